This is an optimization exercise on Yosys and OpenROAD, whose aim is small area and few clock cycles, not a production implementation.
RTL that was checked went through simulation tests only; none was proved equivalent to the original.
The runs stand in the order in which they began. Some may have run side by side, so a run need not build on the results above it, and the first need not be the original design.
Not every run is shown, and edits may drop behaviour that the tests do not exercise.
For run 1, only the layout was checked, not whether the RTL still works.
Power and IR drop assume default switching activity.

==> design.v <==
function integer powlib_clogb2;
  input reg [32-1:0] value;
  begin
    value = value - 1;
    for (powlib_clogb2=0; value>0; powlib_clogb2=powlib_clogb2+1) begin
      value = value >> 1;
    end
  end
endfunction
function integer powlib_grayencode;
  input reg [32-1:0] value;
  begin
    powlib_grayencode = value^(value>>1);
  end
endfunction
function integer powlib_graydecode;
  input reg     [32-1:0] encoded;
        reg     [32-1:0] value;
        integer                  i;
  begin
    value[32-1] = encoded[32-1];
    for (i=32-2; i>=0; i=i-1) begin
      value[i] = encoded[i]^value[i+1];
    end
    powlib_graydecode = value;
  end 
endfunction
function integer powlib_digits;
  input reg     [32-1:0] value;
  input reg     [32-1:0] base;
        integer                  i;
  begin
    i = 0;
    while (value!=0) begin
      value = value/base;
      i     = i+1;
    end
    if (i==0) begin
      powlib_digits = 1;
    end else begin
      powlib_digits = i;
    end    
  end
endfunction
function integer powlib_itoaw;
  parameter                      BASE = 10;          
  parameter                      CW   = 8;  
  input     reg [32-1:0] value;
  begin
    powlib_itoaw = (powlib_digits(value,BASE)+1)*CW;
  end
endfunction    
function [32*8-1:0] powlib_itoa;
  parameter                      BASE = 10;          
  parameter                      CW   = 8;  
  input     reg [32-1:0] value;  
            reg [CW-1:0]         digit;
            integer              i;
  begin
    powlib_itoa = 0;
    i           = 1;
    while (value!=0) begin
      digit                 = value%BASE;
      value                 = value/BASE;
      powlib_itoa[i*CW+:CW] = digit + "0";
      i                     = i+1;
    end
    if (i==1) begin
      powlib_itoa[1*CW+:CW] = "0";
    end
  end
endfunction
`timescale 1ns / 1ps
module powlib_flipflop(d,q,clk,rst,vld);
  parameter              W    = 1;     
  parameter      [W-1:0] INIT = 0;     
  parameter              EAR  = 0;     
  parameter              EVLD = 0;     
  input     wire [W-1:0] d;            
  input     wire         vld;          
  input     wire         clk;          
  input     wire         rst;          
  output    reg  [W-1:0] q;            
            reg          vld0;
  always @(*) begin
    vld0 <= vld==1 || EVLD==0;
  end            
  if (EAR==0) begin
    always @(posedge clk) begin
      if (rst==1) begin
        q <= INIT;
      end else if (vld0==1) begin
        q <= d;
      end
    end
  end else begin
    always @(posedge clk or posedge rst) begin
      if (rst==1) begin
        q <= INIT;
      end else if (vld0==1) begin
        q <= d;
      end    
    end  
  end
endmodule
module powlib_ffsync(d,q,aclk,bclk,arst,brst,vld);
  parameter                W    = 1;     
  parameter        [W-1:0] INIT = 0;     
  parameter                EAR  = 0;     
  parameter                EVLD = 0;     
  parameter                S    = 2;     
  input     wire   [W-1:0] d;            
  input     wire           vld;          
  input     wire           aclk, bclk;   
  input     wire           arst, brst;   
  output    wire   [W-1:0] q;            
            genvar         i;
            wire   [W-1:0] ds [0:S];
            wire   [W-1:0] aq;
  powlib_flipflop #(.W(W),.INIT(INIT),.EAR(EAR),.EVLD(EVLD))  aff (.d(d),.q(aq),.clk(aclk),.rst(arst),.vld(vld));
  for (i=0; i<S; i=i+1) begin
    powlib_flipflop #(.W(W),.INIT(INIT),.EAR(EAR))  bffs (.d(ds[i]),.q(ds[i+1]),.clk(bclk),.rst(brst));
  end
  if (S<1) begin
    assign q     = aq;
  end else begin
    assign ds[0] = aq;
    assign q     = ds[S];
  end 
endmodule
module powlib_edge(d,q,clk,rst,vld);
  parameter              W    = 1;       
  parameter      [W-1:0] INIT = 0;       
  parameter              EAR  = 0;       
  parameter              EHP  = 1;       
  parameter              EHN  = 0;       
  parameter              EVLD = 0;       
  input     wire [W-1:0] d;              
  output    wire [W-1:0] q;              
  input     wire         vld;            
  input     wire         clk;            
  input     wire         rst;            
            wire [W-1:0] q_0;
  assign                 q = ( (EHP!=0) ? (d & ~q_0) : {W{1'd0}} ) |
                             ( (EHN!=0) ? (~d & q_0) : {W{1'd0}} );             
  powlib_flipflop #(.W(W),.INIT(INIT),.EAR(EAR),.EVLD(EVLD))  ff (.d(d),.q(q_0),.clk(clk),.rst(rst),.vld(vld));
endmodule
module powlib_pipe(d,q,clk,rst,vld);
  parameter              W    = 1;     
  parameter      [W-1:0] INIT = 0;     
  parameter              EAR  = 0;     
  parameter              EVLD = 0;     
  parameter              S    = 4;     
  input     wire [W-1:0] d;            
  output    wire [W-1:0] q;            
  input     wire         clk;          
  input     wire         rst;          
  input     wire         vld;          
  if (S<1) begin
    assign q = d;
  end else begin
    powlib_ffsync #(.W(W),.INIT(INIT),.EAR(EAR),.EVLD(EVLD),.S(S-1)) ffs (.d(d),.q(q),.aclk(clk),.bclk(clk),.arst(rst),.brst(rst),.vld(vld));
  end
endmodule
module powlib_flag(q,set,clr,clk,rst);
  parameter      INIT = 0;     
  parameter      EAR  = 0;     
  output    wire q;            
  input     wire set;          
  input     wire clr;          
  input     wire clk;          
  input     wire rst;          
  powlib_flipflop #(.W(1),.INIT(INIT),.EAR(EAR),.EVLD(1)) flag_inst (
    .d((clr) ? 1'd0 :
       (set) ? 1'd1 : q),
    .q(q),
    .clk(clk),
    .rst(rst),
    .vld(clr||set));
endmodule
module powlib_cntr(cntr,nval,adv,ld,dx,clr,clk,rst);
  parameter              W     = 32;  
  parameter      [W-1:0] X     = 1;   
  parameter      [W-1:0] INIT  = 0;   
  parameter              ELD   = 1;   
  parameter              EDX   = 0;   
  parameter              EAR   = 0;   
  output    wire [W-1:0] cntr;        
  input     wire [W-1:0] nval;        
  input     wire         adv;         
  input     wire         ld;          
  input     wire [W-1:0] dx;          
  input     wire         clr;         
  input     wire         clk;         
  input     wire         rst;         
            wire         ld0   = ld && (ELD!=0);
            wire [W-1:0] x0    = (EDX!=0) ? dx : X;        
  powlib_flipflop #(.W(W),.INIT(INIT),.EAR(EAR),.EVLD(1)) cntr_inst (
    .d((clr) ? INIT    : 
       (ld0) ? nval    :
       (adv) ? cntr+x0 : cntr),
    .q(cntr),
    .clk(clk),
    .rst(rst),
    .vld(clr||ld0||adv));
endmodule
module powlib_grayencodeff(d,q,clk,rst,vld);
function integer powlib_clogb2;
  input reg [32-1:0] value;
  begin
    value = value - 1;
    for (powlib_clogb2=0; value>0; powlib_clogb2=powlib_clogb2+1) begin
      value = value >> 1;
    end
  end
endfunction
function integer powlib_grayencode;
  input reg [32-1:0] value;
  begin
    powlib_grayencode = value^(value>>1);
  end
endfunction
function integer powlib_graydecode;
  input reg     [32-1:0] encoded;
        reg     [32-1:0] value;
        integer                  i;
  begin
    value[32-1] = encoded[32-1];
    for (i=32-2; i>=0; i=i-1) begin
      value[i] = encoded[i]^value[i+1];
    end
    powlib_graydecode = value;
  end 
endfunction
function integer powlib_digits;
  input reg     [32-1:0] value;
  input reg     [32-1:0] base;
        integer                  i;
  begin
    i = 0;
    while (value!=0) begin
      value = value/base;
      i     = i+1;
    end
    if (i==0) begin
      powlib_digits = 1;
    end else begin
      powlib_digits = i;
    end    
  end
endfunction
function integer powlib_itoaw;
  parameter                      BASE = 10;          
  parameter                      CW   = 8;  
  input     reg [32-1:0] value;
  begin
    powlib_itoaw = (powlib_digits(value,BASE)+1)*CW;
  end
endfunction    
function [32*8-1:0] powlib_itoa;
  parameter                      BASE = 10;          
  parameter                      CW   = 8;  
  input     reg [32-1:0] value;  
            reg [CW-1:0]         digit;
            integer              i;
  begin
    powlib_itoa = 0;
    i           = 1;
    while (value!=0) begin
      digit                 = value%BASE;
      value                 = value/BASE;
      powlib_itoa[i*CW+:CW] = digit + "0";
      i                     = i+1;
    end
    if (i==1) begin
      powlib_itoa[1*CW+:CW] = "0";
    end
  end
endfunction
  parameter                       W    = 1;            
  parameter      [W-1:0]          INIT = 0;            
  parameter                       EAR  = 0;            
  parameter                       EVLD = 0;            
  input     wire [W-1:0]          d;                   
  input     wire                  vld;                 
  input     wire                  clk;                 
  input     wire                  rst;                 
  output    wire [W-1:0]          q;                   
            wire [32-1:0] d0 = powlib_grayencode(d); 
            wire [W-1:0]          d1 = d0[W-1:0];
  powlib_flipflop #(.W(W),.INIT(powlib_grayencode(INIT)),.EAR(EAR),.EVLD(EVLD)) ff_inst (
    .d(d1),.q(q),.vld(vld),.clk(clk),.rst(rst));
endmodule
module powlib_graydecodeff(d,q,clk,rst,vld);
function integer powlib_clogb2;
  input reg [32-1:0] value;
  begin
    value = value - 1;
    for (powlib_clogb2=0; value>0; powlib_clogb2=powlib_clogb2+1) begin
      value = value >> 1;
    end
  end
endfunction
function integer powlib_grayencode;
  input reg [32-1:0] value;
  begin
    powlib_grayencode = value^(value>>1);
  end
endfunction
function integer powlib_graydecode;
  input reg     [32-1:0] encoded;
        reg     [32-1:0] value;
        integer                  i;
  begin
    value[32-1] = encoded[32-1];
    for (i=32-2; i>=0; i=i-1) begin
      value[i] = encoded[i]^value[i+1];
    end
    powlib_graydecode = value;
  end 
endfunction
function integer powlib_digits;
  input reg     [32-1:0] value;
  input reg     [32-1:0] base;
        integer                  i;
  begin
    i = 0;
    while (value!=0) begin
      value = value/base;
      i     = i+1;
    end
    if (i==0) begin
      powlib_digits = 1;
    end else begin
      powlib_digits = i;
    end    
  end
endfunction
function integer powlib_itoaw;
  parameter                      BASE = 10;          
  parameter                      CW   = 8;  
  input     reg [32-1:0] value;
  begin
    powlib_itoaw = (powlib_digits(value,BASE)+1)*CW;
  end
endfunction    
function [32*8-1:0] powlib_itoa;
  parameter                      BASE = 10;          
  parameter                      CW   = 8;  
  input     reg [32-1:0] value;  
            reg [CW-1:0]         digit;
            integer              i;
  begin
    powlib_itoa = 0;
    i           = 1;
    while (value!=0) begin
      digit                 = value%BASE;
      value                 = value/BASE;
      powlib_itoa[i*CW+:CW] = digit + "0";
      i                     = i+1;
    end
    if (i==1) begin
      powlib_itoa[1*CW+:CW] = "0";
    end
  end
endfunction
  parameter                       W    = 1;          
  parameter      [W-1:0]          INIT = 0;          
  parameter                       EAR  = 0;          
  parameter                       EVLD = 0;          
  input     wire [W-1:0]          d;                 
  input     wire                  vld;               
  input     wire                  clk;               
  input     wire                  rst;               
  output    wire [W-1:0]          q;                 
            wire [32-1:0] d0 = powlib_graydecode(d); 
            wire [W-1:0]          d1 = d0[W-1:0];
  powlib_flipflop #(.W(W),.INIT(powlib_graydecode(INIT)),.EAR(EAR),.EVLD(EVLD)) ff_inst (
    .d(d1),.q(q),.vld(vld),.clk(clk),.rst(rst));
endmodule
module powlib_dpram(wridx,wrdata,wrvld,wrbe,rdidx,rddata,rdrdy,clk,wrclk,rdclk);
function integer powlib_clogb2;
  input reg [32-1:0] value;
  begin
    value = value - 1;
    for (powlib_clogb2=0; value>0; powlib_clogb2=powlib_clogb2+1) begin
      value = value >> 1;
    end
  end
endfunction
function integer powlib_grayencode;
  input reg [32-1:0] value;
  begin
    powlib_grayencode = value^(value>>1);
  end
endfunction
function integer powlib_graydecode;
  input reg     [32-1:0] encoded;
        reg     [32-1:0] value;
        integer                  i;
  begin
    value[32-1] = encoded[32-1];
    for (i=32-2; i>=0; i=i-1) begin
      value[i] = encoded[i]^value[i+1];
    end
    powlib_graydecode = value;
  end 
endfunction
function integer powlib_digits;
  input reg     [32-1:0] value;
  input reg     [32-1:0] base;
        integer                  i;
  begin
    i = 0;
    while (value!=0) begin
      value = value/base;
      i     = i+1;
    end
    if (i==0) begin
      powlib_digits = 1;
    end else begin
      powlib_digits = i;
    end    
  end
endfunction
function integer powlib_itoaw;
  parameter                      BASE = 10;          
  parameter                      CW   = 8;  
  input     reg [32-1:0] value;
  begin
    powlib_itoaw = (powlib_digits(value,BASE)+1)*CW;
  end
endfunction    
function [32*8-1:0] powlib_itoa;
  parameter                      BASE = 10;          
  parameter                      CW   = 8;  
  input     reg [32-1:0] value;  
            reg [CW-1:0]         digit;
            integer              i;
  begin
    powlib_itoa = 0;
    i           = 1;
    while (value!=0) begin
      digit                 = value%BASE;
      value                 = value/BASE;
      powlib_itoa[i*CW+:CW] = digit + "0";
      i                     = i+1;
    end
    if (i==1) begin
      powlib_itoa[1*CW+:CW] = "0";
    end
  end
endfunction
  parameter                    W      = 32;                
  parameter                    D      = 128;               
  parameter         [W*D-1:0]  INIT   = 0;                 
  parameter                    WIDX   = powlib_clogb2(D);  
  parameter                    EWBE   = 0;                 
  parameter                    ERDRDY = 0;                 
  parameter                    ERRD   = 0;                 
  parameter                    EASYNC = 0;                 
  parameter                    EDBG   = 0;                 
  parameter                    ID     = "DPRAM";           
  input     wire    [WIDX-1:0] wridx;                      
  input     wire    [W-1:0]    wrdata;                     
  input     wire               wrvld;                      
  input     wire    [W-1:0]    wrbe;                       
  input     wire    [WIDX-1:0] rdidx;                      
  output    reg     [W-1:0]    rddata;                     
  input     wire               rdrdy;                      
  input     wire               clk;                        
  input     wire               wrclk;                      
  input     wire               rdclk;                      
            wire               wrclk0, rdclk0;
            reg     [W-1:0]    mem[D-1:0];                 
            reg                rdrdy0;
            integer            i; 
  assign wrclk0 = (EASYNC!=0) ? wrclk : clk; 
  assign rdclk0 = (EASYNC!=0) ? rdclk : clk;
  always @(*) begin
    rdrdy0 <= rdrdy==1 || ERDRDY==0;
  end    
  if (ERRD!=0) begin
    always @(posedge rdclk0) begin
      if (rdrdy0==1) begin
        rddata <= mem[rdidx];
      end
    end
  end else begin
    always @(*) begin
      rddata <= mem[rdidx];
    end
  end
  always @(posedge wrclk0) begin               
    if (EWBE==0) begin
      if (wrvld==1) begin
        mem[wridx] <= wrdata;
      end
    end else begin
      for (i=0; i<W; i=i+1) begin
        if (wrbe[i]==1) begin
          mem[wridx][i] <= wrdata[i];
        end
      end
    end    
  end
  if (EDBG!=0) begin
    always @(posedge wrclk0) begin      
      for (i=0; i<D; i=i+1) begin
        $display("ID: %s, i: %d, mem[i]: %h", ID, i, mem[i]);        
      end     
    end
  end
endmodule
`timescale 1ns / 1ps
module powlib_downfifo(wrdata,wrvld,wrrdy,wrnf,rddata,rdvld,rdrdy,wrclk,wrrst,rdclk,rdrst);
function integer powlib_clogb2;
  input reg [32-1:0] value;
  begin
    value = value - 1;
    for (powlib_clogb2=0; value>0; powlib_clogb2=powlib_clogb2+1) begin
      value = value >> 1;
    end
  end
endfunction
function integer powlib_grayencode;
  input reg [32-1:0] value;
  begin
    powlib_grayencode = value^(value>>1);
  end
endfunction
function integer powlib_graydecode;
  input reg     [32-1:0] encoded;
        reg     [32-1:0] value;
        integer                  i;
  begin
    value[32-1] = encoded[32-1];
    for (i=32-2; i>=0; i=i-1) begin
      value[i] = encoded[i]^value[i+1];
    end
    powlib_graydecode = value;
  end 
endfunction
function integer powlib_digits;
  input reg     [32-1:0] value;
  input reg     [32-1:0] base;
        integer                  i;
  begin
    i = 0;
    while (value!=0) begin
      value = value/base;
      i     = i+1;
    end
    if (i==0) begin
      powlib_digits = 1;
    end else begin
      powlib_digits = i;
    end    
  end
endfunction
function integer powlib_itoaw;
  parameter                      BASE = 10;          
  parameter                      CW   = 8;  
  input     reg [32-1:0] value;
  begin
    powlib_itoaw = (powlib_digits(value,BASE)+1)*CW;
  end
endfunction    
function [32*8-1:0] powlib_itoa;
  parameter                      BASE = 10;          
  parameter                      CW   = 8;  
  input     reg [32-1:0] value;  
            reg [CW-1:0]         digit;
            integer              i;
  begin
    powlib_itoa = 0;
    i           = 1;
    while (value!=0) begin
      digit                 = value%BASE;
      value                 = value/BASE;
      powlib_itoa[i*CW+:CW] = digit + "0";
      i                     = i+1;
    end
    if (i==1) begin
      powlib_itoa[1*CW+:CW] = "0";
    end
  end
endfunction
  parameter                  W      = 16;          
  parameter                  MULT   = 2;           
  parameter                  NFS    = 0;           
  parameter                  D      = 12;          
  parameter                  S      = 0;           
  parameter                  EASYNC = 0;           
  parameter                  DD     = 8;           
  parameter                  EAR    = 0;           
  parameter                  ID     = "DOWNFIFO";  
  parameter                  EDBG   = 0;           
  localparam                 WR_W   = W*MULT;      
  localparam                 PTR_W  = powlib_clogb2(WR_W);
  input      wire             wrclk;                
  input      wire             wrrst;                
  input      wire             rdclk;                
  input      wire             rdrst;                
  input      wire [WR_W-1:0]  wrdata;               
  input      wire             wrvld;                
  output     wire             wrrdy;                
  output     wire             wrnf;                 
  output     wire [W-1:0]     rddata;               
  output     wire             rdvld;                
  input      wire             rdrdy;                
             wire [WR_W-1:0]  data_s0_0, data_s1_0;
             wire [W-1:0]     data_s1_1 [0:MULT-1];
             reg  [W-1:0]     data_s2_0;
             wire [W-1:0]     data_s3_0;
             wire             vld_s0_0, vld_s0_1, vld_s1_0, 
                              vld_s1_1, vld_s2_0, vld_s3_0;
             wire             rdy_s0_0, rdy_s3_0;
             wire             nf_s3_0;             
             wire [PTR_W-1:0] ptr_s1_0;
             wire             adv_s0_0;
             wire             clr_s0_0;
             genvar           i;
  powlib_swissfifo #(.W(WR_W),.NFS(NFS),.D(D),.S(S),
    .EASYNC(EASYNC),.DD(DD),.EAR(EAR),
    .ID({ID,"_WR_FIFO"}),.EDBG(EDBG))
  fifo_wr_s0_inst (
    .wrdata(wrdata),.wrvld(wrvld),.wrrdy(wrrdy),.wrnf(wrnf),.wrclk(wrclk),.wrrst(wrrst),
    .rddata(data_s0_0),.rdvld(vld_s0_0),.rdrdy(rdy_s0_0),.rdclk(rdclk),.rdrst(rdrst));
  assign rdy_s0_0 = !nf_s3_0 && (!adv_s0_0 || clr_s0_0);
  assign vld_s0_1 = vld_s0_0 && rdy_s0_0;
  assign adv_s0_0 = vld_s1_0 || (ptr_s1_0!=0);
  assign clr_s0_0 = ptr_s1_0 == (MULT-1);
  powlib_flipflop #(.W(WR_W), .EAR(EAR),.EVLD(1)) data_s0_s1_0_inst (.d(data_s0_0),.q(data_s1_0),.vld(vld_s0_1),   .clk(rdclk),.rst(1'd0));
  powlib_flipflop #(.W(1),    .EAR(EAR))           vld_s0_s1_0_inst (.d(vld_s0_1), .q(vld_s1_0),                   .clk(rdclk),.rst(rdrst));  
  powlib_cntr     #(.W(PTR_W),.EAR(EAR),.ELD(0))  cntr_s0_s1_0_inst (.cntr(ptr_s1_0),.adv(adv_s0_0),.clr(clr_s0_0),.clk(rdclk),.rst(rdrst));
  for (i=0; i<MULT; i=i+1) assign data_s1_1[i] = data_s1_0[i*W+:W];
  assign vld_s1_1 = adv_s0_0;
  always @(posedge rdclk) data_s2_0 <= data_s1_1[ptr_s1_0];
  powlib_flipflop #(.W(1),    .EAR(EAR))           vld_s1_s2_0_inst (.d(vld_s1_1), .q(vld_s2_0),                   .clk(rdclk),.rst(rdrst));
  powlib_flipflop #(.W(W),    .EAR(EAR))          data_s2_s3_0_inst (.d(data_s2_0),.q(data_s3_0),                  .clk(rdclk),.rst(1'd0));
  powlib_flipflop #(.W(1),    .EAR(EAR))           vld_s2_s3_0_inst (.d(vld_s2_0), .q(vld_s3_0),                   .clk(rdclk),.rst(rdrst));   
  powlib_swissfifo #(.W(W),.NFS(3+(MULT-1)),.D(10+(MULT-1)),
    .EASYNC(0),.EAR(EAR),.ID({ID,"_RD_FIFO"}),.EDBG(EDBG))
  fifo_s3_rd_inst (
    .wrdata(data_s3_0),.wrvld(vld_s3_0),.wrrdy(rdy_s3_0),.wrnf(nf_s3_0),.wrclk(rdclk),.wrrst(rdrst),
    .rddata(rddata),.rdvld(rdvld),.rdrdy(rdrdy),.rdclk(rdclk),.rdrst(rdrst));   
endmodule
module powlib_upfifo(wrdata,wrvld,wrrdy,wrnf,rddata,rdvld,rdrdy,wrclk,wrrst,rdclk,rdrst);
function integer powlib_clogb2;
  input reg [32-1:0] value;
  begin
    value = value - 1;
    for (powlib_clogb2=0; value>0; powlib_clogb2=powlib_clogb2+1) begin
      value = value >> 1;
    end
  end
endfunction
function integer powlib_grayencode;
  input reg [32-1:0] value;
  begin
    powlib_grayencode = value^(value>>1);
  end
endfunction
function integer powlib_graydecode;
  input reg     [32-1:0] encoded;
        reg     [32-1:0] value;
        integer                  i;
  begin
    value[32-1] = encoded[32-1];
    for (i=32-2; i>=0; i=i-1) begin
      value[i] = encoded[i]^value[i+1];
    end
    powlib_graydecode = value;
  end 
endfunction
function integer powlib_digits;
  input reg     [32-1:0] value;
  input reg     [32-1:0] base;
        integer                  i;
  begin
    i = 0;
    while (value!=0) begin
      value = value/base;
      i     = i+1;
    end
    if (i==0) begin
      powlib_digits = 1;
    end else begin
      powlib_digits = i;
    end    
  end
endfunction
function integer powlib_itoaw;
  parameter                      BASE = 10;          
  parameter                      CW   = 8;  
  input     reg [32-1:0] value;
  begin
    powlib_itoaw = (powlib_digits(value,BASE)+1)*CW;
  end
endfunction    
function [32*8-1:0] powlib_itoa;
  parameter                      BASE = 10;          
  parameter                      CW   = 8;  
  input     reg [32-1:0] value;  
            reg [CW-1:0]         digit;
            integer              i;
  begin
    powlib_itoa = 0;
    i           = 1;
    while (value!=0) begin
      digit                 = value%BASE;
      value                 = value/BASE;
      powlib_itoa[i*CW+:CW] = digit + "0";
      i                     = i+1;
    end
    if (i==1) begin
      powlib_itoa[1*CW+:CW] = "0";
    end
  end
endfunction
  parameter                  W      = 16;          
  parameter                  MULT   = 2;           
  parameter                  NFS    = 0;           
  parameter                  D      = 8;           
  parameter                  S      = 0;           
  parameter                  EASYNC = 0;           
  parameter                  DD     = 4;           
  parameter                  EAR    = 0;           
  parameter                  ID     = "UPFIFO";    
  parameter                  EDBG   = 0;           
  localparam                 RD_W   = W*MULT;      
  localparam                 PTR_W  = powlib_clogb2(RD_W);
  input      wire             wrclk;                
  input      wire             wrrst;                
  input      wire             rdclk;                
  input      wire             rdrst;                
  input      wire [W-1:0]     wrdata;               
  input      wire             wrvld;                
  output     wire             wrrdy;                
  output     wire             wrnf;                 
  output     wire [RD_W-1:0]  rddata;               
  output     wire             rdvld;                
  input      wire             rdrdy;                
             wire [W-1:0]     data_s0_0, data_s1_0;
             reg  [W-1:0]     datas_s2_0 [0:MULT-1];
             wire [RD_W-1:0]  datas_s2_1, datas_s3_0;
             wire             vld_s0_0, vld_s0_1, 
                              vld_s1_0, vld_s1_1,
                              vld_s2_0, vld_s3_0;
             wire             rdy_s0_0, rdy_s3_0, nf_s3_0;
             wire [PTR_W-1:0] ptr_s2_0;
             wire             adv_s1_0, clr_s1_0;
             genvar           i;
  powlib_swissfifo #(.W(W),.NFS(NFS),.D(D),.S(S),
    .EASYNC(0),.DD(DD),.EAR(EAR),
    .ID({ID,"_WR_FIFO"}),.EDBG(EDBG))
  fifo_wr_s0_inst (
    .wrdata(wrdata),.wrvld(wrvld),.wrrdy(wrrdy),.wrnf(wrnf),.wrclk(wrclk),.wrrst(wrrst),
    .rddata(data_s0_0),.rdvld(vld_s0_0),.rdrdy(rdy_s0_0),.rdclk(wrclk),.rdrst(wrrst));
  assign rdy_s0_0 = !nf_s3_0;
  assign vld_s0_1 = vld_s0_0 && rdy_s0_0;
  powlib_flipflop #(.W(W),    .EAR(EAR))         data_s0_s1_inst  (.d(data_s0_0), .q(data_s1_0),                .clk(wrclk),.rst(1'd0));
  powlib_flipflop #(.W(1),    .EAR(EAR))          vld_s0_s1_inst  (.d(vld_s0_1),  .q(vld_s1_0),                 .clk(wrclk),.rst(wrrst));
  assign vld_s1_1 = (ptr_s2_0==(MULT-1)) && vld_s1_0;
  assign adv_s1_0 = vld_s1_0;
  assign clr_s1_0 = vld_s1_1;
  always @(posedge wrclk) datas_s2_0[ptr_s2_0] <= data_s1_0;  
  powlib_flipflop #(.W(1),    .EAR(EAR))          vld_s1_s2_inst  (.d(vld_s1_1),  .q(vld_s2_0),                 .clk(wrclk),.rst(wrrst));
  powlib_cntr     #(.W(PTR_W),.EAR(EAR),.ELD(0)) cntr_s1_s2_inst (.cntr(ptr_s2_0),.adv(adv_s1_0),.clr(clr_s1_0),.clk(wrclk),.rst(wrrst));
  for (i=0; i<MULT; i=i+1) assign datas_s2_1[i*W+:W] = datas_s2_0[i];
  powlib_flipflop #(.W(RD_W),.EAR(EAR))          data_s2_s3_inst  (.d(datas_s2_1),.q(datas_s3_0),               .clk(wrclk),.rst(1'd0));
  powlib_flipflop #(.W(1),   .EAR(EAR))          vld_s2_s3_inst   (.d(vld_s2_0),  .q(vld_s3_0),                 .clk(wrclk),.rst(wrrst));
  powlib_swissfifo #(.W(RD_W),.NFS(3),.D(10),
    .EASYNC(EASYNC),.EAR(EAR),
    .ID({ID,"_RD_FIFO"}),.EDBG(EDBG))
  fifo_s3_rd_inst (
    .wrdata(datas_s3_0),.wrvld(vld_s3_0),.wrrdy(rdy_s3_0),.wrnf(nf_s3_0),.wrclk(wrclk),.wrrst(wrrst),
    .rddata(rddata),.rdvld(rdvld),.rdrdy(rdrdy),.rdclk(rdclk),.rdrst(rdrst));  
endmodule
module powlib_swissfifo(wrdata,wrvld,wrrdy,wrnf,rddata,rdvld,rdrdy,wrclk,wrrst,rdclk,rdrst);
  parameter               W      = 16;          
  parameter               NFS    = 0;           
  parameter               D      = 8;           
  parameter               S      = 0;           
  parameter               EASYNC = 0;           
  parameter               DD     = 4;           
  parameter               EAR    = 0;           
  parameter               ID     = "SWISSFIFO"; 
  parameter               EDBG   = 0;           
  input      wire         wrclk;                
  input      wire         wrrst;                
  input      wire         rdclk;                
  input      wire         rdrst;                
  input      wire [W-1:0] wrdata;               
  input      wire         wrvld;                
  output     wire         wrrdy;                
  output     wire         wrnf;                 
  output     wire [W-1:0] rddata;               
  output     wire         rdvld;                
  input      wire         rdrdy;                
             wire [W-1:0] data_s0_0, data_s1_0, 
                          data_s2_0, data_s3_0,
                          data_s4_0;
             wire         vld_s0_0, vld_s1_0, vld_s1_1,
                          vld_s2_0, vld_s3_0, vld_s4_0,
                          rdy_s0_0, rdy_s1_0, rdy_s2_0,
                          rdy_s3_0, rdy_s4_0,
                          nf_s0_0, nf_s2_0;
  if (S!=0 && EASYNC!=0) begin
    localparam LD        = D-( 2*(S+1)+DD );
    assign     data_s0_0 = wrdata;
    assign     vld_s0_0  = wrvld;
    assign     wrrdy     = rdy_s0_0;
    assign     wrnf      = nf_s0_0;
    assign     rdy_s1_0  = ~nf_s2_0;
    assign     vld_s1_1  = vld_s1_0 & rdy_s1_0; 
    assign     rddata    = data_s4_0;
    assign     rdvld     = vld_s4_0;
    assign     rdy_s4_0  = rdrdy;
    powlib_sfifo #(.W(W),.D(S+1),.NFS(NFS),.EAR(EAR),.EDBG(EDBG),.ID({ID,"_SFIFO_0"})) sfifo_0_inst (
      .wrdata(data_s0_0),.wrvld(vld_s0_0),.wrrdy(rdy_s0_0),.wrnf(nf_s0_0),
      .rddata(data_s1_0),.rdvld(vld_s1_0),.rdrdy(rdy_s1_0), 
      .clk(wrclk),.rst(wrrst));
    powlib_pipe #(.W(W),.EAR(EAR),.S(S)) datapipe_inst (
      .d(data_s1_0),.q(data_s2_0),.clk(wrclk),.rst(0));
    powlib_pipe #(.W(1),.EAR(EAR),.S(S)) vldpipe_inst (
      .d(vld_s1_1),.q(vld_s2_0),.clk(wrclk),.rst(wrrst));  
    powlib_sfifo #(.W(W),.D(LD+S+1),.NFS(S),.EAR(EAR),.EDBG(EDBG),.ID({ID,"_SFIFO_1"})) sfifo_1_inst (
      .wrdata(data_s2_0),.wrvld(vld_s2_0),.wrrdy(rdy_s2_0),.wrnf(nf_s2_0),
      .rddata(data_s3_0),.rdvld(vld_s3_0),.rdrdy(rdy_s3_0), 
      .clk(wrclk),.rst(wrrst));  
    powlib_afifo #(.W(W),.D(DD),.EAR(EAR),.EDBG(EDBG),.ID({ID,"_AFIFO"})) afifo_inst (
      .wrdata(data_s3_0),.wrvld(vld_s3_0),.wrrdy(rdy_s3_0),.wrclk(wrclk),.wrrst(wrrst),
      .rddata(data_s4_0),.rdvld(vld_s4_0),.rdrdy(rdy_s4_0),.rdclk(rdclk),.rdrst(rdrst));
    initial begin
      if ( ( 2*(S+1)+DD )>=D ) begin
        $display("ID: %s, D: %d, S: %d, DD: %d, EASYNC: %d, D should be greater than ( 2*(S+1)+DD ).", ID, D, S, DD, EASYNC);
        $finish;
      end
    end
  end
  if (S!=0 && EASYNC==0) begin
    localparam LD        = D-( 2*(S+1) );
    assign     data_s0_0 = wrdata;
    assign     vld_s0_0  = wrvld;
    assign     wrrdy     = rdy_s0_0;
    assign     wrnf      = nf_s0_0;
    assign     rdy_s1_0  = ~nf_s2_0;
    assign     vld_s1_1  = vld_s1_0 & rdy_s1_0; 
    assign     rddata    = data_s3_0;
    assign     rdvld     = vld_s3_0;
    assign     rdy_s3_0  = rdrdy;
    powlib_sfifo #(.W(W),.D(S+1),.NFS(NFS),.EAR(EAR),.EDBG(EDBG),.ID({ID,"_SFIFO_0"})) sfifo_0_inst (
      .wrdata(data_s0_0),.wrvld(vld_s0_0),.wrrdy(rdy_s0_0),.wrnf(nf_s0_0),
      .rddata(data_s1_0),.rdvld(vld_s1_0),.rdrdy(rdy_s1_0), 
      .clk(wrclk),.rst(wrrst));
    powlib_pipe #(.W(W),.EAR(EAR),.S(S)) datapipe_inst (
      .d(data_s1_0),.q(data_s2_0),.clk(wrclk),.rst(0));
    powlib_pipe #(.W(1),.EAR(EAR),.S(S)) vldpipe_inst (
      .d(vld_s1_1),.q(vld_s2_0),.clk(wrclk),.rst(wrrst));  
    powlib_sfifo #(.W(W),.D(LD+S+1),.NFS(S),.EAR(EAR),.EDBG(EDBG),.ID({ID,"_SFIFO_1"})) sfifo_1_inst (
      .wrdata(data_s2_0),.wrvld(vld_s2_0),.wrrdy(rdy_s2_0),.wrnf(nf_s2_0),
      .rddata(data_s3_0),.rdvld(vld_s3_0),.rdrdy(rdy_s3_0), 
      .clk(wrclk),.rst(wrrst));  
    initial begin
      if ( ( 2*(S+1) )>=D ) begin
        $display("ID: %s, D: %d, S: %d, DD: %d, EASYNC: %d, D should be greater than ( 2*(S+1) ).", ID, D, S, DD, EASYNC);
        $finish;
      end    
    end
  end
  if (S==0 && EASYNC!=0) begin
    localparam LD        = D-( DD );
    assign     data_s0_0 = wrdata;
    assign     vld_s0_0  = wrvld;
    assign     wrrdy     = rdy_s0_0;
    assign     wrnf      = nf_s0_0;
    assign     rddata    = data_s2_0;
    assign     rdvld     = vld_s2_0;
    assign     rdy_s2_0  = rdrdy;
    powlib_sfifo #(.W(W),.D(LD),.NFS(NFS),.EAR(EAR),.EDBG(EDBG),.ID({ID,"_SFIFO"})) sfifo_inst (
      .wrdata(data_s0_0),.wrvld(vld_s0_0),.wrrdy(rdy_s0_0),.wrnf(nf_s0_0),
      .rddata(data_s1_0),.rdvld(vld_s1_0),.rdrdy(rdy_s1_0), 
      .clk(wrclk),.rst(wrrst));
    powlib_afifo #(.W(W),.D(DD),.EAR(EAR),.EDBG(EDBG),.ID({ID,"_AFIFO"})) afifo_inst (
      .wrdata(data_s1_0),.wrvld(vld_s1_0),.wrrdy(rdy_s1_0),.wrclk(wrclk),.wrrst(wrrst),
      .rddata(data_s2_0),.rdvld(vld_s2_0),.rdrdy(rdy_s2_0),.rdclk(rdclk),.rdrst(rdrst));
    initial begin
      if ( ( DD )>=D ) begin
        $display("ID: %s, D: %d, S: %d, DD: %d, EASYNC: %d, D should be greater than ( DD ).", ID, D, S, DD, EASYNC);
        $finish;
      end    
    end    
  end
  if (S==0 && EASYNC==0) begin
    assign data_s0_0 = wrdata;
    assign vld_s0_0  = wrvld;
    assign wrrdy     = rdy_s0_0;
    assign wrnf      = nf_s0_0;
    assign rddata    = data_s1_0;
    assign rdvld     = vld_s1_0;
    assign rdy_s1_0  = rdrdy;
    powlib_sfifo #(.W(W),.D(D),.NFS(NFS),.EAR(EAR),.EDBG(EDBG),.ID({ID,"_SFIFO"})) sfifo_inst (
      .wrdata(data_s0_0),.wrvld(vld_s0_0),.wrrdy(rdy_s0_0),.wrnf(nf_s0_0),
      .rddata(data_s1_0),.rdvld(vld_s1_0),.rdrdy(rdy_s1_0), 
      .clk(wrclk),.rst(wrrst));
  end
endmodule
module powlib_sfifo(wrdata,wrvld,wrrdy,wrnf,rddata,rdvld,rdrdy,clk,rst);
function integer powlib_clogb2;
  input reg [32-1:0] value;
  begin
    value = value - 1;
    for (powlib_clogb2=0; value>0; powlib_clogb2=powlib_clogb2+1) begin
      value = value >> 1;
    end
  end
endfunction
function integer powlib_grayencode;
  input reg [32-1:0] value;
  begin
    powlib_grayencode = value^(value>>1);
  end
endfunction
function integer powlib_graydecode;
  input reg     [32-1:0] encoded;
        reg     [32-1:0] value;
        integer                  i;
  begin
    value[32-1] = encoded[32-1];
    for (i=32-2; i>=0; i=i-1) begin
      value[i] = encoded[i]^value[i+1];
    end
    powlib_graydecode = value;
  end 
endfunction
function integer powlib_digits;
  input reg     [32-1:0] value;
  input reg     [32-1:0] base;
        integer                  i;
  begin
    i = 0;
    while (value!=0) begin
      value = value/base;
      i     = i+1;
    end
    if (i==0) begin
      powlib_digits = 1;
    end else begin
      powlib_digits = i;
    end    
  end
endfunction
function integer powlib_itoaw;
  parameter                      BASE = 10;          
  parameter                      CW   = 8;  
  input     reg [32-1:0] value;
  begin
    powlib_itoaw = (powlib_digits(value,BASE)+1)*CW;
  end
endfunction    
function [32*8-1:0] powlib_itoa;
  parameter                      BASE = 10;          
  parameter                      CW   = 8;  
  input     reg [32-1:0] value;  
            reg [CW-1:0]         digit;
            integer              i;
  begin
    powlib_itoa = 0;
    i           = 1;
    while (value!=0) begin
      digit                 = value%BASE;
      value                 = value/BASE;
      powlib_itoa[i*CW+:CW] = digit + "0";
      i                     = i+1;
    end
    if (i==1) begin
      powlib_itoa[1*CW+:CW] = "0";
    end
  end
endfunction
  parameter                     W     = 16;       
  parameter                     D     = 8;        
  parameter                     NFS   = 0;        
  parameter                     EAR   = 0;        
  parameter                     EDBG  = 0;        
  parameter                     ID    = "SFIFO";  
  localparam                    WPTR  = powlib_clogb2(D);
  localparam         [WPTR-1:0] NFT   = D-NFS-1;  
  input      wire               clk;              
  input      wire               rst;              
  input      wire    [W-1:0]    wrdata;           
  input      wire               wrvld;            
  output     wire               wrrdy;            
  output     wire               wrnf;             
  output     wire    [W-1:0]    rddata;           
  output     wire               rdvld;            
  input      wire               rdrdy;            
             wire    [WPTR-1:0] wrptr, rdptr0, rdptrm1;     
  assign                        wrrdy  = (wrptr!=rdptrm1) && !rst;
             wire               wrinc  =  wrvld && wrrdy; 
             wire               wrclr  = (wrptr==(D-1))   && wrinc;    
  assign                        rdvld  = rdvld1;
             wire               rdvld0 = (rdptr0!=wrptr)  && !rst;
             wire               rdinc  = rdvld0 && (rdrdy||!rdvld1);    
             wire               rdrdy0 = rdinc || (rdvld1 && rdrdy);             
             wire               rdclr0 = (rdptr0==(D-1))  && rdinc;   
             wire    [WPTR-1:0] amtcurr;
             wire               amtop  =  wrinc || rdinc;      
             wire    [WPTR-1:0] amtdx  = (wrinc!=0 && rdinc==0) ?  1 : 
                                         (wrinc==0 && rdinc!=0) ? -1 : 0;
  assign                        wrnf   = (amtcurr>=NFT)   || rst;                     
  powlib_cntr     #(.W(WPTR),.ELD(0),            .EAR(EAR))  wrcntr_inst (.cntr(wrptr),  .adv(wrinc),           .clr(wrclr), .clk(clk),.rst(rst));
  powlib_cntr     #(.W(WPTR),.ELD(0),            .EAR(EAR))  rdcntr_inst (.cntr(rdptr0), .adv(rdinc),           .clr(rdclr0),.clk(clk),.rst(rst));
  powlib_cntr     #(.W(WPTR),.ELD(0), .EDX(1),   .EAR(EAR))  nfcntr_inst (.cntr(amtcurr),.adv(amtop),.dx(amtdx),.clr(1'b0),  .clk(clk),.rst(rst));  
  powlib_flipflop #(.W(WPTR),.EVLD(1),.INIT(D-1),.EAR(EAR)) rdptrm1_inst (.d(rdptr0),.q(rdptrm1),.vld(rdinc),                .clk(clk),.rst(rst));  
  powlib_flipflop #(.W(1),   .EVLD(1),           .EAR(EAR))   rdvld_inst (.d(rdvld0),.q(rdvld1), .vld(rdrdy0),               .clk(clk),.rst(rst));
  powlib_dpram    #(.W(W),.D(D),.EDBG(EDBG),.ID({ID,"_DPRAM"}),.ERRD(1),.ERDRDY(1)) ram_inst (.wridx(wrptr),.wrdata(wrdata),.wrvld(wrinc),.rdidx(rdptr0),.rddata(rddata),.rdrdy(rdrdy0),.clk(clk));
  initial begin
    if ((NFS+1)>D) begin
      $display("ID: %s, NFS: %d, D: %d, NFS+1 should not be greater than D.", ID, NFS, D);
      $finish;
    end
    if (D<2) begin
      $display("ID: %s, D: %d, D should be at least 2.", ID, D);
      $finish;
    end
  end
endmodule
module powlib_afifo(wrdata,wrvld,wrrdy,rddata,rdvld,rdrdy,wrclk,wrrst,rdclk,rdrst);
function integer powlib_clogb2;
  input reg [32-1:0] value;
  begin
    value = value - 1;
    for (powlib_clogb2=0; value>0; powlib_clogb2=powlib_clogb2+1) begin
      value = value >> 1;
    end
  end
endfunction
function integer powlib_grayencode;
  input reg [32-1:0] value;
  begin
    powlib_grayencode = value^(value>>1);
  end
endfunction
function integer powlib_graydecode;
  input reg     [32-1:0] encoded;
        reg     [32-1:0] value;
        integer                  i;
  begin
    value[32-1] = encoded[32-1];
    for (i=32-2; i>=0; i=i-1) begin
      value[i] = encoded[i]^value[i+1];
    end
    powlib_graydecode = value;
  end 
endfunction
function integer powlib_digits;
  input reg     [32-1:0] value;
  input reg     [32-1:0] base;
        integer                  i;
  begin
    i = 0;
    while (value!=0) begin
      value = value/base;
      i     = i+1;
    end
    if (i==0) begin
      powlib_digits = 1;
    end else begin
      powlib_digits = i;
    end    
  end
endfunction
function integer powlib_itoaw;
  parameter                      BASE = 10;          
  parameter                      CW   = 8;  
  input     reg [32-1:0] value;
  begin
    powlib_itoaw = (powlib_digits(value,BASE)+1)*CW;
  end
endfunction    
function [32*8-1:0] powlib_itoa;
  parameter                      BASE = 10;          
  parameter                      CW   = 8;  
  input     reg [32-1:0] value;  
            reg [CW-1:0]         digit;
            integer              i;
  begin
    powlib_itoa = 0;
    i           = 1;
    while (value!=0) begin
      digit                 = value%BASE;
      value                 = value/BASE;
      powlib_itoa[i*CW+:CW] = digit + "0";
      i                     = i+1;
    end
    if (i==1) begin
      powlib_itoa[1*CW+:CW] = "0";
    end
  end
endfunction
  parameter                  W    = 16;        
  parameter                  D    = 8;         
  parameter                  EAR  = 0;         
  parameter                  EDBG = 0;         
  parameter                  ID   = "AFIFO";   
  localparam                 WPTR =  powlib_clogb2(D);
  input      wire [W-1:0]    wrdata;           
  input      wire            wrvld;            
  output     wire            wrrdy;            
  output     wire [W-1:0]    rddata;           
  output     wire            rdvld;            
  input      wire            rdrdy;            
  input      wire            wrclk;            
  input      wire            wrrst;            
  input      wire            rdclk;            
  input      wire            rdrst;            
             wire [WPTR-1:0] wrptr, graywrptr,   graywrptr0;
             wire [WPTR-1:0] rdptr, grayrdptrm1, grayrdptrm10;
             wire            rdrdy0 = rdinc || (rdvld1 && rdrdy); 
             assign          rdvld  = rdvld1;
  powlib_afifo_wrcntrl #(.W(WPTR),.EAR(EAR)) wrcntrl_inst (
    .wrptr(wrptr),.graywrptr(graywrptr),.grayrdptrm1(grayrdptrm10),
    .wrvld(wrvld),.wrrdy(wrrdy),.wrinc(wrinc),
    .wrclk(wrclk),.wrrst(wrrst));
  powlib_afifo_rdcntrl #(.W(WPTR),.EAR(EAR)) rdcntrl_inst (
    .rdptr(rdptr), .grayrdptrm1(grayrdptrm1),.graywrptr(graywrptr0),
    .rdvld(rdvld0),.rdvld1(rdvld1),.rdrdy(rdrdy),.rdinc(rdinc),
    .rdclk(rdclk), .rdrst(rdrst));
  powlib_ffsync #(.W(WPTR),.INIT(0),.EAR(EAR)) graywrptr_sync_inst (
    .d(graywrptr),.q(graywrptr0),
    .aclk(wrclk),.bclk(rdclk),.arst(wrrst),.brst(rdrst));
  powlib_ffsync #(.W(WPTR),.INIT(powlib_grayencode({WPTR{1'd1}})),.EAR(EAR)) grayrdptrm1_sync_inst (
    .d(grayrdptrm1),.q(grayrdptrm10),
    .aclk(rdclk),.bclk(wrclk),.arst(rdrst),.brst(wrrst));
  powlib_flipflop #(.W(1),.EVLD(1),.EAR(EAR)) rdvld_inst (.d(rdvld0),.q(rdvld1),.vld(rdrdy0),.clk(rdclk),.rst(rdrst));
  powlib_dpram #(.W(W),.D(D),.EDBG(EDBG),.ERRD(1),.ERDRDY(1),.EASYNC(1),.ID({ID,"_DPRAM"})) ram_inst (
    .wridx(wrptr),.wrdata(wrdata),.wrvld(wrinc), .wrclk(wrclk),
    .rdidx(rdptr),.rddata(rddata),.rdrdy(rdrdy0),.rdclk(rdclk));
  initial begin
    if ((1<<WPTR)!=D) begin
      $display("ID: %s, D: %d, D is not a power of 2.", ID, D);
      $finish;
    end
    if (D<2) begin
      $display("ID: %s, D: %d, D should be at least 2.", ID, D);
      $finish;
    end    
  end
endmodule
module powlib_afifo_wrcntrl(wrptr,graywrptr,grayrdptrm1,wrvld,wrrdy,wrinc,wrclk,wrrst);
function integer powlib_clogb2;
  input reg [32-1:0] value;
  begin
    value = value - 1;
    for (powlib_clogb2=0; value>0; powlib_clogb2=powlib_clogb2+1) begin
      value = value >> 1;
    end
  end
endfunction
function integer powlib_grayencode;
  input reg [32-1:0] value;
  begin
    powlib_grayencode = value^(value>>1);
  end
endfunction
function integer powlib_graydecode;
  input reg     [32-1:0] encoded;
        reg     [32-1:0] value;
        integer                  i;
  begin
    value[32-1] = encoded[32-1];
    for (i=32-2; i>=0; i=i-1) begin
      value[i] = encoded[i]^value[i+1];
    end
    powlib_graydecode = value;
  end 
endfunction
function integer powlib_digits;
  input reg     [32-1:0] value;
  input reg     [32-1:0] base;
        integer                  i;
  begin
    i = 0;
    while (value!=0) begin
      value = value/base;
      i     = i+1;
    end
    if (i==0) begin
      powlib_digits = 1;
    end else begin
      powlib_digits = i;
    end    
  end
endfunction
function integer powlib_itoaw;
  parameter                      BASE = 10;          
  parameter                      CW   = 8;  
  input     reg [32-1:0] value;
  begin
    powlib_itoaw = (powlib_digits(value,BASE)+1)*CW;
  end
endfunction    
function [32*8-1:0] powlib_itoa;
  parameter                      BASE = 10;          
  parameter                      CW   = 8;  
  input     reg [32-1:0] value;  
            reg [CW-1:0]         digit;
            integer              i;
  begin
    powlib_itoa = 0;
    i           = 1;
    while (value!=0) begin
      digit                 = value%BASE;
      value                 = value/BASE;
      powlib_itoa[i*CW+:CW] = digit + "0";
      i                     = i+1;
    end
    if (i==1) begin
      powlib_itoa[1*CW+:CW] = "0";
    end
  end
endfunction
  parameter              W   = 16;        
  parameter              EAR = 0;
  output    wire [W-1:0] wrptr;
  output    wire [W-1:0] graywrptr;
  input     wire [W-1:0] grayrdptrm1;
  input     wire         wrvld;
  output    wire         wrrdy;
  output    wire         wrinc;
  input     wire         wrclk;
  input     wire         wrrst;
            wire [W-1:0] wrptr0;
            wire         wrinc0 = wrvld && wrrdy0;
            wire         wrrdy0 = (graywrptr!=grayrdptrm1) && !wrrst;
  assign                 wrinc  = wrinc0;
  assign                 wrrdy  = wrrdy0;
  powlib_flipflop #(.W(W),.INIT(0),.EAR(EAR),.EVLD(1)) wrptr0_inst (
    .d(wrptr0),.q(wrptr),.vld(wrinc0),.clk(wrclk),.rst(wrrst));
  powlib_grayencodeff #(.W(W),.INIT(0),.EAR(EAR),.EVLD(1)) encode_inst (
    .d(wrptr0),.q(graywrptr),.vld(wrinc0),.clk(wrclk),.rst(wrrst));
  powlib_cntr #(.W(W),.INIT(1),.EAR(EAR),.ELD(0)) cntr_inst (
    .cntr(wrptr0),.adv(wrinc0),.clr(1'd0),.clk(wrclk),.rst(wrrst));
endmodule
module powlib_afifo_rdcntrl(rdptr,grayrdptrm1,graywrptr,rdvld,rdvld1,rdrdy,rdclk,rdrst,rdinc);
function integer powlib_clogb2;
  input reg [32-1:0] value;
  begin
    value = value - 1;
    for (powlib_clogb2=0; value>0; powlib_clogb2=powlib_clogb2+1) begin
      value = value >> 1;
    end
  end
endfunction
function integer powlib_grayencode;
  input reg [32-1:0] value;
  begin
    powlib_grayencode = value^(value>>1);
  end
endfunction
function integer powlib_graydecode;
  input reg     [32-1:0] encoded;
        reg     [32-1:0] value;
        integer                  i;
  begin
    value[32-1] = encoded[32-1];
    for (i=32-2; i>=0; i=i-1) begin
      value[i] = encoded[i]^value[i+1];
    end
    powlib_graydecode = value;
  end 
endfunction
function integer powlib_digits;
  input reg     [32-1:0] value;
  input reg     [32-1:0] base;
        integer                  i;
  begin
    i = 0;
    while (value!=0) begin
      value = value/base;
      i     = i+1;
    end
    if (i==0) begin
      powlib_digits = 1;
    end else begin
      powlib_digits = i;
    end    
  end
endfunction
function integer powlib_itoaw;
  parameter                      BASE = 10;          
  parameter                      CW   = 8;  
  input     reg [32-1:0] value;
  begin
    powlib_itoaw = (powlib_digits(value,BASE)+1)*CW;
  end
endfunction    
function [32*8-1:0] powlib_itoa;
  parameter                      BASE = 10;          
  parameter                      CW   = 8;  
  input     reg [32-1:0] value;  
            reg [CW-1:0]         digit;
            integer              i;
  begin
    powlib_itoa = 0;
    i           = 1;
    while (value!=0) begin
      digit                 = value%BASE;
      value                 = value/BASE;
      powlib_itoa[i*CW+:CW] = digit + "0";
      i                     = i+1;
    end
    if (i==1) begin
      powlib_itoa[1*CW+:CW] = "0";
    end
  end
endfunction
  parameter              W   = 16;        
  parameter              EAR = 0;
  output    wire [W-1:0] rdptr;
  output    wire [W-1:0] grayrdptrm1;
  input     wire [W-1:0] graywrptr;
  output    wire         rdvld;
  input     wire         rdvld1;
  input     wire         rdrdy;
  output    wire         rdinc;
  input     wire         rdclk;
  input     wire         rdrst;
            wire [W-1:0] grayrdptr;
            wire         rdvld0 = (graywrptr!=grayrdptr) && !rdrst;
            wire [W-1:0] rdptr0;
            wire         rdinc0 = rdvld0 && (rdrdy||!rdvld1);
  assign                 rdvld  = rdvld0;
  assign                 rdinc  = rdinc0;
  powlib_flipflop #(.W(W),.INIT(0),.EAR(EAR),.EVLD(1)) rdptr0_inst (
    .d(rdptr0),.q(rdptr),.vld(rdinc0),.clk(rdclk),.rst(rdrst));
  powlib_flipflop #(.W(W),.INIT(powlib_grayencode({W{1'd1}})),.EAR(EAR),.EVLD(1)) encodem1_inst (
    .d(grayrdptr),.q(grayrdptrm1),.vld(rdinc0),.clk(rdclk),.rst(rdrst));
  powlib_grayencodeff #(.W(W),.INIT(0),.EAR(EAR),.EVLD(1)) encode_inst (
    .d(rdptr0),.q(grayrdptr),.vld(rdinc0),.clk(rdclk),.rst(rdrst));
  powlib_cntr #(.W(W),.INIT(1),.EAR(EAR),.ELD(0)) cntr_inst (
    .cntr(rdptr0),.adv(rdinc0),.clr(1'd0),.clk(rdclk),.rst(rdrst));
endmodule
`timescale 1ns / 1ps
module powlib_buscross(wrclks,wrrsts,wrdatas,wraddrs,wrvlds,wrrdys,wrnfs,
                       rdclks,rdrsts,rddatas,rdaddrs,rdvlds,rdrdys);
function integer powlib_clogb2;
  input reg [32-1:0] value;
  begin
    value = value - 1;
    for (powlib_clogb2=0; value>0; powlib_clogb2=powlib_clogb2+1) begin
      value = value >> 1;
    end
  end
endfunction
function integer powlib_grayencode;
  input reg [32-1:0] value;
  begin
    powlib_grayencode = value^(value>>1);
  end
endfunction
function integer powlib_graydecode;
  input reg     [32-1:0] encoded;
        reg     [32-1:0] value;
        integer                  i;
  begin
    value[32-1] = encoded[32-1];
    for (i=32-2; i>=0; i=i-1) begin
      value[i] = encoded[i]^value[i+1];
    end
    powlib_graydecode = value;
  end 
endfunction
function integer powlib_digits;
  input reg     [32-1:0] value;
  input reg     [32-1:0] base;
        integer                  i;
  begin
    i = 0;
    while (value!=0) begin
      value = value/base;
      i     = i+1;
    end
    if (i==0) begin
      powlib_digits = 1;
    end else begin
      powlib_digits = i;
    end    
  end
endfunction
function integer powlib_itoaw;
  parameter                      BASE = 10;          
  parameter                      CW   = 8;  
  input     reg [32-1:0] value;
  begin
    powlib_itoaw = (powlib_digits(value,BASE)+1)*CW;
  end
endfunction    
function [32*8-1:0] powlib_itoa;
  parameter                      BASE = 10;          
  parameter                      CW   = 8;  
  input     reg [32-1:0] value;  
            reg [CW-1:0]         digit;
            integer              i;
  begin
    powlib_itoa = 0;
    i           = 1;
    while (value!=0) begin
      digit                 = value%BASE;
      value                 = value/BASE;
      powlib_itoa[i*CW+:CW] = digit + "0";
      i                     = i+1;
    end
    if (i==1) begin
      powlib_itoa[1*CW+:CW] = "0";
    end
  end
endfunction
  parameter                        NFS       = 0;                      
  parameter                        D         = 8;                      
  parameter                        S         = 0;                      
  parameter                        EAR       = 0;                      
  parameter                        ID        = "BUSCROSS";             
  parameter                        EDBG      = 0;                      
  parameter                        B_WRS     = 4;                      
  parameter                        B_RDS     = 3;                      
  parameter                        B_AW      = 2;                      
  parameter                        B_DW      = 4;                      
  parameter                        B_D       = 8;                      
  parameter                        B_S       = 0;                      
  parameter                        B_DD      = 4;                      
  parameter      [B_WRS*B_RDS-1:0] B_EASYNCS = {1'b0,1'b0,1'b0,1'b0,
                                                1'b0,1'b0,1'b0,1'b0,
                                                1'b0,1'b0,1'b0,1'b0};  
  parameter      [B_AW*B_RDS-1:0]  B_BASES   = {2'b00,2'b10,2'b11};    
  parameter      [B_AW*B_RDS-1:0]  B_SIZES   = {2'b01,2'b00,2'b00};    
  input     wire [B_WRS-1:0]       wrclks;                             
  input     wire [B_WRS-1:0]       wrrsts;                             
  input     wire [B_WRS*B_DW-1:0]  wrdatas;                            
  input     wire [B_WRS*B_AW-1:0]  wraddrs;                            
  input     wire [B_WRS-1:0]       wrvlds;                             
  output    wire [B_WRS-1:0]       wrrdys;                             
  output    wire [B_WRS-1:0]       wrnfs;                              
  input     wire [B_RDS-1:0]       rdclks;                             
  input     wire [B_RDS-1:0]       rdrsts;                             
  output    wire [B_RDS*B_DW-1:0]  rddatas;                            
  output    wire [B_RDS*B_AW-1:0]  rdaddrs;                            
  output    wire [B_RDS-1:0]       rdvlds;                             
  input     wire [B_RDS-1:0]       rdrdys;                             
            wire [B_WRS*B_DW-1:0]  datas_s0_0;
            wire [B_WRS*B_AW-1:0]  addrs_s0_0;
            wire [B_WRS-1:0]       vlds_s0_0;
            wire [B_RDS-1:0]       rdys_s0_0 [0:B_WRS-1];
            wire [B_WRS-1:0]       rdys_s0_1 [0:B_RDS-1];
            wire [B_WRS-1:0]       nfs_s0_0;
            genvar i, j;
  for (i=0; i<B_WRS; i=i+1) begin
    wire                             vld_s0_0;
    wire                             rdy_s0_0;    
    assign                           vlds_s0_0[i] = vld_s0_0 && rdy_s0_0;
    assign                           rdy_s0_0     = &rdys_s0_0[i];    
    powlib_busfifo #(.NFS(NFS),.D(D),.S(S),.EAR(EAR),.ID({ID,"_INPUTFIFO"}),.B_AW(B_AW),.B_DW(B_DW)) fifo_in_s0_inst (
      .wrclk(wrclks[i]),.wrrst(wrrsts[i]),.rdclk(wrclks[i]),.rdrst(wrrsts[i]),
      .wrdata(   wrdatas[i*B_DW+:B_DW]),.wraddr(   wraddrs[i*B_AW+:B_AW]),.wrvld(wrvlds[i]),.wrrdy(wrrdys[i]),.wrnf(wrnfs[i]),
      .rddata(datas_s0_0[i*B_DW+:B_DW]),.rdaddr(addrs_s0_0[i*B_AW+:B_AW]),.rdvld(vld_s0_0), .rdrdy(rdy_s0_0));    
  end
  for (j=0; j<B_RDS; j=j+1) begin    
    for (i=0; i<B_WRS; i=i+1) begin
      assign rdys_s0_0[i][j] = rdys_s0_1[j][i];
    end    
    powlib_buscross_lane #(
      .NFS(0),.D(B_D),.S(B_S),.DD(B_DD),.EAR(EAR),.ID({ID,"_LANE"}),.EDBG(EDBG),
      .B_WRS(B_WRS),.B_AW(B_AW),.B_DW(B_DW),.B_EASYNCS(B_EASYNCS[j*B_WRS+:B_WRS]),
      .B_BASE(B_BASES[j*B_AW+:B_AW]),.B_SIZE(B_SIZES[j*B_AW+:B_AW]))
    lane_s0_out_inst (
      .wrclks(wrclks),.wrrsts(wrrsts),.rdclk(rdclks[j]),.rdrst(rdrsts[j]),
      .wrdatas(datas_s0_0),.wraddrs(addrs_s0_0),.wrvlds(vlds_s0_0),.wrrdys(rdys_s0_1[j]),.wrnfs(nfs_s0_0),
      .rddata(rddatas[j*B_DW+:B_DW]),.rdaddr(rdaddrs[j*B_AW+:B_AW]),.rdvld(rdvlds[j]),.rdrdy(rdrdys[j]));    
  end
endmodule
module powlib_buscross_lane(wrdatas,wraddrs,wrvlds,wrrdys,wrnfs,wrclks,wrrsts,rddata,rdaddr,rdvld,rdrdy,rdclk,rdrst);
function integer powlib_clogb2;
  input reg [32-1:0] value;
  begin
    value = value - 1;
    for (powlib_clogb2=0; value>0; powlib_clogb2=powlib_clogb2+1) begin
      value = value >> 1;
    end
  end
endfunction
function integer powlib_grayencode;
  input reg [32-1:0] value;
  begin
    powlib_grayencode = value^(value>>1);
  end
endfunction
function integer powlib_graydecode;
  input reg     [32-1:0] encoded;
        reg     [32-1:0] value;
        integer                  i;
  begin
    value[32-1] = encoded[32-1];
    for (i=32-2; i>=0; i=i-1) begin
      value[i] = encoded[i]^value[i+1];
    end
    powlib_graydecode = value;
  end 
endfunction
function integer powlib_digits;
  input reg     [32-1:0] value;
  input reg     [32-1:0] base;
        integer                  i;
  begin
    i = 0;
    while (value!=0) begin
      value = value/base;
      i     = i+1;
    end
    if (i==0) begin
      powlib_digits = 1;
    end else begin
      powlib_digits = i;
    end    
  end
endfunction
function integer powlib_itoaw;
  parameter                      BASE = 10;          
  parameter                      CW   = 8;  
  input     reg [32-1:0] value;
  begin
    powlib_itoaw = (powlib_digits(value,BASE)+1)*CW;
  end
endfunction    
function [32*8-1:0] powlib_itoa;
  parameter                      BASE = 10;          
  parameter                      CW   = 8;  
  input     reg [32-1:0] value;  
            reg [CW-1:0]         digit;
            integer              i;
  begin
    powlib_itoa = 0;
    i           = 1;
    while (value!=0) begin
      digit                 = value%BASE;
      value                 = value/BASE;
      powlib_itoa[i*CW+:CW] = digit + "0";
      i                     = i+1;
    end
    if (i==1) begin
      powlib_itoa[1*CW+:CW] = "0";
    end
  end
endfunction
  parameter                        NFS       = 0;        
  parameter                        D         = 8;        
  parameter                        S         = 0;        
  parameter                        DD        = 4;        
  parameter                        EAR       = 0;        
  parameter                        ID        = "LANE";   
  parameter                        EDBG      = 0;        
  parameter                        B_WRS     = 4;
  parameter                        B_AW      = 2;
  parameter                        B_DW      = 4;
  parameter       [B_WRS-1:0]      B_EASYNCS = {1'b0,1'b0,1'b0,1'b0};           
  parameter       [B_AW-1:0]       B_BASE    = 0;        
  parameter       [B_AW-1:0]       B_SIZE    = 2;        
  localparam      [B_AW-1:0]       B_HIGH    = B_BASE+B_SIZE;  
  input      wire [B_WRS-1:0]      wrclks;
  input      wire [B_WRS-1:0]      wrrsts;
  input      wire [B_WRS*B_DW-1:0] wrdatas;
  input      wire [B_WRS*B_AW-1:0] wraddrs;
  input      wire [B_WRS-1:0]      wrvlds;
  output     wire [B_WRS-1:0]      wrrdys; 
  output     wire [B_WRS-1:0]      wrnfs;  
  input      wire                  rdclk;
  input      wire                  rdrst;
  output     wire [B_DW-1:0]       rddata;
  output     wire [B_AW-1:0]       rdaddr;
  output     wire                  rdvld;
  input      wire                  rdrdy;  
             wire [B_WRS-1:0]      conds_s0_0;    
             wire [B_WRS-1:0]      vlds_s1_0; 
             wire                  vld_s1_0;
             wire [B_DW-1:0]       data_s1_0;
             wire [B_AW-1:0]       addr_s1_0; 
             wire [B_DW-1:0]       data_s2_0;
             wire [B_AW-1:0]       addr_s2_0;             
             wire                  vld_s2_0;
             wire                  nf_s2_0;
             wire                  rdy_s2_0;
             wire [B_DW-1:0]       datas_s1_2 [0:B_WRS];
             wire [B_AW-1:0]       addrs_s1_2 [0:B_WRS];
             genvar                i;
             assign                vld_s1_0 = |vlds_s1_0;
             assign                datas_s1_2[0] = {B_DW{1'b0}};
             assign                addrs_s1_2[0] = {B_AW{1'b0}};
             assign                data_s1_0 = datas_s1_2[B_WRS];
             assign                addr_s1_0 = addrs_s1_2[B_WRS];
  for (i=0; i<B_WRS; i=i+1) begin
    wire [B_DW-1:0] data_in_0;
    wire [B_AW-1:0] addr_in_0;
    wire [B_DW-1:0] data_s0_0;
    wire [B_AW-1:0] addr_s0_0;
    wire            vld_s0_0;
    wire            rdy_s0_0;
    wire            cond_s0_0;
    wire            cond_s0_1;   
    wire            cond_in_0;
    wire            vld_in_0;
    wire            rdy_in_0;
    wire            nf_in_0;
    wire [B_DW-1:0] data_s1_1;
    wire [B_AW-1:0] addr_s1_1;     
    assign          addr_in_0     = wraddrs[i*B_AW+:B_AW];
    assign          data_in_0     = wrdatas[i*B_DW+:B_DW];
    assign          cond_in_0     = (addr_in_0>=B_BASE) && (addr_in_0<=B_HIGH);        
    assign          vld_in_0      = cond_in_0 && wrvlds[i];                            
    assign          wrrdys[i]     = rdy_in_0;
    assign          wrnfs[i]      = nf_in_0; 
    assign          conds_s0_0[i] = ((i==0) ? 0 :  conds_s0_0[i-1]) || vld_s0_0;       
    assign          cond_s0_0     = ((i==0) ? 1 : !conds_s0_0[i-1]) && conds_s0_0[i];  
    assign          cond_s0_1     = cond_s0_0 && !nf_s2_0;
    assign          rdy_s0_0      = cond_s0_1;
    assign          addrs_s1_2[i+1] = addrs_s1_2[i] | ((vlds_s1_0[i]) ? addr_s1_1 : {B_AW{1'b0}});  
    assign          datas_s1_2[i+1] = datas_s1_2[i] | ((vlds_s1_0[i]) ? data_s1_1 : {B_DW{1'b0}});  
    powlib_busfifo #(
      .D(D),.S(S),.EASYNC(B_EASYNCS[i]),.DD(DD),.EAR(EAR),
      .ID({ID,"_INFIFO"}),.EDBG(EDBG),
      .B_AW(B_AW),.B_DW(B_DW))
    fifo_in_s0_inst (
      .wrclk(wrclks[i]),.wrrst(wrrsts[i]),
      .rdclk(rdclk),    .rdrst(rdrst),
      .wrdata(data_in_0),.wraddr(addr_in_0),.wrvld(vld_in_0),.wrrdy(rdy_in_0),.wrnf(nf_in_0),
      .rddata(data_s0_0),.rdaddr(addr_s0_0),.rdvld(vld_s0_0),.rdrdy(rdy_s0_0));
    powlib_flipflop #(         .EAR(EAR))  vld_s0_s1_0_inst (.d(cond_s0_1),.q(vlds_s1_0[i]),.clk(rdclk),.rst(rdrst));
    powlib_flipflop #(.W(B_AW),.EAR(EAR)) addr_s0_s1_0_inst (.d(addr_s0_0),.q(addr_s1_1),   .clk(rdclk),.rst(1'b0));
    powlib_flipflop #(.W(B_DW),.EAR(EAR)) data_s0_s1_0_inst (.d(data_s0_0),.q(data_s1_1),   .clk(rdclk),.rst(1'b0));
  end
  powlib_flipflop #(         .EAR(EAR))  vld_s1_s2_0_inst (.d( vld_s1_0),.q( vld_s2_0),.clk(rdclk),.rst(rdrst));
  powlib_flipflop #(.W(B_AW),.EAR(EAR)) addr_s1_s2_0_inst (.d(addr_s1_0),.q(addr_s2_0),.clk(rdclk),.rst(1'b0));
  powlib_flipflop #(.W(B_DW),.EAR(EAR)) data_s1_s2_0_inst (.d(data_s1_0),.q(data_s2_0),.clk(rdclk),.rst(1'b0));  
  powlib_busfifo #(
    .NFS(2),.D(8),.EAR(EAR),.EDBG(EDBG),.ID({ID,"_OUTFIFO"}),
    .B_AW(B_AW),.B_DW(B_DW)) 
  fifo_s2_out_inst (
    .wrclk(rdclk),.wrrst(rdrst),.rdclk(rdclk),.rdrst(rdrst),
    .wrdata(data_s2_0),.wraddr(addr_s2_0),.wrvld(vld_s2_0),.wrrdy(rdy_s2_0),.wrnf(nf_s2_0),
    .rddata(rddata),   .rdaddr(rdaddr),   .rdvld(rdvld),   .rdrdy(rdrdy));
endmodule
module powlib_busfifo(wrdata,wraddr,wrvld,wrrdy,wrnf,wrclk,wrrst,
                      rddata,rdaddr,rdvld,rdrdy,     rdclk,rdrst);
  parameter                   NFS    = 0;           
  parameter                   D      = 8;           
  parameter                   S      = 0;           
  parameter                   EASYNC = 0;           
  parameter                   DD     = 4;           
  parameter                   EAR    = 0;           
  parameter                   ID     = "BUSFIFO";   
  parameter                   EDBG   = 0;           
  parameter                   B_AW   = 2;           
  parameter                   B_DW   = 4;           
  localparam                  OFF_0  = 0;
  localparam                  OFF_1  = OFF_0+B_DW;
  localparam                  OFF_2  = OFF_1+B_AW;
  localparam                  B_WW   = OFF_2;
  input      wire             wrclk;                
  input      wire             wrrst;                
  input      wire             rdclk;                
  input      wire             rdrst;                
  input      wire [B_DW-1:0]  wrdata;               
  input      wire [B_AW-1:0]  wraddr;               
  input      wire             wrvld;                
  output     wire             wrrdy;                
  output     wire             wrnf;                 
  output     wire [B_DW-1:0]  rddata;               
  output     wire [B_AW-1:0]  rdaddr;               
  output     wire             rdvld;                
  input      wire             rdrdy;                
             wire [B_WW-1:0]  wrword;  
             wire [B_WW-1:0]  rdword;
  assign                      wrword[OFF_0 +: B_DW]  = wrdata;
  assign                      wrword[OFF_1 +: B_AW]  = wraddr;                     
  assign                      rddata                 = rdword[OFF_0 +: B_DW];
  assign                      rdaddr                 = rdword[OFF_1 +: B_AW];
  powlib_swissfifo #(
    .W(B_WW),.NFS(NFS),.D(D),.S(S),.EASYNC(EASYNC),.DD(DD),.EAR(EAR),
    .ID({ID,"_SWISS"}),.EDBG(EDBG))
  swissfifo_inst (
    .wrdata(wrword),.wrvld(wrvld),.wrrdy(wrrdy),.wrnf(wrnf),.wrclk(wrclk),.wrrst(wrrst),
    .rddata(rdword),.rdvld(rdvld),.rdrdy(rdrdy),            .rdclk(rdclk),.rdrst(rdrst));
endmodule
`timescale 1ns / 1ps
module powlib_ipunpackintr0(wrdata,rddata,rdbe,rdop);
function integer powlib_clogb2;
  input reg [32-1:0] value;
  begin
    value = value - 1;
    for (powlib_clogb2=0; value>0; powlib_clogb2=powlib_clogb2+1) begin
      value = value >> 1;
    end
  end
endfunction
function integer powlib_grayencode;
  input reg [32-1:0] value;
  begin
    powlib_grayencode = value^(value>>1);
  end
endfunction
function integer powlib_graydecode;
  input reg     [32-1:0] encoded;
        reg     [32-1:0] value;
        integer                  i;
  begin
    value[32-1] = encoded[32-1];
    for (i=32-2; i>=0; i=i-1) begin
      value[i] = encoded[i]^value[i+1];
    end
    powlib_graydecode = value;
  end 
endfunction
function integer powlib_digits;
  input reg     [32-1:0] value;
  input reg     [32-1:0] base;
        integer                  i;
  begin
    i = 0;
    while (value!=0) begin
      value = value/base;
      i     = i+1;
    end
    if (i==0) begin
      powlib_digits = 1;
    end else begin
      powlib_digits = i;
    end    
  end
endfunction
function integer powlib_itoaw;
  parameter                      BASE = 10;          
  parameter                      CW   = 8;  
  input     reg [32-1:0] value;
  begin
    powlib_itoaw = (powlib_digits(value,BASE)+1)*CW;
  end
endfunction    
function [32*8-1:0] powlib_itoa;
  parameter                      BASE = 10;          
  parameter                      CW   = 8;  
  input     reg [32-1:0] value;  
            reg [CW-1:0]         digit;
            integer              i;
  begin
    powlib_itoa = 0;
    i           = 1;
    while (value!=0) begin
      digit                 = value%BASE;
      value                 = value/BASE;
      powlib_itoa[i*CW+:CW] = digit + "0";
      i                     = i+1;
    end
    if (i==1) begin
      powlib_itoa[1*CW+:CW] = "0";
    end
  end
endfunction
  parameter                   B_BPD   = 4;
  localparam                  B_DW    = 8*B_BPD;
  localparam                  B_BEW   = B_BPD;
  localparam                  B_OPW   = 1;
  localparam                  OFF_0   = 0;
  localparam                  OFF_1   = OFF_0+B_DW;
  localparam                  OFF_2   = OFF_1+B_BEW;
  localparam                  OFF_3   = OFF_2+B_OPW;
  localparam                  B_WW    = OFF_3;
  input      wire [B_WW-1:0]  wrdata;
  output     wire [B_DW-1:0]  rddata;
  output     wire [B_BEW-1:0] rdbe;
  output     wire [B_OPW-1:0] rdop;
  assign                      rddata = wrdata[OFF_0+:B_DW];
  assign                      rdbe   = wrdata[OFF_1+:B_BEW];
  assign                      rdop   = wrdata[OFF_2+:B_OPW];
endmodule
module powlib_ippackintr0(rddata,wrdata,wrbe,wrop);
function integer powlib_clogb2;
  input reg [32-1:0] value;
  begin
    value = value - 1;
    for (powlib_clogb2=0; value>0; powlib_clogb2=powlib_clogb2+1) begin
      value = value >> 1;
    end
  end
endfunction
function integer powlib_grayencode;
  input reg [32-1:0] value;
  begin
    powlib_grayencode = value^(value>>1);
  end
endfunction
function integer powlib_graydecode;
  input reg     [32-1:0] encoded;
        reg     [32-1:0] value;
        integer                  i;
  begin
    value[32-1] = encoded[32-1];
    for (i=32-2; i>=0; i=i-1) begin
      value[i] = encoded[i]^value[i+1];
    end
    powlib_graydecode = value;
  end 
endfunction
function integer powlib_digits;
  input reg     [32-1:0] value;
  input reg     [32-1:0] base;
        integer                  i;
  begin
    i = 0;
    while (value!=0) begin
      value = value/base;
      i     = i+1;
    end
    if (i==0) begin
      powlib_digits = 1;
    end else begin
      powlib_digits = i;
    end    
  end
endfunction
function integer powlib_itoaw;
  parameter                      BASE = 10;          
  parameter                      CW   = 8;  
  input     reg [32-1:0] value;
  begin
    powlib_itoaw = (powlib_digits(value,BASE)+1)*CW;
  end
endfunction    
function [32*8-1:0] powlib_itoa;
  parameter                      BASE = 10;          
  parameter                      CW   = 8;  
  input     reg [32-1:0] value;  
            reg [CW-1:0]         digit;
            integer              i;
  begin
    powlib_itoa = 0;
    i           = 1;
    while (value!=0) begin
      digit                 = value%BASE;
      value                 = value/BASE;
      powlib_itoa[i*CW+:CW] = digit + "0";
      i                     = i+1;
    end
    if (i==1) begin
      powlib_itoa[1*CW+:CW] = "0";
    end
  end
endfunction
  parameter                   B_BPD                 = 4;
  localparam                  B_DW                  = 8*B_BPD;
  localparam                  B_BEW                 = B_BPD;
  localparam                  B_OPW                 = 1;
  localparam                  OFF_0                 = 0;
  localparam                  OFF_1                 = OFF_0+B_DW;
  localparam                  OFF_2                 = OFF_1+B_BEW;
  localparam                  OFF_3                 = OFF_2+B_OPW;
  localparam                  B_WW                  = OFF_3;
  output     wire [B_WW-1:0]  rddata;
  input      wire [B_DW-1:0]  wrdata;
  input      wire [B_BEW-1:0] wrbe;  
  input      wire [B_OPW-1:0] wrop;
  assign                      rddata[OFF_0+:B_DW]  = wrdata;
  assign                      rddata[OFF_1+:B_BEW] = wrbe;
  assign                      rddata[OFF_2+:B_OPW] = wrop;
endmodule
module powlib_ipram(wraddr,wrdata,wrvld,wrrdy,wrnf,rdaddr,rddata,rdvld,rdrdy,clk,rst);
function integer powlib_clogb2;
  input reg [32-1:0] value;
  begin
    value = value - 1;
    for (powlib_clogb2=0; value>0; powlib_clogb2=powlib_clogb2+1) begin
      value = value >> 1;
    end
  end
endfunction
function integer powlib_grayencode;
  input reg [32-1:0] value;
  begin
    powlib_grayencode = value^(value>>1);
  end
endfunction
function integer powlib_graydecode;
  input reg     [32-1:0] encoded;
        reg     [32-1:0] value;
        integer                  i;
  begin
    value[32-1] = encoded[32-1];
    for (i=32-2; i>=0; i=i-1) begin
      value[i] = encoded[i]^value[i+1];
    end
    powlib_graydecode = value;
  end 
endfunction
function integer powlib_digits;
  input reg     [32-1:0] value;
  input reg     [32-1:0] base;
        integer                  i;
  begin
    i = 0;
    while (value!=0) begin
      value = value/base;
      i     = i+1;
    end
    if (i==0) begin
      powlib_digits = 1;
    end else begin
      powlib_digits = i;
    end    
  end
endfunction
function integer powlib_itoaw;
  parameter                      BASE = 10;          
  parameter                      CW   = 8;  
  input     reg [32-1:0] value;
  begin
    powlib_itoaw = (powlib_digits(value,BASE)+1)*CW;
  end
endfunction    
function [32*8-1:0] powlib_itoa;
  parameter                      BASE = 10;          
  parameter                      CW   = 8;  
  input     reg [32-1:0] value;  
            reg [CW-1:0]         digit;
            integer              i;
  begin
    powlib_itoa = 0;
    i           = 1;
    while (value!=0) begin
      digit                 = value%BASE;
      value                 = value/BASE;
      powlib_itoa[i*CW+:CW] = digit + "0";
      i                     = i+1;
    end
    if (i==1) begin
      powlib_itoa[1*CW+:CW] = "0";
    end
  end
endfunction
  parameter                  ID       = "IPRAM";   
  parameter                  EAR      = 0;         
  parameter                  EDBG     = 0;
  parameter                  IN_NFS   = 0;
  parameter                  IN_D     = 8;
  parameter                  IN_S     = 0;
  parameter                  B_SIZE   = 8'hFF;
  parameter                  B_BPD    = 4;
  parameter                  B_AW     = 8*B_BPD;
  localparam                 B_DW     = 8*B_BPD;
  localparam                 B_BEW    = B_BPD;
  localparam                 B_OPW    = 1;
  localparam                 B_WW     = B_OPW+B_BEW+B_DW;
  localparam                 RAM_D    = (B_SIZE+1)/B_BPD;
  localparam                 RAM_WIDX = powlib_clogb2(RAM_D);
  localparam                 RAM_LB   = powlib_clogb2(B_BPD);
  input  wire                clk;
  input  wire                rst;
  input  wire [B_AW-1:0]     wraddr;
  input  wire [B_WW-1:0]     wrdata;
  input  wire                wrvld;
  output wire                wrrdy;
  output wire                wrnf;
  output wire [B_AW-1:0]     rdaddr;
  output wire [B_WW-1:0]     rddata;
  output wire                rdvld;
  input  wire                rdrdy;
         wire [B_DW-1:0]     wrdata_s0_0;
         wire [B_DW-1:0]     rddata_s1_0;
         wire [B_DW-1:0]     wrbe_s0_0;
         wire [RAM_WIDX-1:0] wridx_s0_0;
         wire [RAM_WIDX-1:0] rdidx_s0_0;
         wire [B_WW-1:0]     data_in_0;
         wire [B_AW-1:0]     addr_in_0;   
         wire [B_AW-1:0]     addr_s0_0;
         wire [B_WW-1:0]     data_s0_0;
         wire [B_DW-1:0]     data_s0_1;
         wire [B_BEW-1:0]    be_s0_0;
         wire [B_OPW-1:0]    op_s0_0;
         wire [B_AW-1:0]     addr_s1_0;
         wire [B_DW-1:0]     data_s1_0;
         wire [B_AW-1:0]     addr_s2_0;
         wire [B_DW-1:0]     data_s2_0;
         wire [B_WW-1:0]     data_s2_1;
         wire                vld_in_0, rdy_in_0, vld_in_1;
         wire                vld_s0_0, vld_s0_1, vld_s1_0, vld_s2_0;
         wire                rdy_s2_0, nf_s2_0;
         genvar              i;
  for (i=0; i<B_BPD; i=i+1) begin
    wire be_s0_1 = (vld_s0_0)&&(op_s0_0==1'd0)&&(be_s0_0[i]);
    powlib_dpram         #(.W(8),.D(RAM_D),.EDBG(EDBG),.ID({ID,"_DPRAM"}),.ERRD(1)) ram_inst (
      .wridx(wridx_s0_0),.wrdata(wrdata_s0_0[(i*8)+:8]),.wrvld(be_s0_1),
      .rdidx(rdidx_s0_0),.rddata(rddata_s1_0[(i*8)+:8]),.clk(clk));
  end
  powlib_busfifo #(.NFS(IN_NFS),.D(IN_D),.S(IN_S),.EAR(EAR),.ID({ID,"_INFIFO"}),.EDBG(EDBG),.B_AW(B_AW),.B_DW(B_WW)) infifo_inst (
    .wrdata(wrdata),.wraddr(wraddr),.wrvld(wrvld),.wrrdy(wrrdy),.wrnf(wrnf),.wrclk(clk),.wrrst(rst),
    .rddata(data_in_0),.rdaddr(addr_in_0),.rdvld(vld_in_0),.rdrdy(rdy_in_0),.rdclk(clk),.rdrst(rst));
  assign rdy_in_0 = !nf_s2_0;
  assign vld_in_1 = vld_in_0 && rdy_in_0;
  powlib_flipflop #(.W(B_AW),.EAR(EAR)) addr_in_s0_inst (.d(addr_in_0),.q(addr_s0_0),.clk(clk),.rst(1'd0));
  powlib_flipflop #(.W(B_WW),.EAR(EAR)) data_in_s0_inst (.d(data_in_0),.q(data_s0_0),.clk(clk),.rst(1'd0));
  powlib_flipflop #(.W(1),   .EAR(EAR)) vld_in_s0_inst  (.d(vld_in_1), .q(vld_s0_0), .clk(clk),.rst(rst));
  powlib_ipunpackintr0 #(.B_BPD(B_BPD)) unpack_s0_inst  (.wrdata(data_s0_0),.rddata(data_s0_1),.rdbe(be_s0_0),.rdop(op_s0_0));
  assign wridx_s0_0  = addr_s0_0[RAM_LB+:RAM_WIDX];
  assign wrdata_s0_0 = data_s0_1;  
  assign rdidx_s0_0  = wridx_s0_0;
  assign vld_s0_1    = (vld_s0_0==1)&&(op_s0_0==1'd1);  
  powlib_flipflop #(.W(1),   .EAR(EAR)) vld_s0_s1_inst  (.d(vld_s0_1),          .q(vld_s1_0), .clk(clk),.rst(rst));
  powlib_flipflop #(.W(B_AW),.EAR(EAR)) addr_s0_s1_inst (.d(data_s0_1[0+:B_AW]),.q(addr_s1_0),.clk(clk),.rst(1'd0));
  assign data_s1_0   = rddata_s1_0;
  powlib_flipflop #(.W(1),   .EAR(EAR)) vld_s1_s2_inst  (.d(vld_s1_0), .q(vld_s2_0), .clk(clk),.rst(rst));
  powlib_flipflop #(.W(B_AW),.EAR(EAR)) addr_s1_s2_inst (.d(addr_s1_0),.q(addr_s2_0),.clk(clk),.rst(1'd0));
  powlib_flipflop #(.W(B_DW),.EAR(EAR)) data_s1_s2_inst (.d(data_s1_0),.q(data_s2_0),.clk(clk),.rst(1'd0));
  powlib_ippackintr0 #(.B_BPD(B_BPD)) pack_s2_inst   (.wrdata(data_s2_0),.wrbe({B_BEW{1'b1}}),.wrop(1'd0),.rddata(data_s2_1));
  powlib_busfifo #(.NFS(3),.D(8),.S(IN_S),.ID({ID,"_OUTFIFO"}),.EDBG(EDBG),.B_AW(B_AW),.B_DW(B_WW)) outfifo_inst (
    .wrdata(data_s2_1),.wraddr(addr_s2_0),.wrvld(vld_s2_0),.wrrdy(rdy_s2_0),.wrnf(nf_s2_0),.wrclk(clk),.wrrst(rst),
    .rddata(rddata),.rdaddr(rdaddr),.rdvld(rdvld),.rdrdy(rdrdy),.rdclk(clk),.rdrst(rst));
  initial begin
    if (B_DW<B_AW) begin
      $display("ID: %s, B_DW: %d, B_AW: %d, B_DW must be equal to or greater than B_AW", ID, B_DW, B_AW);
      $finish;
    end
  end
endmodule
`timescale 1ns / 1ps
module powlib_ipram_top(clk,rst,wraddr,wrdata,wrvld,wrrdy,rdaddr,rddata,rdvld,rdrdy);
  localparam          B_AW = 32;
  localparam          B_WW = 37;
  input  wire             clk;
  input  wire             rst;
  input  wire [B_AW-1:0]  wraddr;
  input  wire [B_WW-1:0]  wrdata;
  input  wire             wrvld;
  output wire             wrrdy;
  output wire [B_AW-1:0]  rdaddr;
  output wire [B_WW-1:0]  rddata;
  output wire             rdvld;
  input  wire             rdrdy;
         wire             wrnf;
  powlib_ipram ram_inst (
    .wraddr(wraddr),.wrdata(wrdata),.wrvld(wrvld),.wrrdy(wrrdy),.wrnf(wrnf),
    .rdaddr(rdaddr),.rddata(rddata),.rdvld(rdvld),.rdrdy(rdrdy),
    .clk(clk),.rst(rst));
endmodule
==> run.sh <==
#!/bin/bash
# synth_recipe.tcl (not shown) runs the flow's synth.tcl, then flattens the netlist and writes it again
# the make line also repeats each setting of config.mk as NAME=value (left out here)
make -C /OpenROAD-flow-scripts/flow DESIGN_CONFIG=/design/flow/config.mk WORK_HOME=/design/flow/orfs CLKGATE_MAP_FILE= SYNTH_SCRIPT=/design/flow/synth_recipe.tcl finish
==> config.mk <==
export PLATFORM = sky130hd
export DESIGN_NAME = powlib_ipram_top
export DESIGN_NICKNAME = powlib_ipram_top
export VERILOG_FILES = /design/flow/design.v
export SDC_FILE = /design/flow/constraint.sdc
export NUM_CORES = 4
export LEC_CHECK = 0
export CAP_MARGIN = 20
export CORE_MARGIN = 2
export CORE_UTILIZATION = 40
export SLEW_MARGIN = 20
==> constraint.sdc <==
create_clock -name core_clock -period 4.0 [get_ports {clk}]
set_input_delay 0.8000 -clock core_clock [delete_from_list [all_inputs] [get_ports {clk}]]
set_output_delay 0.8000 -clock core_clock [all_outputs]
set_load 0.01 [all_outputs]
==> summary.md, run 1 <==
| Metric | Value |
|---|---|
| Cells after Synth | 5,821 |
| Final setup violation count | 0 |
| Largest cells by area after synthesis | edfxtp_1 (76%), mux4_2 (9.0%), dfxtp_1 (3.3%), a221oi_1 (1.8%), mux2i_1 (1.6%) |
| Clock slew at reported path FFs | 0.06 ns |
| Post-CTS Setup Repair Bufs | 0 |
| Largest net degree at the start of global routing | 132 |
| DIE HEIGHT | 548 µm |
| Congestion Overflow GR | 0 |
| # clock sinks | 3,208 |
| Final setup margin | 0.535 ns |
| Status | timing/DRC/antenna clean |
| CTS resizes | 0 |
| WP data arrival | 4.13 ns |
| Clk network pwr share | 0.390 |
| Highest Clock Rate | 289 MHz |
| Most common cell in the synthesized netlist | edfxtp_1 |
| Initial antenna violation count | 22 |
| Clock latency on the worst-skew pair | 0.88 ns |
| Post-synth EDFFs | 3,011 |
| Fraction of layout cells with a size suffix above 1 | 0.239 |
| Ys flop type | edfxtp_1 |
| CTS hold repair buffers | 0 |
| Drt drc | 0 |
| Synth Warn # | 14 |
| Die W | 548 µm |
| Ys async rst share | 0 |
| Placed insts | 9,944 |
| Relative contribution of sequential cells to total power | 0.523 |
| Nets | 6,438 |
| Core area | 294,000 µm² |
| Seq cells post-synth | 3,208 |
| Post-Place Setup Slack | 0.413 ns |
| Root Buffer | clkbuf_16 |
| GPL Wtd Cong | 0.857 |
| Int Pwr | 58.4 mW |
| Post-DRT Antenna Nets | 0 |
| Full die area | 301,000 µm² |
| Rows | 199 |
| Crit end category | flop |
| Startpoint types | flop |
| Total power | 76.5 mW |
| Net Sw Power | 18.1 mW |
| Vias/cell | 5.62 |
| Dominant cell type by area after synthesis | edfxtp_1 |
| Post-synthesis sequential area ratio | 0.796 |
| H-tree levels | 5 |
| Synthesized area | 119,000 µm² |
| Initial Util | 0.403 |
| RSZ-0062 raised after global routing | false |
| Tmin final | 3.47 ns |
| Synthesized area per cell | 20.4 µm² |
| CTS tree | done |
| Port buffer count | 112 |
| Leak | 43.4 nW |
| Crit share post-route | 0.866 |
| CP Max Fanout | 44 |
| Post-synth cell types | 56 |
| Least-Margin Pin Slew | 1.20 ns |
| Total CTS buffers | 326 |
| Detailed Route WL | 293,000 µm |
| Initial drt markers | 6,913 |
| IO Count | 144 |
| Finished Cell Area | 138,000 µm² |
| Worst endpoint required time | 4.66 ns |
| Max_cap viols | 0 |
| Post-DP HPWL | 179,000 µm |
| Routed len/inst | 27.8 µm |
| Switching share of power | 0.236 |
| Slew HR | 0.194 |
| Maximum VDD drop | 349 µV |
| Max Slew Vio Count | 0 |
| Total GRT Usage | 0.192 |
| Synth top area share | 0.763 |
| TritonRoute pass-1 iters | 5 |
| Final Skew | 0.0450 ns |
| Clock Tree Buf Depth | 4 |
| Synth cell count leaders | edfxtp_1 (3,011), mux4_2 (474), nor2_1 (341), a221oi_1 (247), nand2_1 (240) |
| Vias in the first global route | 59,387 |
| P&R area growth vs syn | 16.2% |
| P per Cell Area | 555 nW/µm² |
| First-pass GRT wire length | 422,000 µm |
| Logic pwr share | 0.087 |
| Non-Filler Instances | 10,544 |
| Worst min path class | reg -> reg |
| Worst Setup Path Type | reg -> reg |
| Via count | 59,252 |
| Final hold viol count | 0 |
| Placed Area | 127,000 µm² |
## routing by layer
| metal | vias to the layer above | track usage | part of all wire |
|---|---|---|---|
| met2 | 2460 | 0.303 | 0.47 |
| met5 | - | 0 | 0.00032 |
| met4 | 14 | 0.0549 | 0.028 |
| met1 | 31282 | 0.273 | 0.42 |
| met3 | 449 | 0.0348 | 0.080 |
| li1 | 25047 | - | - |
## placed cells by master (no fill, tap or decap), types with 6 or more instances in the layout
| cell | Yosys | final |
|---|---|---|
| clkinv_1 | 0 | 47 |
| nand4_1 | 29 | 29 |
| clkbuf_8 | 0 | 22 |
| dfxtp_4 | 0 | 12 |
| o21ai_0 | 100 | 100 |
| clkinv_2 | 0 | 57 |
| a221oi_1 | 247 | 247 |
| dfxtp_1 | 197 | 156 |
| inv_1 | 13 | 13 |
| buf_4 | 16 | 402 |
| nand2b_1 | 11 | 7 |
| mux2i_1 | 190 | 190 |
| o22a_1 | 30 | 30 |
| ha_1 | 11 | 11 |
| xnor2_1 | 6 | 6 |
| o211ai_1 | 31 | 31 |
| clkinvlp_4 | 0 | 8 |
| diode_2 | 0 | 10 |
| nor2b_1 | 9 | 8 |
| o22ai_1 | 67 | 67 |
| bufinv_16 | 0 | 24 |
| buf_12 | 0 | 49 |
| mux4_2 | 474 | 474 |
| a21oi_1 | 93 | 93 |
| a22oi_1 | 137 | 137 |
| nor2_1 | 341 | 336 |
| nand2_1 | 240 | 236 |
| edfxtp_1 | 3011 | 3011 |
| dfxtp_2 | 0 | 29 |
| clkdlybuf4s50_1 | 0 | 112 |
| a211oi_1 | 27 | 27 |
| xor2_1 | 7 | 7 |
| clkbuf_1 | 199 | 81 |
| clkbuf_16 | 0 | 336 |
| nor3b_4 | 0 | 8 |
| mux2_2 | 113 | 113 |
## critical path, stage by stage (launching register included)
cell      delay, ns
dfxtp_4        0.88
and3b_2        0.50
a22oi_1        0.27
o211ai_1       0.19
a211oi_1       1.03
nand4_1        0.23
## cell families (layout without fill, tap and decap cells)
group                    after synthesis  after routing  synth area share
flip-flops                          3208           3208             0.796
multiplexers                         777            777             0.117
AND/OR/NAND/NOR                      687            687            0.0245
buffers and inverters                376           1167            0.0145
XOR/XNOR                              13             13          0.000961
other                                  2             15         0.0000634
adder cells (fa/ha/maj)               12             12           0.00133
AO/OA/AOI/OAI                        746            746            0.0455
## final timing paths
kind,start,end,slack [ns],cells after the start
worst max-delay path,ram_inst.addr_in_s0_inst.q[3],ram_inst.genblk1[1].ram_inst.rddata[2],0.53,5
worst min-delay path,ram_inst.genblk1[1].ram_inst.rddata[6],ram_inst.data_s1_s2_inst.q[14],0.33,0
worst min register to register,ram_inst.genblk1[1].ram_inst.rddata[6],ram_inst.data_s1_s2_inst.q[14],0.33,0
worst max register to register,ram_inst.addr_in_s0_inst.q[3],ram_inst.genblk1[1].ram_inst.rddata[2],0.53,5
## final cells by class
type	count	area [µm²]
diodes	10	25.0
clock buffers	439	9010
clock inverters	151	1450
fillers	24258	157000
inverters	14	60.1
multi-input cells	2240	22700
flip-flops and latches	3208	94400
well taps	3919	4900
repair buffers	563	5120
## metrics by stage
stage          hold slack [ns]  setup TNS, ns   util
2_1_floorplan            0.310         -28.66      -
3_3_place_gp             0.312              0  0.432
3_5_place_dp             0.312              0  0.432
4_1_cts                  0.325              0  0.468
5_1_grt                  0.331              0  0.468
6_report                 0.325              0  0.468
## power by group through the flow
stage                     sequential [mW]  clock (mW)  combinational [mW]
after floorplan                      40.2           0                3.78
after global placement               40.7           0                6.55
after detailed placement             40.8           0                6.64
after CTS                            40.0        30.3                6.66
after global routing                 40.1        31.6                7.05
final                                40.0        29.8                6.63
==> run 2: changes to the inputs <==
==> design.v (replaced) <==
`timescale 1ns / 1ps
module powlib_ipram_top(clk,rst,wraddr,wrdata,wrvld,wrrdy,rdaddr,rddata,rdvld,rdrdy);
  input  wire             clk;
  input  wire             rst;
  input  wire [31:0]      wraddr;
  input  wire [36:0]      wrdata;
  input  wire             wrvld;
  output wire             wrrdy;
  output wire [31:0]      rdaddr;
  output wire [36:0]      rddata;
  output wire             rdvld;
  input  wire             rdrdy;
  reg  [31:0] mem [0:63];
  reg  [31:0] h_addr, s_addr;
  reg  [5:0]  h_idx,  s_idx;
  reg         h_vld,  s_vld;
  wire [5:0]  idx   = wraddr[7:2];
  wire        op_rd = wrdata[36];
  wire [3:0]  be    = wrdata[35:32];
  wire h_pop  = h_vld && rdrdy;
  wire blk    = (h_vld && !rdrdy && h_idx==idx) || (s_vld && s_idx==idx);
  assign wrrdy = op_rd ? (!s_vld || rdrdy) : !blk;
  wire wr     = wrvld && !op_rd && !blk && !rst;
  wire rd     = wrvld && op_rd && (!s_vld || rdrdy) && !rst;
  integer k;
  always @(posedge clk) begin
    for (k=0; k<4; k=k+1)
      if (wr && be[k]) mem[idx][k*8+:8] <= wrdata[k*8+:8];
  end
  wire h_load = !h_vld || rdrdy;
  always @(posedge clk) begin
    if (h_load) begin
      h_addr <= s_vld ? s_addr : wrdata[31:0];
      h_idx  <= s_vld ? s_idx  : idx;
    end
  end
  wire s_load = h_vld && (s_vld == rdrdy);
  always @(posedge clk) begin
    if (s_load) begin
      s_addr <= wrdata[31:0];
      s_idx  <= idx;
    end
  end
  always @(posedge clk) begin
    if (rst) begin
      h_vld <= 1'b0;
      s_vld <= 1'b0;
    end else begin
      if (h_load) h_vld <= s_vld || rd;
      if (h_load) s_vld <= s_vld && rd;
      else        s_vld <= s_vld || rd;
    end
  end
  assign rdaddr = h_addr;
  wire [63:0] h_sel;
  wire [31:0] h_word;
  genvar gi, gb;
  for (gi=0; gi<64; gi=gi+1) begin : g_sel
    assign h_sel[gi] = (h_idx == gi);
  end
  for (gb=0; gb<32; gb=gb+1) begin : g_bit
    wire [21:0] grp_n;
    wire [5:0]  any;
    wire [1:0]  none;
    for (gi=0; gi<21; gi=gi+1) begin : g_grp
      ram_aoi222 aoi_inst (
        .a1(h_sel[3*gi]),  .a2(mem[3*gi][gb]),
        .b1(h_sel[3*gi+1]),.b2(mem[3*gi+1][gb]),
        .c1(h_sel[3*gi+2]),.c2(mem[3*gi+2][gb]),
        .y(grp_n[gi]));
    end
    ram_nand2 last_inst (.a(h_sel[63]),.b(mem[63][gb]),.y(grp_n[21]));
    for (gi=0; gi<5; gi=gi+1) begin : g_n4
      ram_nand4 n4_inst (.a(grp_n[4*gi]),.b(grp_n[4*gi+1]),.c(grp_n[4*gi+2]),.d(grp_n[4*gi+3]),.y(any[gi]));
    end
    ram_nand2 n2_inst (.a(grp_n[20]),.b(grp_n[21]),.y(any[5]));
    ram_nor3 r0_inst (.a(any[0]),.b(any[1]),.c(any[2]),.y(none[0]));
    ram_nor3 r1_inst (.a(any[3]),.b(any[4]),.c(any[5]),.y(none[1]));
    ram_nand2 o_inst (.a(none[0]),.b(none[1]),.y(h_word[gb]));
  end
  assign rddata = {5'b01111, h_word};
  assign rdvld  = h_vld;
endmodule
module ram_aoi222(a1,a2,b1,b2,c1,c2,y);
  input  wire a1, a2, b1, b2, c1, c2;
  output wire y;
  assign y = !((a1 && a2) || (b1 && b2) || (c1 && c2));
endmodule
module ram_nand4(a,b,c,d,y);
  input  wire a, b, c, d;
  output wire y;
  assign y = !(a && b && c && d);
endmodule
module ram_nand2(a,b,y);
  input  wire a, b;
  output wire y;
  assign y = !(a && b);
endmodule
module ram_nor3(a,b,c,y);
  input  wire a, b, c;
  output wire y;
  assign y = !(a || b || c);
endmodule
--- a/config.mk
+++ b/config.mk
@@ -11 +11,2 @@
 export SLEW_MARGIN = 20
+export SYNTH_HIERARCHICAL = 1
==> summary.md, run 2 <==
| Metric | Value |
|---|---|
| Vias/cell | 6.23 |
| Post-synth cell types | 34 |
| Initial drt markers | 8,748 |
| Max_cap viols | 0 |
| WP data arrival | 3.69 ns |
| Synth cell count leaders | edfxtp_1 (2,124), a222oi_1 (672), nand2_1 (289), nor3_1 (177), nand4_1 (163) |
| Largest net degree at the start of global routing | 75 |
| Maximum VDD drop | 400 µV |
| Seq cells post-synth | 2,126 |
| Hold path depth | 1 |
| Die W | 442 µm |
| Port buffer count | 112 |
| Clock Tree Buf Depth | 3 |
| Biggest register | mem |
| Worst endpoint required time | 3.20 ns |
| Max Slew Vio Count | 0 |
| Post-DP HPWL | 154,000 µm |
| Hold Slack | 0.142 ns |
| Post-DRT Antenna Nets | 0 |
| Worst Reg-to-Reg Cells | 8 |
| P per Cell Area | 479 nW/µm² |
| Total GRT Usage | 0.239 |
| Crit end category | output pin |
| Initial Util | 0.403 |
| Finished Cell Area | 95,500 µm² |
| Placed Area | 86,600 µm² |
| P&R area growth vs syn | 24.7% |
| TritonRoute pass-1 iters | 8 |
| Nets | 4,916 |
| CTS tree | done |
| Synth Warn # | 7 |
| Post-Place Setup Slack | -0.452 ns |
| Routed len/inst | 32.3 µm |
| Least-Margin Pin Slew | 1.19 ns |
| Synthesized area per cell | 19.6 µm² |
| Via count | 46,815 |
| Most frequent cells in the layout | edfxtp_1 (2,124), a222oi_1 (672), buf_4 (559), nand2_1 (251), clkbuf_16 (210) |
| Crit share post-route | 1.12 |
| RR Endpoint | mem[10][20] |
| Synthesized area | 76,600 µm² |
| CP Max Fanout | 7 |
| Placed insts | 7,033 |
| Final setup margin | -0.486 ns |
| Core area | 190,000 µm² |
| First-pass GRT wire length | 333,000 µm |
| Slew HR | 0.205 |
| IO Count | 144 |
| Reg2Reg Launch Point | h_idx[2] |
| Most common cell in the synthesized netlist | edfxtp_1 |
| Hold Path Sink | s_addr[2] |
| Tmin final | 4.49 ns |
| Post-synthesis sequential area ratio | 0.833 |
| Highest Clock Rate | 223 MHz |
| Non-Filler Instances | 7,518 |
| Ys flop type | edfxtp_1 |
| Startpoint types | flop |
| Final setup violation count | 32 |
| # clock sinks | 2,126 |
| Largest register FFs | 2,048 |
| Synth top area share | 0.832 |
| Min-delay src | wrdata[2] |
| Worst Setup Path Type | reg -> out |
| Final Skew | 0.0657 ns |
| Post-synth EDFFs | 2,124 |
| Clock latency on the worst-skew pair | 0.88 ns |
| Total CTS buffers | 202 |
| Dominant cell type by area after synthesis | edfxtp_1 |
| Fraction of layout cells with a size suffix above 1 | 0.279 |
| CTS hold repair buffers | 0 |
| GPL Wtd Cong | 0.958 |
| Drt drc | 0 |
| R2R Setup Slk | 1.00 ns |
| Clock slew at reported path FFs | 0.07 ns |
| Commonest non-fill, non-tap cell in the layout | edfxtp_1 |
| Vias in the first global route | 44,399 |
| Ys async rst share | 0 |
| Largest cells by area after synthesis | edfxtp_1 (83%), a222oi_1 (8.8%), nand2_1 (1.4%), nand4_1 (1.3%), nor3_1 (1.2%) |
| Leading registers by flop count | mem x2048, h_addr x32, s_addr x32 |
| Root Buffer | clkbuf_16 |
| Setup TNS Final | -11.78 ns |
| RSZ-0062 raised after global routing | true |
| Initial antenna violation count | 20 |
| H-tree levels | 4 |
| SO Viols | negative setup slack |
| Leak | 30.4 nW |
| Detailed Route WL | 243,000 µm |
| Status | finished with violations |
| DIE HEIGHT | 442 µm |
| Final hold viol count | 0 |
| Congestion Overflow GR | 0 |
| Worst min path class | in -> reg |
| Cells after Synth | 3,919 |
| Full die area | 195,000 µm² |
| Rows | 160 |
## run 2: changes by cell type in the layout (fill, tap and decap cells not counted), moves of 100 or more
cell       delta
dfxtp_1     -155
nand4_1     +134
clkbuf_16   -126
buf_4       +157
a221oi_1    -247
nor3_1      +146
edfxtp_1    -887
a22oi_1     -137
mux4_2      -474
mux2i_1     -190
o21ai_0     -100
nor2_1      -289
a222oi_1    +672
## run 2: worst max path at each step
| stage | slack (ns) | cells past startpoint | startpoint | endpoint |
|---|---|---|---|---|
| floorplan | 0.52 | 8 | h_idx[4] | rddata[0] |
| global placement | -0.42 | 10 | h_idx[2] | rddata[31] |
| detailed placement | -0.45 | 10 | h_idx[2] | rddata[31] |
| CTS | -0.41 | 12 | h_idx[1] | rddata[21] |
| global route | -0.50 | 12 | h_idx[0] | rddata[26] |
| finish | -0.49 | 11 | h_idx[1] | rddata[19] |
## run 2: what timing repair did
action / in CTS / in global routing
buffers inserted: 73 / 26
gates resized for setup: 312 / 53
gates cloned: 13 / 6
pin swaps: 264 / 142
endpoints found under the setup margin: 32 / 33
## run 2: layout make-up
type	count	area, µm²
flip-flops and latches	2126	63800
inverters	3	11.3
repair buffers	831	8200
fillers	15316	94700
diodes	2	5.00
well taps	2511	3140
clock inverters	118	1290
clock buffers	249	5230
multi-input cells	1678	13800
## run 2: stage by stage
stage	power [mW]	utilization
after global placement	27.1	0.454
after floorplan	25.7	-
after global routing	46.9	0.502
after CTS	45.9	0.499
final	45.8	0.502
after detailed placement	27.1	0.455
## run 2: cells by family after synthesis
| kind of cell | share of synthesized area |
|---|---|
| AOI/OAI and AO/OA | 0.0884 |
| xor gates and xnor gates | 0.00137 |
| adders and majority gates | 0.000163 |
| buffers and inverters | 0.00679 |
| DFF | 0.833 |
| muxes | 0.00558 |
| other | 0.0000980 |
| and+or+nand+nor | 0.0647 |
## run 2: per-layer routing
layer  up-vias  global-route usage  wire [µm]
li1      19396                   -          -
met1     24003               0.318      89800
met2      2951               0.386     116000
met3       461              0.0342      23900
met4         4               0.120      13200
met5         -                   0         27
## run 2: Yosys stat by module (local to each module, per instance)
module            cells  flops+latches  cell area, µm²  copies in the design
ram_nand2             1              0            3.75                    96
ram_nor3              1              0            10.0                    64
powlib_ipram_top   2927           2126           67900                     1
ram_nand4             1              0            6.26                   160
ram_aoi222            1              0            10.0                   672
## run 2: power by group
group / total [mW] / internal (mW) / leakage, nW / switching, mW
sequential: 24.6 / 24.6 / 19.2 / 0.0228
combinational: 2.37 / 0.826 / 8.10 / 1.54
clock: 18.8 / 10.5 / 3.15 / 8.33
## run 2: worst max-delay path, cell delays in order, from the launching register on
cell	delay (ns)
edfxtp_1	0.47
buf_6	0.17
buf_6	0.12
nand3_4	0.09
buf_6	0.12
nor2_4	0.08
buf_12	0.17
a222oi_1	0.51
nand4_1	0.41
nor3_4	0.36
nand2_2	0.14
buf_6	0.15
Testbench counts for the RTL of run 2, summed over its fixed seeds: cycles 8,060.
==> run 3: changes to the inputs <==
--- a/design.v
+++ b/design.v
@@ -13,4 +13,4 @@
   reg  [31:0] mem [0:63];
-  reg  [31:0] h_addr, s_addr;
-  reg  [5:0]  h_idx,  s_idx;
+  reg  [31:0] h_addr, h_data, s_addr;
+  reg  [5:0]  s_idx;
   reg         h_vld,  s_vld;
@@ -19,4 +19,4 @@
   wire [3:0]  be    = wrdata[35:32];
-  wire h_pop  = h_vld && rdrdy;
-  wire blk    = (h_vld && !rdrdy && h_idx==idx) || (s_vld && s_idx==idx);
+  wire h_load = !h_vld || rdrdy;
+  wire blk    = s_vld && !rdrdy && (s_idx == idx);
   assign wrrdy = op_rd ? (!s_vld || rdrdy) : !blk;
@@ -24,8 +24,23 @@
   wire rd     = wrvld && op_rd && (!s_vld || rdrdy) && !rst;
-  integer k;
+  wire [255:0] we;
+  ram_wrdec wrdec_inst (.idx(idx),.wr(wr),.be(be),.we(we));
+  integer w, k;
   always @(posedge clk) begin
-    for (k=0; k<4; k=k+1)
-      if (wr && be[k]) mem[idx][k*8+:8] <= wrdata[k*8+:8];
+    for (w=0; w<64; w=w+1)
+      for (k=0; k<4; k=k+1)
+        if (we[4*w+k]) mem[w][k*8+:8] <= wrdata[k*8+:8];
   end
-  wire h_load = !h_vld || rdrdy;
+  wire [5:0]  r_idx = s_vld ? s_idx : idx;
+  wire [31:0] r_word;
+  ram_rdmux rdmux_inst (
+    .idx(r_idx),
+    .words({mem[63],mem[62],mem[61],mem[60],mem[59],mem[58],mem[57],mem[56],
+            mem[55],mem[54],mem[53],mem[52],mem[51],mem[50],mem[49],mem[48],
+            mem[47],mem[46],mem[45],mem[44],mem[43],mem[42],mem[41],mem[40],
+            mem[39],mem[38],mem[37],mem[36],mem[35],mem[34],mem[33],mem[32],
+            mem[31],mem[30],mem[29],mem[28],mem[27],mem[26],mem[25],mem[24],
+            mem[23],mem[22],mem[21],mem[20],mem[19],mem[18],mem[17],mem[16],
+            mem[15],mem[14],mem[13],mem[12],mem[11],mem[10],mem[9], mem[8],
+            mem[7], mem[6], mem[5], mem[4], mem[3], mem[2], mem[1], mem[0]}),
+    .word(r_word));
   always @(posedge clk) begin
@@ -33,3 +48,3 @@
       h_addr <= s_vld ? s_addr : wrdata[31:0];
-      h_idx  <= s_vld ? s_idx  : idx;
+      h_data <= r_word;
     end
@@ -54,7 +69,13 @@
   assign rdaddr = h_addr;
-  wire [63:0] h_sel;
-  wire [31:0] h_word;
+  assign rddata = {5'b01111, h_data};
+  assign rdvld  = h_vld;
+endmodule
+module ram_rdmux(idx,words,word);
+  input  wire [5:0]    idx;
+  input  wire [2047:0] words;
+  output wire [31:0]   word;
+  wire [63:0] sel;
   genvar gi, gb;
   for (gi=0; gi<64; gi=gi+1) begin : g_sel
-    assign h_sel[gi] = (h_idx == gi);
+    assign sel[gi] = (idx == gi);
   end
@@ -63,11 +84,11 @@
     wire [5:0]  any;
-    wire [1:0]  none;
+    wire [2:0]  none;
     for (gi=0; gi<21; gi=gi+1) begin : g_grp
       ram_aoi222 aoi_inst (
-        .a1(h_sel[3*gi]),  .a2(mem[3*gi][gb]),
-        .b1(h_sel[3*gi+1]),.b2(mem[3*gi+1][gb]),
-        .c1(h_sel[3*gi+2]),.c2(mem[3*gi+2][gb]),
+        .a1(sel[3*gi]),  .a2(words[(3*gi)*32+gb]),
+        .b1(sel[3*gi+1]),.b2(words[(3*gi+1)*32+gb]),
+        .c1(sel[3*gi+2]),.c2(words[(3*gi+2)*32+gb]),
         .y(grp_n[gi]));
     end
-    ram_nand2 last_inst (.a(h_sel[63]),.b(mem[63][gb]),.y(grp_n[21]));
+    ram_nand2 last_inst (.a(sel[63]),.b(words[63*32+gb]),.y(grp_n[21]));
     for (gi=0; gi<5; gi=gi+1) begin : g_n4
@@ -76,8 +97,29 @@
     ram_nand2 n2_inst (.a(grp_n[20]),.b(grp_n[21]),.y(any[5]));
-    ram_nor3 r0_inst (.a(any[0]),.b(any[1]),.c(any[2]),.y(none[0]));
-    ram_nor3 r1_inst (.a(any[3]),.b(any[4]),.c(any[5]),.y(none[1]));
-    ram_nand2 o_inst (.a(none[0]),.b(none[1]),.y(h_word[gb]));
+    for (gi=0; gi<3; gi=gi+1) begin : g_r2
+      ram_nor2 r2_inst (.a(any[2*gi]),.b(any[2*gi+1]),.y(none[gi]));
+    end
+    ram_nand3 o_inst (.a(none[0]),.b(none[1]),.c(none[2]),.y(word[gb]));
   end
-  assign rddata = {5'b01111, h_word};
-  assign rdvld  = h_vld;
+endmodule
+module ram_wrdec(idx,wr,be,we);
+  input  wire [5:0]   idx;
+  input  wire         wr;
+  input  wire [3:0]   be;
+  output wire [255:0] we;
+  wire [7:0]  lo_n;    
+  wire [7:0]  hi;      
+  wire [31:0] hb_n;    
+  genvar gh, gl, gk;
+  for (gl=0; gl<8; gl=gl+1) begin : g_lo
+    assign lo_n[gl] = !(idx[2:0] == gl);
+  end
+  for (gh=0; gh<8; gh=gh+1) begin : g_hi
+    assign hi[gh] = wr && (idx[5:3] == gh);
+    for (gk=0; gk<4; gk=gk+1) begin : g_hb
+      ram_nand2 hb_inst (.a(hi[gh]),.b(be[gk]),.y(hb_n[4*gh+gk]));
+      for (gl=0; gl<8; gl=gl+1) begin : g_we
+        ram_nor2 we_inst (.a(hb_n[4*gh+gk]),.b(lo_n[gl]),.y(we[4*(8*gh+gl)+gk]));
+      end
+    end
+  end
 endmodule
@@ -93,2 +135,7 @@
 endmodule
+module ram_nand3(a,b,c,y);
+  input  wire a, b, c;
+  output wire y;
+  assign y = !(a && b && c);
+endmodule
 module ram_nand2(a,b,y);
@@ -98,6 +145,6 @@
 endmodule
-module ram_nor3(a,b,c,y);
-  input  wire a, b, c;
+module ram_nor2(a,b,y);
+  input  wire a, b;
   output wire y;
-  assign y = !(a || b || c);
+  assign y = !(a || b);
 endmodule
--- a/config.mk
+++ b/config.mk
@@ -9,3 +9,5 @@
 export CORE_MARGIN = 2
-export CORE_UTILIZATION = 40
+export CORE_UTILIZATION = 65
+export CTS_CLUSTER_DIAMETER = 60
+export CTS_CLUSTER_SIZE = 40
 export SLEW_MARGIN = 20
==> summary.md, run 3 <==
| Metric | Value |
|---|---|
| Post-synthesis mux area share | 0.00567 |
| Worst endpoint required time | 4.62 ns |
| Vias/cell | 7.37 |
| Clock Tree Buf Depth | 3 |
| Cells after Synth | 3,645 |
| Worst min path class | reg -> reg |
| Status | timing/DRC/antenna clean |
| Die W | 345 µm |
| Final setup violation count | 0 |
| Most common cell in the synthesized netlist | edfxtp_1 |
| H-tree levels | 4 |
| Placed insts | 5,666 |
| Post-Synth Adder-Cell Area | 0.000315 |
| Most frequent cells in the layout | edfxtp_1 (2,150), a222oi_1 (672), buf_4 (364), nor2_1 (353), nand4_1 (161) |
| Seq cells post-synth | 2,152 |
| First-pass GRT wire length | 290,000 µm |
| Root Buffer | clkbuf_16 |
| Footprint of the multi-input gates | 10,900 µm² |
| IO Count | 144 |
| Synth top area share | 0.856 |
| Synthesized area per cell | 20.7 µm² |
| Initial drt markers | 8,910 |
| Synth cell count leaders | edfxtp_1 (2,150), a222oi_1 (672), nor2_1 (417), nand4_1 (161), nand2_1 (98) |
| Non-Filler Instances | 5,912 |
| Post-synth cell types | 40 |
| Crit end category | flop |
| Final hold viol count | 0 |
| CP dominant cell by count | buf_4 |
| CTS resizes | 0 |
| Worst Setup Path Type | reg -> reg |
| WP data arrival | 4.31 ns |
| Clock slew at reported path FFs | 0.08 ns |
| Crit share post-route | 0.924 |
| Min-delay src | s_addr[2] |
| Post-DP HPWL | 133,000 µm |
| Startpoint types | flop |
| Fillers | 6,291 |
| Port buffer count | 112 |
| Full die area | 119,000 µm² |
| Congestion Overflow GR | 0 |
| Biggest register | mem |
| Total CTS buffers | 137 |
| Ys async rst share | 0 |
| Sequential cell area | 64,600 µm² |
| Reg2Reg Launch Point | s_vld |
| Routed len/inst | 34.7 µm |
| Largest family of logic cells by synthesized area | compound AO/OA/AOI/OAI gates |
| XOR/XNOR Fraction of Synth Area | 0.000697 |
| Total power | 42.1 mW |
| Detailed Route WL | 205,000 µm |
| Commonest non-fill, non-tap cell in the layout | edfxtp_1 |
| Final Skew | 0.0310 ns |
| Max Slew Vio Count | 0 |
| Synth Warn # | 8 |
| Slowest cell on the critical path | nor2_2 |
| Max_cap viols | 0 |
| Ys flop type | edfxtp_1 |
| Compound-gate portion of the synthesized area | 0.0894 |
| DIE HEIGHT | 345 µm |
| Synthesized area | 75,400 µm² |
| Crit-path leading delay family | simple AND/OR/NAND/NOR gates |
| Leak | 27.3 nW |
| # clock sinks | 2,152 |
| Drt drc | 0 |
| Slew HR | 0.227 |
| P per Cell Area | 484 nW/µm² |
| Core area | 115,000 µm² |
| CTS hold repair buffers | 0 |
| Largest register FFs | 2,048 |
| CP Max Fanout | 13 |
| Crit-path cells | mux2_2 > nand4bb_1 > buf_4 > nor2_2 > a222oi_1 > buf_4 > nand4_1 > nor2_1 > buf_4 > nand3_1 |
| TritonRoute pass-1 iters | 10 |
| Buf/Inv on CP | 3 |
| CTS tree | done |
| Initial antenna violation count | 11 |
| GPL Wtd Cong | 0.878 |
| Post-synthesis simple-gate area fraction | 0.0458 |
| Clock latency on the worst-skew pair | 0.77 ns |
| Vias in the first global route | 42,031 |
| Fraction of layout cells with a size suffix above 1 | 0.181 |
| Initial Util | 0.658 |
| Largest cells by area after synthesis | edfxtp_1 (86%), a222oi_1 (8.9%), nor2_1 (2.1%), nand4_1 (1.3%), mux2_2 (0.57%) |
| Post-DRT Antenna Nets | 0 |
| Maximum VDD drop | 407 µV |
| Least-Margin Pin Slew | 1.16 ns |
| RSZ-0062 raised after global routing | false |
| P&R area growth vs syn | 15.4% |
| Biggest cell delay along the critical path | 0.76 ns |
| Setup TNS Final | 0 ns |
| Rows | 124 |
| Total GRT Usage | 0.347 |
| Via count | 43,573 |
| Post-synthesis sequential area ratio | 0.856 |
| Tmin final | 3.69 ns |
| Largest net degree at the start of global routing | 52 |
| Post-CTS Setup Repair Bufs | 0 |
| Highest Clock Rate | 271 MHz |
| CP startpoint | s_vld |
| Post-synth EDFFs | 2,150 |
| Nets | 4,367 |
| Dominant cell type by area after synthesis | edfxtp_1 |
## run 3: cell types whose count changed in the layout (fill, tap and decap cells not counted), sizes merged, moves of 7 or more
cell           previous run  this run
edfxtp                 2124      2150
or2                      12         1
inv                      13        35
nand3                     8        33
nor4                     81         1
nand2b                    9         2
nor2                    114       418
clkdlybuf4s50            48        80
nand2                   289        98
clkinv                   85        41
nor3                    241         0
clkbuf                  257       148
buf                     771       446
## run 3: final cells by class
class,count,area share
Antenna cell,2,0.0000575
Clock buffer,148,0.0413
Clock inverter,96,0.0142
Inverter,2,0.0000863
Multi-Input combinational cell,1474,0.125
Sequential cell,2152,0.742
Tap cell,1512,0.0217
Timing Repair Buffer,526,0.0548
## run 3: cell families after synthesis
kind of cell | count (synthesis)
compound gates | 675
xor+xnor | 6
fa+ha+maj | 2
buf+inv | 22
flops | 2152
mux | 38
other cells | 2
simple gates | 748
## run 3: where the power goes
group / total [mW] / switching [mW] / internal (mW) / leakage [nW]
logic: 1.71 / 1.19 / 0.521 / 5.49
clock network: 15.4 / 7.66 / 7.71 / 2.33
registers: 25.0 / 0.0770 / 24.9 / 19.4
## run 3: path summary, 6_finish.rpt
check | to | slack, ns | depth (start not counted)
min reg2reg | h_addr[2] | 0.55 | 1
min | h_addr[2] | 0.55 | 1
max | h_data[21] | 0.31 | 10
max reg2reg | h_data[21] | 0.31 | 10
## run 3: metrics by stage
stage	util	setup slack, ns	hold slack [ns]	cell area, µm²
after floorplan	-	0.558	0.523	75400
after global placement	0.716	-0.170	0.529	82100
after detailed placement	0.717	-0.212	0.532	82200
after CTS	0.759	0.372	0.537	87000
after global routing	0.759	0.240	0.562	87000
final	0.759	0.305	0.549	87000
## run 3: metal layers
layer | up-vias | routed length [µm] | track usage | share of wire
met4 | 6 | 8720 | 0.143 | 0.043
met5 | - | 36 | 0 | 0.00018
li1 | 17784 | - | - | -
met1 | 22248 | 73700 | 0.491 | 0.36
met3 | 398 | 25500 | 0.0685 | 0.12
met2 | 3137 | 97200 | 0.541 | 0.47
## run 3: modules after synthesis, one instance, submodules excluded
module / times used / cells inside
ram_wrdec: 1 / 16
ram_nor2: 352 / 1
ram_nand4: 160 / 1
powlib_ipram_top: 1 / 2222
ram_aoi222: 672 / 1
ram_rdmux: 1 / 95
ram_nand3: 32 / 1
ram_nand2: 96 / 1
Testbench counts for the RTL of run 3, summed over its fixed seeds: cycles 8,048.
==> run 4: changes to the inputs <==
--- a/config.mk
+++ b/config.mk
@@ -9,5 +9,5 @@
 export CORE_MARGIN = 2
-export CORE_UTILIZATION = 65
-export CTS_CLUSTER_DIAMETER = 60
-export CTS_CLUSTER_SIZE = 40
+export CORE_UTILIZATION = 70
+export CTS_CLUSTER_DIAMETER = 100
+export CTS_CLUSTER_SIZE = 25
 export SLEW_MARGIN = 20
==> summary.md, run 4 <==
| Metric | Value |
|---|---|
| Biggest cell delay along the critical path | 1.01 ns |
| Post-CTS Setup Repair Bufs | 0 |
| Ys flop type | edfxtp_1 |
| Clock slew at reported path FFs | 0.09 ns |
| P&R area growth vs syn | 13.8% |
| Post-synth cell types | 40 |
| Tmin final | 3.76 ns |
| RR Endpoint | h_data[3] |
| Seq cells post-synth | 2,152 |
| CTS tree | done |
| Initial drt markers | 9,527 |
| Die W | 332 µm |
| Largest cells by area after synthesis | edfxtp_1 (86%), a222oi_1 (8.9%), nor2_1 (2.1%), nand4_1 (1.3%), mux2_2 (0.57%) |
| Post-DRT Antenna Nets | 0 |
| P per Cell Area | 437 nW/µm² |
| Crit end category | flop |
| First-pass GRT wire length | 283,000 µm |
| Crit-path cells | clkdlybuf4s50_1 > mux2_2 > nand4bb_1 > nor2_2 > a222oi_1 > buf_4 > nand4_1 > buf_4 > nor2_1 > nand3_1 |
| Startpoint types | input pin |
| Highest Clock Rate | 266 MHz |
| RSZ-0062 raised after global routing | false |
| Post-synth EDFFs | 2,150 |
| Worst Reg-to-Reg Cells | 9 |
| DIE HEIGHT | 332 µm |
| Crit share post-route | 0.941 |
| Synth top area share | 0.856 |
| Least-Margin Pin Slew | 1.17 ns |
| CP Max Fanout | 16 |
| Status | timing/DRC/antenna clean |
| Fillers | 5,272 |
| Non-Filler Instances | 5,821 |
| Fraction of layout cells with a size suffix above 1 | 0.185 |
| Most frequent cells in the layout | edfxtp_1 (2,150), a222oi_1 (672), buf_4 (512), nor2_1 (353), nand4_1 (161) |
| Core area | 107,000 µm² |
| R2R Setup Slk | 0.32 ns |
| Post-DP HPWL | 130,000 µm |
| CP dominant cell by count | buf_4 |
| IO Count | 144 |
| Nets | 4,473 |
| Core Util, Final | 0.803 |
| TritonRoute pass-1 iters | 12 |
| Root Buffer | clkbuf_16 |
| Leak | 27.1 nW |
| Worst Setup Path Type | in -> reg |
| Initial antenna violation count | 9 |
| Post-synthesis sequential area ratio | 0.856 |
| Cells after Synth | 3,645 |
| Commonest non-fill, non-tap cell in the layout | edfxtp_1 |
| Full die area | 110,000 µm² |
| Largest register FFs | 2,048 |
| Maximum VDD drop | 491 µV |
| Hold Path Sink | s_addr[27] |
| Setup TNS Final | 0 ns |
| Slowest cell on the critical path | nor2_2 |
| Placed Area | 83,100 µm² |
| Worst endpoint required time | 4.57 ns |
| Slew HR | 0.217 |
| H-tree levels | 3 |
| Initial Util | 0.706 |
| Synthesized area per cell | 20.7 µm² |
| Max Slew Vio Count | 0 |
| Placed insts | 5,704 |
| WP data arrival | 4.34 ns |
| Rows | 120 |
| Total CTS buffers | 96 |
| Ys async rst share | 0 |
| Port buffer count | 112 |
| Hold path depth | 1 |
| Clock Tree Buf Depth | 3 |
| GPL Wtd Cong | 0.883 |
| Final setup violation count | 0 |
| Min-delay src | wrdata[27] |
| Final Skew | 0.0217 ns |
| Biggest register | mem |
| Congestion Overflow GR | 0 |
| Max_cap viols | 0 |
| Most common cell in the synthesized netlist | edfxtp_1 |
| Final hold viol count | 0 |
| Total GRT Usage | 0.357 |
| # clock sinks | 2,152 |
| Finished Cell Area | 85,800 µm² |
| Worst min path class | in -> reg |
| Vias/cell | 7.58 |
| Detailed Route WL | 198,000 µm |
| Post-Place Setup Slack | -0.372 ns |
| Dominant cell type by area after synthesis | edfxtp_1 |
| Vias in the first global route | 42,207 |
| Largest net degree at the start of global routing | 65 |
| CTS hold repair buffers | 0 |
| Clock latency on the worst-skew pair | 0.72 ns |
| Synth Warn # | 8 |
| Final setup margin | 0.237 ns |
| Via count | 44,105 |
| Synth cell count leaders | edfxtp_1 (2,150), a222oi_1 (672), nor2_1 (417), nand4_1 (161), nand2_1 (98) |
| Reg2Reg Launch Point | s_vld |
| Synthesized area | 75,400 µm² |
| Routed len/inst | 33.9 µm |
| Drt drc | 0 |
| CTS resizes | 0 |
run 4: cell counts after synthesis:
Identical to the previous run, type by type.
run 4: critical path, delay by kind of cell:
family                 cells  cell delay, ns
buffers and inverters      3            0.89
muxes                      1            0.47
and+or+nand+nor            5            1.76
AOI/OAI and AO/OA          1            0.39
run 4: modules after synthesis, one instance, submodules excluded, a selection:
| module | times used | flops+latches |
|---|---|---|
| ram_nand3 | 32 | 0 |
| ram_nand4 | 160 | 0 |
| ram_wrdec | 1 | 0 |
| ram_nand2 | 96 | 0 |
| ram_aoi222 | 672 | 0 |
| ram_nor2 | 352 | 0 |
| powlib_ipram_top | 1 | 2152 |
run 4: routing by layer:
metal,GRT usage,part of all wire
met1,0.511,0.35
met2,0.574,0.48
met3,0.0640,0.13
met4,0.115,0.037
met5,0,0.000035
run 4: cell families (layout without fill, tap and decap cells):
logic type	Yosys count	count (layout)	synth area share
multiplexers	38	38	0.00567
AND/OR/NAND/NOR	748	748	0.0458
adder cells (fa/ha/maj)	2	2	0.000315
AO/OA/AOI/OAI	675	675	0.0894
XOR/XNOR	6	6	0.000697
flip-flops	2152	2152	0.856
other	2	8	0.0000996
buffers and inverters	22	789	0.00154
run 4: how the worst max path moves through the flow:
stage,from,to,slack [ns],depth (start not counted)
floorplan,wraddr[5],h_data[0],0.56,8
global placement,wraddr[5],h_data[1],-0.23,9
detailed placement,wraddr[6],h_data[1],-0.37,9
CTS,wraddr[6],h_data[6],0.25,9
global route,wraddr[4],h_data[3],0.21,10
finish,wraddr[4],h_data[3],0.24,10
run 4: layout make-up:
class / count / area (µm²) / area share
diodes: 3 / 7.51 / 0.0000875
clock buffers: 111 / 2560 / 0.0299
clock inverters: 3 / 47.5 / 0.000554
inverters: 2 / 7.51 / 0.0000875
multi-input cells: 1474 / 11000 / 0.128
flip-flops and latches: 2152 / 64600 / 0.753
well taps: 1403 / 1760 / 0.0205
repair buffers: 673 / 5840 / 0.0680
run 4: report_power, final:
part	total [mW]	internal, mW	switching [mW]
Combinational	1.59	0.485	1.11
Sequential	25.0	24.9	0.103
Clock	10.9	4.56	6.29
Total	37.5	30.0	7.50
run 4: per-stage QoR:
| step | hold WS, ns | power (mW) |
|---|---|---|
| floorplan | 0.523 | 25.9 |
| global placement | 0.527 | 27.0 |
| detailed placement | 0.537 | 27.1 |
| CTS | 0.317 | 37.5 |
| global route | 0.330 | 38.3 |
| finish | 0.341 | 37.5 |
==> run 5: changes to the inputs <==
--- a/config.mk
+++ b/config.mk
@@ -9,5 +9,5 @@
 export CORE_MARGIN = 2
-export CORE_UTILIZATION = 70
-export CTS_CLUSTER_DIAMETER = 100
-export CTS_CLUSTER_SIZE = 25
+export CORE_UTILIZATION = 65
+export CTS_CLUSTER_DIAMETER = 150
+export CTS_CLUSTER_SIZE = 30
 export SLEW_MARGIN = 20
==> summary.md, run 5 <==
| Metric | Value |
|---|---|
| Status | timing/DRC/antenna clean |
| Maximum VDD drop | 417 µV |
| Post-DP HPWL | 133,000 µm |
| Slew HR | 0.208 |
| Core area | 115,000 µm² |
| Vias in the first global route | 41,343 |
| Worst endpoint required time | 4.57 ns |
| Finished Cell Area | 84,400 µm² |
| WP data arrival | 4.29 ns |
| Final hold viol count | 0 |
| Post-synth cell types | 40 |
| Final setup violation count | 0 |
| Vias/cell | 7.48 |
| Worst Reg-to-Reg Cells | 10 |
| Full die area | 119,000 µm² |
| Commonest non-fill, non-tap cell in the layout | edfxtp_1 |
| Routed len/inst | 35.3 µm |
| Clock latency on the worst-skew pair | 0.71 ns |
| First-pass GRT wire length | 287,000 µm |
| P per Cell Area | 436 nW/µm² |
| Total CTS buffers | 81 |
| Max Slew Vio Count | 0 |
| H-tree levels | 3 |
| Largest cells by area after synthesis | edfxtp_1 (86%), a222oi_1 (8.9%), nor2_1 (2.1%), nand4_1 (1.3%), mux2_2 (0.57%) |
| Nets | 4,311 |
| # clock sinks | 2,152 |
| Total power | 36.8 mW |
| Worst Setup Path Type | reg -> reg |
| GPL Wtd Cong | 0.878 |
| CP Max Fanout | 13 |
| Most frequent cells in the layout | edfxtp_1 (2,150), a222oi_1 (672), buf_4 (364), nor2_1 (353), nand4_1 (161) |
| R2R Setup Slk | 0.28 ns |
| Crit share post-route | 0.931 |
| Biggest register | mem |
| Worst min path class | reg -> reg |
| Post-DRT Antenna Nets | 0 |
| Via count | 43,098 |
| Detailed Route WL | 204,000 µm |
| Startpoint types | flop |
| Ys flop type | edfxtp_1 |
| Highest Clock Rate | 269 MHz |
| Synth top area share | 0.856 |
| Synth Warn # | 8 |
| Drt drc | 0 |
| Largest register FFs | 2,048 |
| Rows | 124 |
| Max_cap viols | 0 |
| Synthesized area per cell | 20.7 µm² |
| P&R area growth vs syn | 11.8% |
| Non-Filler Instances | 5,764 |
| IO Count | 144 |
| Post-CTS Setup Repair Bufs | 0 |
| CTS hold repair buffers | 0 |
| Clock Tree Buf Depth | 3 |
| Die W | 345 µm |
| Final Skew | 0.0290 ns |
| Least-Margin Pin Slew | 1.19 ns |
| Fraction of layout cells with a size suffix above 1 | 0.153 |
| Setup TNS Final | 0 ns |
| Synthesized area | 75,400 µm² |
| Post-Place Setup Slack | -0.212 ns |
| Clock slew at reported path FFs | 0.11 ns |
| Port buffer count | 112 |
| Hold path depth | 1 |
| RSZ-0062 raised after global routing | false |
| Post-synthesis sequential area ratio | 0.856 |
| Dominant cell type by area after synthesis | edfxtp_1 |
| TritonRoute pass-1 iters | 10 |
| Placed insts | 5,666 |
| Ys async rst share | 0 |
| Min-delay src | s_addr[19] |
| Initial drt markers | 9,239 |
| Initial antenna violation count | 10 |
| Leak | 26.0 nW |
| Most common cell in the synthesized netlist | edfxtp_1 |
| CTS tree | done |
| RR Endpoint | h_data[21] |
| Root Buffer | clkbuf_16 |
| Cells after Synth | 3,645 |
| Congestion Overflow GR | 0 |
| Post-synth EDFFs | 2,150 |
| Placed Area | 82,200 µm² |
| CTS resizes | 0 |
| DIE HEIGHT | 345 µm |
| Tmin final | 3.72 ns |
| Seq cells post-synth | 2,152 |
| Reg2Reg Launch Point | s_vld |
| Fillers | 6,588 |
| Total GRT Usage | 0.342 |
| Hold Path Sink | h_addr[19] |
| Final setup margin | 0.277 ns |
| Largest net degree at the start of global routing | 52 |
| Initial Util | 0.658 |
| Synth cell count leaders | edfxtp_1 (2,150), a222oi_1 (672), nor2_1 (417), nand4_1 (161), nand2_1 (98) |
| Crit end category | flop |
-- run 5: changes by cell type in the layout (fill, tap and decap cells not counted), moves of 2 or more --
cell | previous run | this run
nor2_4 | 17 | 2
nor2_2 | 48 | 63
buf_12 | 52 | 54
clkbuf_16 | 101 | 85
clkbuf_1 | 10 | 8
buf_4 | 512 | 364
-- run 5: worst max path at each step --
stage,endpoint,start,slack (ns),cells after the start
floorplan,h_data[0],wraddr[5],0.56,8
global placement,h_data[21],wraddr[7],-0.17,10
detailed placement,h_data[21],wraddr[4],-0.21,11
CTS,wrrdy,wraddr[4],0.37,7
global route,h_data[23],s_vld,0.22,10
finish,h_data[21],s_vld,0.28,10
-- run 5: layout make-up --
type | instances | area, µm² | area share
sequential | 2152 | 64600 | 0.766
multi-input combinational | 1474 | 10900 | 0.129
tap | 1512 | 1890 | 0.0224
clock inverter | 3 | 26.3 | 0.000311
clock buffer | 93 | 2160 | 0.0256
timing repair buffer | 526 | 4760 | 0.0565
antenna | 2 | 5.00 | 0.0000593
inverter | 2 | 7.51 | 0.0000890
-- run 5: logic make-up after synthesis --
family,Yosys count,share of synthesized area
flip-flops,2152,0.856
AND/OR/NAND/NOR,748,0.0458
AO/OA/AOI/OAI,675,0.0894
multiplexers,38,0.00567
buffers and inverters,22,0.00154
XOR/XNOR,6,0.000697
adder cells (fa/ha/maj),2,0.000315
other,2,0.0000996
-- run 5: critical path, cell delays in order (launching register included) --
cell and delay [ns]:
dfxtp_2 0.57, mux2_2 0.55, nand4bb_1 0.44, buf_4 0.25
nor2_2 0.75, a222oi_1 0.31, buf_4 0.20, nand4_1 0.14
nor2_1 0.07, buf_4 0.16, nand3_1 0.12
-- run 5: metrics by stage --
step | hold WS (ns) | util
6_report | 0.559 | 0.736
5_1_grt | 0.568 | 0.736
4_1_cts | 0.563 | 0.736
3_5_place_dp | 0.532 | 0.717
3_3_place_gp | 0.529 | 0.716
2_1_floorplan | 0.523 | -
-- run 5: layer usage --
| layer | wire [µm] | vias to the layer above | part of all wire | track usage |
|---|---|---|---|---|
| li1 | - | 17495 | - | - |
| met1 | 73000 | 22093 | 0.36 | 0.491 |
| met2 | 96800 | 3146 | 0.48 | 0.539 |
| met3 | 26100 | 360 | 0.13 | 0.0670 |
| met4 | 7710 | 4 | 0.038 | 0.115 |
| met5 | 27 | - | 0.00013 | 0 |
-- run 5: per-module statistics from Yosys, one instance, submodules excluded --
| module | cell area, µm² | copies in the design | cells | flip-flops and latches |
|---|---|---|---|---|
| powlib_ipram_top | 65300 | 1 | 2222 | 2152 |
| ram_rdmux | 465 | 1 | 95 | 0 |
| ram_wrdec | 145 | 1 | 16 | 0 |
| ram_aoi222 | 10.0 | 672 | 1 | 0 |
| ram_nand4 | 6.26 | 160 | 1 | 0 |
| ram_nand3 | 5.00 | 32 | 1 | 0 |
| ram_nand2 | 3.75 | 96 | 1 | 0 |
| ram_nor2 | 3.75 | 352 | 1 | 0 |
-- run 5: power breakdown --
group	internal [mW]	total [mW]	switching, mW
logic	0.521	1.71	1.19
registers	24.9	25.0	0.0760
clock network	3.88	10.1	6.18
total	29.3	36.8	7.44
==> run 6: changes to the inputs <==
==> flow/run.sh (new file) <==
#!/bin/bash
set -euo pipefail
cat >> config.mk <<'CFG'
export BUFFER_PORTS_ARGS = -buffer_cell sky130_fd_sc_hd__buf_1
export RECOVER_POWER = 100
CFG
bash standard.sh finish > flow_make.log 2>&1
==> standard.sh (new file) <==
#!/bin/bash
# synth_recipe.tcl (not shown) runs the flow's synth.tcl, then flattens the netlist and writes it again
# the make line also repeats each setting of config.mk as NAME=value (left out here)
make -C /OpenROAD-flow-scripts/flow DESIGN_CONFIG=/design/flow/config.mk WORK_HOME=/design/flow/orfs CLKGATE_MAP_FILE= SYNTH_SCRIPT=/design/flow/synth_recipe.tcl "${@:-finish}"
--- a/config.mk
+++ b/config.mk
@@ -14 +14,3 @@
 export SYNTH_HIERARCHICAL = 1
+export BUFFER_PORTS_ARGS = -buffer_cell sky130_fd_sc_hd__buf_1
+export RECOVER_POWER = 100
removed: run.sh
==> summary.md, run 6 <==
| Metric | Value |
|---|---|
| Worst min path class | in -> reg |
| CTS hold repair buffers | 0 |
| GPL Wtd Cong | 0.872 |
| IO Count | 144 |
| Vias in the first global route | 40,381 |
| RSZ-0062 raised after global routing | false |
| Root Buffer | clkbuf_16 |
| Final setup violation count | 0 |
| Min-delay src | rst |
| First-pass GRT wire length | 283,000 µm |
| Synth top area share | 0.856 |
| Rows | 124 |
| Ys flop type | edfxtp_1 |
| Clock slew at reported path FFs | 0.11 ns |
| Most common cell in the synthesized netlist | edfxtp_1 |
| Post-DRT Antenna Nets | 0 |
| Synth cell count leaders | edfxtp_1 (2,150), a222oi_1 (672), nor2_1 (417), nand4_1 (161), nand2_1 (98) |
| Dominant cell type by area after synthesis | edfxtp_1 |
| Nets | 4,111 |
| Final hold viol count | 0 |
| Slew HR | -1.21 |
| Buf/Inv on CP | 3 |
| H-tree levels | 3 |
| Total CTS buffers | 81 |
| Synthesized area | 75,400 µm² |
| Hold path depth | 2 |
| Drt drc | 0 |
| Least-Margin Pin Slew | 3.31 ns |
| Largest net degree at the start of global routing | 63 |
| Setup TNS Final | 0 ns |
| TritonRoute pass-1 iters | 10 |
| Startpoint types | flop |
| Reg2Reg Launch Point | s_vld |
| Crit-path leading delay family | simple AND/OR/NAND/NOR gates |
| Non-Filler Instances | 5,569 |
| Highest Clock Rate | 256 MHz |
| Clock Tree Buf Depth | 3 |
| Max Slew Vio Count | 1,632 |
| R2R Setup Slk | 0.1 ns |
| Post-synth EDFFs | 2,150 |
| Post-synth cell types | 40 |
| RR Endpoint | h_data[14] |
| SO Viols | max-capacitance violations, max-slew violations |
| Post-DP HPWL | 132,000 µm |
| Crit end category | flop |
| Full die area | 119,000 µm² |
| CP Max Fanout | 17 |
| Die W | 345 µm |
| Clock latency on the worst-skew pair | 0.70 ns |
| Port buffer count | 112 |
| Worst Setup Path Type | reg -> reg |
| Biggest register | mem |
| Hold Slack | 0.351 ns |
| Synthesized area per cell | 20.7 µm² |
| Initial Util | 0.658 |
| Status | finished with violations |
| Cells after Synth | 3,645 |
| Commonest non-fill, non-tap cell in the layout | edfxtp_1 |
| Most frequent cells in the layout | edfxtp_1 (2,150), a222oi_1 (672), nor2_1 (353), nand4_1 (161), buf_4 (119) |
| Total GRT Usage | 0.341 |
| Fraction of layout cells with a size suffix above 1 | 0.0867 |
| Initial drt markers | 8,864 |
| Crit share post-route | 0.976 |
| Core area | 115,000 µm² |
| Worst endpoint required time | 4.46 ns |
| Post-synthesis sequential area ratio | 0.856 |
| Initial antenna violation count | 7 |
| Placed insts | 5,465 |
| Footprint of the multi-input gates | 10,900 µm² |
| Ys async rst share | 0 |
| P per Cell Area | 447 nW/µm² |
| CTS tree | done |
| Vias/cell | 7.59 |
| Largest cells by area after synthesis | edfxtp_1 (86%), a222oi_1 (8.9%), nor2_1 (2.1%), nand4_1 (1.3%), mux2_2 (0.57%) |
| Largest register FFs | 2,048 |
| Leak | 24.4 nW |
| Crit-path cells | mux2_1 > or2_2 > clkbuf_2 > nor2_2 > buf_12 > a222oi_1 > nand4_1 > nor2_1 > clkbuf_4 > nand3_1 |
| Biggest cell delay along the critical path | 0.56 ns |
| Congestion Overflow GR | 0 |
| Fillers | 6,889 |
| Post-CTS Setup Repair Bufs | 0 |
| Worst Reg-to-Reg Cells | 10 |
| DIE HEIGHT | 345 µm |
| # clock sinks | 2,152 |
| Final Skew | 0.0196 ns |
| Detailed Route WL | 203,000 µm |
| Slowest cell on the critical path | dfxtp_2 |
| Maximum VDD drop | 450 µV |
| Placed Area | 79,800 µm² |
| CTS resizes | 0 |
| Max_cap viols | 44 |
| Synth Warn # | 8 |
| WP data arrival | 4.36 ns |
| Sequential cell area | 64,600 µm² |
| Hold Path Sink | s_vld |
| Via count | 42,266 |
| Finished Cell Area | 81,700 µm² |
| P&R area growth vs syn | 8.31% |
| Tmin final | 3.90 ns |
| Routed len/inst | 36.4 µm |
| Seq cells post-synth | 2,152 |
[run 6: metrics by stage]
stage	setup slack [ns]	util	power, mW
after global placement	-0.00994	0.695	27.0
after detailed placement	-0.166	0.696	27.0
final	0.0961	0.713	36.6
after CTS	0.127	0.715	36.6
after floorplan	0.558	-	25.9
after global routing	0.0646	0.712	37.5
[run 6: routing by layer]
layer,vias up,part of all wire,global-route usage
li1,17106,-,-
met1,21634,0.36,0.492
met2,3199,0.47,0.532
met3,323,0.13,0.0692
met4,4,0.035,0.116
met5,-,0.00013,0
[run 6: how the worst max path moves through the flow]
stage,cells after the start,end,slack [ns],from
2_1_floorplan,8,h_data[0],0.56,wraddr[5]
3_3_place_gp,10,h_data[18],-0.01,wraddr[4]
3_5_place_dp,10,h_data[18],-0.17,wraddr[4]
4_1_cts,9,h_data[18],0.13,s_vld
5_1_grt,10,h_data[17],0.06,s_vld
6_report,10,h_data[14],0.1,s_vld
[run 6: Yosys stat by module, one instance, submodules excluded]
module	cells	copies in the design	area, µm²	flip-flops and latches
ram_nand3	1	32	5.00	0
ram_aoi222	1	672	10.0	0
ram_nor2	1	352	3.75	0
ram_nand4	1	160	6.26	0
ram_nand2	1	96	3.75	0
powlib_ipram_top	2222	1	65300	2152
ram_rdmux	95	1	465	0
ram_wrdec	16	1	145	0
[run 6: logic make-up after synthesis]
| logic type | count (synthesis) | synth area share |
|---|---|---|
| flip-flops | 2152 | 0.856 |
| AO/OA/AOI/OAI | 675 | 0.0894 |
| multiplexers | 38 | 0.00567 |
| AND/OR/NAND/NOR | 748 | 0.0458 |
| adder cells (fa/ha/maj) | 2 | 0.000315 |
| buffers and inverters | 22 | 0.00154 |
| other | 2 | 0.0000996 |
| XOR/XNOR | 6 | 0.000697 |
[run 6: layout make-up]
| cell class | count | area share |
|---|---|---|
| diodes | 8 | 0.000245 |
| clock buffers | 92 | 0.0264 |
| clock inverters | 3 | 0.000322 |
| inverters | 2 | 0.0000919 |
| multi-input cells | 1474 | 0.134 |
| flip-flops and latches | 2152 | 0.791 |
| well taps | 1512 | 0.0232 |
| repair buffers | 326 | 0.0253 |
[run 6: report_power, final]
| group | total [mW] | switching (mW) | leakage [nW] | internal, mW |
|---|---|---|---|---|
| sequential | 25.1 | 0.105 | 19.4 | 25.0 |
| clock | 10.0 | 6.16 | 1.07 | 3.87 |
| combinational | 1.47 | 1.17 | 3.86 | 0.303 |
| total | 36.6 | 7.43 | 24.4 | 29.1 |
==> run 7: changes to the inputs <==
--- a/flow/run.sh
+++ b/flow/run.sh
@@ -4,3 +4,2 @@
 export BUFFER_PORTS_ARGS = -buffer_cell sky130_fd_sc_hd__buf_1
-export RECOVER_POWER = 100
 CFG
--- a/config.mk
+++ b/config.mk
@@ -15,2 +15 @@
 export BUFFER_PORTS_ARGS = -buffer_cell sky130_fd_sc_hd__buf_1
-export RECOVER_POWER = 100
==> summary.md, run 7 <==
| Metric | Value |
|---|---|
| Finished Cell Area | 82,000 µm² |
| Post-DP HPWL | 132,000 µm |
| Slowest cell on the critical path | a222oi_1 |
| Highest Clock Rate | 257 MHz |
| Total power | 36.6 mW |
| Sequential cell area | 64,600 µm² |
| Clock Tree Buf Depth | 3 |
| Max Slew Vio Count | 0 |
| Status | timing/DRC/antenna clean |
| Largest cells by area after synthesis | edfxtp_1 (86%), a222oi_1 (8.9%), nor2_1 (2.1%), nand4_1 (1.3%), mux2_2 (0.57%) |
| Via count | 42,430 |
| Footprint of the multi-input gates | 10,900 µm² |
| Final Skew | 0.0266 ns |
| Vias in the first global route | 40,381 |
| Leak | 24.7 nW |
| Post-Place Setup Slack | -0.166 ns |
| Commonest non-fill, non-tap cell in the layout | edfxtp_1 |
| Cells after Synth | 3,645 |
| Setup TNS Final | 0 ns |
| Seq cells post-synth | 2,152 |
| Worst endpoint required time | 4.45 ns |
| Initial antenna violation count | 7 |
| CTS hold repair buffers | 0 |
| Clock slew at reported path FFs | 0.11 ns |
| Clock latency on the worst-skew pair | 0.70 ns |
| Crit share post-route | 0.972 |
| Met3 Resource Use GR | 0.0692 |
| Initial Util | 0.658 |
| Largest register FFs | 2,048 |
| Core area | 115,000 µm² |
| Die W | 345 µm |
| Post-synth EDFFs | 2,150 |
| Crit-path leading delay family | simple AND/OR/NAND/NOR gates |
| Post-synth cell types | 40 |
| DIE HEIGHT | 345 µm |
| Buf/Inv on CP | 2 |
| Final hold viol count | 0 |
| Post-synthesis sequential area ratio | 0.856 |
| P per Cell Area | 446 nW/µm² |
| Total CTS buffers | 81 |
| Most common cell in the synthesized netlist | edfxtp_1 |
| TritonRoute pass-1 iters | 9 |
| Placed Area | 79,800 µm² |
| R2R Setup Slk | 0.11 ns |
| Largest net degree at the start of global routing | 63 |
| Full die area | 119,000 µm² |
| Post-CTS Setup Repair Bufs | 0 |
| Ys async rst share | 0 |
| Drt drc | 0 |
| Root Buffer | clkbuf_16 |
| Post-DRT Antenna Nets | 0 |
| CP Max Fanout | 21 |
| Routing usage on met1 | 0.492 |
| Synth cell count leaders | edfxtp_1 (2,150), a222oi_1 (672), nor2_1 (417), nand4_1 (161), nand2_1 (98) |
| Most frequent cells in the layout | edfxtp_1 (2,150), a222oi_1 (672), nor2_1 (353), buf_4 (188), nand4_1 (161) |
| Synth Warn # | 8 |
| Dominant cell type by area after synthesis | edfxtp_1 |
| P&R area growth vs syn | 8.71% |
| GPL Wtd Cong | 0.872 |
| GR peak layer | met2 |
| Synthesized area | 75,400 µm² |
| Core Util, Final | 0.715 |
| Startpoint types | flop |
| Initial drt markers | 8,915 |
| Crit-path cells | mux2_2 > buf_4 > nand4bb_1 > nor2_2 > buf_4 > a222oi_1 > nand4_1 > nor2_1 > nand3_1 |
| CTS tree | done |
| Synth top area share | 0.856 |
| Met2 Use GR | 0.532 |
| Fraction of layout cells with a size suffix above 1 | 0.112 |
| IO Count | 144 |
| # clock sinks | 2,152 |
| Total GRT Usage | 0.341 |
| Fillers | 6,784 |
| Ys flop type | edfxtp_1 |
| Routed len/inst | 36.4 µm |
| Congestion Overflow GR | 0 |
| Final setup margin | 0.114 ns |
| Biggest cell delay along the critical path | 0.68 ns |
| H-tree levels | 3 |
| Worst min path class | in -> reg |
| Biggest register | mem |
| Rows | 124 |
| Nets | 4,111 |
| Slew HR | 0.190 |
| Port buffer count | 112 |
| Tmin final | 3.89 ns |
| First-pass GRT wire length | 283,000 µm |
| Detailed Route WL | 203,000 µm |
| Maximum VDD drop | 457 µV |
| Max_cap viols | 0 |
| RSZ-0062 raised after global routing | false |
| CP dominant cell by count | buf_4 |
| Vias/cell | 7.63 |
| Worst Setup Path Type | reg -> reg |
| Crit end category | flop |
| Final setup violation count | 0 |
| Least-Margin Pin Slew | 1.21 ns |
| CTS resizes | 0 |
| WP data arrival | 4.33 ns |
| Synthesized area per cell | 20.7 µm² |
==> run 7: cell counts after synthesis <==
Identical to the previous run, type by type.
==> run 7: worst paths after layout <==
check | from | to | depth (start not counted)
max | s_vld | h_data[9] | 9
min | wrdata[15] | s_addr[15] | 1
max reg2reg | s_vld | h_data[9] | 9
min reg2reg | s_addr[10] | h_addr[10] | 1
==> run 7: kinds of logic (layout without fill, tap and decap cells) <==
logic type / Yosys count / in the layout / share of synthesized area
AO/OA/AOI/OAI: 675 / 675 / 0.0894
other: 2 / 8 / 0.0000996
adder cells (fa/ha/maj): 2 / 2 / 0.000315
multiplexers: 38 / 38 / 0.00567
buffers and inverters: 22 / 423 / 0.00154
flip-flops: 2152 / 2152 / 0.856
XOR/XNOR: 6 / 6 / 0.000697
AND/OR/NAND/NOR: 748 / 748 / 0.0458
==> run 7: per-layer routing <==
layer	part of all wire	vias up	wire length, µm
li1	-	17115	-
met1	0.36	21719	72900
met2	0.47	3269	95500
met3	0.13	321	26900
met4	0.037	6	7480
met5	0.00020	-	41
==> run 7: per-module statistics from Yosys (local to each module, per instance) <==
module,cells inside,flops+latches
powlib_ipram_top,2222,2152
ram_nand2,1,0
ram_nand4,1,0
ram_nand3,1,0
ram_wrdec,16,0
ram_rdmux,95,0
ram_nor2,1,0
ram_aoi222,1,0
==> run 7: cell type report <==
class,count,area share
sequential,2152,0.788
multi-input combinational,1474,0.133
timing repair buffer,326,0.0289
clock buffer,92,0.0263
tap,1512,0.0231
clock inverter,3,0.000320
inverter,2,0.0000915
antenna,3,0.0000915
==> run 7: report_power, final <==
group / leakage (nW) / switching (mW) / internal (mW)
sequential: 19.4 / 0.105 / 24.9
clock: 1.07 / 6.16 / 3.87
combinational: 4.18 / 1.17 / 0.334
total: 24.7 / 7.43 / 29.1
==> run 7: per-stage QoR <==
step / std cells / hold slack (ns)
after detailed placement: 5465 / 0.535
after floorplan: 3648 / 0.523
after global placement: 5463 / 0.529
after CTS: 5560 / 0.301
final: 5564 / 0.340
after global routing: 5561 / 0.327

-- afterwards: timing with drivers on the ports --
In the flow no input, the clock included, has a driving cell. The finished layouts below were timed again as built, in two steps.
Step 1 (the two cells are an assumption about what drives the block):
set clk [get_ports {clk}]
set_driving_cell -lib_cell sky130_fd_sc_hd__clkbuf_16 $clk
set_driving_cell -lib_cell sky130_fd_sc_hd__buf_2 [delete_from_list [all_inputs] $clk]
Step 2 times the ports against the registers' clock, not the clock port: input delays grow and output delays shrink by t, the midpoint of the rising clock arrivals with the driver on.
a / b / c = ideal / step 1 / step 2; a / b = the first two.
| run | shift t [ns] | slack for setup (ns) | hold slack, ns | slew at the worst register clock pin (ns) |
|---|---|---|---|---|
| run 1 | 0.963 | 0.535 / 0.438 / 0.379 | 0.325 / 0.325 / 0.325 | 0.07 / 0.07 |
| run 2 | 0.929 | -0.486 / -0.570 / 0.006 | 0.142 / 0.179 / 0.547 | 0.07 / 0.07 |
| run 3 | 0.835 | 0.305 / 0.305 / -0.329 | 0.549 / 0.535 / 0.549 | 0.10 / 0.10 |
| run 4 | 0.790 | 0.237 / 0.219 / -0.496 | 0.341 / 0.286 / 0.559 | 0.10 / 0.10 |
| run 5 | 0.776 | 0.277 / 0.277 / -0.340 | 0.559 / 0.559 / 0.559 | 0.11 / 0.11 |
| run 6 | 0.766 | 0.096 / 0.096 / -0.423 | 0.351 / 0.298 / 0.559 | 0.11 / 0.11 |
| run 7 | 0.767 | 0.114 / 0.114 / -0.190 | 0.340 / 0.292 / 0.559 | 0.11 / 0.11 |
The setup slack of run 4, which loses most, moves by -0.018 ns with the drivers and by -0.733 ns with both steps.
